This is an optimization exercise on Yosys and OpenROAD, whose aim is small area and a short achievable clock period, not a production implementation. Function was checked by simulation only, so behaviour that the tests miss may differ from the original. Order is by start time. A run may have started before the one above it ended, and the first run may already hold edits. The series may have gaps, and a smaller design here may also do less where the tests do not look. The flow treats the clock pin as an ideal source, which a real chip does not have. No activity file was given, so power comes from the tool's default toggle rates.

--- flow/config.mk ---
export PLATFORM = sky130hd
export DESIGN_NAME = pipeline
export DESIGN_NICKNAME = pipeline
export VERILOG_FILES = /design/flow/design.v
export SDC_FILE = /design/flow/constraint.sdc
export NUM_CORES = 8
export LEC_CHECK = 0
export CAP_MARGIN = 40
export CORE_MARGIN = 2
export CORE_UTILIZATION = 25
export SLEW_MARGIN = 40
--- flow/design.v ---
module alu (
  input logic [31:0] i_operand_a,   
  input logic [31:0] i_operand_b,   
  input logic [3:0] i_alu_op,       
  output logic [31:0] o_alu_data    
);
  logic [32:0] sub_result, add_result;
  logic [31:0] shifted_data;     
  logic [4:0] shift_amount;      
  logic sign_bit;                
  always_comb begin
    o_alu_data = 32'b0;
    sub_result = 33'b0;
    shifted_data = 32'b0;
    shift_amount = 5'b0;
    sign_bit = i_operand_a[31];   
    add_result = i_operand_a + i_operand_b;
    sub_result = {1'b0, i_operand_a} + ({1'b0, ~i_operand_b} + 1);
    case (i_alu_op)
      4'b0000: begin  
        o_alu_data = i_operand_a + i_operand_b;
      end
      4'b0001: begin  
        o_alu_data = sub_result[31:0];
      end
      4'b0010: begin  
        o_alu_data = (i_operand_a[31] ^ i_operand_b[31]) ? i_operand_a[31] : sub_result[31];
      end
      4'b0011: begin  
        o_alu_data = !sub_result[32];
      end
      4'b0100: begin  
        o_alu_data = i_operand_a ^ i_operand_b;
      end
      4'b0101: begin  
        o_alu_data = i_operand_a | i_operand_b;
      end
      4'b0110: begin  
        o_alu_data = i_operand_a & i_operand_b;
      end
      4'b0111: begin
        shifted_data = i_operand_a;
        shift_amount = i_operand_b[4:0];   
        if (shift_amount[0]) shifted_data = {shifted_data[30:0], 1'b0};    
        if (shift_amount[1]) shifted_data = {shifted_data[29:0], 2'b0};    
        if (shift_amount[2]) shifted_data = {shifted_data[27:0], 4'b0};    
        if (shift_amount[3]) shifted_data = {shifted_data[23:0], 8'b0};    
        if (shift_amount[4]) shifted_data = {shifted_data[15:0], 16'b0};   
        o_alu_data = shifted_data;
      end
      4'b1000: begin
        shifted_data = i_operand_a;
        shift_amount = i_operand_b[4:0];   
        if (shift_amount[0]) shifted_data = {1'b0, shifted_data[31:1]};    
        if (shift_amount[1]) shifted_data = {2'b0, shifted_data[31:2]};    
        if (shift_amount[2]) shifted_data = {4'b0, shifted_data[31:4]};    
        if (shift_amount[3]) shifted_data = {8'b0, shifted_data[31:8]};    
        if (shift_amount[4]) shifted_data = {16'b0, shifted_data[31:16]};  
        o_alu_data = shifted_data;
      end
      4'b1001: begin
        shifted_data = i_operand_a;
        shift_amount = i_operand_b[4:0];   
        if (shift_amount[0]) shifted_data = {sign_bit, shifted_data[31:1]};    
        if (shift_amount[1]) shifted_data = {{2{sign_bit}}, shifted_data[31:2]};    
        if (shift_amount[2]) shifted_data = {{4{sign_bit}}, shifted_data[31:4]};    
        if (shift_amount[3]) shifted_data = {{8{sign_bit}}, shifted_data[31:8]};    
        if (shift_amount[4]) shifted_data = {{16{sign_bit}}, shifted_data[31:16]};  
        o_alu_data = shifted_data;
      end
      4'b1010: begin
        o_alu_data = {add_result[31:1],1'b0};
      end
      4'b1111: begin
        o_alu_data = i_operand_b;
      end
      default: begin  
        o_alu_data = 32'b0;
      end
    endcase
  end
endmodule
module brc (
  input logic [31:0] i_rs1_data,    
  input logic [31:0] i_rs2_data,    
  input logic i_br_un,              
  output logic o_br_less,           
  output logic o_br_equal           
);
  logic [31:0] eq_bits;             
  logic [32:0] sub_result;          
  assign eq_bits = ~(i_rs1_data ^ i_rs2_data);
  assign o_br_equal = &eq_bits;
  always_comb begin
    sub_result = {1'b0, i_rs1_data} + ({1'b0, ~i_rs2_data} + 1);
    if (i_br_un) begin
      o_br_less = !sub_result[32];
    end else begin
      o_br_less = (i_rs1_data[31] ^ i_rs2_data[31]) ? i_rs1_data[31] : sub_result[31];
    end
  end
endmodule
module br_ctr_unit(
    input logic [31:0] instr_E,
    input logic br_less,
    input logic br_equal,
    output logic ctr_opa_sel_E,
    output logic opa_sel,
    output logic pc_sel
);
  logic [6:0] opcode;
  logic [2:0] funct3;
  logic [6:0] funct7;
  assign opcode = instr_E[6:0];
  assign funct3 = instr_E[14:12];
  assign funct7 = instr_E[31:25];
    always_comb begin
	 ctr_opa_sel_E = 0;
	 opa_sel = 0;
	 pc_sel = 0;
    if (opcode == 7'b1100011) begin  
      ctr_opa_sel_E = 1;
      case (funct3)
        3'b000: begin
          if (br_equal) begin
            opa_sel = 1'b1;
            pc_sel = 1'b1;
          end else begin
            pc_sel = 1'b0;
          end
        end
        3'b001: begin
          if (br_equal) begin
            pc_sel = 1'b0;
          end else begin
            opa_sel = 1'b1;
            pc_sel = 1'b1;
          end
        end
        3'b100: begin
          if (br_less) begin
            opa_sel = 1'b1;
            pc_sel = 1'b1;
          end else begin
            pc_sel = 1'b0;
          end
        end
        3'b101: begin
          if (br_equal || (!br_equal && !br_less)) begin
            opa_sel = 1'b1;
            pc_sel = 1'b1;
          end else begin
            pc_sel = 1'b0;
          end
        end
        3'b110: begin
          if (br_less) begin
            opa_sel = 1'b1;
            pc_sel = 1'b1;
          end else begin
            pc_sel = 1'b0;
          end
        end
        3'b111: begin
          if (br_equal || (!br_equal && !br_less)) begin
            opa_sel = 1'b1;
            pc_sel = 1'b1;
          end else begin
            pc_sel = 1'b0;
          end
        end
      endcase
    end
    else ctr_opa_sel_E = 0;
    end
endmodule
module ctrl_unit (
  input logic [31:0] instr,
  output logic rd_wren,
  output logic insn_vld,
  output logic br_un,
  output logic pc_sel,
  output logic opa_sel,
  output logic opb_sel,
  output logic [3:0] alu_op,
  output logic [1:0] mem_wren,
  output logic [1:0]i_data_type,
  output logic i_unsigned,
  output logic [1:0] wb_sel
);
  logic [6:0] opcode;
  logic [2:0] funct3;
  logic [6:0] funct7;
  assign opcode = instr[6:0];
  assign funct3 = instr[14:12];
  assign funct7 = instr[31:25];
  always_comb begin
  i_unsigned = 1'b0;
  i_data_type = 2'b11;
  rd_wren = 0;
  insn_vld = 0;
  br_un = 0;
  pc_sel = 0;
  opa_sel = 0;
  opb_sel = 0;
  alu_op = 4'b0000;
  mem_wren = 0;
  wb_sel = 2'b00;
  case (opcode)
    7'b0110011: begin   
      rd_wren = 1;
      insn_vld = 1;
      opb_sel = 1;
      wb_sel = 2'b01;
      case (funct3) 
        3'b000: alu_op = (funct7 == 7'b0000000) ? 4'b0000 : 4'b0001; 
        3'b001: alu_op = 4'b0111;
        3'b010: alu_op = 4'b0010;
        3'b011: alu_op = 4'b0011;
        3'b100: alu_op = 4'b0100;
        3'b101: alu_op = (funct7 == 7'b0000000) ? 4'b1000 : 4'b1001;
        3'b110: alu_op = 4'b0101;
        3'b111: alu_op = 4'b0110;
        default: alu_op = 4'b0000;
      endcase
    end
    7'b0010011: begin   
      rd_wren = 1;
      insn_vld = 1;
      wb_sel = 2'b01;
      case (funct3)
        3'b000: alu_op = 4'b0000;
        3'b001: alu_op = 4'b0111;
        3'b010: alu_op = 4'b0010;
        3'b011: alu_op = 4'b0011;
        3'b100: alu_op = 4'b0100;
        3'b101: alu_op = (funct7 == 7'b0000000) ? 4'b1000 : 4'b1001;
        3'b110: alu_op = 4'b0101;
        3'b111: alu_op = 4'b0110;
        default: alu_op = 4'b0000;
      endcase
    end
    7'b0110111: begin
      rd_wren = 1;
      insn_vld = 1;
      alu_op = 4'b1111;
      wb_sel = 2'b01;
    end
    7'b0000011: begin  
      mem_wren = 2'b10;
      rd_wren = 1;
      insn_vld = 1;
      wb_sel = 2'b00;
      alu_op = 4'b0000;
      case (funct3)
        3'b000: begin
          i_data_type = 2'b10;
        end
        3'b001: begin
          i_data_type = 2'b01;
        end
        3'b010: begin
          i_data_type = 2'b00;
        end
        3'b100: begin
          i_data_type = 2'b10;
          i_unsigned = 1'b1;
        end
        3'b101: begin
          i_data_type = 2'b01;
          i_unsigned = 1'b1;
        end
        default: begin
          i_data_type = 2'b00;
          i_unsigned = 1'b0;
        end
      endcase
    end
    7'b0100011: begin   
      insn_vld = 1;
      alu_op = 4'b0000;  
      mem_wren = 2'b01;
      case (funct3)
        3'b000: begin
          i_data_type = 2'b10;
        end
        3'b001: begin
          i_data_type = 2'b01;
        end
        3'b010: begin
          i_data_type = 2'b00;
        end
        default: begin
          i_data_type = 2'b00;
          i_unsigned = 1'b0;
        end
      endcase
    end
    7'b1100011: begin  
      insn_vld = 1;
      br_un = funct3[1];
      alu_op = 4'b0000;
    end
    7'b1101111: begin
      insn_vld = 1;
      rd_wren = 1;
      pc_sel = 1'b1;
      opa_sel = 1'b1;
      wb_sel = 2'b10;
    end
    7'b0010111: begin
      insn_vld = 1;
      rd_wren = 1;
      opa_sel = 1;
      wb_sel = 2'b01;
    end
    7'b1100111: begin
      insn_vld = 1;
      rd_wren = 1;
      pc_sel = 1;
      wb_sel = 2'b10;
    end
  endcase
  end
endmodule
module ImmGen (
  input logic [31:0] instr,
  output logic [31:0] imm
);
  always_comb begin
    case (instr[6:0])
      7'b0010011, 7'b0000011, 7'b1100111:
        imm = {{20{instr[31]}}, instr[31:20]};  
      7'b0100011:
        imm = {{20{instr[31]}}, instr[31:25], instr[11:7]};  
      7'b1100011:
        imm = {{19{instr[31]}}, instr[31], instr[7], instr[30:25], instr[11:8], 1'b0};  
      7'b0110111, 7'b0010111:
        imm = {instr[31:12], 12'b0};  
      7'b1101111:
        imm = {{11{instr[31]}}, instr[31], instr[19:12], instr[20], instr[30:21], 1'b0};  
      default:
        imm = 32'b0;
    endcase
  end
endmodule
module mux_2to1 (
  input logic [31:0] a,
  input logic [31:0] b,
  input logic sel,
  output logic [31:0] y
);
  assign y = sel ? b : a;
endmodule
module mux_3to1 (
  input logic [31:0] a,
  input logic [31:0] b,
  input logic [31:0] c,
  input logic [1:0] sel,
  output logic [31:0] y
);
  always_comb begin 
    case (sel) 
      2'b00: y = a;
      2'b01: y = b;
      2'b10: y = c;
      default: y = 32'b0;
    endcase
  end
endmodule
module pc (
  input logic i_clk,
  input logic i_rst_n, en,
  input logic StallF,
  input logic [31:0] PC_i,
  output logic [31:0] PC_o
);
  always_ff @(posedge i_clk or negedge i_rst_n) begin
    if (!i_rst_n) begin
      PC_o <= 0;
    end else if (StallF) begin
    end else begin
      PC_o <= PC_i;
    end
  end
endmodule
module pc_adder (
  input logic [31:0] pc,
  output logic [31:0] pcp
);
  assign pcp = pc + 4;
endmodule
module regfile (
  input logic i_clk,               
  input logic i_rst_n,               
  input logic [4:0] i_rs1_addr,    
  input logic [4:0] i_rs2_addr,    
  input logic [4:0] i_rd_addr,     
  input logic [31:0] i_rd_data,    
  input logic i_rd_wren,           
  output logic [31:0] o_rs1_data,  
  output logic [31:0] o_rs2_data,  
  output logic [31:0] checker1,
  output logic [31:0] checker2,
  output logic [31:0] checker3,
  output logic [31:0] checker4,
  output logic [31:0] checker10
);
  logic [31:0] regfile [31:0];
  assign o_rs1_data = (i_rs1_addr == 5'b0) ? 32'b0 : regfile[i_rs1_addr];
  assign o_rs2_data = (i_rs2_addr == 5'b0) ? 32'b0 : regfile[i_rs2_addr];
  assign checker1 = regfile[1];
  assign checker2 = regfile[2];
  assign checker3 = regfile[3];
  assign checker4 = regfile[4];
  assign checker10 = regfile[10];
  always_ff @(negedge i_clk or negedge i_rst_n) begin
    if (!i_rst_n) begin
      regfile[0] <= 32'b0;
		  regfile[1] <= 32'b0;
		  regfile[2] <= 32'b0;
		  regfile[3] <= 32'b0;
		  regfile[4] <= 32'b0;
		  regfile[5] <= 32'b0;
		  regfile[6] <= 32'b0;
		  regfile[7] <= 32'b0;
		  regfile[8] <= 32'b0;
		  regfile[9] <= 32'b0;
		  regfile[10] <= 32'b0;
		  regfile[11] <= 32'b0;
		  regfile[12] <= 32'b0;
		  regfile[13] <= 32'b0;
		  regfile[14] <= 32'b0;
		  regfile[15] <= 32'b0;
		  regfile[16] <= 32'b0;
		  regfile[17] <= 32'b0;
		  regfile[18] <= 32'b0;
		  regfile[19] <= 32'b0;
		  regfile[20] <= 32'b0;
		  regfile[21] <= 32'b0;
		  regfile[22] <= 32'b0;
		  regfile[23] <= 32'b0;
		  regfile[24] <= 32'b0;
		  regfile[25] <= 32'b0;
		  regfile[26] <= 32'b0;
		  regfile[27] <= 32'b0;
		  regfile[28] <= 32'b0;
		  regfile[29] <= 32'b0;
		  regfile[30] <= 32'b0;
		  regfile[31] <= 32'b0;
    end else if (i_rd_wren && (i_rd_addr != 5'b0)) begin
      regfile[i_rd_addr] <= i_rd_data;
    end
  end
endmodule
module lsu (
    input  logic        i_clk,
    input  logic        i_rst_n,
    input  logic [31:0] i_lsu_addr,
    input  logic [31:0] i_st_data,
    input  logic [1:0]  i_lsu_wren,
    input  logic [31:0] i_io_sw,
    input  logic [3:0]  i_io_btn,
    input  logic [1:0]  i_data_type,
    input  logic 		   i_unsigned,
    output logic [31:0] o_ld_data,
    output logic [31:0] o_io_ledr,
    output logic [31:0] o_io_ledg,
    output logic [6:0]  o_io_hex0,
    output logic [6:0]  o_io_hex1,
    output logic [6:0]  o_io_hex2,
    output logic [6:0]  o_io_hex3,
    output logic [6:0]  o_io_hex4,
    output logic [6:0]  o_io_hex5,
    output logic [6:0]  o_io_hex6,
    output logic [6:0]  o_io_hex7,
    output logic [31:0] o_io_lcd
    );
    parameter w = 2'b00, hw = 2'b01, b = 2'b10;
    parameter is_input_peripheral = 2'd0, is_output_peripheral = 2'd1, is_data_memory = 2'd2;
    logic [1:0] map; 
    logic [7:0] lcd_control [3:0];
    logic [7:0] seven_segment [7:0];
    logic [7:0] green_leds [3:0];
    logic [7:0] red_leds [3:0];
    logic [7:0] bank0 [31:0];
    logic [7:0] bank1 [31:0];
    logic [7:0] bank2 [31:0];
    logic [7:0] bank3 [31:0];
    logic [1:0] a_lo;
    logic [4:0] a_row;
    logic [4:0] row [3:0];
    logic [7:0] bank_q [3:0];
    logic [7:0] dm_byte [3:0];
    assign a_lo  = i_lsu_addr[1:0];
    assign a_row = i_lsu_addr[6:2];
    always_comb begin : bank_rows
      for (int j = 0; j < 4; j++) row[j] = a_row + {4'b0, (2'(j) < a_lo)};
    end
    assign bank_q[0] = bank0[row[0]];
    assign bank_q[1] = bank1[row[1]];
    assign bank_q[2] = bank2[row[2]];
    assign bank_q[3] = bank3[row[3]];
    always_comb begin : byte_rotate
      for (int k = 0; k < 4; k++) dm_byte[k] = bank_q[2'(a_lo + 2'(k))];
    end
    logic [7:0] switches [15:0];
    logic [7:0] buttons  [15:0];
	  logic [3:0] data_be;
    assign o_io_ledr = {red_leds[3],red_leds[2],red_leds[1],red_leds[0]};
    assign o_io_ledg = {green_leds[3],green_leds[2],green_leds[1],green_leds[0]};
    assign o_io_lcd = {lcd_control[3],lcd_control[2],lcd_control[1],lcd_control[0]};
    assign o_io_hex0 = seven_segment[0][6:0];
    assign o_io_hex1 = seven_segment[1][6:0];
    assign o_io_hex2 = seven_segment[2][6:0];
    assign o_io_hex3 = seven_segment[3][6:0];
    assign o_io_hex4 = seven_segment[4][6:0];
    assign o_io_hex5 = seven_segment[5][6:0];
    assign o_io_hex6 = seven_segment[6][6:0];
    assign o_io_hex7 = seven_segment[7][6:0];
    always_comb begin: byte_address_enable
	    data_be = '0;
      if(i_lsu_wren[1] || i_lsu_wren[0]) begin
        case(i_data_type)
            w: data_be = 4'b1111;
            hw: data_be = 4'b0011;
            b: data_be = 4'b0001;
            default: data_be = 4'b0000;
        endcase
      end
    end
    logic [3:0] i_bmask;
    always_comb begin : memory_mapping
        map = 2'b11;  
        if (i_lsu_addr >= 32'h02000 && i_lsu_addr <= 32'h03FFF) begin
            map = is_data_memory;
        end if (i_lsu_addr >= 32'h07000 && i_lsu_addr <= 32'h0703F)
            map = is_output_peripheral;
        if (i_lsu_addr >= 32'h07800 && i_lsu_addr <= 32'h0781F)
            map = is_input_peripheral;
    end
    logic [12:0] lsu_addr[3:0];
    assign lsu_addr[0]= i_lsu_addr[12:0];
    assign lsu_addr[1]= i_lsu_addr[12:0] + 13'd1;
    assign lsu_addr[2]= i_lsu_addr[12:0] + 13'd2;
    assign lsu_addr[3]= i_lsu_addr[12:0] + 13'd3;
    logic [31:0] ld_data;
    always_comb begin : load_data
      ld_data = '0;
        case(map)
            is_data_memory: begin
                ld_data = {dm_byte[3], dm_byte[2], dm_byte[1], dm_byte[0]};
            end
            is_input_peripheral: begin
                case (i_lsu_addr[31:4]) 
                    24'h0780:  ld_data = {switches[lsu_addr[3][3:0]], switches[lsu_addr[2][3:0]], switches[lsu_addr[1][3:0]], switches[lsu_addr[0][3:0]]};
                    24'h0781:  ld_data = {buttons[lsu_addr[3][3:0]], buttons[lsu_addr[2][3:0]], buttons[lsu_addr[1][3:0]], buttons[lsu_addr[0][3:0]]};
                    default:   ld_data = 32'b0;
                endcase
            end
            is_output_peripheral: begin
                case (i_lsu_addr[31:4]) 
                    28'h0700: ld_data = {((lsu_addr[3][3:2] == 2'b00) ? red_leds[lsu_addr[3][1:0]] : 8'b0),((lsu_addr[2][3:2] == 2'b00) ? red_leds[lsu_addr[2][1:0]] : 8'b0),((lsu_addr[1][3:2] == 2'b00) ? red_leds[lsu_addr[1][1:0]] : 8'b0),((lsu_addr[0][3:2] == 2'b00) ? red_leds[lsu_addr[0][1:0]] : 8'b0)};
                    28'h0701: ld_data = {((lsu_addr[3][3:2] == 2'b00) ? green_leds[lsu_addr[3][1:0]] : 8'b0),((lsu_addr[2][3:2] == 2'b00) ? green_leds[lsu_addr[2][1:0]] : 8'b0),((lsu_addr[1][3:2] == 2'b00) ? green_leds[lsu_addr[1][1:0]] : 8'b0),((lsu_addr[0][3:2] == 2'b00) ? green_leds[lsu_addr[0][1:0]] : 8'b0)};
                    28'h0703: ld_data = {((lsu_addr[3][3:2] == 2'b00) ? lcd_control[lsu_addr[3][1:0]] : 8'b0), ((lsu_addr[2][3:2] == 2'b00) ? lcd_control[lsu_addr[2][1:0]] : 8'b0), ((lsu_addr[1][3:2] == 2'b00) ? lcd_control[lsu_addr[1][1:0]] : 8'b0), ((lsu_addr[0][3:2] == 2'b00) ? lcd_control[lsu_addr[0][1:0]] : 8'b0)};
                    28'h0702: ld_data = {seven_segment[lsu_addr[3][2:0]], seven_segment[lsu_addr[2][2:0]], seven_segment[lsu_addr[1][2:0]], seven_segment[lsu_addr[0][2:0]]};
                    default:  ld_data = 32'b0;
                endcase
            end
        endcase
    end
    always_comb begin: load_unit
      o_ld_data = ld_data;
      if (i_unsigned) begin
        if (i_data_type == hw) 
            o_ld_data = {16'b0, ld_data[15:0]};
        else if (i_data_type == b) 
            o_ld_data = {24'b0, ld_data[7:0]};
        else if (i_data_type == w)
            o_ld_data = ld_data;
      end else begin 
        if (i_data_type == hw) 
            o_ld_data = {{16{ld_data[15]}}, ld_data[15:0]};
        else if (i_data_type == b) 
            o_ld_data = {{24{ld_data[7]}}, ld_data[7:0]};
        else if (i_data_type == w)
            o_ld_data = ld_data;
      end
    end
    always_ff @(posedge i_clk or negedge i_rst_n) begin :output_buffer_store_unit
        if (!i_rst_n) begin
            red_leds[0] <= 0;
            red_leds[1] <= 0;
            red_leds[2] <= 0;
            red_leds[3] <= 0;
            green_leds[0] <= 0;
            green_leds[1] <= 0;
            green_leds[2] <= 0;
            green_leds[3] <= 0;
            lcd_control[0] <= 0;
            lcd_control[1] <= 0;
            lcd_control[2] <= 0;
            lcd_control[3] <= 0;
            seven_segment[0] <= 0;
            seven_segment[1] <= 0;
            seven_segment[2] <= 0;
            seven_segment[3] <= 0;
            seven_segment[4] <= 0;
            seven_segment[5] <= 0;
            seven_segment[6] <= 0;
            seven_segment[7] <= 0;
        end else if (i_lsu_wren[0]) begin
          if ((map == is_output_peripheral)) begin
              case (i_lsu_addr[31:4])
                  28'h0700: begin
                      if (data_be[0]) 
                          red_leds[0] <= i_st_data[7:0];
                      if (data_be[1]) 
                          red_leds[1] <= i_st_data[15:8];
                      if (data_be[2]) 
                          red_leds[2] <= i_st_data[23:16];
                      if (data_be[3]) 
                          red_leds[3] <= i_st_data[31:24];
                  end
                  28'h0701: begin
                      if (data_be[0]) 
                          green_leds[0] <= i_st_data[7:0];
                      if (data_be[1]) 
                          green_leds[1] <= i_st_data[15:8];
                      if (data_be[2]) 
                          green_leds[2] <= i_st_data[23:16];
                      if (data_be[3]) 
                          green_leds[3] <= i_st_data[31:24];
                  end
                  28'h0702: begin
                      if (data_be[0]) 
                          seven_segment[lsu_addr[0][2:0]] <= i_st_data[7:0];
                      if (data_be[1]) 
                          seven_segment[lsu_addr[1][2:0]] <= i_st_data[15:8];
                      if (data_be[2]) 
                          seven_segment[lsu_addr[2][2:0]] <= i_st_data[23:16];
                      if (data_be[3]) 
                          seven_segment[lsu_addr[3][2:0]] <= i_st_data[31:24];
                  end
                  28'h0703: begin
                      if (data_be[0]) 
                          lcd_control[0] <= i_st_data[7:0];
                      if (data_be[1]) 
                          lcd_control[1] <= i_st_data[15:8];
                      if (data_be[2]) 
                          lcd_control[2] <= i_st_data[23:16];
                      if (data_be[3]) 
                          lcd_control[3] <= i_st_data[31:24];
                  end
              endcase
          end
        end
    end
    logic dm_we;
    logic [3:0] bank_we;
    logic [7:0] bank_d [3:0];
    assign dm_we = i_rst_n && i_lsu_wren[0] && (map != is_output_peripheral)
                   && (i_lsu_addr >= 32'h02000 && i_lsu_addr <= 32'h03FFF);
    always_comb begin : bank_write
      for (int j = 0; j < 4; j++) begin
        bank_we[j] = dm_we && data_be[2'(2'(j) - a_lo)];
        bank_d[j]  = i_st_data[8*(2'(2'(j) - a_lo)) +: 8];
      end
    end
    always_ff @(posedge i_clk) begin : data_memory
      if (bank_we[0]) bank0[row[0]] <= bank_d[0];
      if (bank_we[1]) bank1[row[1]] <= bank_d[1];
      if (bank_we[2]) bank2[row[2]] <= bank_d[2];
      if (bank_we[3]) bank3[row[3]] <= bank_d[3];
    end
    always_comb begin : input_buffer_store_unit
            switches[0] = i_io_sw[7:0];
            switches[1] = i_io_sw[15:8];
            switches[2] = i_io_sw[23:16];
            switches[3] = i_io_sw[31:24];
            buttons[0]  = {4'b0, i_io_btn};
            for (int k = 4; k < 16; k++) switches[k] = 8'b0;
            for (int k = 1; k < 16; k++) buttons[k] = 8'b0;
    end
endmodule
module insn_vld (
  input logic i_clk,
  input logic i_rst_n,
  input logic insn_vld,
  output logic o_insn_vld
);
  always_ff @(posedge i_clk or negedge i_rst_n) begin
    if (!i_rst_n) begin
      o_insn_vld <= 1'b0;
    end else begin
      o_insn_vld <= insn_vld;
    end
  end
endmodule
module hazard_unit (
    input logic [31:0] instr_D,
    input logic [31:0] instr_E,
    input logic [31:0] instr_M,
    input logic [31:0] instr_W,
    input logic [1:0] wb_sel_E,
    input logic rd_wren_D,
    input logic rd_wren_E,
    input logic rd_wren_M,
    input logic rd_wren_W,
	input logic pc_sel_E,
    output logic StallF,
    output logic StallD,
    output logic FlushD,
    output logic StallE,
    output logic FlushE,
    output logic StallM,
    output logic FlushM,
    output logic StallW,
    output logic FlushW,
    output logic [1:0] ForwardAE,
    output logic [1:0] ForwardBE,
    output logic ldStall_check
);
logic [4:0] rs1_addr_D, rs2_addr_D, rs1_addr_E, rs2_addr_E, rd_addr_E, rd_addr_M, rd_addr_W;
logic ldStall, brFlush;
assign ldStall_check = ldStall;
assign rs1_addr_D = instr_D [19:15];
assign rs2_addr_D = instr_D [24:20];
assign rs1_addr_E = instr_E [19:15];
assign rs2_addr_E = instr_E [24:20];
assign rd_addr_E = instr_E [11:7];
assign rd_addr_M = instr_M [11:7];
assign rd_addr_W = instr_W [11:7];
always_comb begin
    if  (((rs1_addr_E == rd_addr_M) && rd_wren_M) && (rs1_addr_E != 0)) begin
        ForwardAE = 2'b10;
    end else if (((rs1_addr_E == rd_addr_W) && rd_wren_W) && (rs1_addr_E != 0)) begin
        ForwardAE = 2'b01;
    end else begin
		ForwardAE = 2'b00;
	end
    if (((rs2_addr_E == rd_addr_M) && rd_wren_M) && (rs2_addr_E != 0))begin
        ForwardBE = 2'b10;
    end else if   (((rs2_addr_E == rd_addr_W) && rd_wren_W) && (rs2_addr_E != 0)) begin
        ForwardBE = 2'b01;
    end else begin
	    ForwardBE = 2'b00;
	end
    brFlush = pc_sel_E;
    ldStall = ((instr_E[6:0] == 7'b0000011) & ((rs1_addr_D == rd_addr_E) | (rs2_addr_D == rd_addr_E)));    
    StallD = ldStall;
    StallF = ldStall;
    FlushD = brFlush;
    FlushE = ldStall | brFlush;
    StallE = 1'b0;
    FlushM = 1'b0;
    StallM = 1'b0;
    StallW = 1'b0;
    FlushW = 1'b0;
end
endmodule
module first_register (
    input logic i_clk,
    input logic i_rst_n,
    input logic StallD,
    input logic FlushD,
    input logic [31:0] instrF,
    input logic [31:0] PCF,
    input logic [31:0] PCPlus4F,
    output logic [31:0] instrD, 
    output logic [31:0] PCD,
    output logic [31:0] PCPlus4D
);
    always_ff @(posedge i_clk or negedge i_rst_n) begin
        if (!i_rst_n) begin
            instrD <= 32'd0;
            PCD <= 32'd0;
            PCPlus4D <= 32'd0;
        end
        else if (StallD) begin
        end
        else if (FlushD) begin
            instrD <= 32'd0;
            PCD <= 32'd0;
            PCPlus4D <= 32'd0;
        end
        else begin
            instrD <= instrF;
            PCD <= PCF;
            PCPlus4D <= PCPlus4F;
        end
    end
endmodule
module second_register (
    input logic i_clk,
    input logic i_rst_n,
    input logic StallE,
    input logic FlushE,
    input logic br_un_D,
    input logic [31:0] PCD,
    input logic [31:0] PCPlus4D,
    input logic [31:0] instrD,
    input logic [31:0] rs1_dataD,
    input logic [31:0] rs2_dataD,
    input logic [4:0] rd_addrD,
    input logic [31:0] immD,
    input logic pc_selD,
    input logic rd_wrenD,
    input logic opa_selD,
    input logic opb_selD,
    input logic [3:0] alu_opD,
    input logic [1:0] mem_wrenD,
    input logic [1:0] wb_selD,
    input logic i_unsignedD,
    input logic [1:0] i_data_typeD,
    output logic [31:0] PCE,
    output logic [31:0] PCPlus4E,
    output logic [31:0] instrE,
    output logic [31:0] rs1_dataE,
    output logic [31:0] rs2_dataE,
    output logic [4:0] rd_addrE,
    output logic [31:0] immE,
    output logic pc_selE,
    output logic rd_wrenE,
    output logic opa_selE,
    output logic opb_selE,
    output logic [3:0] alu_opE,
    output logic [1:0] mem_wrenE,
    output logic [1:0] wb_selE,
    output logic i_unsignedE,
    output logic br_un_E,
    output logic [1:0] i_data_typeE
);
    always_ff @(posedge i_clk or negedge i_rst_n) begin
        if (!i_rst_n) begin
            PCE <= 32'd0;
            PCPlus4E <= 32'd0;
            instrE <= 32'd0;
            rs1_dataE <= 32'd0;
            rs2_dataE <= 32'd0;
            rd_addrE <= 5'd0;
            immE <= 32'd0;
            pc_selE <= 1'b0;
            rd_wrenE <= 1'b0;
            opa_selE <= 1'b0;
            opb_selE <= 1'b0;
            alu_opE <= 4'd0;
            mem_wrenE <= 2'b0;
            wb_selE <= 2'd0;
            i_unsignedE <= 1'b0;
            i_data_typeE <= 2'b0;
            br_un_E <= 0;
        end else if (StallE) begin
        end else if (FlushE) begin
            PCE <= 32'd0;
            PCPlus4E <= 32'd0;
            instrE <= 32'd0;
            rs1_dataE <= 32'd0;
            rs2_dataE <= 32'd0;
            rd_addrE <= 5'd0;
            immE <= 32'd0;
            pc_selE <= 1'b0;
            rd_wrenE <= 1'b0;
            opa_selE <= 1'b0;
            opb_selE <= 1'b0;
            alu_opE <= 4'd0;
            mem_wrenE <= 2'b0;
            wb_selE <= 2'd0;
            i_unsignedE <= 1'b0;
            i_data_typeE <= 2'b0;
            br_un_E <= 0;
        end else begin
            PCE <= PCD;
            PCPlus4E <= PCPlus4D;
            instrE <= instrD;
            rs1_dataE <= rs1_dataD;
            rs2_dataE <= rs2_dataD;
            rd_addrE <= rd_addrD;
            immE <= immD;
            pc_selE <= pc_selD;
            rd_wrenE <= rd_wrenD;
            opa_selE <= opa_selD;
            opb_selE <= opb_selD;
            alu_opE <= alu_opD;
            mem_wrenE <= mem_wrenD;
            wb_selE <= wb_selD;
            i_unsignedE <= i_unsignedD;
            i_data_typeE <= i_data_typeD;
            br_un_E <= br_un_D;
        end
    end
endmodule
module third_register (
    input logic i_clk,
    input logic i_rst_n,
    input logic StallM,
    input logic FlushM,
    input logic [31:0] instrE,
    input logic [31:0] alu_dataE,
    input logic [31:0] rs2_dataHE,
    input logic [4:0] rd_addrE,
    input logic [31:0] PCE,
    input logic [31:0] PCPlus4E,
    input logic rd_wrenE,
    input logic [1:0] mem_wrenE,
    input logic [1:0] wb_selE,
    input logic i_unsignedE,
    input logic [1:0] i_data_typeE,
    output logic [31:0] instrM,
    output logic [31:0] alu_dataM,
    output logic [31:0] rs2_dataHM,
    output logic [4:0] rd_addrM,
    output logic [31:0] PCM,
    output logic [31:0] PCPlus4M,
    output logic rd_wrenM,
    output logic [1:0] mem_wrenM,
    output logic [1:0] wb_selM,
    output logic i_unsignedM,
    output logic [1:0] i_data_typeM
);
    always_ff @(posedge i_clk or negedge i_rst_n) begin
        if (!i_rst_n) begin
            instrM <= 32'd0;
            alu_dataM <= 32'd0;
            rs2_dataHM <= 32'd0;
            rd_addrM <= 5'd0;
            PCPlus4M <= 32'd0;
            rd_wrenM <= 1'b0;
            mem_wrenM <= 2'b0;
            wb_selM <= 2'd0;
            i_unsignedM <= 1'b0;
            i_data_typeM <= 2'b0;
            PCM <= 0;
        end else if (StallM) begin
        end else if (FlushM) begin
            instrM <= 32'd0;
            alu_dataM <= 32'd0;
            rs2_dataHM <= 32'd0;
            rd_addrM <= 5'd0;
            PCPlus4M <= 32'd0;
            rd_wrenM <= 1'b0;
            mem_wrenM <= 2'b0;
            wb_selM <= 2'd0;
            i_unsignedM <= 1'b0;
            i_data_typeM <= 2'b0;
            PCM <= 0;
        end else begin
            instrM <= instrE;
            alu_dataM <= alu_dataE;
            rs2_dataHM <= rs2_dataHE;
            rd_addrM <= rd_addrE;
            PCPlus4M <= PCPlus4E;
            rd_wrenM <= rd_wrenE;
            mem_wrenM <= mem_wrenE;
            wb_selM <= wb_selE;
            i_unsignedM <= i_unsignedE;
            i_data_typeM <= i_data_typeE;
            PCM <= PCE;
        end
    end
endmodule
module fourth_register (
    input logic i_clk,
    input logic i_rst_n,
    input logic StallW,
    input logic FlushW,
    input logic [31:0] instrM,
    input logic [31:0] alu_dataM,
    input logic [31:0] ld_dataM,
    input logic [4:0] rd_addrM,
    input logic [31:0] PCM,
    input logic [31:0] PCPlus4M,
    input logic rd_wrenM,
    input logic [1:0] wb_selM,
    output logic [31:0] instrW,
    output logic [31:0] alu_dataW,
    output logic [31:0] ld_dataW,
    output logic [4:0] rd_addrW,
    output logic [31:0] PCW,
    output logic [31:0] PCPlus4W,
    output logic rd_wrenW,
    output logic [1:0] wb_selW
);
    always_ff @(posedge i_clk or negedge i_rst_n) begin
        if (!i_rst_n) begin
            instrW <= 32'd0;
            alu_dataW <= 32'd0;
            ld_dataW <= 32'd0;
            rd_addrW <= 5'd0;
            PCPlus4W <= 32'd0;
            rd_wrenW <= 1'b0;
            wb_selW <= 2'd0;
            PCW <= 0;
        end else if (StallW) begin
        end else if (FlushW) begin
            instrW <= 32'd0;
            alu_dataW <= 32'd0;
            ld_dataW <= 32'd0;
            rd_addrW <= 5'd0;
            PCPlus4W <= 32'd0;
            rd_wrenW <= 1'b0;
            wb_selW <= 2'd0;
            PCW <= 0;
        end else begin
            instrW <= instrM;
            alu_dataW <= alu_dataM;
            ld_dataW <= ld_dataM;
            rd_addrW <= rd_addrM;
            PCPlus4W <= PCPlus4M;
            rd_wrenW <= rd_wrenM;
            wb_selW <= wb_selM;
            PCW <= PCM;
        end
    end
endmodule
module pipeline (
  input logic i_clk,          
  input logic i_rst_n,        
  input logic [31:0] i_io_sw,      
  input logic [3:0] i_io_btn,       
  output logic [31:0] o_imem_addr,  
  input logic [31:0] i_imem_data,   
  output logic [31:0] checker1, checker2, checker3, checker4, checker10,
  output logic [31:0] o_pc_debug,   
  output logic o_insn_vld,         
  output logic [31:0] o_io_ledr,   
  output logic [31:0] o_io_ledg,   
  output logic [6:0] o_io_hex0,    
  output logic [6:0] o_io_hex1,    
  output logic [6:0] o_io_hex2,    
  output logic [6:0] o_io_hex3,    
  output logic [6:0] o_io_hex4,    
  output logic [6:0] o_io_hex5,    
  output logic [6:0] o_io_hex6,    
  output logic [6:0] o_io_hex7,    
  output logic [31:0] o_io_lcd    
);
logic [31:0] PC_M, PCPlus4_F, alu_data_E, PCnext_F, PC_F, instr_F, instr_D, PC_D, PCPlus4_D, wb_data_W, rs1_data_D, rs2_data_D, imm_D, PC_E, PCPlus4_E, instr_E, rs1_data_E, rs2_data_E, imm_E, operand_a_E, operand_b_E, instr_M, alu_data_M, rs2_data_M, PCPlus4_M, ld_data_M, instr_W, alu_data_W, ld_data_W, PCPlus4_W, rs1_data_HE, rs2_data_HE, rs2_data_HM;
logic [4:0] rd_addr_W, rd_addr_E, rd_addr_M;
logic [3:0] alu_op_D, alu_op_E;
logic [1:0] mem_wren_D, data_type_D, wb_sel_D, mem_wren_E, wb_sel_E, data_type_E, mem_wren_M, wb_sel_M, data_type_M, wb_sel_W, ForwardAE, ForwardBE, ForwardaE, ForwardbE;
logic br_un_D, ldStall_check;
logic opa_sel_final, pc_sel_final, br_opa_sel, br_pc_sel, ctr_opa_sel_E, pc_sel_E, rd_wren_W, br_un_E, br_less_E, br_equal_E, rd_wren_D, ins_vld_D, pc_sel_D, opa_sel_D, opb_sel_D, unsigned_D, rd_wren_E, opa_sel_E, opb_sel_E, unsigned_E, rd_wren_M, unsigned_M, StallF, StallD, FlushD, StallE, FlushE, StallM, FlushM, StallW, FlushW;
mux_2to1 muxPCsel (
  .a(PCPlus4_F),
  .b(alu_data_E),
  .sel(pc_sel_final),
  .y(PCnext_F)
);
pc Pc (
  .i_clk(i_clk),
  .i_rst_n(i_rst_n),
  .en(1),
  .StallF(StallF),
  .PC_i(PCnext_F),
  .PC_o(PC_F)
);
pc_adder adder (
  .pc(PC_F),
  .pcp(PCPlus4_F)
);
assign o_imem_addr = PC_F;
assign instr_F = i_imem_data;
first_register firstDff (
  .i_clk(i_clk),
  .i_rst_n(i_rst_n),
  .StallD(StallD),
  .FlushD(FlushD),
  .instrF(instr_F),
  .PCF(PC_F),
  .PCPlus4F(PCPlus4_F),
  .instrD(instr_D),
  .PCD(PC_D),
  .PCPlus4D(PCPlus4_D)
);
regfile regf(
  .i_clk(i_clk),
  .i_rst_n(i_rst_n),
  .i_rs1_addr(instr_D[19:15]),
  .i_rs2_addr(instr_D[24:20]),
  .i_rd_addr(rd_addr_W),
  .i_rd_data(wb_data_W),
  .i_rd_wren(rd_wren_W),
  .o_rs1_data(rs1_data_D),
  .o_rs2_data(rs2_data_D),
  .checker1(checker1),
  .checker2(checker2),
  .checker3(checker3),
  .checker4(checker4),
  .checker10(checker10)
);
ImmGen immgen (
  .instr(instr_D),
  .imm(imm_D)
);
ctrl_unit ctrl (
  .instr(instr_D),
  .rd_wren(rd_wren_D),
  .insn_vld(ins_vld_D),
  .br_un(br_un_D),
  .pc_sel(pc_sel_D),
  .opa_sel(opa_sel_D),
  .opb_sel(opb_sel_D),
  .alu_op(alu_op_D),
  .mem_wren(mem_wren_D),
  .i_data_type(data_type_D),
  .i_unsigned(unsigned_D),
  .wb_sel(wb_sel_D)
);
second_register secondDff (
  .i_clk(i_clk),
  .i_rst_n(i_rst_n),
  .StallE(StallE),
  .FlushE(FlushE),
  .PCD(PC_D),
  .br_un_D(br_un_D),
  .br_un_E(br_un_E),
  .PCPlus4D(PCPlus4_D),
  .instrD(instr_D),
  .rs1_dataD(rs1_data_D),
  .rs2_dataD(rs2_data_D),
  .rd_addrD(instr_D[11:7]),
  .immD(imm_D),
  .pc_selD(pc_sel_D),
  .rd_wrenD(rd_wren_D),
  .opa_selD(opa_sel_D),
  .opb_selD(opb_sel_D),
  .alu_opD(alu_op_D),
  .mem_wrenD(mem_wren_D),
  .wb_selD(wb_sel_D),
  .i_unsignedD(unsigned_D),
  .i_data_typeD(data_type_D),
  .PCE(PC_E),
  .PCPlus4E(PCPlus4_E),
  .instrE(instr_E),
  .rs1_dataE(rs1_data_E),
  .rs2_dataE(rs2_data_E),
  .rd_addrE(rd_addr_E),
  .immE(imm_E),
  .pc_selE(pc_sel_E),
  .rd_wrenE(rd_wren_E),
  .opa_selE(opa_sel_E),
  .opb_selE(opb_sel_E),
  .alu_opE(alu_op_E),
  .mem_wrenE(mem_wren_E),
  .wb_selE(wb_sel_E),
  .i_unsignedE(unsigned_E),
  .i_data_typeE(data_type_E)
);
brc Brc (
  .i_rs1_data(rs1_data_HE),
  .i_rs2_data(rs2_data_HE),
  .i_br_un(br_un_E),
  .o_br_less(br_less_E),
  .o_br_equal(br_equal_E)
);
br_ctr_unit brctr (
  .instr_E(instr_E),
  .br_less(br_less_E),
  .br_equal(br_equal_E),
  .ctr_opa_sel_E(ctr_opa_sel_E),
  .opa_sel(br_opa_sel),
  .pc_sel(br_pc_sel)
);
mux_2to1 brctrpcsel (
  .a(pc_sel_E),
  .b(br_pc_sel),
  .sel(ctr_opa_sel_E),
  .y(pc_sel_final)
);
mux_2to1 brctropasel (
  .a(opa_sel_E),
  .b(br_opa_sel),
  .sel(ctr_opa_sel_E),
  .y(opa_sel_final)
);
mux_3to1 data1forwardsel (
  .a(rs1_data_E),
  .b(wb_data_W),
  .c(alu_data_M),
  .sel(ForwardAE),
  .y(rs1_data_HE)
);
mux_2to1 muxOperandasel (
  .a(rs1_data_HE),
  .b(PC_E),
  .sel(opa_sel_final),
  .y(operand_a_E)  
);
mux_3to1 data2forwardsel (
  .a(rs2_data_E),
  .b(wb_data_W),
  .c(alu_data_M),
  .sel(ForwardBE),
  .y(rs2_data_HE)
);
mux_2to1 muxOperandbsel (
  .a(imm_E),
  .b(rs2_data_HE),
  .sel(opb_sel_E),
  .y(operand_b_E)  
);
alu Alu (
 .i_operand_a(operand_a_E),
 .i_operand_b(operand_b_E),
 .i_alu_op(alu_op_E),
 .o_alu_data(alu_data_E)
);
third_register thirdDff (
  .i_clk(i_clk),
  .i_rst_n(i_rst_n),
  .StallM(StallM),
  .FlushM(FlushM),
  .instrE(instr_E),
  .alu_dataE(alu_data_E),
  .rs2_dataHE(rs2_data_HE),
  .rd_addrE(rd_addr_E),
  .PCE(PC_E),
  .PCPlus4E(PCPlus4_E),
  .rd_wrenE(rd_wren_E),
  .mem_wrenE(mem_wren_E),
  .wb_selE(wb_sel_E),
  .i_unsignedE(unsigned_E),
  .i_data_typeE(data_type_E),
  .instrM(instr_M),
  .alu_dataM(alu_data_M),
  .rs2_dataHM(rs2_data_HM),
  .rd_addrM(rd_addr_M),
  .PCPlus4M(PCPlus4_M),
  .rd_wrenM(rd_wren_M),
  .mem_wrenM(mem_wren_M),
  .wb_selM(wb_sel_M),
  .PCM(PC_M),
  .i_unsignedM(unsigned_M),
  .i_data_typeM(data_type_M)
);
lsu Lsu (
  .i_clk(i_clk),
  .i_rst_n(i_rst_n),
  .i_lsu_addr(alu_data_M),
  .i_st_data(rs2_data_HM),
  .i_lsu_wren(mem_wren_M),
  .i_io_sw(i_io_sw),
  .i_data_type(data_type_M),
  .i_unsigned(unsigned_M),
  .i_io_btn(i_io_btn),
  .o_ld_data(ld_data_M),
  .o_io_ledr(o_io_ledr),
  .o_io_ledg(o_io_ledg),
  .o_io_hex0(o_io_hex0),
  .o_io_hex1(o_io_hex1),
  .o_io_hex2(o_io_hex2),
  .o_io_hex3(o_io_hex3),
  .o_io_hex4(o_io_hex4),
  .o_io_hex5(o_io_hex5),
  .o_io_hex6(o_io_hex6),
  .o_io_hex7(o_io_hex7),
  .o_io_lcd(o_io_lcd)
);
fourth_register fourthDff (
  .i_clk(i_clk),
  .i_rst_n(i_rst_n),
  .StallW(StallW),
  .FlushW(FlushW),
  .instrM(instr_M),
  .alu_dataM(alu_data_M),
  .ld_dataM(ld_data_M),
  .rd_addrM(rd_addr_M),
  .PCM(PC_M),
  .PCPlus4M(PCPlus4_M),
  .rd_wrenM(rd_wren_M),
  .wb_selM(wb_sel_M),
  .instrW(instr_W),
  .alu_dataW(alu_data_W),
  .ld_dataW(ld_data_W),
  .rd_addrW(rd_addr_W),
  .PCW(o_pc_debug),
  .PCPlus4W(PCPlus4_W),
  .rd_wrenW(rd_wren_W),
  .wb_selW(wb_sel_W)
);
mux_3to1 muxWBsel (
  .a(ld_data_W),
  .b(alu_data_W),
  .c(PCPlus4_W),
  .sel(wb_sel_W),
  .y(wb_data_W)
);
insn_vld ins_vld (
  .i_clk(i_clk),
  .i_rst_n(i_rst_n),
  .insn_vld(ins_vld_D),
  .o_insn_vld(o_insn_vld)
);
hazard_unit hazard (
  .instr_D(instr_D),
  .instr_E(instr_E),
  .instr_M(instr_M),
  .instr_W(instr_W),
  .wb_sel_E(wb_sel_E),
  .rd_wren_D(),
  .rd_wren_E(rd_wren_E),
  .rd_wren_M(rd_wren_M),
  .rd_wren_W(rd_wren_W),
  .pc_sel_E(pc_sel_final),
  .StallF(StallF),
  .StallD(StallD),
  .FlushD(FlushD),
  .StallE(StallE),
  .FlushE(FlushE),
  .StallM(StallM),
  .FlushM(FlushM),
  .StallW(StallW),
  .FlushW(FlushW),
  .ForwardAE(ForwardAE),
  .ForwardBE(ForwardBE),
  .ldStall_check(ldStall_check)
);
endmodule
--- flow/run.sh ---
#!/bin/bash
# synth_recipe.tcl (not shown) runs the flow's synth.tcl, then flattens the netlist and writes it again
# the make line also repeats each setting of config.mk as NAME=value (left out here)
make -C /OpenROAD-flow-scripts/flow DESIGN_CONFIG=/design/flow/config.mk WORK_HOME=/design/flow/orfs CLKGATE_MAP_FILE= SYNTH_SCRIPT=/design/flow/synth_recipe.tcl finish
--- flow/constraint.sdc ---
create_clock -name core_clock -period 12.0 [get_ports {i_clk}]
set_input_delay 2.4000 -clock core_clock [delete_from_list [all_inputs] [get_ports {i_clk}]]
set_output_delay 2.4000 -clock core_clock [all_outputs]
set_load 0.01 [all_outputs]
==> flow_metrics.tcl, run 1 <==
set metrics [dict create \
    power_switching_share 0.297 \
    dp_hpwl_um 444000 \
    min_from "secondDff.PCPlus4E[23]$_DFF_PN0_" \
    maxCapViolCount 0 \
    r2r-start "secondDff.instrE[16]$_DFF_PN0_" \
    p_per_area_mw_per_mm2 152 \
    timing.hold.ws_ps 320 \
    setup_viol 0 \
    vias_per_cell 5.87 \
    path_common_cell "o21ai_0" \
    fin_nets 12900 \
    fin_crit_sh 0.939 \
    reg2reg_depth 52 \
    tightest_slew_ps 1040 \
    clockBufferDepth 4 \
    drtIter0Drc 20600 \
    critPathKind "flip-flop to flip-flop" \
    arrival_ps 12080 \
    instances_no_fill 20200 \
    path_max_fanout 25 \
    status "complete, no violations" \
    clkPwrFrac 0.396 \
    finalHoldViolCount 0 \
    synth_flop_cell "edfxtp_1" \
    area_delta_synth_final_pct 18.8 \
    drc_errors 0 \
    cp-start-kind "flip-flop" \
    clock-sinks 2775 \
    cts-buffers-inserted 307 \
    required_ps 12820 \
    cts_setup_buffers 0 \
    chipHeight_um 741 \
    clkTransAtPathRegs_ps 60 \
    insertion_delay_ps 1000 \
    placed_cell_area_mm2 0.151 \
    rows 270 \
    comb_power_share 0.151 \
    finalInstanceArea_mm2 0.161 \
    p_seq_frac 0.453 \
    switchingPower_mw 7.29 \
    fp.dieW_um 741 \
    place_congestion 1.05 \
    synth_cells 12600 \
    core_mm2 0.541 \
    io_pins 447 \
    syn_area_mm2 0.136 \
    dieArea_mm2 0.549 \
    slowest_stage "or4_4" \
    cts_tree "built" \
    num_vias 119000 \
    gr-total-overflow 0 \
    reg2reg_slack_ps 730 \
    drive_above_1_share 0.143 \
    async_flop_share 0.631 \
    min_path_type "flip-flop to flip-flop" \
    final_util 0.298 \
    end_kind "flip-flop" \
    synth_warnings 34 \
    grt_usage 0.232 \
    hold_path_depth 0 \
    fin_skew_ps 134 \
    grt_max_degree 181 \
    synth_edf_count 1024 \
    p_leak_nw 61.7 \
    critPathMaxStageDelay_ps 580 \
    slew_headroom 0.302 \
    reg2reg_to "Pc.PC_o[25]$_DFFE_PN0N_" \
    p_int_mw 17.2 \
    holdPathEnd "thirdDff.PCPlus4M[23]$_DFF_PN0_" \
    period_minus_slack_ps 11270 \
    max_freq_mhz 88.8 \
    maxSlewViolCount 0 \
    dr.pass1.iters 13 \
    rsz0062_at_grt "no" \
    final_cell_mix "1291 x nand2_1, 1135 x nor2_1, 1083 x a21oi_1" \
    wl_per_cell_um 33.0 \
    synth-seq-cells 2775 \
    final_common_cell "nand2_1" \
    antenna_found_initial 56 \
    routed_wl_um 668000 \
    ir_drop_mv 0.109 \
    detail-route-antenna-nets 0 \
    htreeDepth 5 \
    syn_area_per_cell_um2 10.8 \
    grt_pass1_wl_um 911000 \
    io_buffers 446 \
    grt_pass1_vias 110000 \
    synth_sequential_area_ratio 0.549 \
    initial_core_util 0.251 \
    synth.distinct_cells 99 \
    cts_root_buffer "clkbuf_16" \
    tns_ps 0 \
    dp_cells 19600 \
]
## synth_stat cells, types with 214 or more instances
| cell | count | area share |
|---|---|---|
| a21oi_1 | 1118 | 0.041 |
| a221oi_1 | 334 | 0.022 |
| a22o_1 | 285 | 0.018 |
| a22oi_1 | 391 | 0.022 |
| clkbuf_1 | 966 | 0.027 |
| dfrtn_1 | 992 | 0.18 |
| dfrtp_1 | 759 | 0.14 |
| edfxtp_1 | 1024 | 0.23 |
| mux2i_1 | 237 | 0.017 |
| mux4_2 | 352 | 0.058 |
| nand2_1 | 1308 | 0.036 |
| nand3_1 | 214 | 0.0079 |
| nor2_1 | 1280 | 0.035 |
| nor3_1 | 222 | 0.0082 |
| o21ai_0 | 953 | 0.035 |
## flip-flops by register name, indices dropped and copies added, names as in the netlist, 64 cells and up
register / flops
Lsu.bank2: 256
regf.regfile: 992
Lsu.bank0: 256
Lsu.bank1: 256
Lsu.seven_segment: 64
Lsu.bank3: 256
## power groups by stage
| stage | Sequential [mW] | Clock, mW | Combinational (mW) |
|---|---|---|---|
| after floorplan | 10.9 | 0 | 1.89 |
| after global placement | 11.3 | 0 | 3.54 |
| after detailed placement | 11.3 | 0 | 3.58 |
| after CTS | 11.1 | 9.78 | 3.60 |
| after global routing | 11.1 | 10.2 | 3.85 |
| final | 11.1 | 9.70 | 3.71 |
## kinds of logic (layout without fill, tap and decap cells)
kind of cell             count (synthesis)  after routing  share of synthesized area
XOR/XNOR                                77             77                    0.00496
AO/OA/AOI/OAI                         4033           4033                      0.196
flip-flops                            2775           2775                      0.549
buffers and inverters                 1319           1669                     0.0383
other                                    0             59                          0
adder cells (fa/ha/maj)                152            152                     0.0142
AND/OR/NAND/NOR                       3511           3511                      0.111
multiplexers                           730            730                     0.0875
## cell type report
type | count | area [um2]
fillers | 55400 | 380000
flip-flops and latches | 2775 | 74600
multi-input cells | 8503 | 58000
well taps | 7208 | 9020
repair buffers | 956 | 8930
clock buffers | 402 | 8540
clock inverters | 148 | 1590
inverters | 163 | 612
diodes | 59 | 148
## per-layer routing
layer	global-route usage	vias up	wire [um]	part of all wire
li1	-	47800	-	-
met1	0.283	58600	243000	0.36
met2	0.335	9578	277000	0.42
met3	0.0905	2667	87800	0.13
met4	0.164	24	59300	0.089
met5	0.00646	-	478	0.00072
## per-stage QoR
stage / setup WS (ps) / power, mW
after floorplan: 846 / 12.8
after global placement: 344 / 14.8
after detailed placement: 436 / 14.9
after CTS: 403 / 24.5
after global routing: 40.4 / 25.1
final: 734 / 24.5
## worst max-delay path by stage
stage | start | to | slack (ps) | depth (start not counted)
floorplan | fourthDff.instrW[8]$_DFF_PN0_ | Pc.PC_o[31]$_DFFE_PN0N_ | 850 | 61
detailed placement | secondDff.instrE[16]$_DFF_PN0_ | Pc.PC_o[31]$_DFFE_PN0N_ | 440 | 53
global route | secondDff.instrE[16]$_DFF_PN0_ | Pc.PC_o[30]$_DFFE_PN0N_ | 40 | 51
finish | secondDff.instrE[16]$_DFF_PN0_ | Pc.PC_o[25]$_DFFE_PN0N_ | 730 | 52
CTS | secondDff.instrE[16]$_DFF_PN0_ | Pc.PC_o[31]$_DFFE_PN0N_ | 400 | 53
global placement | secondDff.instrE[21]$_DFF_PN0_ | Pc.PC_o[31]$_DFFE_PN0N_ | 340 | 54
## critical path: cells and delay by family (launching register included)
family          cells  cell delay, ps
compound gates     33            6460
fa+ha+maj           4            1290
buf+inv             7            1140
flops               1             430
mux                 1             180
simple gates        7            1640
## what timing repair did
action                                  CTS  global route
hold buffers                              0             0
endpoints found under the setup margin    0             9
gates resized for setup                   0             6
==> inputs of run 2 (changes only) <==
==> flow/design.v (replaced) <==
module alu (
  input  logic [31:0] i_a,         
  input  logic [31:0] i_b,         
  input  logic        i_sub,       
  input  logic        i_sra,       
  input  logic        i_r_add, i_r_slt, i_r_sltu, i_r_xor, i_r_or, i_r_and,
  input  logic        i_r_sll, i_r_srl,
  input  logic        i_r_ext,     
  input  logic [31:0] i_ext,
  output logic [31:0] o_sum,
  output logic        o_lt,        
  output logic        o_ltu,       
  output logic [31:0] o_res
);
  logic [32:0] s33;
  assign s33   = {1'b0, i_a} + {1'b0, i_b ^ {32{i_sub}}} + {32'b0, i_sub};
  assign o_sum = s33[31:0];
  assign o_ltu = !s33[32];
  assign o_lt  = (i_a[31] ^ i_b[31]) ? i_a[31] : s33[31];
  logic [31:0] sh_in, sh_out, a_rev, sh_rev;
  logic [63:0] sh_wide;
  logic [4:0]  shamt;
  logic        fill;
  assign shamt = i_b[4:0];
  assign fill  = i_sra & i_a[31];
  always_comb begin
    for (int i = 0; i < 32; i++) a_rev[i] = i_a[31-i];
  end
  assign sh_in  = i_r_sll ? a_rev : i_a;
  assign sh_wide = {{32{fill}}, sh_in} >> shamt;
  assign sh_out  = sh_wide[31:0];
  always_comb begin
    for (int i = 0; i < 32; i++) sh_rev[i] = sh_out[31-i];
  end
  always_comb begin
    o_res = ({32{i_r_add}}  & o_sum)
          | ({32{i_r_slt}}  & {31'b0, o_lt})
          | ({32{i_r_sltu}} & {31'b0, o_ltu})
          | ({32{i_r_xor}}  & (i_a ^ i_b))
          | ({32{i_r_or}}   & (i_a | i_b))
          | ({32{i_r_and}}  & (i_a & i_b))
          | ({32{i_r_sll}}  & sh_rev)
          | ({32{i_r_srl}}  & sh_out)
          | ({32{i_r_ext}}  & i_ext);
  end
endmodule
module regfile (
  input  logic        i_clk,
  input  logic        i_rst_n,
  input  logic [4:0]  i_rs1_addr,
  input  logic [4:0]  i_rs2_addr,
  input  logic [4:0]  i_rd_addr,
  input  logic [31:0] i_rd_data,
  input  logic        i_rd_wren,    
  output logic [31:0] o_rs1_data,
  output logic [31:0] o_rs2_data,
  output logic [31:0] checker1,
  output logic [31:0] checker2,
  output logic [31:0] checker3,
  output logic [31:0] checker4,
  output logic [31:0] checker10
);
  wire  [31:0] rf [0:31];
  logic [31:0] vld;
  logic [31:0] we;
  assign rf[0]  = '0;
  assign vld[0] = 1'b0;
  assign we[0]  = 1'b0;
  for (genvar i = 1; i < 32; i++) begin : g_ent
    logic [31:0] q;
    assign we[i] = i_rd_wren && (i_rd_addr == 5'(i));
    assign rf[i] = q;
    if (i == 1 || i == 2 || i == 3 || i == 4 || i == 10) begin : g_rst
      always_ff @(posedge i_clk or negedge i_rst_n) begin
        if (!i_rst_n)   q <= '0;
        else if (we[i]) q <= i_rd_data;
      end
      assign vld[i] = 1'b1;
    end else begin : g_vld
      logic v;
      always_ff @(posedge i_clk) begin
        if (we[i]) q <= i_rd_data;
      end
      always_ff @(posedge i_clk or negedge i_rst_n) begin
        if (!i_rst_n)   v <= 1'b0;
        else if (we[i]) v <= 1'b1;
      end
      assign vld[i] = v;
    end
  end
  logic [31:0] sel1, sel2;
  always_comb begin
    for (int i = 0; i < 32; i++) begin
      sel1[i] = (i_rs1_addr == 5'(i)) && vld[i];
      sel2[i] = (i_rs2_addr == 5'(i)) && vld[i];
    end
  end
  always_comb begin
    o_rs1_data = '0;
    o_rs2_data = '0;
    for (int i = 1; i < 32; i++) begin
      o_rs1_data = o_rs1_data | ({32{sel1[i]}} & rf[i]);
      o_rs2_data = o_rs2_data | ({32{sel2[i]}} & rf[i]);
    end
  end
  assign checker1  = rf[1];
  assign checker2  = rf[2];
  assign checker3  = rf[3];
  assign checker4  = rf[4];
  assign checker10 = rf[10];
endmodule
module lsu (
  input  logic        i_clk,
  input  logic        i_rst_n,
  input  logic [31:0] i_lsu_addr,
  input  logic [31:0] i_st_data,
  input  logic        i_store,
  input  logic        i_sz_b,       
  input  logic        i_sz_h,       
  input  logic        i_unsigned,
  input  logic [31:0] i_io_sw,
  input  logic [3:0]  i_io_btn,
  output logic [31:0] o_ld_data,
  output logic [31:0] o_io_ledr,
  output logic [31:0] o_io_ledg,
  output logic [6:0]  o_io_hex0,
  output logic [6:0]  o_io_hex1,
  output logic [6:0]  o_io_hex2,
  output logic [6:0]  o_io_hex3,
  output logic [6:0]  o_io_hex4,
  output logic [6:0]  o_io_hex5,
  output logic [6:0]  o_io_hex6,
  output logic [6:0]  o_io_hex7,
  output logic [31:0] o_io_lcd
);
  logic [1:0] lo;
  logic [4:0] r;
  logic       is_dm, is_out, is_in;
  logic [3:0] be;
  assign lo     = i_lsu_addr[1:0];
  assign r      = i_lsu_addr[6:2];
  assign is_dm  = (i_lsu_addr[31:13] == 19'd1);
  assign is_out = (i_lsu_addr[31:6]  == 26'h1C0);
  assign is_in  = (i_lsu_addr[31:5]  == 27'h3C0);
  assign be     = i_sz_b ? 4'b0001 : (i_sz_h ? 4'b0011 : 4'b1111);
  logic [31:0] oh_r, oh_r1;
  always_comb begin
    for (int i = 0; i < 32; i++) oh_r[i] = (r == 5'(i));
  end
  assign oh_r1 = {oh_r[30:0], oh_r[31]};
  logic       dm_we;
  assign dm_we = i_rst_n && i_store && is_dm;
  wire [7:0] bank_q [0:3];
  for (genvar j = 0; j < 4; j++) begin : g_bank
    logic [31:0] rsel;
    logic [1:0]  kk;             
    logic        bwe;
    logic [7:0]  bd, q;
    logic [7:0]  mem [0:31];
    assign rsel = (2'(j) < lo) ? oh_r1 : oh_r;
    assign kk   = 2'(2'(j) - lo);
    assign bwe  = dm_we && be[kk];
    assign bd   = i_st_data[8*kk +: 8];
    for (genvar i = 0; i < 32; i++) begin : g_row
      always_ff @(posedge i_clk) begin
        if (bwe && rsel[i]) mem[i] <= bd;
      end
    end
    always_comb begin
      q = '0;
      for (int i = 0; i < 32; i++) q = q | ({8{rsel[i]}} & mem[i]);
    end
    assign bank_q[j] = q;
  end
  logic [7:0] red_leds [0:3];
  logic [7:0] green_leds [0:3];
  logic [7:0] lcd_regs [0:3];
  logic [7:0] seg [0:7];
  logic       out_we;
  assign out_we = i_store && is_out;
  for (genvar k = 0; k < 4; k++) begin : g_w4
    always_ff @(posedge i_clk or negedge i_rst_n) begin
      if (!i_rst_n) begin
        red_leds[k]   <= '0;
        green_leds[k] <= '0;
        lcd_regs[k]   <= '0;
      end else begin
        if (out_we && i_lsu_addr[5:4] == 2'd0 && be[k]) red_leds[k]   <= i_st_data[8*k +: 8];
        if (out_we && i_lsu_addr[5:4] == 2'd1 && be[k]) green_leds[k] <= i_st_data[8*k +: 8];
        if (out_we && i_lsu_addr[5:4] == 2'd3 && be[k]) lcd_regs[k]   <= i_st_data[8*k +: 8];
      end
    end
  end
  for (genvar d = 0; d < 8; d++) begin : g_seg
    logic [2:0] k;               
    logic       we;
    assign k  = 3'(3'(d) - i_lsu_addr[2:0]);
    assign we = out_we && (i_lsu_addr[5:4] == 2'd2) && !k[2] && be[k[1:0]];
    always_ff @(posedge i_clk or negedge i_rst_n) begin
      if (!i_rst_n) seg[d] <= '0;
      else if (we)  seg[d] <= i_st_data[8*k[1:0] +: 8];
    end
  end
  assign o_io_ledr = {red_leds[3], red_leds[2], red_leds[1], red_leds[0]};
  assign o_io_ledg = {green_leds[3], green_leds[2], green_leds[1], green_leds[0]};
  assign o_io_lcd  = {lcd_regs[3], lcd_regs[2], lcd_regs[1], lcd_regs[0]};
  assign o_io_hex0 = seg[0][6:0];
  assign o_io_hex1 = seg[1][6:0];
  assign o_io_hex2 = seg[2][6:0];
  assign o_io_hex3 = seg[3][6:0];
  assign o_io_hex4 = seg[4][6:0];
  assign o_io_hex5 = seg[5][6:0];
  assign o_io_hex6 = seg[6][6:0];
  assign o_io_hex7 = seg[7][6:0];
  wire [7:0] lane [0:3];
  for (genvar k = 0; k < 4; k++) begin : g_lane
    logic [3:0] s;               
    logic [7:0] dm_b, w4, out_b, in_b;
    assign s    = i_lsu_addr[3:0] + 4'(k);
    assign dm_b = bank_q[2'(lo + 2'(k))];
    always_comb begin
      case (i_lsu_addr[5:4])
        2'd0:    w4 = red_leds[s[1:0]];
        2'd1:    w4 = green_leds[s[1:0]];
        2'd3:    w4 = lcd_regs[s[1:0]];
        default: w4 = '0;
      endcase
      if (i_lsu_addr[5:4] == 2'd2) out_b = seg[3'(i_lsu_addr[2:0] + 3'(k))];
      else                         out_b = (s[3:2] == 2'd0) ? w4 : 8'd0;
      if (i_lsu_addr[4]) in_b = (s == 4'd0) ? {4'b0, i_io_btn} : 8'd0;
      else               in_b = (s[3:2] == 2'd0) ? i_io_sw[8*s[1:0] +: 8] : 8'd0;
    end
    assign lane[k] = ({8{is_dm}} & dm_b) | ({8{is_out}} & out_b) | ({8{is_in}} & in_b);
  end
  logic sb, sh;
  assign sb = !i_unsigned && lane[0][7];
  assign sh = !i_unsigned && lane[1][7];
  always_comb begin
    if (i_sz_b)      o_ld_data = {{24{sb}}, lane[0]};
    else if (i_sz_h) o_ld_data = {{16{sh}}, lane[1], lane[0]};
    else             o_ld_data = {lane[3], lane[2], lane[1], lane[0]};
  end
endmodule
module pipeline (
  input  logic        i_clk,
  input  logic        i_rst_n,
  input  logic [31:0] i_io_sw,
  input  logic [3:0]  i_io_btn,
  output logic [31:0] o_imem_addr,
  input  logic [31:0] i_imem_data,
  output logic [31:0] checker1, checker2, checker3, checker4, checker10,
  output logic [31:0] o_pc_debug,
  output logic        o_insn_vld,
  output logic [31:0] o_io_ledr,
  output logic [31:0] o_io_ledg,
  output logic [6:0]  o_io_hex0,
  output logic [6:0]  o_io_hex1,
  output logic [6:0]  o_io_hex2,
  output logic [6:0]  o_io_hex3,
  output logic [6:0]  o_io_hex4,
  output logic [6:0]  o_io_hex5,
  output logic [6:0]  o_io_hex6,
  output logic [6:0]  o_io_hex7,
  output logic [31:0] o_io_lcd
);
  logic [31:0] f_pc;
  logic        d_valid;
  logic [31:0] d_instr;
  logic        e_valid, e_wren, e_load, e_store, e_br, e_jal, e_jalr;
  logic [4:0]  e_rd;
  logic        e_fa, e_fb;                  
  logic        e_use_imm, e_sub, e_sra;
  logic        e_r_add, e_r_slt, e_r_sltu, e_r_xor, e_r_or, e_r_and, e_r_sll, e_r_srl;
  logic        e_x_link, e_x_tgt, e_x_imm;
  logic        e_bc_eq, e_bc_ne, e_bc_lt, e_bc_ge, e_bu;
  logic        e_sz_b, e_sz_h, e_uns;
  logic [31:0] e_pc, e_rs1v, e_rs2v, e_imm;
  logic        m_valid, m_wren, m_load, m_store;
  logic [4:0]  m_rd;
  logic        m_sz_b, m_sz_h, m_uns;
  logic [31:0] m_res, m_st, m_pc;
  logic [31:0] w_pc;
  logic        ld_stall, redirect;
  logic [31:0] redirect_pc;
  assign o_imem_addr = f_pc;
  always_ff @(posedge i_clk or negedge i_rst_n) begin
    if (!i_rst_n)       f_pc <= '0;
    else if (!ld_stall) f_pc <= redirect ? redirect_pc : f_pc + 32'd4;
  end
  always_ff @(posedge i_clk or negedge i_rst_n) begin
    if (!i_rst_n)       d_valid <= 1'b0;
    else if (!ld_stall) d_valid <= !redirect;
  end
  always_ff @(posedge i_clk) begin
    if (!ld_stall) d_instr <= i_imem_data;
  end
  logic [6:0] opc;
  logic [2:0] f3;
  logic [4:0] rs1, rs2, rd;
  logic       f7nz;
  assign opc  = d_instr[6:0];
  assign f3   = d_instr[14:12];
  assign rs1  = d_instr[19:15];
  assign rs2  = d_instr[24:20];
  assign rd   = d_instr[11:7];
  assign f7nz = |d_instr[31:25];
  logic is_op, is_opi, is_lui, is_auipc, is_load, is_store, is_br, is_jal, is_jalr;
  assign is_op    = (opc == 7'b0110011);
  assign is_opi   = (opc == 7'b0010011);
  assign is_lui   = (opc == 7'b0110111);
  assign is_auipc = (opc == 7'b0010111);
  assign is_load  = (opc == 7'b0000011);
  assign is_store = (opc == 7'b0100011);
  assign is_br    = (opc == 7'b1100011);
  assign is_jal   = (opc == 7'b1101111);
  assign is_jalr  = (opc == 7'b1100111);
  logic recognized, wr_rd;
  assign recognized = is_op | is_opi | is_lui | is_auipc | is_load | is_store | is_br | is_jal | is_jalr;
  assign wr_rd      = (is_op | is_opi | is_lui | is_auipc | is_load | is_jal | is_jalr) && (rd != 5'd0);
  logic [31:0] imm;
  always_comb begin
    if (is_opi | is_load | is_jalr) imm = {{20{d_instr[31]}}, d_instr[31:20]};
    else if (is_store)              imm = {{20{d_instr[31]}}, d_instr[31:25], d_instr[11:7]};
    else if (is_br)                 imm = {{20{d_instr[31]}}, d_instr[7], d_instr[30:25], d_instr[11:8], 1'b0};
    else if (is_lui | is_auipc)     imm = {d_instr[31:12], 12'b0};
    else if (is_jal)                imm = {{12{d_instr[31]}}, d_instr[19:12], d_instr[20], d_instr[30:21], 1'b0};
    else                            imm = '0;
  end
  logic alu_rr, alu_ri;
  assign alu_rr = is_op;
  assign alu_ri = is_op | is_opi;
  logic [31:0] wb_m;             
  logic [31:0] rf_rs1, rf_rs2;
  regfile regf (
    .i_clk      (i_clk),
    .i_rst_n    (i_rst_n),
    .i_rs1_addr (rs1),
    .i_rs2_addr (rs2),
    .i_rd_addr  (m_rd),
    .i_rd_data  (wb_m),
    .i_rd_wren  (m_wren),
    .o_rs1_data (rf_rs1),
    .o_rs2_data (rf_rs2),
    .checker1   (checker1),
    .checker2   (checker2),
    .checker3   (checker3),
    .checker4   (checker4),
    .checker10  (checker10)
  );
  logic [31:0] rs1v, rs2v;
  logic        byp1, byp2;
  assign byp1 = m_wren && (m_rd == rs1);
  assign byp2 = m_wren && (m_rd == rs2);
  assign rs1v = byp1 ? wb_m : rf_rs1;
  assign rs2v = (is_jal | is_jalr) ? f_pc : (byp2 ? wb_m : rf_rs2);    
  logic [4:0] rs1_h, rs2_h;
  assign rs1_h    = d_valid ? rs1 : 5'd0;
  assign rs2_h    = d_valid ? rs2 : 5'd0;
  assign ld_stall = e_load && ((rs1_h == e_rd) || (rs2_h == e_rd));
  logic go;    
  assign go = d_valid && !ld_stall && !redirect;
  always_ff @(posedge i_clk or negedge i_rst_n) begin
    if (!i_rst_n) begin
      e_valid <= 1'b0;
      e_wren  <= 1'b0;
      e_load  <= 1'b0;
      e_store <= 1'b0;
      e_br    <= 1'b0;
      e_jal   <= 1'b0;
      e_jalr  <= 1'b0;
    end else begin
      e_valid <= go;
      e_wren  <= go && wr_rd;
      e_load  <= go && is_load;
      e_store <= go && is_store;
      e_br    <= go && is_br;
      e_jal   <= go && is_jal;
      e_jalr  <= go && is_jalr;
    end
  end
  always_ff @(posedge i_clk) begin
    e_rd      <= rd;
    e_fa      <= e_wren && (e_rd == rs1);
    e_fb      <= e_wren && (e_rd == rs2);
    e_use_imm <= !is_op && !is_br;
    e_sub     <= (is_op && f3 == 3'b000 && f7nz) || is_br || (alu_ri && f3[2:1] == 2'b01);
    e_sra     <= f7nz && (f3 == 3'b101);
    e_r_add   <= alu_ri ? (f3 == 3'b000) : !(is_jal | is_jalr | is_lui | is_auipc);
    e_r_slt   <= alu_ri && (f3 == 3'b010);
    e_r_sltu  <= alu_ri && (f3 == 3'b011);
    e_r_xor   <= alu_ri && (f3 == 3'b100);
    e_r_or    <= alu_ri && (f3 == 3'b110);
    e_r_and   <= alu_ri && (f3 == 3'b111);
    e_r_sll   <= alu_ri && (f3 == 3'b001);
    e_r_srl   <= alu_ri && (f3 == 3'b101);
    e_x_link  <= is_jal | is_jalr;
    e_x_tgt   <= is_auipc;
    e_x_imm   <= is_lui;
    e_bc_eq   <= (f3 == 3'b000);
    e_bc_ne   <= (f3 == 3'b001);
    e_bc_lt   <= (f3 == 3'b100) || (f3 == 3'b110);
    e_bc_ge   <= (f3 == 3'b101) || (f3 == 3'b111);
    e_bu      <= f3[1];
    e_sz_b    <= is_load ? (f3[1:0] == 2'b00) : (f3 == 3'b000);
    e_sz_h    <= is_load ? (f3[1:0] == 2'b01) : (f3 == 3'b001);
    e_uns     <= f3[2];
    e_pc      <= f_pc - 32'd4;
    e_rs1v    <= rs1v;
    e_rs2v    <= rs2v;
    e_imm     <= imm;
  end
  always_ff @(posedge i_clk or negedge i_rst_n) begin
    if (!i_rst_n) o_insn_vld <= 1'b0;
    else          o_insn_vld <= d_valid && recognized;
  end
  logic [31:0] op_a, fw_b, op_b, tgt, sum, res, ext;
  logic        lt, ltu, eq, cond, taken;
  assign op_a = e_fa ? m_res : e_rs1v;
  assign fw_b = e_fb ? m_res : e_rs2v;
  assign op_b = e_use_imm ? e_imm : fw_b;
  assign tgt  = e_pc + e_imm;
  assign ext  = ({32{e_x_link}} & e_rs2v) | ({32{e_x_tgt}} & tgt) | ({32{e_x_imm}} & e_imm);
  alu Alu (
    .i_a     (op_a),
    .i_b     (op_b),
    .i_sub   (e_sub),
    .i_sra   (e_sra),
    .i_r_add (e_r_add),
    .i_r_slt (e_r_slt),
    .i_r_sltu(e_r_sltu),
    .i_r_xor (e_r_xor),
    .i_r_or  (e_r_or),
    .i_r_and (e_r_and),
    .i_r_sll (e_r_sll),
    .i_r_srl (e_r_srl),
    .i_r_ext (e_x_link | e_x_tgt | e_x_imm),
    .i_ext   (ext),
    .o_sum   (sum),
    .o_lt    (lt),
    .o_ltu   (ltu),
    .o_res   (res)
  );
  assign eq    = (op_a == fw_b);
  assign cond  = (e_bc_eq & eq) | (e_bc_ne & !eq) | (e_bc_lt & (e_bu ? ltu : lt)) | (e_bc_ge & !(e_bu ? ltu : lt));
  assign taken = e_br & cond;
  assign redirect    = e_jal | e_jalr | taken;
  assign redirect_pc = e_jalr ? sum : tgt;
  always_ff @(posedge i_clk or negedge i_rst_n) begin
    if (!i_rst_n) begin
      m_valid <= 1'b0;
      m_wren  <= 1'b0;
      m_load  <= 1'b0;
      m_store <= 1'b0;
    end else begin
      m_valid <= e_valid;
      m_wren  <= e_wren;
      m_load  <= e_load;
      m_store <= e_store;
    end
  end
  always_ff @(posedge i_clk) begin
    m_rd   <= e_rd;
    m_sz_b <= e_sz_b;
    m_sz_h <= e_sz_h;
    m_uns  <= e_uns;
    m_res  <= res;
    m_st   <= fw_b;
    m_pc   <= e_pc;
  end
  logic [31:0] ld_data;
  lsu Lsu (
    .i_clk      (i_clk),
    .i_rst_n    (i_rst_n),
    .i_lsu_addr (m_res),
    .i_st_data  (m_st),
    .i_store    (m_store),
    .i_sz_b     (m_sz_b),
    .i_sz_h     (m_sz_h),
    .i_unsigned (m_uns),
    .i_io_sw    (i_io_sw),
    .i_io_btn   (i_io_btn),
    .o_ld_data  (ld_data),
    .o_io_ledr  (o_io_ledr),
    .o_io_ledg  (o_io_ledg),
    .o_io_hex0  (o_io_hex0),
    .o_io_hex1  (o_io_hex1),
    .o_io_hex2  (o_io_hex2),
    .o_io_hex3  (o_io_hex3),
    .o_io_hex4  (o_io_hex4),
    .o_io_hex5  (o_io_hex5),
    .o_io_hex6  (o_io_hex6),
    .o_io_hex7  (o_io_hex7),
    .o_io_lcd   (o_io_lcd)
  );
  assign wb_m = m_load ? ld_data : m_res;
  always_ff @(posedge i_clk or negedge i_rst_n) begin
    if (!i_rst_n) w_pc <= '0;
    else          w_pc <= m_valid ? m_pc : 32'd0;
  end
  assign o_pc_debug = w_pc;
endmodule
==> run 2 against run 1 <==
Against the previous run: global-route usage is 1.1 points higher; synthesized cell count down 24%; routed wire length decreased by 7.2%; core utilization fell by 0.068 points; power shrank 8.7%; count of clock-buffer cells in the layout shrank 43; sequential cell count decreased by 203; clock skew fell by 40 ps; fmax up 61%; worst setup slack better by 4300 ps; non-clock buffer count decreased by 179; highest routed layer unchanged.
==> flow_metrics.tcl, run 2 <==
set metrics [dict create \
    status "complete, no violations" \
    dp_hpwl_um 417000 \
    io_buffers 446 \
    fin_crit_sh 0.583 \
    clockBufferDepth 4 \
    io_pins 447 \
    initial_core_util 0.251 \
    drive_above_1_share 0.143 \
    drc_errors 0 \
    grt_usage 0.244 \
    synth.area.top_cells "edfxtp_1 47%, dfrtp_1 8.8%, dfxtp_1 4.4%" \
    synth_edf_count 1888 \
    final_util 0.298 \
    chipHeight_um 696 \
    ir_drop_mv 0.122 \
    synth_common_cells "1888 x edfxtp_1, 590 x nand3_1, 583 x nand2_1, 577 x clkbuf_1, 549 x a22oi_1" \
    clkTransAtPathRegs_ps 60 \
    end_kind "flip-flop" \
    p_leak_nw 49.8 \
    cts_setup_buffers 0 \
    max_flop_register "Lsu.g_bank.mem" \
    dieArea_mm2 0.485 \
    synth_flop_cell "edfxtp_1" \
    synth-seq-cells 2572 \
    rsz0062_at_grt "no" \
    maxCapViolCount 0 \
    reg_top3 "Lsu.g_bank.mem (1024), regf.g_ent.q (992), Lsu.seg (64)" \
    setup_viol 0 \
    postCtsHoldBufs 0 \
    p_per_area_mw_per_mm2 158 \
    worstPathCellList "inv_1 -> ha_4 -> buf_4 -> buf_4 -> nand2b_1 -> o22ai_1 -> nor4_1 -> a21oi_1 -> a21oi_1 -> a311oi_1 -> nor2_1 -> a21oi_1 -> nor2_1 -> inv_1" \
    async_flop_share 0.164 \
    path_common_cell "a21oi_1" \
    synth_cells 9574 \
    period_minus_slack_ps 6990 \
    tns_ps 0 \
    max_freq_mhz 143 \
    reg2reg_depth 14 \
    largest_reg_flops 1024 \
    htreeDepth 5 \
    slew_headroom 0.272 \
    yosysTopAreaCellShare 0.473 \
    clock-sinks 2572 \
    area_delta_synth_final_pct 18.7 \
    arrival_ps 7680 \
    min_path_type "flip-flop to flip-flop" \
    cts-buffers-inserted 274 \
    cp-start-kind "flip-flop" \
    required_ps 12690 \
    detail-route-antenna-nets 0 \
    final_cell_mix "1888 x edfxtp_1, 587 x nand3_1, 579 x nand2_1" \
    cts_root_buffer "clkbuf_16" \
    insertion_delay_ps 1030 \
    hold_path_depth 0 \
    final_common_cell "edfxtp_1" \
    wl_per_cell_um 37.6 \
    fillers 48100 \
    yosysMostFrequentCell "edfxtp_1" \
    grt_max_degree 123 \
    dr.pass1.iters 13 \
    antenna_found_initial 87 \
    path_max_fanout 67 \
    dp_cells 15900 \
    core_mm2 0.478 \
    fp.dieW_um 696 \
    synth_sequential_area_ratio 0.605 \
    tightest_slew_ps 1080 \
    synth.largest_area_cell "edfxtp_1" \
    critPathKind "flip-flop to flip-flop" \
    vias_per_cell 6.17 \
    power.total_mw 22.4 \
    syn_area_mm2 0.120 \
    drtIter0Drc 20000 \
    syn_area_per_cell_um2 12.5 \
    rows 254 \
    finalHoldViolCount 0 \
    critPathMaxStageDelay_ps 860 \
    maxSlewViolCount 0 \
    grt_pass1_vias 93800 \
    instances_no_fill 16500 \
    gr-total-overflow 0 \
    routed_wl_um 619000 \
    slowest_stage "a311oi_1" \
    grt_pass1_wl_um 820000 \
    num_vias 102000 \
    synth.distinct_cells 105 \
    place_congestion 1.01 \
    cts_tree "built" \
    fin_nets 10000 \
    fin_skew_ps 93.7 \
    synth_warnings 12 \
    cts-resized-gates 0 \
]
-- run 2: cell types whose count changed after synthesis, moves of 252 or more --
cell      change
a21oi_1     -859
clkbuf_1    -389
dfrtn_1     -992
dfrtp_1     -336
dfxtp_1     +261
edfxtp_1    +864
mux4_2      -252
nand2_1     -725
nand3_1     +376
nor2_1      -949
o21ai_0     -624
-- run 2: through the flow --
stage               hold slack (ps)  cell area [um2]  setup slack, ps
finish                          333           142000             5010
global route                    347           142000             4870
CTS                             342           142000             5380
detailed placement              330           133000             5390
global placement                323           132000             5100
floorplan                       310           120000             5740
-- run 2: final timing paths --
path / to / startpoint / slack (ps)
max in group asynchronous: Lsu.seg[2][4]$_DFFE_PN0P_ / i_rst_n / 8280
hold / removal: m_sz_h$_DFF_P_ / e_sz_h$_DFF_P_ / 330
hold reg to reg: m_sz_h$_DFF_P_ / e_sz_h$_DFF_P_ / 330
setup reg to reg: regf.g_ent[8].q[17]$_DFFE_PP_ / m_res[1]$_DFF_P_ / 5010
min in group asynchronous: f_pc[15]$_DFFE_PN0N_ / i_rst_n / 1320
setup / recovery: regf.g_ent[8].q[17]$_DFFE_PP_ / m_res[1]$_DFF_P_ / 5010
-- run 2: per-layer routing --
metal | part of all wire | wire length [um] | vias up | track usage
li1 | - | - | 38800 | -
met5 | 0.0015 | 941 | - | 0.00940
met2 | 0.42 | 260000 | 9776 | 0.359
met1 | 0.34 | 209000 | 50300 | 0.282
met4 | 0.090 | 55600 | 68 | 0.172
met3 | 0.15 | 93700 | 2661 | 0.106
-- run 2: cell type report --
| cell class | count | area (um2) | share of cell area |
|---|---|---|---|
| Sequential cell | 2572 | 72500 | 0.510 |
| Multi-Input combinational cell | 6005 | 44500 | 0.313 |
| Tap cell | 6400 | 8010 | 0.0563 |
| Clock buffer | 359 | 7500 | 0.0527 |
| Timing Repair Buffer | 777 | 7310 | 0.0514 |
| Clock inverter | 143 | 1480 | 0.0104 |
| Inverter | 172 | 646 | 0.00454 |
| Antenna cell | 50 | 125 | 0.000880 |
-- run 2: cell families (layout without fill, tap and decap cells) --
family | count (synthesis) | in the layout | synth area share
DFF | 2572 | 2572 | 0.605
AOI/OAI and AO/OA | 2618 | 2618 | 0.166
adders and majority gates | 143 | 143 | 0.0151
buffers and inverters | 997 | 1451 | 0.0344
other | 0 | 50 | 0
muxes | 521 | 521 | 0.0566
and+or+nand+nor | 2519 | 2519 | 0.108
xor gates and xnor gates | 204 | 204 | 0.0149
-- run 2: power by group --
part           internal (mW)  switching (mW)
Sequential              9.98           0.466
Clock                   4.85            3.87
Combinational          0.925            2.28
-- run 2: worst max-delay path, delay by kind of cell, from the launching register on --
| family | cells | cell delay [ps] |
|---|---|---|
| and+or+nand+nor | 4 | 980 |
| DFF | 1 | 510 |
| AOI/OAI and AO/OA | 5 | 2140 |
| buffers and inverters | 4 | 2470 |
| adders and majority gates | 1 | 500 |
==> inputs of run 3 (changes only) <==
--- a/flow/design.v
+++ b/flow/design.v
@@ -1,8 +1,10 @@
 module alu (
-  input  logic [31:0] i_a,         
+  input  logic [31:0] i_a,
   input  logic [31:0] i_b,         
   input  logic        i_sub,       
-  input  logic        i_sra,       
-  input  logic        i_r_add, i_r_slt, i_r_sltu, i_r_xor, i_r_or, i_r_and,
-  input  logic        i_r_sll, i_r_srl,
+  input  logic [4:0]  i_shamt,     
+  input  logic        i_sra,
+  input  logic        i_r_add, i_r_xor, i_r_or, i_r_and, i_r_sll, i_r_srl,
+  input  logic        i_r_lt,      
+  input  logic        i_lt,
   input  logic        i_r_ext,     
@@ -10,17 +12,9 @@
   output logic [31:0] o_sum,
-  output logic        o_lt,        
-  output logic        o_ltu,       
   output logic [31:0] o_res
 );
-  logic [32:0] s33;
-  assign s33   = {1'b0, i_a} + {1'b0, i_b ^ {32{i_sub}}} + {32'b0, i_sub};
-  assign o_sum = s33[31:0];
-  assign o_ltu = !s33[32];
-  assign o_lt  = (i_a[31] ^ i_b[31]) ? i_a[31] : s33[31];
+  assign o_sum = i_a + i_b + {31'b0, i_sub};
   logic [31:0] sh_in, sh_out, a_rev, sh_rev;
   logic [63:0] sh_wide;
-  logic [4:0]  shamt;
   logic        fill;
-  assign shamt = i_b[4:0];
-  assign fill  = i_sra & i_a[31];
+  assign fill = i_sra & i_a[31];
   always_comb begin
@@ -28,4 +22,4 @@
   end
-  assign sh_in  = i_r_sll ? a_rev : i_a;
-  assign sh_wide = {{32{fill}}, sh_in} >> shamt;
+  assign sh_in   = i_r_sll ? a_rev : i_a;
+  assign sh_wide = {{32{fill}}, sh_in} >> i_shamt;
   assign sh_out  = sh_wide[31:0];
@@ -35,11 +29,10 @@
   always_comb begin
-    o_res = ({32{i_r_add}}  & o_sum)
-          | ({32{i_r_slt}}  & {31'b0, o_lt})
-          | ({32{i_r_sltu}} & {31'b0, o_ltu})
-          | ({32{i_r_xor}}  & (i_a ^ i_b))
-          | ({32{i_r_or}}   & (i_a | i_b))
-          | ({32{i_r_and}}  & (i_a & i_b))
-          | ({32{i_r_sll}}  & sh_rev)
-          | ({32{i_r_srl}}  & sh_out)
-          | ({32{i_r_ext}}  & i_ext);
+    o_res = ({32{i_r_add}} & o_sum)
+          | ({32{i_r_lt}}  & {31'b0, i_lt})
+          | ({32{i_r_xor}} & (i_a ^ i_b))
+          | ({32{i_r_or}}  & (i_a | i_b))
+          | ({32{i_r_and}} & (i_a & i_b))
+          | ({32{i_r_sll}} & sh_rev)
+          | ({32{i_r_srl}} & sh_out)
+          | ({32{i_r_ext}} & i_ext);
   end
@@ -51,5 +44,8 @@
   input  logic [4:0]  i_rs2_addr,
-  input  logic [4:0]  i_rd_addr,
+  input  logic [4:0]  i_rd_addr,    
   input  logic [31:0] i_rd_data,
   input  logic        i_rd_wren,    
+  input  logic [4:0]  i_wb_addr,    
+  input  logic [31:0] i_wb_data,
+  input  logic        i_wb_wren,
   output logic [31:0] o_rs1_data,
@@ -70,5 +66,5 @@
     logic [31:0] q;
-    assign we[i] = i_rd_wren && (i_rd_addr == 5'(i));
     assign rf[i] = q;
     if (i == 1 || i == 2 || i == 3 || i == 4 || i == 10) begin : g_rst
+      assign we[i] = i_rd_wren && (i_rd_addr == 5'(i));
       always_ff @(posedge i_clk or negedge i_rst_n) begin
@@ -80,4 +76,5 @@
       logic v;
+      assign we[i] = i_wb_wren && (i_wb_addr == 5'(i));
       always_ff @(posedge i_clk) begin
-        if (we[i]) q <= i_rd_data;
+        if (we[i]) q <= i_wb_data;
       end
@@ -97,10 +94,11 @@
   end
-  always_comb begin
-    o_rs1_data = '0;
-    o_rs2_data = '0;
-    for (int i = 1; i < 32; i++) begin
-      o_rs1_data = o_rs1_data | ({32{sel1[i]}} & rf[i]);
-      o_rs2_data = o_rs2_data | ({32{sel2[i]}} & rf[i]);
-    end
-  end
+  logic [1023:0] rf_flat;
+  for (genvar i = 0; i < 32; i++) begin : g_flat
+    assign rf_flat[32*i +: 32] = rf[i];
+  end
+  logic [31:0] rd1_q, rd2_q;
+  rf_read rd1 (.i_sel(sel1), .i_data(rf_flat), .o_data(rd1_q));
+  rf_read rd2 (.i_sel(sel2), .i_data(rf_flat), .o_data(rd2_q));
+  assign o_rs1_data = rd1_q;
+  assign o_rs2_data = rd2_q;
   assign checker1  = rf[1];
@@ -111,2 +109,12 @@
 endmodule
+module rf_read (
+  input  logic [31:0]   i_sel,
+  input  logic [1023:0] i_data,
+  output logic [31:0]   o_data
+);
+  always_comb begin
+    o_data = '0;
+    for (int i = 1; i < 32; i++) o_data = o_data | ({32{i_sel[i]}} & i_data[32*i +: 32]);
+  end
+endmodule
 module lsu (
@@ -115,3 +123,6 @@
   input  logic [31:0] i_lsu_addr,
+  input  logic [31:0] i_row_oh,     
+  input  logic [2:0]  i_row_up,     
   input  logic [31:0] i_st_data,
+  input  logic        i_load,
   input  logic        i_store,
@@ -122,3 +133,3 @@
   input  logic [3:0]  i_io_btn,
-  output logic [31:0] o_ld_data,
+  output logic [31:0] o_wb_data,    
   output logic [31:0] o_io_ledr,
@@ -136,3 +147,2 @@
   logic [1:0] lo;
-  logic [4:0] r;
   logic       is_dm, is_out, is_in;
@@ -140,3 +150,2 @@
   assign lo     = i_lsu_addr[1:0];
-  assign r      = i_lsu_addr[6:2];
   assign is_dm  = (i_lsu_addr[31:13] == 19'd1);
@@ -146,8 +155,6 @@
   logic [31:0] oh_r, oh_r1;
-  always_comb begin
-    for (int i = 0; i < 32; i++) oh_r[i] = (r == 5'(i));
-  end
+  assign oh_r  = i_row_oh;
   assign oh_r1 = {oh_r[30:0], oh_r[31]};
   logic       dm_we;
-  assign dm_we = i_rst_n && i_store && is_dm;
+  assign dm_we = i_store && is_dm;
   wire [7:0] bank_q [0:3];
@@ -159,3 +166,4 @@
     logic [7:0]  mem [0:31];
-    assign rsel = (2'(j) < lo) ? oh_r1 : oh_r;
+    if (j < 3) begin : g_ru assign rsel = i_row_up[j] ? oh_r1 : oh_r; end
+    else       begin : g_r3 assign rsel = oh_r; end
     assign kk   = 2'(2'(j) - lo);
@@ -168,6 +176,7 @@
     end
-    always_comb begin
-      q = '0;
-      for (int i = 0; i < 32; i++) q = q | ({8{rsel[i]}} & mem[i]);
+    logic [255:0] flat;
+    for (genvar i = 0; i < 32; i++) begin : g_flat
+      assign flat[8*i +: 8] = mem[i];
     end
+    dm_read rd (.i_sel(rsel), .i_data(flat), .o_data(q));
     assign bank_q[j] = q;
@@ -214,29 +223,63 @@
   assign o_io_hex7 = seg[7][6:0];
+  logic [31:0] w4, w4_rot, w4_l, seg_l, io_w;
+  logic [63:0] w4_rot2, seg_all, seg_rot;
+  logic [3:0]  below;            
+  logic [3:0]  keep;
+  assign w4 = is_in ? (i_lsu_addr[4] ? {28'd0, i_io_btn} : i_io_sw) :
+              (i_lsu_addr[5:4] == 2'd0) ? {red_leds[3], red_leds[2], red_leds[1], red_leds[0]} :
+              (i_lsu_addr[5:4] == 2'd1) ? {green_leds[3], green_leds[2], green_leds[1], green_leds[0]} :
+                                          {lcd_regs[3], lcd_regs[2], lcd_regs[1], lcd_regs[0]};
+  assign w4_rot2 = {w4, w4} >> {lo, 3'b000};
+  assign w4_rot  = w4_rot2[31:0];
+  assign below   = (lo == 2'd0) ? 4'b1111 : (lo == 2'd1) ? 4'b0111 : (lo == 2'd2) ? 4'b0011 : 4'b0001;
+  assign keep    = (i_lsu_addr[3:2] == 2'd0) ? below : (i_lsu_addr[3:2] == 2'd3) ? ~below : 4'b0000;
+  assign w4_l    = w4_rot & {{8{keep[3]}}, {8{keep[2]}}, {8{keep[1]}}, {8{keep[0]}}};
+  assign seg_all = {seg[7], seg[6], seg[5], seg[4], seg[3], seg[2], seg[1], seg[0]};
+  assign seg_rot = ({seg_all, seg_all} >> {i_lsu_addr[2:0], 3'b000});
+  assign seg_l   = seg_rot[31:0];
+  assign io_w    = ({32{is_out && i_lsu_addr[5:4] == 2'd2}} & seg_l)
+                 | ({32{(is_out && i_lsu_addr[5:4] != 2'd2) || is_in}} & w4_l);
+  logic l_b, l_h, l_w, io_rd;
+  logic [3:0] lane_on;           
+  assign l_b   = i_load && i_sz_b;
+  assign l_h   = i_load && i_sz_h;
+  assign l_w   = i_load && !i_sz_b && !i_sz_h;
+  assign io_rd = is_out || is_in;
+  assign lane_on = {l_w, l_w, i_load && !i_sz_b, i_load};
   wire [7:0] lane [0:3];
   for (genvar k = 0; k < 4; k++) begin : g_lane
-    logic [3:0] s;               
-    logic [7:0] dm_b, w4, out_b, in_b;
-    assign s    = i_lsu_addr[3:0] + 4'(k);
-    assign dm_b = bank_q[2'(lo + 2'(k))];
-    always_comb begin
-      case (i_lsu_addr[5:4])
-        2'd0:    w4 = red_leds[s[1:0]];
-        2'd1:    w4 = green_leds[s[1:0]];
-        2'd3:    w4 = lcd_regs[s[1:0]];
-        default: w4 = '0;
-      endcase
-      if (i_lsu_addr[5:4] == 2'd2) out_b = seg[3'(i_lsu_addr[2:0] + 3'(k))];
-      else                         out_b = (s[3:2] == 2'd0) ? w4 : 8'd0;
-      if (i_lsu_addr[4]) in_b = (s == 4'd0) ? {4'b0, i_io_btn} : 8'd0;
-      else               in_b = (s[3:2] == 2'd0) ? i_io_sw[8*s[1:0] +: 8] : 8'd0;
+    logic [3:0] dsel;            
+    logic       isel;
+    for (genvar j = 0; j < 4; j++) begin : g_sel
+      assign dsel[j] = lane_on[k] && is_dm && (lo == 2'((j - k) & 3));
     end
-    assign lane[k] = ({8{is_dm}} & dm_b) | ({8{is_out}} & out_b) | ({8{is_in}} & in_b);
-  end
-  logic sb, sh;
-  assign sb = !i_unsigned && lane[0][7];
-  assign sh = !i_unsigned && lane[1][7];
+    assign isel    = lane_on[k] && io_rd;
+    assign lane[k] = ({8{dsel[0]}} & bank_q[0]) | ({8{dsel[1]}} & bank_q[1])
+                   | ({8{dsel[2]}} & bank_q[2]) | ({8{dsel[3]}} & bank_q[3])
+                   | ({8{isel}} & io_w[8*k +: 8]);
+  end
+  logic       s8, s16, s8_io, s16_io;
+  logic [3:0] s8_sel, s16_sel;
+  for (genvar j = 0; j < 4; j++) begin : g_ssel
+    assign s8_sel[j]  = !i_unsigned && l_b && is_dm && (lo == 2'(j));
+    assign s16_sel[j] = !i_unsigned && is_dm && ((l_b && lo == 2'(j)) || (l_h && lo == 2'((j - 1) & 3)));
+  end
+  assign s8_io  = !i_unsigned && l_b && io_rd && io_w[7];
+  assign s16_io = !i_unsigned && io_rd && ((l_b && io_w[7]) || (l_h && io_w[15]));
+  assign s8  = (s8_sel[0] && bank_q[0][7]) || (s8_sel[1] && bank_q[1][7])
+            || (s8_sel[2] && bank_q[2][7]) || (s8_sel[3] && bank_q[3][7]) || s8_io;
+  assign s16 = (s16_sel[0] && bank_q[0][7]) || (s16_sel[1] && bank_q[1][7])
+            || (s16_sel[2] && bank_q[2][7]) || (s16_sel[3] && bank_q[3][7]) || s16_io;
+  assign o_wb_data[7:0]   = lane[0] | ({8{!i_load}} & i_lsu_addr[7:0]);
+  assign o_wb_data[15:8]  = lane[1] | {8{s8}} | ({8{!i_load}} & i_lsu_addr[15:8]);
+  assign o_wb_data[31:16] = {lane[3], lane[2]} | {16{s16}} | ({16{!i_load}} & i_lsu_addr[31:16]);
+endmodule
+module dm_read (
+  input  logic [31:0]  i_sel,
+  input  logic [255:0] i_data,
+  output logic [7:0]   o_data
+);
   always_comb begin
-    if (i_sz_b)      o_ld_data = {{24{sb}}, lane[0]};
-    else if (i_sz_h) o_ld_data = {{16{sh}}, lane[1], lane[0]};
-    else             o_ld_data = {lane[3], lane[2], lane[1], lane[0]};
+    o_data = '0;
+    for (int i = 0; i < 32; i++) o_data = o_data | ({8{i_sel[i]}} & i_data[8*i +: 8]);
   end
@@ -270,6 +313,10 @@
   logic [4:0]  e_rd;
-  logic        e_fa, e_fb;                  
-  logic        e_use_imm, e_sub, e_sra;
-  logic        e_r_add, e_r_slt, e_r_sltu, e_r_xor, e_r_or, e_r_and, e_r_sll, e_r_srl;
-  logic        e_x_link, e_x_tgt, e_x_imm;
+  logic        e_a_m, e_a_w, e_a_r;          
+  logic        e_b_m, e_b_w, e_b_r;          
+  logic        e_o_m, e_o_w, e_o_r, e_o_i;   
+  logic        e_o_mn, e_o_wn;               
+  logic        e_s_m, e_s_w, e_s_r, e_s_i;   
+  logic        e_sub, e_sra, e_ltu;
+  logic        e_r_add, e_r_lt, e_r_xor, e_r_or, e_r_and, e_r_sll, e_r_srl;
+  logic        e_x_pass;                     
   logic        e_bc_eq, e_bc_ne, e_bc_lt, e_bc_ge, e_bu;
@@ -281,5 +328,10 @@
   logic [31:0] m_res, m_st, m_pc;
-  logic [31:0] w_pc;
-  logic        ld_stall, redirect;
-  logic [31:0] redirect_pc;
+  logic [31:0] m_oh;                        
+  logic [2:0]  m_up;                        
+  logic [31:0] w_pc, w_res;
+  logic        w_wren;
+  logic [4:0]  w_rd;
+  logic        ld_stall, redirect, taken;
+  logic [31:0] tgt;
+  logic [31:0] f_pc_alt;
   assign o_imem_addr = f_pc;
@@ -287,3 +339,3 @@
     if (!i_rst_n)       f_pc <= '0;
-    else if (!ld_stall) f_pc <= redirect ? redirect_pc : f_pc + 32'd4;
+    else                f_pc <= e_jalr ? sum : taken ? tgt : f_pc_alt;
   end
@@ -341,2 +393,5 @@
     .i_rd_wren  (m_wren),
+    .i_wb_addr  (w_rd),
+    .i_wb_data  (w_res),
+    .i_wb_wren  (w_wren),
     .o_rs1_data (rf_rs1),
@@ -349,8 +404,22 @@
   );
-  logic [31:0] rs1v, rs2v;
-  logic        byp1, byp2;
-  assign byp1 = m_wren && (m_rd == rs1);
-  assign byp2 = m_wren && (m_rd == rs2);
-  assign rs1v = byp1 ? wb_m : rf_rs1;
-  assign rs2v = (is_jal | is_jalr) ? f_pc : (byp2 ? wb_m : rf_rs2);    
+  logic a_m, a_w, b_m, b_w;
+  assign a_m = e_wren && (e_rd == rs1) && !pre1;
+  assign a_w = m_wren && (m_rd == rs1) && !pre1;
+  assign b_m = e_wren && (e_rd == rs2) && !pre2;
+  assign b_w = m_wren && (m_rd == rs2) && !pre2;
+  logic        is_sub, is_slti, pre1, pre2, w1, w2;
+  logic [31:0] rs1v, rs2v, pre2_v;
+  assign is_sub  = is_op && f3 == 3'b000 && f7nz;
+  assign is_slti = is_opi && f3[2:1] == 2'b01;
+  assign pre1    = is_auipc;
+  assign pre2    = is_jal || is_jalr || is_lui || is_slti;
+  assign pre2_v  = (is_jal || is_jalr) ? f_pc : imm;
+  assign w1      = w_wren && (w_rd == rs1);
+  assign w2      = w_wren && (w_rd == rs2);
+  assign rs1v = ({32{pre1}} & (f_pc - 32'd4))
+              | ({32{!pre1 && w1}} & w_res)
+              | ({32{!pre1 && !w1}} & rf_rs1);
+  assign rs2v = ({32{pre2}} & pre2_v)
+              | ({32{!pre2 && w2}} & (w_res ^ {32{is_sub}}))
+              | ({32{!pre2 && !w2}} & (rf_rs2 ^ {32{is_sub}}));
   logic [4:0] rs1_h, rs2_h;
@@ -382,10 +451,23 @@
     e_rd      <= rd;
-    e_fa      <= e_wren && (e_rd == rs1);
-    e_fb      <= e_wren && (e_rd == rs2);
-    e_use_imm <= !is_op && !is_br;
-    e_sub     <= (is_op && f3 == 3'b000 && f7nz) || is_br || (alu_ri && f3[2:1] == 2'b01);
+    e_a_m     <= a_m;
+    e_a_w     <= !a_m && a_w;
+    e_a_r     <= !a_m && !a_w;
+    e_b_m     <= b_m;
+    e_b_w     <= !b_m && b_w;
+    e_b_r     <= !b_m && !b_w;
+    e_o_m     <= (is_op || is_br) && !is_sub && b_m;
+    e_o_w     <= (is_op || is_br) && !is_sub && !b_m && b_w;
+    e_o_mn    <= is_sub && b_m;
+    e_o_wn    <= is_sub && !b_m && b_w;
+    e_o_r     <= (is_op || is_br) && !b_m && !b_w;
+    e_o_i     <= !(is_op || is_br);
+    e_s_m     <= is_op && f3[1:0] == 2'b01 && b_m;
+    e_s_w     <= is_op && f3[1:0] == 2'b01 && !b_m && b_w;
+    e_s_r     <= is_op && f3[1:0] == 2'b01 && !b_m && !b_w;
+    e_s_i     <= is_opi && f3[1:0] == 2'b01;
+    e_sub     <= is_sub;
     e_sra     <= f7nz && (f3 == 3'b101);
-    e_r_add   <= alu_ri ? (f3 == 3'b000) : !(is_jal | is_jalr | is_lui | is_auipc);
-    e_r_slt   <= alu_ri && (f3 == 3'b010);
-    e_r_sltu  <= alu_ri && (f3 == 3'b011);
+    e_ltu     <= f3[0];
+    e_r_add   <= alu_ri ? (f3 == 3'b000) : !(is_jal | is_jalr | is_lui);
+    e_r_lt    <= alu_ri && (f3[2:1] == 2'b01);
     e_r_xor   <= alu_ri && (f3 == 3'b100);
@@ -395,5 +477,3 @@
     e_r_srl   <= alu_ri && (f3 == 3'b101);
-    e_x_link  <= is_jal | is_jalr;
-    e_x_tgt   <= is_auipc;
-    e_x_imm   <= is_lui;
+    e_x_pass  <= is_jal | is_jalr | is_lui;
     e_bc_eq   <= (f3 == 3'b000);
@@ -415,9 +495,16 @@
   end
-  logic [31:0] op_a, fw_b, op_b, tgt, sum, res, ext;
-  logic        lt, ltu, eq, cond, taken;
-  assign op_a = e_fa ? m_res : e_rs1v;
-  assign fw_b = e_fb ? m_res : e_rs2v;
-  assign op_b = e_use_imm ? e_imm : fw_b;
+  logic [31:0] op_a, fw_b, op_b, sum, res;
+  logic [4:0]  shamt;
+  logic        lt, ltu, eq, cond;
+  assign op_a = ({32{e_a_m}} & m_res) | ({32{e_a_w}} & w_res) | ({32{e_a_r}} & e_rs1v);
+  assign fw_b = ({32{e_b_m}} & m_res) | ({32{e_b_w}} & w_res) | ({32{e_b_r}} & e_rs2v);
+  assign op_b = ({32{e_o_m}} & m_res) | ({32{e_o_w}} & w_res) | ({32{e_o_r}} & e_rs2v)
+              | ({32{e_o_mn}} & ~m_res) | ({32{e_o_wn}} & ~w_res)
+              | ({32{e_o_i}} & e_imm);
+  assign shamt = ({5{e_s_m}} & m_res[4:0]) | ({5{e_s_w}} & w_res[4:0]) | ({5{e_s_r}} & e_rs2v[4:0])
+               | ({5{e_s_i}} & e_imm[4:0]);
   assign tgt  = e_pc + e_imm;
-  assign ext  = ({32{e_x_link}} & e_rs2v) | ({32{e_x_tgt}} & tgt) | ({32{e_x_imm}} & e_imm);
+  assign ltu = (op_a < fw_b);
+  assign lt  = (op_a[31] ^ fw_b[31]) ? op_a[31] : ltu;
+  assign eq  = (op_a == fw_b);
   alu Alu (
@@ -425,2 +512,3 @@
     .i_b     (op_b),
+    .i_shamt (shamt),
     .i_sub   (e_sub),
@@ -428,4 +516,2 @@
     .i_r_add (e_r_add),
-    .i_r_slt (e_r_slt),
-    .i_r_sltu(e_r_sltu),
     .i_r_xor (e_r_xor),
@@ -435,14 +521,19 @@
     .i_r_srl (e_r_srl),
-    .i_r_ext (e_x_link | e_x_tgt | e_x_imm),
-    .i_ext   (ext),
+    .i_r_lt  (e_r_lt),
+    .i_lt    (e_ltu ? ltu : lt),
+    .i_r_ext (e_x_pass),
+    .i_ext   (e_rs2v),
     .o_sum   (sum),
-    .o_lt    (lt),
-    .o_ltu   (ltu),
     .o_res   (res)
   );
-  assign eq    = (op_a == fw_b);
+  logic [6:0]  a_lo7;
+  logic [31:0] row_oh;
+  assign a_lo7 = op_a[6:0] + op_b[6:0];
+  always_comb begin
+    for (int i = 0; i < 32; i++) row_oh[i] = (a_lo7[6:2] == 5'(i));
+  end
   assign cond  = (e_bc_eq & eq) | (e_bc_ne & !eq) | (e_bc_lt & (e_bu ? ltu : lt)) | (e_bc_ge & !(e_bu ? ltu : lt));
   assign taken = e_br & cond;
-  assign redirect    = e_jal | e_jalr | taken;
-  assign redirect_pc = e_jalr ? sum : tgt;
+  assign redirect = e_jal | e_jalr | taken;
+  assign f_pc_alt = ld_stall ? f_pc : e_jal ? tgt : f_pc + 32'd4;
   always_ff @(posedge i_clk or negedge i_rst_n) begin
@@ -466,2 +557,4 @@
     m_res  <= res;
+    m_oh   <= row_oh;
+    m_up   <= {a_lo7[1:0] == 2'd3, a_lo7[1], a_lo7[1:0] != 2'd0};
     m_st   <= fw_b;
@@ -469,3 +562,2 @@
   end
-  logic [31:0] ld_data;
   lsu Lsu (
@@ -474,3 +566,6 @@
     .i_lsu_addr (m_res),
+    .i_row_oh   (m_oh),
+    .i_row_up   (m_up),
     .i_st_data  (m_st),
+    .i_load     (m_load),
     .i_store    (m_store),
@@ -481,3 +576,3 @@
     .i_io_btn   (i_io_btn),
-    .o_ld_data  (ld_data),
+    .o_wb_data  (wb_m),
     .o_io_ledr  (o_io_ledr),
@@ -494,3 +589,2 @@
   );
-  assign wb_m = m_load ? ld_data : m_res;
   always_ff @(posedge i_clk or negedge i_rst_n) begin
@@ -499,2 +593,10 @@
   end
+  always_ff @(posedge i_clk or negedge i_rst_n) begin
+    if (!i_rst_n) w_wren <= 1'b0;
+    else          w_wren <= m_wren;
+  end
+  always_ff @(posedge i_clk) begin
+    w_res <= wb_m;
+    w_rd  <= m_rd;
+  end
   assign o_pc_debug = w_pc;
==> flow/flow/run.sh (new file) <==
#!/bin/bash
# Layout flow: the standard ORFS flow (standard.sh: unchanged synthesis,
# same SDC with the 12 ns clock, I/O delays and loads), with changes only to
# how the layout is optimised:
#  - timing repair (floorplan, CTS and global-route steps) is given a setup
#    margin, so it keeps improving the worst paths well below the 12 ns clock;
#    TNS_END_PERCENT limits it to the worst endpoints;
#  - the buffer buffer_ports puts on every input and output port is a
#    sky130_fd_sc_hd__buf_4 rather than the default delay-cell buffer;
#  - after CTS, flow/post_cts.tcl upsizes the flip-flops that drive output
#    ports or start the worst paths and runs timing repair once more.
# ORFS writes each step's full log under orfs/logs/; make's own output goes
# to flow_make.log in this folder.
set -euo pipefail
export SETUP_SLACK_MARGIN=7.9
export TNS_END_PERCENT=30
export BUFFER_PORTS_ARGS="-buffer_cell sky130_fd_sc_hd__buf_4"
export POST_CTS_TCL="$PWD/flow/post_cts.tcl"
bash standard.sh > flow_make.log 2>&1
==> flow/flow/post_cts.tcl (new file) <==
# Post-CTS hook (sourced by ORFS's cts.tcl after its timing repair, before
# 4_1_cts.odb is written).  repair_timing leaves flip-flops at the drive
# strength synthesis gave them; upsize the ones that drive output ports
# (through the port buffers) and the ones that start the worst paths, then
# legalize and run timing repair once more.
proc upsize_ff { inst } {
  set ref [get_property $inst ref_name]
  if {[regexp {^(sky130_fd_sc_hd__(dfrtp|dfxtp))_[12]$} $ref -> base]} {
    replace_cell $inst ${base}_4
    return 1
  }
  return 0
}
set up 0
foreach buf [get_cells output*] {
  foreach pin [get_pins -of_objects [get_nets -of_objects [get_pins [get_full_name $buf]/A]]] {
    if {[get_property $pin direction] != "output"} { continue }
    incr up [upsize_ff [get_cells -of_objects $pin]]
  }
}
foreach path [find_timing_paths -path_delay max -group_path_count 400 -endpoint_path_count 1 -sort_by_slack] {
  set sp [get_property $path startpoint]
  if {[get_property $sp is_port]} { continue }
  incr up [upsize_ff [get_cells -of_objects $sp]]
}
puts "post_cts: upsized $up flip-flops"
detailed_placement
estimate_parasitics -placement
repair_timing_helper
detailed_placement
check_placement -verbose
estimate_parasitics -placement
report_worst_slack -max
==> flow/standard.sh (new file) <==
#!/bin/bash
# synth_recipe.tcl (not shown) runs the flow's synth.tcl, then flattens the netlist and writes it again
# the make line also repeats each setting of config.mk as NAME=value (left out here)
make -C /OpenROAD-flow-scripts/flow DESIGN_CONFIG=/design/flow/config.mk WORK_HOME=/design/flow/orfs CLKGATE_MAP_FILE= SYNTH_SCRIPT=/design/flow/synth_recipe.tcl "${@:-finish}"
--- a/flow/config.mk
+++ b/flow/config.mk
@@ -7,5 +7,8 @@
 export LEC_CHECK = 0
-export CAP_MARGIN = 40
+export CAP_MARGIN = 20
 export CORE_MARGIN = 2
-export CORE_UTILIZATION = 25
-export SLEW_MARGIN = 40
+export CORE_UTILIZATION = 45
+export CTS_CLUSTER_DIAMETER = 100
+export CTS_CLUSTER_SIZE = 20
+export SLEW_MARGIN = 20
+export SYNTH_HIERARCHICAL = 1
removed: flow/run.sh
==> run 3 against run 2 <==
Against the previous run: area after synthesis up 1.6%; clock power down 34%; global-route usage up 12 points; routed wire length down 16%; sequential share of layout area up 4.4 points; sequential power up 4%; fmax up 63%; largest power group unchanged.
==> flow_metrics.tcl, run 3 <==
set metrics [dict create \
    status "complete, no violations" \
    final_common_cell "edfxtp_1" \
    min_from "e_valid$_DFF_PN0_" \
    max_freq_mhz 233 \
    antenna_found_initial 48 \
    synth_warnings 20 \
    slew_headroom 0.0709 \
    ir_drop_mv 0.166 \
    p_leak_nw 47.6 \
    rows 190 \
    drtIter0Drc 15400 \
    syn_area_mm2 0.122 \
    fp.dieW_um 524 \
    period_minus_slack_ps 4290 \
    startpoint "d_instr[16]$_DFFE_PN_" \
    cp-start-kind "flip-flop" \
    power.total_mw 19.2 \
    maxSlewViolCount 0 \
    finalHoldViolCount 0 \
    chipHeight_um 524 \
    tns_ps 0 \
    largest_reg_flops 1024 \
    area_delta_synth_final_pct 12.2 \
    vias_per_cell 7.00 \
    io_pins 447 \
    drc_errors 0 \
    grt_usage 0.367 \
    clkTransAtPathRegs_ps 90 \
    fin_crit_sh 0.358 \
    io_buffers 446 \
    end_kind "flip-flop" \
    placed_cell_area_mm2 0.128 \
    grt_pass1_vias 84800 \
    initial_core_util 0.453 \
    clock-sinks 2656 \
    maxCapViolCount 0 \
    tightest_slew_ps 1390 \
    cts_tree "built" \
    dp_hpwl_um 360000 \
    grt_pass1_wl_um 701000 \
    synth_cells 9101 \
    dieArea_mm2 0.274 \
    fillers 22800 \
    fin_ws_ps 7710 \
    reg_top3 "Lsu.g_bank.mem (1024), regf.g_ent.q (992), Lsu.seg (64)" \
    p_per_area_mw_per_mm2 141 \
    routed_wl_um 520000 \
    wl_per_cell_um 40.0 \
    setup_viol 0 \
    path_max_fanout 25 \
    required_ps 12690 \
    rsz0062_at_grt "yes" \
    insertion_delay_ps 870 \
    final_cell_mix "1888 x edfxtp_1, 1357 x a22oi_1, 722 x buf_4" \
    finalInstanceArea_mm2 0.136 \
    r2r-start "d_instr[16]$_DFFE_PN_" \
    fin_nets 9529 \
    drive_above_1_share 0.253 \
    grt_max_degree 153 \
    critPathKind "flip-flop to flip-flop" \
    gr-total-overflow 0 \
    num_vias 91000 \
    max_flop_register "Lsu.g_bank.mem" \
    dp_slack_ps 6810 \
    multi_input_area_mm2 0.0443 \
    min_path_type "flip-flop to flip-flop" \
    core_mm2 0.268 \
    arrival_ps 4980 \
    dr.pass1.iters 11 \
    seqCellArea_mm2 0.0757 \
    syn_area_per_cell_um2 13.4 \
    detail-route-antenna-nets 0 \
    fin_skew_ps 61.3 \
    place_congestion 1.07 \
]
## run 3: path summary, 6_finish.rpt
kind	endpoint	slack, ps	depth (start not counted)
max	e_rs1v[0]$_DFF_P_	7710	8
min	m_valid$_DFF_PN0_	350	0
max reg2reg	e_rs1v[0]$_DFF_P_	7710	8
min reg2reg	m_valid$_DFF_PN0_	350	0
max in group asynchronous	Lsu.lcd_regs[0][3]$_DFFE_PN0P_	8180	3
min in group asynchronous	w_pc[0]$_DFF_PN0_	1460	1
## run 3: metal layers
metal | up-vias | global-route usage | routed length [um]
met4 | 30 | 0.248 | 45600
met5 | - | 0.00433 | 416
met3 | 1355 | 0.107 | 64100
met1 | 46300 | 0.472 | 189000
li1 | 36600 | - | -
met2 | 6752 | 0.538 | 221000
## run 3: cell type report
type	instances	area share
antenna	20	0.000367
sequential	2656	0.555
clock buffer	251	0.0320
timing repair buffer	784	0.0478
inverter	184	0.00513
clock inverter	26	0.00270
tap	3552	0.0326
multi-input combinational	5534	0.324
## run 3: per-stage QoR
step | hold slack [ps] | util | std cells
after floorplan | 310 | - | 9101
after global placement | 321 | 0.476 | 12600
after detailed placement | 323 | 0.476 | 12600
after global routing | 355 | 0.508 | 13000
final | 349 | 0.508 | 13000
## run 3: power by group
part	leakage (nW)	total [mW]	switching, mW	internal (mW)
Sequential	25.2	10.8	0.573	10.3
Combinational	20.1	2.55	1.71	0.841
Clock	2.27	5.78	3.19	2.58
Total	47.6	19.2	5.48	13.7
## run 3: critical path: stages (launching register included)
cell and delay, ps:
edfxtp_1 700, nor2b_1 590, and3_1 640, buf_4 490, a22oi_1 170, nand4_1 270
or4_1 550, mux2i_1 150, o21ai_1 530
==> inputs of run 4 (changes only) <==
--- a/flow/design.v
+++ b/flow/design.v
@@ -42,4 +42,6 @@
   input  logic        i_rst_n,
-  input  logic [4:0]  i_rs1_addr,
-  input  logic [4:0]  i_rs2_addr,
+  input  logic [3:0]  i_rs1_hi,     
+  input  logic [7:0]  i_rs1_lo,     
+  input  logic [3:0]  i_rs2_hi,
+  input  logic [7:0]  i_rs2_lo,
   input  logic [4:0]  i_rd_addr,    
@@ -90,4 +92,4 @@
     for (int i = 0; i < 32; i++) begin
-      sel1[i] = (i_rs1_addr == 5'(i)) && vld[i];
-      sel2[i] = (i_rs2_addr == 5'(i)) && vld[i];
+      sel1[i] = i_rs1_hi[i / 8] && i_rs1_lo[i % 8] && vld[i];
+      sel2[i] = i_rs2_hi[i / 8] && i_rs2_lo[i % 8] && vld[i];
     end
@@ -114,7 +116,50 @@
 );
-  always_comb begin
-    o_data = '0;
-    for (int i = 1; i < 32; i++) o_data = o_data | ({32{i_sel[i]}} & i_data[32*i +: 32]);
+  for (genvar b = 0; b < 32; b++) begin : g_bit
+    logic [10:0] t;
+    for (genvar g = 0; g < 11; g++) begin : g_t
+      if (g < 10) begin : f
+        aoi222 u (.a0(i_sel[3*g+1]), .a1(i_data[32*(3*g+1)+b]),
+                  .b0(i_sel[3*g+2]), .b1(i_data[32*(3*g+2)+b]),
+                  .c0(i_sel[3*g+3]), .c1(i_data[32*(3*g+3)+b]), .y(t[g]));
+      end else begin : p
+        aoi21n u (.a0(i_sel[31]), .a1(i_data[32*31+b]), .y(t[g]));
+      end
+    end
+    logic [2:0] u3;
+    nand4m n0 (.a(t[0]), .b(t[1]), .c(t[2]),  .d(t[3]), .y(u3[0]));
+    nand4m n1 (.a(t[4]), .b(t[5]), .c(t[6]),  .d(t[7]), .y(u3[1]));
+    nand3m n2 (.a(t[8]), .b(t[9]), .c(t[10]),            .y(u3[2]));
+    or3m   o  (.a(u3[0]), .b(u3[1]), .c(u3[2]), .y(o_data[b]));
   end
 endmodule
+module aoi222 (
+  input  logic a0, a1, b0, b1, c0, c1,
+  output logic y
+);
+  assign y = !((a0 & a1) | (b0 & b1) | (c0 & c1));
+endmodule
+module aoi21n (
+  input  logic a0, a1,
+  output logic y
+);
+  assign y = !(a0 & a1);
+endmodule
+module nand4m (
+  input  logic a, b, c, d,
+  output logic y
+);
+  assign y = !(a & b & c & d);
+endmodule
+module nand3m (
+  input  logic a, b, c,
+  output logic y
+);
+  assign y = !(a & b & c);
+endmodule
+module or3m (
+  input  logic a, b, c,
+  output logic y
+);
+  assign y = a | b | c;
+endmodule
 module lsu (
@@ -125,2 +170,4 @@
   input  logic [2:0]  i_row_up,     
+  input  logic [3:0]  i_lo_oh,      
+  input  logic [3:0]  i_bank_be,    
   input  logic [31:0] i_st_data,
@@ -162,3 +209,2 @@
     logic [31:0] rsel;
-    logic [1:0]  kk;             
     logic        bwe;
@@ -168,5 +214,5 @@
     else       begin : g_r3 assign rsel = oh_r; end
-    assign kk   = 2'(2'(j) - lo);
-    assign bwe  = dm_we && be[kk];
-    assign bd   = i_st_data[8*kk +: 8];
+    assign bwe  = dm_we && i_bank_be[j];
+    assign bd   = ({8{i_lo_oh[j]}} & i_st_data[7:0]) | ({8{i_lo_oh[(j + 3) % 4]}} & i_st_data[15:8])
+                | ({8{i_lo_oh[(j + 2) % 4]}} & i_st_data[23:16]) | ({8{i_lo_oh[(j + 1) % 4]}} & i_st_data[31:24]);
     for (genvar i = 0; i < 32; i++) begin : g_row
@@ -223,3 +269,3 @@
   assign o_io_hex7 = seg[7][6:0];
-  logic [31:0] w4, w4_rot, w4_l, seg_l, io_w;
+  logic [31:0] w4, w4_rot, w4_l, seg_l;
   logic [63:0] w4_rot2, seg_all, seg_rot;
@@ -227,3 +273,3 @@
   logic [3:0]  keep;
-  assign w4 = is_in ? (i_lsu_addr[4] ? {28'd0, i_io_btn} : i_io_sw) :
+  assign w4 = i_lsu_addr[11] ? (i_lsu_addr[4] ? {28'd0, i_io_btn} : i_io_sw) :
               (i_lsu_addr[5:4] == 2'd0) ? {red_leds[3], red_leds[2], red_leds[1], red_leds[0]} :
@@ -239,10 +285,9 @@
   assign seg_l   = seg_rot[31:0];
-  assign io_w    = ({32{is_out && i_lsu_addr[5:4] == 2'd2}} & seg_l)
-                 | ({32{(is_out && i_lsu_addr[5:4] != 2'd2) || is_in}} & w4_l);
-  logic l_b, l_h, l_w, io_rd;
+  logic l_b, l_h, l_w, rd_seg, rd_w4;
   logic [3:0] lane_on;           
-  assign l_b   = i_load && i_sz_b;
-  assign l_h   = i_load && i_sz_h;
-  assign l_w   = i_load && !i_sz_b && !i_sz_h;
-  assign io_rd = is_out || is_in;
+  assign l_b    = i_load && i_sz_b;
+  assign l_h    = i_load && i_sz_h;
+  assign l_w    = i_load && !i_sz_b && !i_sz_h;
+  assign rd_seg = is_out && i_lsu_addr[5:4] == 2'd2;
+  assign rd_w4  = (is_out && i_lsu_addr[5:4] != 2'd2) || is_in;
   assign lane_on = {l_w, l_w, i_load && !i_sz_b, i_load};
@@ -251,10 +296,11 @@
     logic [3:0] dsel;            
-    logic       isel;
+    logic       ssel, wsel;
     for (genvar j = 0; j < 4; j++) begin : g_sel
-      assign dsel[j] = lane_on[k] && is_dm && (lo == 2'((j - k) & 3));
+      assign dsel[j] = lane_on[k] && is_dm && i_lo_oh[(j - k) & 3];
     end
-    assign isel    = lane_on[k] && io_rd;
+    assign ssel    = lane_on[k] && rd_seg;
+    assign wsel    = lane_on[k] && rd_w4;
     assign lane[k] = ({8{dsel[0]}} & bank_q[0]) | ({8{dsel[1]}} & bank_q[1])
                    | ({8{dsel[2]}} & bank_q[2]) | ({8{dsel[3]}} & bank_q[3])
-                   | ({8{isel}} & io_w[8*k +: 8]);
+                   | ({8{ssel}} & seg_l[8*k +: 8]) | ({8{wsel}} & w4_l[8*k +: 8]);
   end
@@ -263,7 +309,8 @@
   for (genvar j = 0; j < 4; j++) begin : g_ssel
-    assign s8_sel[j]  = !i_unsigned && l_b && is_dm && (lo == 2'(j));
-    assign s16_sel[j] = !i_unsigned && is_dm && ((l_b && lo == 2'(j)) || (l_h && lo == 2'((j - 1) & 3)));
+    assign s8_sel[j]  = !i_unsigned && l_b && is_dm && i_lo_oh[j];
+    assign s16_sel[j] = !i_unsigned && is_dm && ((l_b && i_lo_oh[j]) || (l_h && i_lo_oh[(j + 3) % 4]));
   end
-  assign s8_io  = !i_unsigned && l_b && io_rd && io_w[7];
-  assign s16_io = !i_unsigned && io_rd && ((l_b && io_w[7]) || (l_h && io_w[15]));
+  assign s8_io  = !i_unsigned && l_b && ((rd_seg && seg_l[7]) || (rd_w4 && w4_l[7]));
+  assign s16_io = !i_unsigned && ((l_b && ((rd_seg && seg_l[7])  || (rd_w4 && w4_l[7])))
+                               || (l_h && ((rd_seg && seg_l[15]) || (rd_w4 && w4_l[15]))));
   assign s8  = (s8_sel[0] && bank_q[0][7]) || (s8_sel[1] && bank_q[1][7])
@@ -281,7 +328,26 @@
 );
-  always_comb begin
-    o_data = '0;
-    for (int i = 0; i < 32; i++) o_data = o_data | ({8{i_sel[i]}} & i_data[8*i +: 8]);
+  for (genvar b = 0; b < 8; b++) begin : g_bit
+    logic [10:0] t;
+    for (genvar g = 0; g < 11; g++) begin : g_t
+      if (g < 10) begin : f
+        aoi222 u (.a0(i_sel[3*g]),   .a1(i_data[8*(3*g)+b]),
+                  .b0(i_sel[3*g+1]), .b1(i_data[8*(3*g+1)+b]),
+                  .c0(i_sel[3*g+2]), .c1(i_data[8*(3*g+2)+b]), .y(t[g]));
+      end else begin : p
+        aoi22n u (.a0(i_sel[30]), .a1(i_data[8*30+b]), .b0(i_sel[31]), .b1(i_data[8*31+b]), .y(t[g]));
+      end
+    end
+    logic [2:0] u3;
+    nand4m n0 (.a(t[0]), .b(t[1]), .c(t[2]),  .d(t[3]), .y(u3[0]));
+    nand4m n1 (.a(t[4]), .b(t[5]), .c(t[6]),  .d(t[7]), .y(u3[1]));
+    nand3m n2 (.a(t[8]), .b(t[9]), .c(t[10]),            .y(u3[2]));
+    or3m   o  (.a(u3[0]), .b(u3[1]), .c(u3[2]), .y(o_data[b]));
   end
 endmodule
+module aoi22n (
+  input  logic a0, a1, b0, b1,
+  output logic y
+);
+  assign y = !((a0 & a1) | (b0 & b1));
+endmodule
 module pipeline (
@@ -313,3 +379,4 @@
   logic [4:0]  e_rd;
-  logic        e_a_m, e_a_w, e_a_r;          
+  logic        e_f_m, e_f_w, e_f_r;          
+  logic        e_a_m, e_a_w, e_a_r, e_a_pc;  
   logic        e_b_m, e_b_w, e_b_r;          
@@ -330,2 +397,4 @@
   logic [2:0]  m_up;                        
+  logic [3:0]  m_lo_oh;                     
+  logic [3:0]  m_bank_be;                   
   logic [31:0] w_pc, w_res;
@@ -334,3 +403,2 @@
   logic        ld_stall, redirect, taken;
-  logic [31:0] tgt;
   logic [31:0] f_pc_alt;
@@ -339,3 +407,3 @@
     if (!i_rst_n)       f_pc <= '0;
-    else                f_pc <= e_jalr ? sum : taken ? tgt : f_pc_alt;
+    else                f_pc <= redirect ? sum : f_pc_alt;
   end
@@ -345,4 +413,12 @@
   end
+  logic [3:0] d_rs1_hi, d_rs2_hi;
+  logic [7:0] d_rs1_lo, d_rs2_lo;
   always_ff @(posedge i_clk) begin
-    if (!ld_stall) d_instr <= i_imem_data;
+    if (!ld_stall) begin
+      d_instr  <= i_imem_data;
+      d_rs1_hi <= 4'b0001 << i_imem_data[19:18];
+      d_rs1_lo <= 8'b00000001 << i_imem_data[17:15];
+      d_rs2_hi <= 4'b0001 << i_imem_data[24:23];
+      d_rs2_lo <= 8'b00000001 << i_imem_data[22:20];
+    end
   end
@@ -388,4 +464,6 @@
     .i_rst_n    (i_rst_n),
-    .i_rs1_addr (rs1),
-    .i_rs2_addr (rs2),
+    .i_rs1_hi   (d_rs1_hi),
+    .i_rs1_lo   (d_rs1_lo),
+    .i_rs2_hi   (d_rs2_hi),
+    .i_rs2_lo   (d_rs2_lo),
     .i_rd_addr  (m_rd),
@@ -405,7 +483,7 @@
   logic a_m, a_w, b_m, b_w;
-  assign a_m = e_wren && (e_rd == rs1) && !pre1;
-  assign a_w = m_wren && (m_rd == rs1) && !pre1;
+  assign a_m = e_wren && (e_rd == rs1);
+  assign a_w = m_wren && (m_rd == rs1);
   assign b_m = e_wren && (e_rd == rs2) && !pre2;
   assign b_w = m_wren && (m_rd == rs2) && !pre2;
-  logic        is_sub, is_slti, pre1, pre2, w1, w2;
+  logic        is_sub, is_slti, pre2, w1, w2, use_pc;
   logic [31:0] rs1v, rs2v, pre2_v;
@@ -413,3 +491,3 @@
   assign is_slti = is_opi && f3[2:1] == 2'b01;
-  assign pre1    = is_auipc;
+  assign use_pc  = is_br || is_jal || is_auipc;    
   assign pre2    = is_jal || is_jalr || is_lui || is_slti;
@@ -418,5 +496,3 @@
   assign w2      = w_wren && (w_rd == rs2);
-  assign rs1v = ({32{pre1}} & (f_pc - 32'd4))
-              | ({32{!pre1 && w1}} & w_res)
-              | ({32{!pre1 && !w1}} & rf_rs1);
+  assign rs1v = w1 ? w_res : rf_rs1;
   assign rs2v = ({32{pre2}} & pre2_v)
@@ -451,5 +527,9 @@
     e_rd      <= rd;
-    e_a_m     <= a_m;
-    e_a_w     <= !a_m && a_w;
-    e_a_r     <= !a_m && !a_w;
+    e_f_m     <= a_m;
+    e_f_w     <= !a_m && a_w;
+    e_f_r     <= !a_m && !a_w;
+    e_a_m     <= !use_pc && a_m;
+    e_a_w     <= !use_pc && !a_m && a_w;
+    e_a_r     <= !use_pc && !a_m && !a_w;
+    e_a_pc    <= use_pc;
     e_b_m     <= b_m;
@@ -457,8 +537,8 @@
     e_b_r     <= !b_m && !b_w;
-    e_o_m     <= (is_op || is_br) && !is_sub && b_m;
-    e_o_w     <= (is_op || is_br) && !is_sub && !b_m && b_w;
+    e_o_m     <= is_op && !is_sub && b_m;
+    e_o_w     <= is_op && !is_sub && !b_m && b_w;
     e_o_mn    <= is_sub && b_m;
     e_o_wn    <= is_sub && !b_m && b_w;
-    e_o_r     <= (is_op || is_br) && !b_m && !b_w;
-    e_o_i     <= !(is_op || is_br);
+    e_o_r     <= is_op && !b_m && !b_w;
+    e_o_i     <= !is_op;
     e_s_m     <= is_op && f3[1:0] == 2'b01 && b_m;
@@ -498,3 +578,6 @@
   logic        lt, ltu, eq, cond;
-  assign op_a = ({32{e_a_m}} & m_res) | ({32{e_a_w}} & w_res) | ({32{e_a_r}} & e_rs1v);
+  logic [31:0] fw_a;
+  assign fw_a = ({32{e_f_m}} & m_res) | ({32{e_f_w}} & w_res) | ({32{e_f_r}} & e_rs1v);
+  assign op_a = ({32{e_a_m}} & m_res) | ({32{e_a_w}} & w_res) | ({32{e_a_r}} & e_rs1v)
+              | ({32{e_a_pc}} & e_pc);
   assign fw_b = ({32{e_b_m}} & m_res) | ({32{e_b_w}} & w_res) | ({32{e_b_r}} & e_rs2v);
@@ -505,6 +588,5 @@
                | ({5{e_s_i}} & e_imm[4:0]);
-  assign tgt  = e_pc + e_imm;
-  assign ltu = (op_a < fw_b);
-  assign lt  = (op_a[31] ^ fw_b[31]) ? op_a[31] : ltu;
-  assign eq  = (op_a == fw_b);
+  assign ltu = (fw_a < fw_b);
+  assign lt  = (fw_a[31] ^ fw_b[31]) ? fw_a[31] : ltu;
+  assign eq  = (fw_a == fw_b);
   alu Alu (
@@ -534,2 +616,7 @@
   end
+  logic [3:0] lo_oh, be_e, bank_be;
+  assign lo_oh = 4'b0001 << a_lo7[1:0];
+  assign be_e  = e_sz_b ? 4'b0001 : (e_sz_h ? 4'b0011 : 4'b1111);
+  assign bank_be = ({4{lo_oh[0]}} & be_e) | ({4{lo_oh[1]}} & {be_e[2:0], be_e[3]})
+                 | ({4{lo_oh[2]}} & {be_e[1:0], be_e[3:2]}) | ({4{lo_oh[3]}} & {be_e[0], be_e[3:1]});
   assign cond  = (e_bc_eq & eq) | (e_bc_ne & !eq) | (e_bc_lt & (e_bu ? ltu : lt)) | (e_bc_ge & !(e_bu ? ltu : lt));
@@ -537,3 +624,3 @@
   assign redirect = e_jal | e_jalr | taken;
-  assign f_pc_alt = ld_stall ? f_pc : e_jal ? tgt : f_pc + 32'd4;
+  assign f_pc_alt = ld_stall ? f_pc : f_pc + 32'd4;
   always_ff @(posedge i_clk or negedge i_rst_n) begin
@@ -559,2 +646,4 @@
     m_up   <= {a_lo7[1:0] == 2'd3, a_lo7[1], a_lo7[1:0] != 2'd0};
+    m_lo_oh   <= lo_oh;
+    m_bank_be <= bank_be;
     m_st   <= fw_b;
@@ -568,2 +657,4 @@
     .i_row_up   (m_up),
+    .i_lo_oh    (m_lo_oh),
+    .i_bank_be  (m_bank_be),
     .i_st_data  (m_st),
--- a/flow/flow/run.sh
+++ b/flow/flow/run.sh
@@ -8,5 +8,5 @@
 #  - the buffer buffer_ports puts on every input and output port is a
-#    sky130_fd_sc_hd__buf_4 rather than the default delay-cell buffer;
+#    sky130_fd_sc_hd__buf_1 rather than the default delay-cell buffer;
 #  - after CTS, flow/post_cts.tcl upsizes the flip-flops that drive output
-#    ports or start the worst paths and runs timing repair once more.
+#    ports or start the worst paths and runs timing repair once more;
 # ORFS writes each step's full log under orfs/logs/; make's own output goes
@@ -16,3 +16,3 @@
 export TNS_END_PERCENT=30
-export BUFFER_PORTS_ARGS="-buffer_cell sky130_fd_sc_hd__buf_4"
+export BUFFER_PORTS_ARGS="-buffer_cell sky130_fd_sc_hd__buf_1"
 export POST_CTS_TCL="$PWD/flow/post_cts.tcl"
--- a/flow/config.mk
+++ b/flow/config.mk
@@ -7,3 +7,3 @@
 export LEC_CHECK = 0
-export CAP_MARGIN = 20
+export CAP_MARGIN = 10
 export CORE_MARGIN = 2
@@ -12,3 +12,3 @@
 export CTS_CLUSTER_SIZE = 20
-export SLEW_MARGIN = 20
+export SLEW_MARGIN = 10
 export SYNTH_HIERARCHICAL = 1
==> run 4 against run 3 <==
Against the previous run: still clean; power is 0.21% lower; routed wire length fell by 5.6%; clock skew up 0.53 ps; global-route usage down 1.1 points; first-iteration DRC count up 31%; cell count fell by 5.4%; clock power grew 0.7%; synthesized cell count down 10%; worst setup slack worse by 14 ps; largest cell class unchanged; largest power group unchanged; highest routed layer unchanged.
==> flow_metrics.tcl, run 4 <==
set metrics [dict create \
    dieArea_mm2 0.266 \
    reg2reg_depth 13 \
    grt_util_met2 0.513 \
    cp-start-kind "flip-flop" \
    holdPathEnd "m_store$_DFF_PN0_" \
    drtIter0Drc 20200 \
    rows 187 \
    required_ps 12770 \
    initial_core_util 0.453 \
    p_leak_nw 45.3 \
    period_minus_slack_ps 4300 \
    insertion_delay_ps 890 \
    critPathKind "flip-flop to flip-flop" \
    min_path_type "flip-flop to flip-flop" \
    grt_pass1_wl_um 668000 \
    num_vias 88900 \
    p_seq_frac 0.567 \
    instances_no_fill 12300 \
    power_switching_share 0.283 \
    synth_cells 8168 \
    min_from "e_store$_DFF_PN0_" \
    tightest_slew_ps 1280 \
    grt_usage 0.356 \
    vias_per_cell 7.23 \
    fin_ws_ps 7700 \
    fin_skew_ps 61.8 \
    max_freq_mhz 232 \
    final_common_cell "edfxtp_1" \
    comb_power_share 0.129 \
    path_common_cell "buf_4" \
    fin_crit_sh 0.359 \
    status "complete, no violations" \
    slowest_stage "a222oi_1" \
    fp.dieW_um 516 \
    gr-total-overflow 0 \
    reg2reg_to "regf.g_ent[2].q[10]$_DFFE_PN0P_" \
    hold_path_depth 0 \
    path_max_fanout 8 \
    clkTransAtPathRegs_ps 90 \
    timing.hold.ws_ps 363 \
    switchingPower_mw 5.41 \
    io_pins 447 \
    dp_slack_ps 6730 \
    p_int_mw 13.7 \
    max_flop_register "Lsu.g_bank.mem" \
    detail-route-antenna-nets 0 \
    r2r-start "m_up[0]$_DFF_P_" \
    chipHeight_um 516 \
    end_kind "flip-flop" \
    finalHoldViolCount 0 \
    maxCapViolCount 0 \
    grt-busiest-layer "met2" \
    multi_input_area_mm2 0.0412 \
    drc_errors 0 \
    dp_cells 11900 \
    critPathMaxStageDelay_ps 550 \
    syn_area_per_cell_um2 14.4 \
    critPathTopFamily "compound AO/OA/AOI/OAI gates" \
    fin_nets 8824 \
    place_congestion 1.04 \
    ir_drop_mv 0.158 \
    antenna_found_initial 45 \
    reg2reg_slack_ps 7700 \
    rsz0062_at_grt "yes" \
    clkPwrFrac 0.304 \
    maxSlewViolCount 0 \
    met1_usage 0.487 \
    grt_max_degree 129 \
    fillers 22100 \
    grt_use_met3 0.107 \
    seqCellArea_mm2 0.0766 \
    dr.pass1.iters 14 \
    reg_top3 "Lsu.g_bank.mem (1024), regf.g_ent.q (992), Lsu.seg (64)" \
    setup_viol 0 \
    syn_area_mm2 0.118 \
    drive_above_1_share 0.207 \
    arrival_ps 5080 \
    p_per_area_mw_per_mm2 145 \
    final_cell_mix "1912 x edfxtp_1, 1044 x a222oi_1, 435 x buf_1" \
    area_delta_synth_final_pct 12.2 \
    grt_pass1_vias 82500 \
    slew_headroom 0.145 \
    synth_warnings 18 \
    dp_hpwl_um 341000 \
    critical_path_buf_inv_count 3 \
    routed_wl_um 491000 \
    clock-sinks 2691 \
    wl_per_cell_um 39.9 \
    io_buffers 446 \
    core_mm2 0.260 \
    worstPathCellList "buf_12 -> mux2_4 -> a222oi_1 -> nand4_1 -> or3_4 -> a22oi_2 -> nand2_2 -> buf_4 -> buf_4 -> o2bb2ai_1 -> a31oi_4 -> nand3_2 -> mux2_2" \
    cts_tree "built" \
    tns_ps 0 \
    largest_reg_flops 1024 \
]
==> run 4: worst max path at each step <==
stage                                from                         endpoint  slack [ps]  depth (start not counted)
final                     m_up[0]$_DFF_P_  regf.g_ent[2].q[10]$_DFFE_PN0P_        7700                         13
after global routing      m_up[0]$_DFF_P_  regf.g_ent[2].q[23]$_DFFE_PN0P_        7720                         15
after detailed placement          i_rst_n        Lsu.seg[6][5]$_DFFE_PN0P_        6730                          4
after global placement        i_io_sw[23]  regf.g_ent[3].q[31]$_DFFE_PN0P_        6760                          9
after floorplan               i_io_sw[15]  regf.g_ent[3].q[31]$_DFFE_PN0P_        7800                          7
==> run 4: power by group through the flow <==
| stage | clock, mW | combinational, mW | sequential, mW |
|---|---|---|---|
| floorplan | 0 | 1.12 | 10.7 |
| detailed placement | 0 | 2.25 | 11.0 |
| global route | 6.17 | 2.52 | 10.8 |
| global placement | 0 | 2.22 | 11.0 |
| finish | 5.82 | 2.46 | 10.9 |
==> run 4: worst reg2reg max path, cell delays in order, from the launching register on <==
cell,delay (ps)
dfxtp_4,410
buf_12,170
mux2_4,360
a222oi_1,550
nand4_1,350
or3_4,500
a22oi_2,190
nand2_2,100
buf_4,140
buf_4,120
o2bb2ai_1,190
a31oi_4,380
nand3_2,360
mux2_2,390
==> run 4: layout make-up <==
cell class	instances	area share
clock inverters	28	0.00387
flip-flops and latches	2691	0.579
inverters	179	0.00508
multi-input cells	4847	0.311
diodes	25	0.000473
repair buffers	768	0.0346
well taps	3496	0.0330
clock buffers	266	0.0330
==> run 4: metrics by stage <==
step	area (um2)	util	total power, mW
5_1_grt	132000	0.509	19.5
2_1_floorplan	118000	-	11.9
6_report	132000	0.509	19.1
3_5_place_dp	124000	0.477	13.2
3_3_place_gp	124000	0.477	13.2
==> run 4: metal layers <==
metal / vias to the layer above / wire length (um)
met5: - / 207
li1: 35200 / -
met2: 7292 / 207000
met1: 45200 / 182000
met3: 1240 / 69300
met4: 30 / 31400
==> inputs of run 5 (changes only) <==
--- a/flow/design.v
+++ b/flow/design.v
@@ -269,6 +269,4 @@
   assign o_io_hex7 = seg[7][6:0];
-  logic [31:0] w4, w4_rot, w4_l, seg_l;
-  logic [63:0] w4_rot2, seg_all, seg_rot;
-  logic [3:0]  below;            
-  logic [3:0]  keep;
+  logic [31:0] w4;
+  wire  [31:0] w4_l, seg_l;
   assign w4 = i_lsu_addr[11] ? (i_lsu_addr[4] ? {28'd0, i_io_btn} : i_io_sw) :
@@ -277,10 +275,26 @@
                                           {lcd_regs[3], lcd_regs[2], lcd_regs[1], lcd_regs[0]};
-  assign w4_rot2 = {w4, w4} >> {lo, 3'b000};
-  assign w4_rot  = w4_rot2[31:0];
-  assign below   = (lo == 2'd0) ? 4'b1111 : (lo == 2'd1) ? 4'b0111 : (lo == 2'd2) ? 4'b0011 : 4'b0001;
-  assign keep    = (i_lsu_addr[3:2] == 2'd0) ? below : (i_lsu_addr[3:2] == 2'd3) ? ~below : 4'b0000;
-  assign w4_l    = w4_rot & {{8{keep[3]}}, {8{keep[2]}}, {8{keep[1]}}, {8{keep[0]}}};
-  assign seg_all = {seg[7], seg[6], seg[5], seg[4], seg[3], seg[2], seg[1], seg[0]};
-  assign seg_rot = ({seg_all, seg_all} >> {i_lsu_addr[2:0], 3'b000});
-  assign seg_l   = seg_rot[31:0];
+  for (genvar k = 0; k < 4; k++) begin : g_w4l
+    logic [3:0] sel4;
+    for (genvar l = 0; l < 4; l++) begin : g_l
+      if (k + l < 4) begin : lo4
+        assign sel4[l] = i_lo_oh[l] && i_lsu_addr[3:2] == 2'd0;
+      end else begin : hi4
+        assign sel4[l] = i_lo_oh[l] && i_lsu_addr[3:2] == 2'd3;
+      end
+    end
+    assign w4_l[8*k +: 8] = ({8{sel4[0]}} & w4[8*((k + 0) % 4) +: 8]) | ({8{sel4[1]}} & w4[8*((k + 1) % 4) +: 8])
+                          | ({8{sel4[2]}} & w4[8*((k + 2) % 4) +: 8]) | ({8{sel4[3]}} & w4[8*((k + 3) % 4) +: 8]);
+  end
+  for (genvar k = 0; k < 4; k++) begin : g_segl
+    logic [7:0] segsel;          
+    for (genvar m = 0; m < 8; m++) begin : g_m
+      assign segsel[m] = i_lo_oh[m % 4] && (i_lsu_addr[2] == (m / 4));
+    end
+    logic [7:0] sb;
+    always_comb begin
+      sb = '0;
+      for (int m = 0; m < 8; m++) sb = sb | ({8{segsel[m]}} & seg[(m + k) % 8]);
+    end
+    assign seg_l[8*k +: 8] = sb;
+  end
   logic l_b, l_h, l_w, rd_seg, rd_w4;
@@ -293,17 +307,13 @@
   assign lane_on = {l_w, l_w, i_load && !i_sz_b, i_load};
-  wire [7:0] lane [0:3];
-  for (genvar k = 0; k < 4; k++) begin : g_lane
-    logic [3:0] dsel;            
-    logic       ssel, wsel;
-    for (genvar j = 0; j < 4; j++) begin : g_sel
-      assign dsel[j] = lane_on[k] && is_dm && i_lo_oh[(j - k) & 3];
-    end
-    assign ssel    = lane_on[k] && rd_seg;
-    assign wsel    = lane_on[k] && rd_w4;
-    assign lane[k] = ({8{dsel[0]}} & bank_q[0]) | ({8{dsel[1]}} & bank_q[1])
-                   | ({8{dsel[2]}} & bank_q[2]) | ({8{dsel[3]}} & bank_q[3])
-                   | ({8{ssel}} & seg_l[8*k +: 8]) | ({8{wsel}} & w4_l[8*k +: 8]);
+  logic [3:0][3:0] dsel;         
+  logic [3:0]      ssel, wsel;   
+  logic [3:0]      s8_sel, s16_sel;
+  logic            nl, s8s, s8w, s16hs, s16hw;
+  for (genvar k = 0; k < 4; k++) begin : g_sel
+    for (genvar j = 0; j < 4; j++) begin : g_j
+      assign dsel[k][j] = lane_on[k] && is_dm && i_lo_oh[(j - k) & 3];
+    end
+    assign ssel[k] = lane_on[k] && rd_seg;
+    assign wsel[k] = lane_on[k] && rd_w4;
   end
-  logic       s8, s16, s8_io, s16_io;
-  logic [3:0] s8_sel, s16_sel;
   for (genvar j = 0; j < 4; j++) begin : g_ssel
@@ -312,12 +322,31 @@
   end
-  assign s8_io  = !i_unsigned && l_b && ((rd_seg && seg_l[7]) || (rd_w4 && w4_l[7]));
-  assign s16_io = !i_unsigned && ((l_b && ((rd_seg && seg_l[7])  || (rd_w4 && w4_l[7])))
-                               || (l_h && ((rd_seg && seg_l[15]) || (rd_w4 && w4_l[15]))));
-  assign s8  = (s8_sel[0] && bank_q[0][7]) || (s8_sel[1] && bank_q[1][7])
-            || (s8_sel[2] && bank_q[2][7]) || (s8_sel[3] && bank_q[3][7]) || s8_io;
-  assign s16 = (s16_sel[0] && bank_q[0][7]) || (s16_sel[1] && bank_q[1][7])
-            || (s16_sel[2] && bank_q[2][7]) || (s16_sel[3] && bank_q[3][7]) || s16_io;
-  assign o_wb_data[7:0]   = lane[0] | ({8{!i_load}} & i_lsu_addr[7:0]);
-  assign o_wb_data[15:8]  = lane[1] | {8{s8}} | ({8{!i_load}} & i_lsu_addr[15:8]);
-  assign o_wb_data[31:16] = {lane[3], lane[2]} | {16{s16}} | ({16{!i_load}} & i_lsu_addr[31:16]);
+  assign nl    = !i_load;
+  assign s8s   = !i_unsigned && l_b && rd_seg;
+  assign s8w   = !i_unsigned && l_b && rd_w4;
+  assign s16hs = !i_unsigned && l_h && rd_seg;
+  assign s16hw = !i_unsigned && l_h && rd_w4;
+  for (genvar b = 0; b < 32; b++) begin : g_out
+    localparam int K = b / 8;
+    localparam int I = b % 8;
+    if (K == 0) begin : b0
+      ao9 u (.a({dsel[0][0], dsel[0][1], dsel[0][2], dsel[0][3], ssel[0], wsel[0], nl, 1'b0, 1'b0}),
+             .b({bank_q[0][I], bank_q[1][I], bank_q[2][I], bank_q[3][I], seg_l[b], w4_l[b],
+                 i_lsu_addr[b], 1'b0, 1'b0}),
+             .y(o_wb_data[b]));
+    end else if (K == 1) begin : b1
+      ao15 u (.a({dsel[1][0], dsel[1][1], dsel[1][2], dsel[1][3], ssel[1], wsel[1], nl,
+                  s8_sel[0], s8_sel[1], s8_sel[2], s8_sel[3], s8s, s8w, 1'b0, 1'b0}),
+              .b({bank_q[0][I], bank_q[1][I], bank_q[2][I], bank_q[3][I], seg_l[b], w4_l[b],
+                  i_lsu_addr[b], bank_q[0][7], bank_q[1][7], bank_q[2][7], bank_q[3][7],
+                  seg_l[7], w4_l[7], 1'b0, 1'b0}),
+              .y(o_wb_data[b]));
+    end else begin : b23
+      ao15 u (.a({dsel[K][0], dsel[K][1], dsel[K][2], dsel[K][3], ssel[K], wsel[K], nl,
+                  s16_sel[0], s16_sel[1], s16_sel[2], s16_sel[3], s8s, s8w, s16hs, s16hw}),
+              .b({bank_q[0][I], bank_q[1][I], bank_q[2][I], bank_q[3][I], seg_l[b], w4_l[b],
+                  i_lsu_addr[b], bank_q[0][7], bank_q[1][7], bank_q[2][7], bank_q[3][7],
+                  seg_l[7], w4_l[7], seg_l[15], w4_l[15]}),
+              .y(o_wb_data[b]));
+    end
+  end
 endmodule
@@ -352,2 +381,39 @@
 endmodule
+module ao9 (
+  input  logic [8:0] a,
+  input  logic [8:0] b,
+  output logic       y
+);
+  logic [2:0] t;
+  for (genvar g = 0; g < 3; g++) begin : g_t
+    aoi222 u (.a0(a[3*g]), .a1(b[3*g]), .b0(a[3*g+1]), .b1(b[3*g+1]), .c0(a[3*g+2]), .c1(b[3*g+2]), .y(t[g]));
+  end
+  nand3m n (.a(t[0]), .b(t[1]), .c(t[2]), .y(y));
+endmodule
+module ao15 (
+  input  logic [14:0] a,
+  input  logic [14:0] b,
+  output logic        y
+);
+  logic [4:0] t;
+  logic [1:0] u;
+  for (genvar g = 0; g < 5; g++) begin : g_t
+    aoi222 v (.a0(a[3*g]), .a1(b[3*g]), .b0(a[3*g+1]), .b1(b[3*g+1]), .c0(a[3*g+2]), .c1(b[3*g+2]), .y(t[g]));
+  end
+  nand3m n0 (.a(t[0]), .b(t[1]), .c(t[2]), .y(u[0]));
+  nand2m n1 (.a(t[3]), .b(t[4]), .y(u[1]));
+  or2m   o  (.a(u[0]), .b(u[1]), .y(y));
+endmodule
+module nand2m (
+  input  logic a, b,
+  output logic y
+);
+  assign y = !(a & b);
+endmodule
+module or2m (
+  input  logic a, b,
+  output logic y
+);
+  assign y = a | b;
+endmodule
 module pipeline (
==> run 5 against run 4 <==
Against the previous run: register-to-register slack better by 20 ps; routed wire length up 0.74%; clock skew down 3.3 ps; fmax up 0.40%; count of clock-buffer cells in the layout down 20; non-clock buffer count down 11; first-iteration DRC count up 0.47%.
==> flow_metrics.tcl, run 5 <==
set metrics [dict create \
    status "complete, no violations" \
    insertion_delay_ps 880 \
    drive_above_1_share 0.199 \
    critPathKind "flip-flop to flip-flop" \
    grt_usage 0.360 \
    wl_per_cell_um 40.4 \
    tightest_slew_ps 1360 \
    path_max_fanout 28 \
    cp-start-kind "flip-flop" \
    max_flop_register "Lsu.g_bank.mem" \
    finalInstanceArea_mm2 0.131 \
    slew_headroom 0.0889 \
    arrival_ps 5050 \
    fin_skew_ps 58.5 \
    rows 187 \
    vias_per_cell 7.32 \
    setup_viol 0 \
    rsz0062_at_grt "yes" \
    syn_area_mm2 0.118 \
    worstPathCellList "buf_4 -> a222oi_1 -> nand4_1 -> or3_1 -> a222oi_1 -> nand2_1 -> or2_2 -> mux2_2" \
    dp_hpwl_um 336000 \
    reg2reg_slack_ps 7710 \
    final_cell_mix "1912 x edfxtp_1, 1195 x a222oi_1, 484 x mux2_2" \
    critPathMaxStageDelay_ps 930 \
    antenna_found_initial 66 \
    reg_top3 "Lsu.g_bank.mem (1024), regf.g_ent.q (992), Lsu.seg (64)" \
    fillers 22000 \
    dr.pass1.iters 14 \
    dp_slack_ps 6830 \
    required_ps 12760 \
    reg2reg_depth 8 \
    grt_pass1_wl_um 672000 \
    seqCellArea_mm2 0.0766 \
    slowest_stage "or3_1" \
    path_common_cell "a222oi_1" \
    clock-sinks 2691 \
    grt_max_degree 157 \
    area_delta_synth_final_pct 11.8 \
    worstSetupEndpoint "regf.g_ent[4].q[31]$_DFFE_PN0P_" \
    synth_cells 8146 \
    power.total_mw 18.8 \
    gr-total-overflow 0 \
    fp.dieW_um 515 \
    fin_ws_ps 7710 \
    grt_pass1_vias 83600 \
    io_pins 447 \
    detail-route-antenna-nets 0 \
    drc_errors 0 \
    maxSlewViolCount 0 \
    num_vias 89600 \
    place_congestion 1.03 \
    dieArea_mm2 0.265 \
    core_mm2 0.260 \
    end_kind "flip-flop" \
    syn_area_per_cell_um2 14.4 \
    chipHeight_um 515 \
    period_minus_slack_ps 4290 \
    multi_input_area_mm2 0.0406 \
    routed_wl_um 494000 \
    startpoint "m_oh[3]$_DFF_P_" \
    r2r-start "m_oh[3]$_DFF_P_" \
    largest_reg_flops 1024 \
    maxCapViolCount 0 \
    final_common_cell "edfxtp_1" \
    placed_cell_area_mm2 0.124 \
    max_freq_mhz 233 \
    initial_core_util 0.453 \
    p_leak_nw 44.8 \
    fin_nets 8878 \
    clkTransAtPathRegs_ps 90 \
    min_path_type "flip-flop to flip-flop" \
    cts_tree "built" \
    synth_warnings 18 \
    tns_ps 0 \
    io_buffers 446 \
    fin_crit_sh 0.357 \
    ir_drop_mv 0.160 \
    reg2reg_to "regf.g_ent[4].q[31]$_DFFE_PN0P_" \
    drtIter0Drc 20300 \
    finalHoldViolCount 0 \
    timing.hold.ws_ps 368 \
    p_per_area_mw_per_mm2 143 \
]
==> run 5: stage by stage <==
| stage | utilization | instances |
|---|---|---|
| 2_1_floorplan | - | 8209 |
| 3_3_place_gp | 0.478 | 11900 |
| 6_report | 0.506 | 12200 |
| 3_5_place_dp | 0.478 | 11900 |
| 5_1_grt | 0.505 | 12200 |
==> run 5: worst min-delay path by stage <==
| stage | start | to | cells after the start |
|---|---|---|---|
| finish | e_valid$_DFF_PN0_ | m_valid$_DFF_PN0_ | 0 |
| global route | e_valid$_DFF_PN0_ | m_valid$_DFF_PN0_ | 0 |
| detailed placement | e_valid$_DFF_PN0_ | m_valid$_DFF_PN0_ | 0 |
| global placement | e_valid$_DFF_PN0_ | m_valid$_DFF_PN0_ | 0 |
| floorplan | e_uns$_DFF_P_ | m_uns$_DFF_P_ | 0 |
==> run 5: routing by layer <==
| layer | vias to the layer above | global-route usage | wire length, um |
|---|---|---|---|
| met3 | 1460 | 0.104 | 67200 |
| met1 | 45200 | 0.468 | 177000 |
| met4 | 38 | 0.230 | 39500 |
| met2 | 7353 | 0.525 | 210000 |
| met5 | - | 0 | 306 |
| li1 | 35500 | - | - |
==> run 5: area by class of cell <==
| type | count | share of cell area |
|---|---|---|
| Antenna cell | 24 | 0.000457 |
| Clock buffer | 246 | 0.0327 |
| Clock inverter | 26 | 0.00344 |
| Inverter | 178 | 0.00509 |
| Multi-Input combinational cell | 4914 | 0.309 |
| Sequential cell | 2691 | 0.584 |
| Tap cell | 3402 | 0.0324 |
| Timing Repair Buffer | 757 | 0.0332 |
==> run 5: critical path: cells and delay by family, from the launching register on <==
family	cells	cell delay [ps]
and+or+nand+nor	4	1950
muxes	1	320
DFF	1	330
buffers and inverters	1	200
AOI/OAI and AO/OA	2	1310
==> run 5: power by group <==
group          switching [mW]  internal, mW  total [mW]
Sequential              0.480          10.4        10.8
Clock                    3.24          2.54        5.78
Combinational            1.58         0.628        2.21
Total                    5.30          13.5        18.8

## re-timing with driven ports
In the flow no input, the clock included, has a driving cell. The finished layouts below were timed again as built, in two steps. Step 1: set_driving_cell puts a clkbuf_16 on i_clk and a buf_2 on each other input, an assumption about the parent block. Step 2 also shifts input and output timing later by t, the mid clock arrival at the registers, as if the neighbouring blocks saw the same clock. a / b / c = ideal / step 1 / step 2; a / b = the first two.
run	shift t [ns]	slack for setup (ns)	latest minus earliest clock arrival (ns)
run 2	1.099	5.006 / 5.006 / 5.006	0.100 / 0.100
run 3	0.947	7.709 / 7.709 / 6.968	0.067 / 0.066
run 4	0.960	7.696 / 7.634 / 6.859	0.064 / 0.063
run 5	0.958	7.713 / 7.684 / 6.904	0.063 / 0.063
After both steps setup and hold are still met in every run listed. For run 4, which loses most, drivers alone change the setup slack by -0.062 ns; drivers and shift together by -0.837 ns.
